Source: an optimization exercise on an open RTL-to-GDS flow (aim: small area and a short achievable clock period). Production flows keep margins and buffers that such runs may drop.
Function was checked by simulation only, so behaviour that the tests miss may differ from the original.
Order is by start time. A run may have started before the one above it ended, and the first run may already hold edits.
The series may have gaps, and a smaller design here may also do less where the tests do not look.

`flow/config.mk`:
```
export PLATFORM = sky130hd
export DESIGN_NAME = wb_lms
export DESIGN_NICKNAME = wb_lms
export VERILOG_FILES = /design/flow/design.v
export SDC_FILE = /design/flow/constraint.sdc
export NUM_CORES = 4
export LEC_CHECK = 0
export CAP_MARGIN = 20
export CORE_MARGIN = 2
export CORE_UTILIZATION = 40
export SLEW_MARGIN = 20
```
`flow/design.v`:
```
module LMS (
    input Clk,
    input Rst,
    input mode_train,                  
    input signed [15:0] x_in,         
    input signed [15:0] d_in,         
    output signed [15:0] y_out,       
    output signed [15:0] err,         
    output signed [15:0] w0, w1, w2, w3  
);
    parameter signed [15:0] gamma = 16'b0000100000000000;  
    reg signed [15:0] wn[0:3];  
    reg signed [15:0] x[0:3];   
    reg signed [15:0] err_reg;
    always @(posedge Clk or posedge Rst) begin
        if (Rst) begin
            x[0]<=16'sd0; x[1]<=16'sd0; x[2]<=16'sd0; x[3]<=16'sd0;
        end else begin
            x[3]<=x[2];
            x[2]<=x[1];
            x[1]<=x[0];
            x[0]<=x_in;
        end
    end
    wire signed [31:0] y_acc = $signed(wn[0])*x[0] +
                               $signed(wn[1])*x[1] +
                               $signed(wn[2])*x[2] +
                               $signed(wn[3])*x[3];
    assign y_out = y_acc[27:12];
    always @(posedge Clk or posedge Rst) begin
        if (Rst)
            err_reg <= 16'sd0;
        else if (mode_train)
            err_reg <= d_in - y_out;
        else
            err_reg <= 16'sd0;
    end
    assign err = err_reg;
    wire signed [31:0] p0 = $signed(err_reg) * x[0];
    wire signed [31:0] p1 = $signed(err_reg) * x[1];
    wire signed [31:0] p2 = $signed(err_reg) * x[2];
    wire signed [31:0] p3 = $signed(err_reg) * x[3];
    wire signed [15:0] p0_q = p0[27:12];
    wire signed [15:0] p1_q = p1[27:12];
    wire signed [15:0] p2_q = p2[27:12];
    wire signed [15:0] p3_q = p3[27:12];
    wire signed [31:0] m0_long = $signed(gamma) * $signed(p0_q);
    wire signed [31:0] m1_long = $signed(gamma) * $signed(p1_q);
    wire signed [31:0] m2_long = $signed(gamma) * $signed(p2_q);
    wire signed [31:0] m3_long = $signed(gamma) * $signed(p3_q);
    wire signed [15:0] m0 = m0_long[27:12];
    wire signed [15:0] m1 = m1_long[27:12];
    wire signed [15:0] m2 = m2_long[27:12];
    wire signed [15:0] m3 = m3_long[27:12];
    wire signed [15:0] wn_u0 = wn[0] + m0;
    wire signed [15:0] wn_u1 = wn[1] + m1;
    wire signed [15:0] wn_u2 = wn[2] + m2;
    wire signed [15:0] wn_u3 = wn[3] + m3;
    always @(posedge Clk or posedge Rst) begin
        if (Rst)
            {wn[0],wn[1],wn[2],wn[3]} <= 64'sd0;
        else if (mode_train)
            {wn[0],wn[1],wn[2],wn[3]} <= {wn_u0,wn_u1,wn_u2,wn_u3};
    end
    assign w0=wn[0];
    assign w1=wn[1];
    assign w2=wn[2];
    assign w3=wn[3];
endmodule
module wb_lms (
    input  wire        Clk,
    input  wire        Rst,
    input  wire        wb_cyc_i,
    input  wire        wb_stb_i,
    input  wire        wb_we_i,
    input  wire [31:0] wb_adr_i,
    input  wire [15:0] wb_dat_i,
    output reg  [15:0] wb_dat_o,
    output reg         wb_ack_o,
    output reg         irq_o
);
    reg signed [15:0] x_in_reg, d_in_reg;
    reg mode_train_reg;
    wire signed [15:0] y_out, err, w0, w1, w2, w3;
    LMS dut (
        .Clk(Clk),
        .Rst(Rst),
        .mode_train(mode_train_reg),
        .x_in(x_in_reg),
        .d_in(d_in_reg),
        .y_out(y_out),
        .err(err),
        .w0(w0),
        .w1(w1),
        .w2(w2),
        .w3(w3)
    );
    always @(posedge Clk or posedge Rst) begin
        if (Rst) begin
            wb_ack_o       <= 0;
            wb_dat_o       <= 0;
            irq_o          <= 0;
            x_in_reg       <= 0;
            d_in_reg       <= 0;
            mode_train_reg <= 0;
        end else begin
            wb_ack_o <= 0;
            irq_o    <= 0;
            if (wb_cyc_i && wb_stb_i && !wb_ack_o) begin
                wb_ack_o <= 1;
                if (wb_we_i) begin
                    case (wb_adr_i[5:2])
                        4'h0: x_in_reg       <= wb_dat_i;
                        4'h1: d_in_reg       <= wb_dat_i;
                        4'h2: mode_train_reg <= wb_dat_i[0];  
                    endcase
                    irq_o <= 1;  
                end else begin
                    case (wb_adr_i[5:2])
                        4'h3: wb_dat_o <= y_out;
                        4'h4: wb_dat_o <= err;
                        4'h5: wb_dat_o <= w0;
                        4'h6: wb_dat_o <= w1;
                        4'h7: wb_dat_o <= w2;
                        4'h8: wb_dat_o <= w3;
                        default: wb_dat_o <= 16'd0;
                    endcase
                end
            end
        end
    end
endmodule
```
`flow/run.sh`:
```
#!/bin/bash
# synth_recipe.tcl (not shown) runs the flow's synth.tcl, then flattens the netlist and writes it again
# the make line also repeats each setting of config.mk as NAME=value (left out here)
make -C /OpenROAD-flow-scripts/flow DESIGN_CONFIG=/design/flow/config.mk WORK_HOME=/design/flow/orfs CLKGATE_MAP_FILE= SYNTH_SCRIPT=/design/flow/synth_recipe.tcl finish
```
`flow/constraint.sdc`:
```
create_clock -name core_clock -period 10.0 [get_ports {Clk}]
set_input_delay 2.0000 -clock core_clock [delete_from_list [all_inputs] [get_ports {Clk}]]
set_output_delay 2.0000 -clock core_clock [all_outputs]
set_load 0.01 [all_outputs]
```
==> results of run 1 <==
-- layout by cell type (no fill, tap or decap), drive strengths merged, types with 13 or more instances in the layout --
| cell type | instances |
|---|---|
| a21o | 33 |
| a21oi | 93 |
| a22o | 13 |
| a31oi | 17 |
| and2 | 932 |
| and3 | 14 |
| buf | 368 |
| clkbuf | 19 |
| clkdlybuf4s50 | 41 |
| dfrtp | 195 |
| fa | 1983 |
| ha | 605 |
| inv | 2136 |
| mux2 | 89 |
| nand2 | 1012 |
| nand2b | 102 |
| nand3 | 20 |
| nand4 | 16 |
| nor2 | 124 |
| nor3 | 37 |
| o21a | 26 |
| o21ai | 64 |
| o21bai | 18 |
| o31ai | 13 |
| xnor2 | 233 |
| xor2 | 50 |
-- what timing repair did --
action                                  CTS  global route
pin swaps                                 0            17
buffers inserted                          0             9
endpoints found under the setup margin    1             8
resized for setup                         3            59
-- worst max path at each step --
stage / to / slack [ns] / cells past startpoint
global route: dut.err_reg[15] / -0.13 / 37
global placement: dut.err_reg[15] / 0.06 / 34
finish: dut.err_reg[15] / 0.29 / 32
floorplan: dut.err_reg[15] / 0.75 / 39
CTS: dut.err_reg[15] / 0.04 / 38
detailed placement: dut.err_reg[15] / -0.003 / 34
-- cell type report --
type / count / area [sq um]
inverters: 2129 / 8000
multi-input cells: 5620 / 64900
diodes: 5 / 12.5
repair buffers: 409 / 3300
clock inverters: 13 / 138
well taps: 2640 / 3300
fillers: 19200 / 112000
flip-flops and latches: 195 / 4940
clock buffers: 19 / 433
-- metal layers --
metal  vias up  wire length [microns]  global-route usage
li1      24100                      -                   -
met1     28900                  92000               0.306
met2      1625                 107000               0.382
met3       307                  13800              0.0344
met4         0                   8980              0.0829
met5         -                      0                   0
-- critical path, delay by kind of cell, from the launching register on --
family          cells  cell delay (ns)
buf+inv             4             0.55
flops               1             0.69
fa+ha+maj          12             5.58
xor+xnor            2             0.60
simple gates        7             0.83
compound gates      7             1.39
-- per-stage QoR --
stage / TNS (ns) / instance area [sq um] / hold WS (ns) / std cells / worst slack [ns]
6_report: 0 / 85100 / 0.379 / 11000 / 0.288
5_1_grt: -0.129 / 85100 / 0.385 / 11000 / -0.129
4_1_cts: 0 / 84800 / 0.380 / 11000 / 0.0376
3_5_place_dp: -0.00265 / 84200 / 0.361 / 11000 / -0.00265
3_3_place_gp: 0 / 84200 / 0.354 / 11000 / 0.0584
2_1_floorplan: 0 / 79100 / 0.349 / 8329 / 0.753
-- kinds of logic (layout without fill, tap and decap cells) --
family / after synthesis / in the layout
AO/OA/AOI/OAI: 353 / 353
XOR/XNOR: 284 / 284
adder cells (fa/ha/maj): 2588 / 2588
buffers and inverters: 2514 / 2570
flip-flops: 195 / 195
multiplexers: 95 / 95
other: 0 / 5
AND/OR/NAND/NOR: 2300 / 2300
==> impl_results.md, run 1 <==
- Dominant cells by area after synthesis: fa_1 50%, inv_1 10%, ha_1 9.6%, and2_1 7.4%, dfrtp_1 6.2%
- Initial antenna violation count: 7
- Synth Area in Compound Gates: 0.0302
- Hold path startpoint: x_in_reg[9]
- H-tree levels: 4
- Clk buf depth: 2
- CTS tree: built
- HPWL Detailed: 185 mm
- Fin util: 0.432
- Xor and xnor area share after synthesis: 0.0317
- Final Skew: 0.0495 ns
- Synthesized area: 0.0791 sq mm
- Hold WC Path Type: reg -> reg
- Layout overhead on the synthesized area: 7.50%
- Mux cell area share after synthesis: 0.0142
- Top cells by count, synth: 2,126 x inv_1, 1,983 x fa_1, 1,012 x nand2_1, 932 x and2_1, 605 x ha_1
- Total CTS buffers: 17
- Fin. Hold Viols: 0
- YS warnings: 4
- Slowest cell on the critical path: dfrtp_1
- Layout Nets: 11,000
- Reg2reg end: dut.err_reg[15]
- Mapped Cells: 8,329
- Post-synthesis sequential area ratio: 0.0617
- # IOs: 71
- Die width: 449 microns
- Largest family of logic cells by synthesized area: adder cells
- Core region area: 0.197 sq mm
- Rel. slew slack: 0.246
- Ys async rst share: 1.00
- Hold_buf cts: 0
- Yosys reg bits: 195
- Post-synth top area share: 0.502
- Max_cap viols: 0
- Main flop type after synthesis: dfrtp_1
- Crit Path Max Fanout: 9
- DRC: 0
- Reg-to-reg startpoint: dut.wn[1][6]
- TritonCTS Sinks: 195
- TritonRoute pass-1 iters: 8
- Top-count cell post-synth: inv_1
- Crit end category: flip-flop
- Worst skew pair latency: 0.57 ns
- F_max: 0.103 GHz
- Final setup fails: 0
- Slew at the pin closest to its max-slew limit: 1.13 ns
- GR Util All Layers: 0.230
- ANT nets after route: 0
- Largest net degree at the start of global routing: 116
- Crit path from: dut.wn[1][6]
- Largest stage delay on the critical path: 0.69 ns
- RSZ-0062 raised after global routing: yes
- Final Max Tran Viols: 0
- Min cycle time layout: 9.71 ns
- Overflow after GRT: 0
- Status: timing/DRC/antenna clean
- First-iteration detailed-routing DRC count: 3,467
- Num rows: 163
- Syn_nets: 11,000
- R2R setup slack: 0.29 ns
- Worst path most repeated cell: fa_1
- Reg2Reg Depth: 32
- Ratio of cells with drive above 1 in the final layout: 0.0685
- Post-synth EDFFs: 0
- WL per Instance: 20.1 microns
- Detailed-route via count: 54,900
- Largest area contributor in the netlist: fa_1
- Syn avg cell area: 9.50 sq um
- Worst path arrival time: 10.16 ns
- Worst Hold Endpoint: dut.x[0][9]
- Crit Path Category: reg -> reg
- Die area: 0.201 sq mm
- Root buffer cell: clkbuf_16
- Hold-critical path depth: 0
- Clk slew on worst S/H paths: 0.08 ns
- CP required: 10.45 ns
- Routed WL: 222 mm
- Setup crit start kind: flip-flop
- Vias/cell: 4.98
- GP Congestion: 0.930
- Simple logic cell fraction of the synthesized area: 0.146
- First-pass GRT wire length: 358 mm
- Die H: 449 microns
- Yosys cell types: 77
- Final worst-path cycle share: 0.971
- Synth Area in Adders: 0.597
- # port buffers: 42
- Vias in the first global route: 61,600
- Initial core utilization: 0.402
Power of run 1 is left out: the tool's default activity adds up to more than one toggle a clock period on the data nets, which glitch-free logic cannot reach.
## Run 2: large edit since run 1, in outline
flow/design.v: 132 -> 3029 lines; modules unchanged: 1
  LMS: edited, 69 -> 2966 lines, shown in part
==> module LMS, changes in run 2, first 51 of 3029 lines <==
@@ -1,69 +1,2966 @@
 module LMS (
     input Clk,
     input Rst,
-    input mode_train,                  
-    input signed [15:0] x_in,         
-    input signed [15:0] d_in,         
-    output signed [15:0] y_out,       
-    output signed [15:0] err,         
-    output signed [15:0] w0, w1, w2, w3  
+    input mode_train,
+    input [15:0] x_in,
+    input [15:0] d_in,
+    output [15:0] y_out,
+    output [15:0] err,
+    output [15:0] w0, w1, w2, w3
 );
-    parameter signed [15:0] gamma = 16'b0000100000000000;  
-    reg signed [15:0] wn[0:3];  
-    reg signed [15:0] x[0:3];   
-    reg signed [15:0] err_reg;
-    always @(posedge Clk or posedge Rst) begin
-        if (Rst) begin
-            x[0]<=16'sd0; x[1]<=16'sd0; x[2]<=16'sd0; x[3]<=16'sd0;
-        end else begin
-            x[3]<=x[2];
-            x[2]<=x[1];
-            x[1]<=x[0];
-            x[0]<=x_in;
-        end
+  reg [15:0] wn0, wn1, wn2, wn3, err_reg;
+  reg [7:0] x0_neg, x0_one, x0_two;
+  reg [7:0] x1_neg, x1_one, x1_two;
+  reg [7:0] x2_neg, x2_one, x2_two;
+  reg [7:0] x3_neg, x3_one, x3_two;
+  wire [16:0] xe = {x_in, 1'b0};
+  wire [7:0] e_neg, e_one, e_two;
+  genvar g;
+  generate for (g = 0; g < 8; g = g + 1) begin : enc
+    wire b2 = xe[2*g+2], b1 = xe[2*g+1], b0 = xe[2*g];
+    assign e_one[g] = b1 ^ b0;
+    assign e_two[g] = (b2 & ~b1 & ~b0) | (~b2 & b1 & b0);
+    assign e_neg[g] = b2 & ~(b1 & b0);
+  end endgenerate
+  always @(posedge Clk or posedge Rst) begin
+    if (Rst) begin
+      x0_neg <= 8'd0; x0_one <= 8'd0; x0_two <= 8'd0;
+      x1_neg <= 8'd0; x1_one <= 8'd0; x1_two <= 8'd0;
+      x2_neg <= 8'd0; x2_one <= 8'd0; x2_two <= 8'd0;
+      x3_neg <= 8'd0; x3_one <= 8'd0; x3_two <= 8'd0;
+    end else begin
==> run 2 against run 1 <==
  * Global-route usage increased by 6.2 points
  * Flip-flop and latch count increased by 32
  * Maximum frequency increased by 12%
  * Worst setup slack improved by 1.0 ns
  * Clock-buffer cell count increased by 21
  * First-iteration DRC count increased by 70%
  * Via count decreased by 16%
  * Die area decreased by 29%
  * Clock skew decreased by 0.011 ns
  * Critical path depth unchanged
  * Worst hold slack improved by 0.087 ns
  * Core utilization decreased by 0.22 points
  * Critical path type unchanged
  * Largest cell class unchanged
==> impl_results.md, run 2 <==
- Status: timing/DRC/antenna clean
- Placed cell area: 0.0579 sq mm (-31%)
- Root buffer cell: clkbuf_16
- Post-synthesis sequential area ratio: 0.102 (+0.0403)
- Die H: 377 microns (-16%)
- RSZ-0062 raised after global routing: no
- Post-CTS setup buffer count: 0 (unchanged)
- Commonest non-fill, non-tap cell in the layout: a22oi_1
- Yosys reg bits: 227 (+16%)
- Ratio of cells with drive above 1 in the final layout: 0.0745 (+0.00607)
- Initial antenna violation count: 5 (-2)
- Final Max Tran Viols: 0 (unchanged)
- CTS tree: built
- Total CTS buffers: 35 (+18)
- Vias in the first global route: 47,600 (-23%)
- Syn avg cell area: 9.32 sq um (-1.9%)
- GRT Max-Usage Layer: met2
- Detailed-route via count: 46,000 (-16%)
- First-iteration detailed-routing DRC count: 5,910 (+70%)
- Met3 Use GR: 0.0865 (+0.0522)
- Core region area: 0.138 sq mm (-30%)
- Initial core utilization: 0.404 (+0.00272)
- Mapped Cells: 5,983 (-28%)
- Slew at the pin closest to its max-slew limit: 1.20 ns (+0.0729 ns)
- Hold WC Path Type: reg -> reg
- Pre-CTS setup slack: 1.49 ns (+1.50 ns)
- Setup_tns: 0 ns (unchanged)
- Setup crit start kind: flip-flop
- Top-count cell post-synth: a22oi_1
- Max_cap viols: 0 (unchanged)
- HPWL Detailed: 151 mm (-18%)
- Setup ws final: 1.30 ns (+1.01 ns)
- Vias/cell: 6.12 (+23%)
- H-tree levels: 2 (-2)
- GP Congestion: 1.05 (+13%)
- Final setup fails: 0 (unchanged)
- GR Util met1: 0.376 (+0.0696)
- ANT nets after route: 0 (unchanged)
- Overflow after GRT: 0 (unchanged)
- YS warnings: 2 (-2)
- Ys async rst share: 1.00 (unchanged)
- WL per Instance: 27.6 microns (+38%)
- Hold_buf cts: 0 (unchanged)
- DRC: 0 (unchanged)
- TritonCTS Sinks: 227 (+16%)
- Worst path most repeated cell: fa_1
- # port buffers: 42 (unchanged)
- Main flop type after synthesis: dfrtp_1
- First-pass GRT wire length: 310 mm (-13%)
- Slowest cell on the critical path: dfrtp_1
- Layout Nets: 6,917 (-37%)
- Largest stage delay on the critical path: 0.96 ns (+0.27 ns)
- CP required: 10.51 ns (+0.06 ns)
- Final Skew: 0.0383 ns (-0.0111 ns)
- Crit end category: flip-flop
- F_max: 0.115 GHz (+12%)
- Num rows: 136 (-17%)
- # fillers: 13,400 (-30%)
- Layout overhead on the synthesized area: 6.23%
- Fin. Hold Viols: 0 (unchanged)
- Worst skew pair latency: 0.63 ns (+0.06 ns)
- Top cells by count, synth: 943 x a22oi_1, 895 x inv_1, 854 x xnor2_1, 837 x fa_1, 423 x clkbuf_1
- Finished Cell Area: 0.0592 sq mm (-30%)
- Rel. slew slack: 0.197 (-0.0486)
- Clk buf depth: 3 (+1)
- TritonRoute pass-1 iters: 11 (+3)
- Dominant cells by area after synthesis: fa_1 30%, xnor2_1 13%, a22oi_1 13%, dfrtp_1 10%, ha_1 7.6%
- Post_cts resized: 0 (-3)
- # IOs: 71 (unchanged)
- Die area: 0.142 sq mm (-29%)
- Post-synth EDFFs: 0 (unchanged)
- Crit Path Category: reg -> reg
- Crit Path Max Fanout: 18 (+9)
- Die width: 377 microns (-16%)
- Yosys cell types: 76 (-1.3%)
- Met2 GRT Util: 0.437 (+0.0551)
- Min cycle time layout: 8.70 ns (-1.01 ns)
- Post-synth top area share: 0.301 (-0.201)
- Largest area contributor in the netlist: fa_1
- Largest net degree at the start of global routing: 125 (+7.8%)
- GR Util All Layers: 0.292 (+0.0619)
- Clk slew on worst S/H paths: 0.06 ns (-0.02 ns)
- Commonest cells after routing, fill and taps aside: 943 x a22oi_1, 894 x inv_1, 854 x xnor2_1, 837 x fa_1, 349 x xor2_1
- Syn_nets: 7,210 (-34%)
- Final worst-path cycle share: 0.870 (-0.101)
- Synthesized area: 0.0557 sq mm (-30%)
- Worst path arrival time: 9.22 ns (-0.94 ns)
- Routed WL: 208 mm (-6.3%)
run 2: changes by cell type after synthesis, sizes merged, moves of 622 or more:
cell   change
a22oi    +933
and2     -919
fa      -1146
inv     -1218
nand2    -880
xnor2    +622
run 2: metrics by stage:
step,std cells,hold slack (ns),utilization
finish,7515,0.466,0.430
global route,7510,0.476,0.429
CTS,7510,0.467,0.429
detailed placement,7447,0.456,0.420
global placement,7447,0.447,0.420
floorplan,5983,0.349,-
run 2: final timing paths:
| kind | cells after the start | start | slack (ns) | to |
|---|---|---|---|---|
| max | 32 | dut.x0_two[3] | 1.30 | dut.err_reg[15] |
| min reg2reg | 0 | x_in_reg[0] | 0.47 | dut.x0_one[0] |
| min in group asynchronous | 2 | Rst | 1.97 | x_in_reg[14] |
| max in group asynchronous | 3 | Rst | 6.53 | dut.x3_neg[3] |
| min | 0 | x_in_reg[0] | 0.47 | dut.x0_one[0] |
| max reg2reg | 32 | dut.x0_two[3] | 1.30 | dut.err_reg[15] |
run 2: layer usage:
metal	part of all wire	wire, microns	vias to the layer above
met4	0.067	13900	2
met1	0.38	78800	23200
met3	0.12	25100	699
met2	0.43	89800	3043
li1	-	-	19000
met5	0.00011	23	-
run 2: critical path: cells and delay by family, from the launching register on:
family / cells / cell delay (ns)
and+or+nand+nor: 5 / 0.63
buffers and inverters: 4 / 0.65
xor gates and xnor gates: 2 / 0.37
adders and majority gates: 10 / 3.78
AOI/OAI and AO/OA: 11 / 2.20
DFF: 1 / 0.96
run 2: area by class of cell:
| cell class | instances | area, sq um | share of cell area |
|---|---|---|---|
| multi-input combinational | 4258 | 44400 | 0.750 |
| sequential | 227 | 5720 | 0.0967 |
| inverter | 912 | 3430 | 0.0579 |
| tap | 1794 | 2240 | 0.0379 |
| timing repair buffer | 256 | 2060 | 0.0349 |
| clock buffer | 40 | 935 | 0.0158 |
| clock inverter | 23 | 360 | 0.00609 |
| antenna | 5 | 12.5 | 0.000211 |
run 2: cell families (layout without fill, tap and decap cells):
group | Yosys count | count (layout) | share of synthesized area
compound gates | 1396 | 1396 | 0.180
flops | 227 | 227 | 0.102
simple gates | 388 | 388 | 0.0323
other cells | 0 | 5 | 0
xor+xnor | 1204 | 1204 | 0.189
buf+inv | 1498 | 1231 | 0.101
fa+ha+maj | 1174 | 1174 | 0.376
mux | 96 | 96 | 0.0192
Power of run 2 is left out for the same reason.
## Run 3: large edit since run 2, in outline
flow/design.v: 3029 -> 7277 lines; modules unchanged: 1
  LMS: edited, 2966 -> 7214 lines, shown in part
==> module LMS as of run 3, first 47 of 7214 lines <==
module LMS (
    input Clk,
    input Rst,
    input mode_train,
    input [15:0] x_in,
    input [15:0] d_in,
    output [15:0] y_out,
    output [15:0] err,
    output [15:0] w0, w1, w2, w3
);
  reg [15:0] wn0, wn1, wn2, wn3, err_reg;
  reg [7:0] x0_neg, x0_one, x0_two;
  reg [7:0] x1_neg, x1_one, x1_two;
  reg [7:0] x2_neg, x2_one, x2_two;
  reg [7:0] x3_neg, x3_one, x3_two;
  wire [16:0] xe = {x_in, 1'b0};
  wire [7:0] e_neg, e_one, e_two;
  genvar g;
  generate for (g = 0; g < 8; g = g + 1) begin : enc
    wire b2 = xe[2*g+2], b1 = xe[2*g+1], b0 = xe[2*g];
    assign e_one[g] = b1 ^ b0;
    assign e_two[g] = (b2 & ~b1 & ~b0) | (~b2 & b1 & b0);
    assign e_neg[g] = b2 & ~(b1 & b0);
  end endgenerate
  always @(posedge Clk or posedge Rst) begin
    if (Rst) begin
      x0_neg <= 8'd0; x0_one <= 8'd0; x0_two <= 8'd0;
      x1_neg <= 8'd0; x1_one <= 8'd0; x1_two <= 8'd0;
      x2_neg <= 8'd0; x2_one <= 8'd0; x2_two <= 8'd0;
      x3_neg <= 8'd0; x3_one <= 8'd0; x3_two <= 8'd0;
    end else begin
      x3_neg <= x2_neg; x3_one <= x2_one; x3_two <= x2_two;
      x2_neg <= x1_neg; x2_one <= x1_one; x2_two <= x1_two;
      x1_neg <= x0_neg; x1_one <= x0_one; x1_two <= x0_two;
      x0_neg <= e_neg; x0_one <= e_one; x0_two <= e_two;
    end
  end
  wire yss_1;
  wire ysc_2;
  assign yss_1 = x0_neg[0] ^ x1_neg[0] ^ x2_neg[0];
  assign ysc_2 = (x0_neg[0] & x1_neg[0]) | (x0_neg[0] & x2_neg[0]) | (x1_neg[0] & x2_neg[0]);
  wire yss_3;
  wire ysc_4;
  assign yss_3 = x3_neg[0] ^ ((x0_one[0] & wn0[0]) ^ x0_neg[0]) ^ ((x1_one[0] & wn1[0]) ^ x1_neg[0]);
  assign ysc_4 = (x3_neg[0] & ((x0_one[0] & wn0[0]) ^ x0_neg[0])) | (x3_neg[0] & ((x1_one[0] & wn1[0]) ^ x1_neg[0])) | (((x0_one[0] & wn0[0]) ^ x0_neg[0]) & ((x1_one[0] & wn1[0]) ^ x1_neg[0]));
  wire yss_5;
  wire ysc_6;
--- a/flow/config.mk
+++ b/flow/config.mk
@@ -5,7 +5,8 @@
 export SDC_FILE = /design/flow/constraint.sdc
 export NUM_CORES = 4
 export LEC_CHECK = 0
+export ABC_AREA = 1
 export CAP_MARGIN = 20
 export CORE_MARGIN = 2
-export CORE_UTILIZATION = 40
+export CORE_UTILIZATION = 55
 export SLEW_MARGIN = 20
==> run 3 against run 2 <==
  * Highest routed layer unchanged
  * Sequential share of layout area shrank 0.054 points
  * Cell count up 2.2%
  * Flip-flop and latch count did not move
  * Synthesized cell count rose by 7.7%
  * Worst setup slack worse by 0.63 ns
  * Non-clock buffer count is 29 higher
  * Critical path depth is 5 lower
  * Maximum frequency down 6.8%
  * Routed wire length increased by 12%
  * Register-to-register slack lost 0.63 ns
  * Core utilization increased by 16 points
  * Die area is 27% lower
  * Critical endpoint is now dut.err_reg[7]
==> impl_results.md, run 3 <==
- Commonest cells after routing, fill and taps aside: 1,221 x inv_1, 1,054 x xor2_1, 957 x o22ai_1, 917 x fa_1, 550 x nand2_1
- Rel. slew slack: 0.172 (-0.0251)
- Crit Path Category: reg -> reg
- Hold path startpoint: dut.x0_two[1]
- Worst skew pair latency: 0.65 ns (+0.02 ns)
- Die H: 322 microns (-15%)
- Initial antenna violation count: 14 (+9)
- Crit path from: dut.wn0[0]
- Synthesized area: 0.0557 sq mm (about the same)
- Syn_nets: 7,752 (+7.5%)
- Post_cts resized: 0 (unchanged)
- Worst path arrival time: 9.91 ns (+0.69 ns)
- HPWL Detailed: 179 mm (+18%)
- Top-count cell post-synth: inv_1
- Yosys cell types: 46 (-39%)
- Ys async rst share: 1.00 (unchanged)
- CP required: 10.57 ns (+0.06 ns)
- Post-synth EDFFs: 0 (unchanged)
- RSZ-0062 raised after global routing: no
- Max_cap viols: 0 (unchanged)
- Ratio of cells with drive above 1 in the final layout: 0.0591 (-0.0154)
- Top cells by count, synth: 1,230 x inv_1, 1,054 x xor2_1, 957 x o22ai_1, 917 x fa_1, 550 x nand2_1
- Routed WL: 233 mm (+12%)
- Vias/cell: 6.31 (+3.2%)
- GR Util All Layers: 0.455 (+0.163)
- Vias in the first global route: 48,100 (+1.1%)
- H-tree levels: 2 (unchanged)
- Num rows: 116 (-15%)
- Hold WC Path Type: reg -> reg
- Mapped Cells: 6,444 (+7.7%)
- Final Max Tran Viols: 0 (unchanged)
- Reg-to-reg startpoint: dut.wn0[0]
- Final setup fails: 0 (unchanged)
- YS warnings: 2 (unchanged)
- Hold_buf cts: 0 (unchanged)
- Final Skew: 0.0581 ns (+0.0198 ns)
- Yosys reg bits: 227 (unchanged)
- Detailed-route via count: 48,400 (+5.4%)
- Post-CTS setup buffer count: 0 (unchanged)
- # IOs: 71 (unchanged)
- Fin util: 0.589 (+0.160)
- Non-Filler Instances: 7,677 (+2.2%)
- Largest area contributor in the netlist: fa_1
- Post-placement cell count: 7,601 (+2.1%)
- Setup crit start kind: flip-flop
- TritonRoute pass-1 iters: 7 (-4)
- Post-synthesis sequential area ratio: 0.102 (about the same)
- Die area: 0.104 sq mm (-27%)
- Crit end category: flip-flop
- Crit Path Max Fanout: 10 (-8)
- # port buffers: 42 (unchanged)
- Largest net degree at the start of global routing: 128 (+2.4%)
- TritonCTS Sinks: 227 (unchanged)
- Root buffer cell: clkbuf_16
- CTS tree: built
- Commonest non-fill, non-tap cell in the layout: inv_1
- ANT nets after route: 0 (unchanged)
- First-pass GRT wire length: 337 mm (+8.6%)
- Dominant cells by area after synthesis: fa_1 33%, xor2_1 17%, o22ai_1 11%, dfrtp_1 10%, inv_1 8.3%
- Total CTS buffers: 36 (+2.9%)
- Initial core utilization: 0.555 (+0.151)
- Clk slew on worst S/H paths: 0.07 ns (about the same)
- Layout overhead on the synthesized area: 6.13% (about the same)
- Core region area: 0.100 sq mm (-27%)
- Clk buf depth: 3 (unchanged)
- Min cycle time layout: 9.34 ns (+0.634 ns)
- Slew at the pin closest to its max-slew limit: 1.24 ns (+0.0377 ns)
- Layout Nets: 7,591 (+9.7%)
- Syn avg cell area: 8.64 sq um (-7.2%)
- Setup_tns: 0 ns (unchanged)
- Fin. Hold Viols: 0 (unchanged)
- Die width: 322 microns (-15%)
- Status: timing/DRC/antenna clean
- Overflow after GRT: 0 (unchanged)
- GP Congestion: 1.08 (+3.2%)
- DRC: 0 (unchanged)
- F_max: 0.107 GHz (-6.8%)
- Main flop type after synthesis: dfrtp_1
- First-iteration detailed-routing DRC count: 6,485 (+9.7%)
- Final worst-path cycle share: 0.934 (+0.0634)
- Post-synth top area share: 0.330 (+0.0289)
- WL per Instance: 30.4 microns (+10%)
-- run 3: final cells by class --
cell class | instances | area [sq um]
inverters | 1323 | 4990
fillers | 9149 | 41200
flip-flops and latches | 227 | 5680
repair buffers | 285 | 2330
multi-input cells | 4410 | 43100
diodes | 10 | 25.0
clock inverters | 20 | 300
well taps | 1357 | 1700
clock buffers | 45 | 985
-- run 3: worst max-delay path: stages, from the launching register on --
cell      delay [ns]
dfrtp_1         0.72
clkinv_1        0.79
o22ai_1         0.47
xor2_1          0.42
fa_1            0.53
fa_1            0.52
inv_1           0.06
fa_1            0.55
inv_1           0.06
fa_1            0.47
inv_1           0.05
fa_1            0.39
fa_1            0.53
inv_1           0.05
fa_1            0.68
ha_1            0.32
inv_1           0.12
fa_1            0.43
ha_1            0.35
a21oi_1         0.14
inv_1           0.05
a31oi_1         0.27
nor2_1          0.09
o21ai_0         0.26
nand2_1         0.29
inv_1           0.14
fa_1            0.41
nor2_1          0.11
-- run 3: metal layers --
layer / wire length, microns / track usage
met1: 86500 / 0.591
met4: 19900 / 0.305
met2: 95400 / 0.646
met5: 65 / 0
met3: 31400 / 0.152
-- run 3: metrics by stage --
| stage | instance area (sq um) | hold slack [ns] | worst slack, ns |
|---|---|---|---|
| after floorplan | 55700 | 0.352 | 1.78 |
| after global routing | 59100 | 0.438 | 0.509 |
| after CTS | 59100 | 0.422 | 0.985 |
| final | 59100 | 0.425 | 0.663 |
| after global placement | 57800 | 0.398 | 1.05 |
| after detailed placement | 57800 | 0.397 | 0.997 |
-- run 3: path summary, 6_finish.rpt --
| path | slack [ns] | to | depth (start not counted) |
|---|---|---|---|
| worst max-delay path | 0.66 | dut.err_reg[7] | 27 |
| worst min-delay path | 0.42 | dut.x1_two[1] | 0 |
| worst max register to register | 0.66 | dut.err_reg[7] | 27 |
| worst min register to register | 0.42 | dut.x1_two[1] | 0 |
| max in group asynchronous | 6.91 | dut.x3_two[0] | 3 |
| min in group asynchronous | 1.76 | x_in_reg[10] | 2 |
-- run 3: cell families after synthesis --
group | after synthesis | share of synthesized area
flip-flops | 227 | 0.102
AO/OA/AOI/OAI | 1274 | 0.139
adder cells (fa/ha/maj) | 1255 | 0.405
buffers and inverters | 1807 | 0.124
XOR/XNOR | 1092 | 0.172
AND/OR/NAND/NOR | 789 | 0.0579
Power of run 3 is left out for the same reason.
==> run 4, diff against run 3 <==
==> flow/flow/run.sh (new file) <==
#!/bin/bash
# Standard synthesis, then full adders flipped to drop the inverters between them, then the
# standard layout from the floorplan on.
set -euo pipefail
R=$PWD/orfs/results/$FLOW_PLATFORM/wb_lms/base
bash standard.sh "$R/1_2_yosys.v" > synth.log 2>&1
python3 flow/fixinv.py "$R/1_2_yosys.v" "$R/1_2_yosys.fixed.v" > fixinv.log 2>&1
cp "$R/1_2_yosys.v" "$R/1_2_yosys.orig.v"
mv "$R/1_2_yosys.fixed.v" "$R/1_2_yosys.v"
touch "$R/1_2_yosys.v"
bash standard.sh > layout.log 2>&1
==> flow/flow/fixinv.py (new file) <==
#!/usr/bin/env python3
"""Push inverters through full adders in a Yosys netlist.

A full adder is self-dual: FA(~a,~b,~c) = (~sum, ~cout). The adder extraction of the
standard synthesis leaves many inverters between full adders; this script chooses, for
every full adder, whether it works on inverted signals, so that as few inverters as
possible remain, and rewrites the netlist with only those inverters.
usage: fixinv.py in.v out.v
"""
import re, sys, random

src = open(sys.argv[1]).read()
inst_re = re.compile(r'^  (sky130_fd_sc_hd__\w+) (\S+) +\(\n((?:    \.\w+\([^\n]*\),?\n)+)  \);\n', re.M)
pin_re = re.compile(r'    \.(\w+)\((.*)\),?$')
cells = []  # [type, name, [(pin, net)], span]
for m in inst_re.finditer(src):
    pins = [pin_re.match(l).groups() for l in m.group(3).rstrip('\n').split('\n')]
    cells.append([m.group(1), m.group(2), pins, m.span()])

ninst = len(re.findall(r'^  sky130_fd_sc_hd__\w+ ', src, re.M))
if ninst != len(cells) or re.search(r'^\s*assign ', src, re.M):
    print(f"netlist not understood ({ninst} instances, {len(cells)} parsed); left as it is", file=sys.stderr)
    open(sys.argv[2], "w").write(src)
    sys.exit(0)
OUTP = {'X', 'Y', 'Q', 'Q_N', 'SUM', 'COUT', 'HI', 'LO'}
mod_m = re.search(r'^module \w+\((.*?)\);', src, re.M | re.S)
ports = set()
for m in re.finditer(r'^\s*(input|output)\s+(\[\d+:\d+\]\s+)?(\S+);', src, re.M):
    ports.add(m.group(3))
def base_name(n):
    n = n.strip()
    if n.startswith('\\'):
        return n.split(' ')[0][1:]
    return re.sub(r'\[\d+\]$', '', n)
def is_port(n):
    return base_name(n) in ports

def is_inv(t):
    return re.match(r'sky130_fd_sc_hd__(clk)?inv_\d+$', t) is not None
def is_fa(t):
    return re.match(r'sky130_fd_sc_hd__fa_\d+$', t) is not None

driver = {}
inv_of = {}  # out net -> in net for collapsible inverters
for ci, (t, name, pins, span) in enumerate(cells):
    for p, n in pins:
        if p in OUTP:
            driver[n.strip()] = ci
for ci, (t, name, pins, span) in enumerate(cells):
    if is_inv(t):
        d = dict(pins)
        o, a = d['Y'].strip(), d['A'].strip()
        if not is_port(o):
            inv_of[o] = a

def resolve(n):
    c = 0
    while n in inv_of:
        n = inv_of[n]; c ^= 1
    return n, c

flip = [0] * len(cells)
def is_x(t):
    return re.match(r'sky130_fd_sc_hd__x(n)?or2_1$', t) is not None
fa_ids = [ci for ci, c in enumerate(cells) if is_fa(c[0])]
x_ids = [ci for ci, c in enumerate(cells) if is_x(c[0])]
# consumer pins: (ci, pin, base, c)
cons = []
for ci, (t, name, pins, span) in enumerate(cells):
    if ci in () or (is_inv(t) and dict(pins)['Y'].strip() in inv_of):
        continue
    for pi, (p, n) in enumerate(pins):
        if p in OUTP: continue
        n = n.strip()
        if n.startswith("1'b") or n == '': continue
        b, c = resolve(n)
        cons.append((ci, pi, b, c))
by_base = {}
by_cell = {}
for k, (ci, pi, b, c) in enumerate(cons):
    by_base.setdefault(b, []).append(k)
    by_cell.setdefault(ci, []).append(k)
def f_drv(b):
    d = driver.get(b)
    return flip[d] if d is not None else 0
isfa = [is_fa(c[0]) for c in cells]
def need(k):
    ci, pi, b, c = cons[k]
    return c ^ (flip[ci] if isfa[ci] else 0) ^ f_drv(b)
ninv = {}
for b, ks in by_base.items():
    ninv[b] = sum(need(k) for k in ks)
def cost():
    return sum(1 for v in ninv.values() if v > 0)
start = cost()
outs_of = {ci: [n.strip() for p, n in cells[ci][2] if p in OUTP] for ci in fa_ids + x_ids}
def affected(ci):
    ks = set(by_cell.get(ci, [])) if isfa[ci] else set()
    for o in outs_of[ci]:
        ks.update(by_base.get(o, []))
    return ks
def do_flip(ci):
    ks = affected(ci)
    bases = set(cons[k][2] for k in ks)
    before = sum(1 for b in bases if ninv[b] > 0)
    for k in ks: ninv[cons[k][2]] -= need(k)
    flip[ci] ^= 1
    for k in ks: ninv[cons[k][2]] += need(k)
    after = sum(1 for b in bases if ninv[b] > 0)
    return after - before
import math
fl_ids = fa_ids + x_ids
random.seed(1)
cur = cost()
best = cur; bestflip = flip[:]
T = 2.0
nmoves = 400000
for it in range(nmoves):
    ci = random.choice(fl_ids)
    d = do_flip(ci)
    if d <= 0 or random.random() < math.exp(-d / T):
        cur += d
        if cur < best:
            best = cur; bestflip = flip[:]
    else:
        do_flip(ci)
    T = max(0.02, 2.0 * (1 - it / nmoves))
for ci in fl_ids:
    if flip[ci] != bestflip[ci]:
        do_flip(ci)
end = cost()
print(f"inverters: {len(inv_of)} collapsible, nets needing one before {start}, after {end}", file=sys.stderr)

# rewrite
newinv = {}
def esc(n):
    return n + ' ' if n.startswith('\\') else n
def inv_net(b):
    if b not in newinv:
        newinv[b] = f"_fixinv{len(newinv)}_"
    return newinv[b]
pieces = []
last = 0
for ci, (t, name, pins, span) in enumerate(cells):
    pieces.append(src[last:span[0]])
    last = span[1]
    if is_inv(t) and dict(pins)['Y'].strip() in inv_of:
        continue
    ks = {cons[k][1]: k for k in by_cell.get(ci, [])}
    lines = []
    for pi, (p, n) in enumerate(pins):
        if pi in ks:
            k = ks[pi]
            b = cons[k][2]
            n = inv_net(b) if need(k) else esc(b)
        if is_x(t) and flip[ci] and p in ('X', 'Y'):
            p = 'Y' if p == 'X' else 'X'
        lines.append(f"    .{p}({n})")
    if is_x(t) and flip[ci]:
        t = t.replace('xnor2', 'XOR2') if 'xnor2' in t else t.replace('xor2', 'xnor2')
        t = t.replace('XOR2', 'xor2')
    pieces.append(f"  {t} {name} (\n" + ",\n".join(lines) + "\n  );\n")
pieces.append(src[last:])
out = "".join(pieces)
decl = "".join(f"  wire {v};\n" for v in newinv.values())
cellsv = "".join(f"  sky130_fd_sc_hd__inv_1 _fixinvc{i}_ (\n    .A({esc(b)}),\n    .Y({v})\n  );\n" for i, (b, v) in enumerate(newinv.items()))
k = out.rfind("endmodule")
out = out[:k] + cellsv + out[k:]
# declarations after the module header
m = re.search(r'^module \w+\(.*?\);\n', out, re.M | re.S)
out = out[:m.end()] + decl + out[m.end():]
open(sys.argv[2], "w").write(out)
==> flow/standard.sh (new file) <==
#!/bin/bash
# synth_recipe.tcl (not shown) runs the flow's synth.tcl, then flattens the netlist and writes it again
# the make line also repeats each setting of config.mk as NAME=value (left out here)
make -C /OpenROAD-flow-scripts/flow DESIGN_CONFIG=/design/flow/config.mk WORK_HOME=/design/flow/orfs CLKGATE_MAP_FILE= SYNTH_SCRIPT=/design/flow/synth_recipe.tcl "${@:-finish}"
removed: flow/run.sh
==> run 4 against run 3 <==
  * Register-to-register slack improved by 0.50 ns
  * Critical path type unchanged
  * Clock skew decreased by 0.027 ns
  * Critical path depth is 2 higher
  * Critical endpoint is now dut.err_reg[8]
  * Worst setup slack improved by 0.50 ns
  * Highest routed layer unchanged
  * Synthesized cell count decreased by 13%
==> impl_results.md, run 4 <==
- Status: timing/DRC/antenna clean
- Setup_tns: 0 ns (unchanged)
- Final setup fails: 0 (unchanged)
- Commonest non-fill, non-tap cell in the layout: o22ai_1
- Layout overhead on the synthesized area: 5.77%
- Final Skew: 0.0309 ns (-0.0272 ns)
- Vias in the first global route: 46,100 (-4.3%)
- GR Util All Layers: 0.437 (-0.0181)
- CP required: 10.51 ns (-0.06 ns)
- Routed WL: 212 mm (-9.1%)
- GP Congestion: 1.05 (-3.5%)
- # IOs: 71 (unchanged)
- Slowest cell on the critical path: dfrtp_1
- Die area: 0.0981 sq mm (-5.5%)
- Vias/cell: 6.71 (+6.4%)
- Hold_buf cts: 0 (unchanged)
- RSZ-0062 raised after global routing: no
- # port buffers: 42 (unchanged)
- F_max: 0.113 GHz (+5.7%)
- Root buffer cell: clkbuf_16
- # fillers: 8,405 (-8.1%)
- Crit path from: dut.wn1[0]
- Post_cts resized: 0 (unchanged)
- Num rows: 113 (-2.6%)
- Fin. Hold Viols: 0 (unchanged)
- Total CTS buffers: 37 (+2.8%)
- Clk slew on worst S/H paths: 0.07 ns (about the same)
- Die width: 313 microns (-2.8%)
- Final Max Tran Viols: 0 (unchanged)
- Hold path startpoint: dut.x1_two[7]
- Fin util: 0.586 (-0.00322)
- Crit Path Category: reg -> reg
- Setup crit start kind: flip-flop
- Post-CTS setup buffer count: 0 (unchanged)
- Detailed-route via count: 45,100 (-6.8%)
- Max_cap viols: 0 (unchanged)
- Clk buf depth: 3 (unchanged)
- Crit Path Max Fanout: 11 (+1)
- Die H: 313 microns (-2.8%)
- Core region area: 0.0949 sq mm (-5.4%)
- Mapped Cells: 5,618 (-13%)
- Slew at the pin closest to its max-slew limit: 1.24 ns (+0.00293 ns)
- Crit end category: flip-flop
- DRC: 0 (unchanged)
- Final worst-path cycle share: 0.884 (-0.0501)
- Worst skew pair latency: 0.65 ns (about the same)
- TritonRoute pass-1 iters: 9 (+2)
- Largest net degree at the start of global routing: 77 (-40%)
- Synthesized area: 0.0526 sq mm (-5.6%)
- Largest stage delay on the critical path: 0.86 ns (+0.07 ns)
- Initial core utilization: 0.554 (-0.00113)
- First-pass GRT wire length: 312 mm (-7.4%)
- YS warnings: 2 (unchanged)
- Worst path arrival time: 9.35 ns (-0.56 ns)
- Initial antenna violation count: 10 (-4)
- Worst path most repeated cell: fa_1
- Syn avg cell area: 9.36 sq um (+8.3%)
- Rel. slew slack: 0.169 (-0.00286)
- WL per Instance: 31.5 microns (+3.8%)
- Min cycle time layout: 8.84 ns (-0.501 ns)
- H-tree levels: 2 (unchanged)
- First-iteration detailed-routing DRC count: 6,111 (-5.8%)
- Hold WC Path Type: reg -> reg
- HPWL Detailed: 159 mm (-12%)
- Layout Nets: 6,732 (-11%)
- Syn_nets: 6,926 (-11%)
- ANT nets after route: 0 (unchanged)
- Commonest cells after routing, fill and taps aside: 957 x o22ai_1, 917 x fa_1, 614 x xnor2_1, 550 x nand2_1, 480 x inv_1
- TritonCTS Sinks: 227 (unchanged)
- Ratio of cells with drive above 1 in the final layout: 0.0576 (-0.00151)
- CTS tree: built
- Overflow after GRT: 0 (unchanged)
- Reg-to-reg startpoint: dut.wn1[0]
[run 4: final timing paths]
check,end,slack (ns),cells after the start
worst min-delay path,dut.x2_two[7],0.41,0
worst max-delay path,dut.err_reg[8],1.16,29
worst max register to register,dut.err_reg[8],1.16,29
max in group asynchronous,dut.wn2[5],6.77,3
min in group asynchronous,x_in_reg[10],1.84,2
worst min register to register,dut.x2_two[7],0.41,0
[run 4: worst max-delay path: cells and delay by family (launching register included)]
family,cells,cell delay (ns)
fa+ha+maj,11,4.27
simple gates,9,1.39
flops,1,0.86
compound gates,3,0.83
buf+inv,4,0.75
xor+xnor,2,0.61
[run 4: layout make-up]
cell class,instances,area [sq um],area share
Multi-Input combinational cell,4410,43100,0.775
Sequential cell,227,5680,0.102
Timing Repair Buffer,251,2020,0.0364
Inverter,497,1870,0.0337
Tap cell,1265,1580,0.0285
Clock buffer,44,992,0.0178
Clock inverter,22,333,0.00598
Antenna cell,7,17.5,0.000315
[run 4: metrics by stage]
stage	worst slack (ns)	cell area [sq um]	hold slack, ns	cells
after floorplan	1.78	52600	0.352	5618
after global placement	1.61	54300	0.395	6649
after detailed placement	1.56	54300	0.398	6649
after CTS	1.55	55600	0.418	6715
after global routing	0.782	55600	0.428	6717
final	1.16	55600	0.414	6723
[run 4: routing by layer]
metal / GRT usage / part of all wire / vias to the layer above
li1: - / - / 18400
met1: 0.558 / 0.36 / 22200
met2: 0.612 / 0.41 / 3522
met3: 0.176 / 0.15 / 976
met4: 0.287 / 0.084 / 10
met5: 0 / 0.00041 / -
Power of run 4 is left out for the same reason.
## Run 5: large edit since run 4, in outline
flow/design.v: 7277 -> 7405 lines; modules unchanged: 0
  LMS: edited, 7214 -> 7337 lines, shown in part
  wb_lms: edited, 63 -> 68 lines
==> module LMS as of run 5, first 47 of 7337 lines <==
module LMS (
    input Clk,
    input Rst,
    input mode_train,
    input [15:0] x_in,
    input [15:0] d_in,
    output [15:0] y_out,
    output [15:0] err,
    output [15:0] w0, w1, w2, w3
);
  reg [15:0] wn0, wn1, wn2, wn3;
  reg [7:0] x0_neg, x0_one, x0_two;
  reg [7:0] x1_neg, x1_one, x1_two;
  reg [7:0] x2_neg, x2_one, x2_two;
  reg [7:0] x3_neg, x3_one, x3_two;
  wire [16:0] xe = {x_in, 1'b0};
  wire [7:0] e_neg, e_one, e_two;
  genvar g;
  generate for (g = 0; g < 8; g = g + 1) begin : enc
    wire b2 = xe[2*g+2], b1 = xe[2*g+1], b0 = xe[2*g];
    assign e_one[g] = b1 ^ b0;
    assign e_two[g] = (b2 & ~b1 & ~b0) | (~b2 & b1 & b0);
    assign e_neg[g] = b2 & ~(b1 & b0);
  end endgenerate
  always @(posedge Clk or posedge Rst) begin
    if (Rst) begin
      x0_neg <= 8'd0; x0_one <= 8'd0; x0_two <= 8'd0;
      x1_neg <= 8'd0; x1_one <= 8'd0; x1_two <= 8'd0;
      x2_neg <= 8'd0; x2_one <= 8'd0; x2_two <= 8'd0;
      x3_neg <= 8'd0; x3_one <= 8'd0; x3_two <= 8'd0;
    end else begin
      x3_neg <= x2_neg; x3_one <= x2_one; x3_two <= x2_two;
      x2_neg <= x1_neg; x2_one <= x1_one; x2_two <= x1_two;
      x1_neg <= x0_neg; x1_one <= x0_one; x1_two <= x0_two;
      x0_neg <= e_neg; x0_one <= e_one; x0_two <= e_two;
    end
  end
  wire yss_1;
  wire ysc_2;
  assign yss_1 = x0_neg[0] ^ x1_neg[0] ^ x2_neg[0];
  assign ysc_2 = (x0_neg[0] & x1_neg[0]) | (x0_neg[0] & x2_neg[0]) | (x1_neg[0] & x2_neg[0]);
  wire yss_3;
  wire ysc_4;
  assign yss_3 = x3_neg[0] ^ ((x0_one[0] & wn0[0]) ^ x0_neg[0]) ^ ((x1_one[0] & wn1[0]) ^ x1_neg[0]);
  assign ysc_4 = (x3_neg[0] & ((x0_one[0] & wn0[0]) ^ x0_neg[0])) | (x3_neg[0] & ((x1_one[0] & wn1[0]) ^ x1_neg[0])) | (((x0_one[0] & wn0[0]) ^ x0_neg[0]) & ((x1_one[0] & wn1[0]) ^ x1_neg[0]));
  wire yss_5;
  wire ysc_6;
==> module wb_lms as of run 5 <==
module wb_lms (
    input  wire        Clk,
    input  wire        Rst,
    input  wire        wb_cyc_i,
    input  wire        wb_stb_i,
    input  wire        wb_we_i,
    input  wire [31:0] wb_adr_i,
    input  wire [15:0] wb_dat_i,
    output reg  [15:0] wb_dat_o,
    output reg         wb_ack_o,
    output reg         irq_o
);
    reg [15:0] x_in_reg, d_in_reg;
    reg mode_train_reg;
    wire [15:0] y_out, err, w0, w1, w2, w3;
    LMS dut (
        .Clk(Clk),
        .Rst(Rst),
        .mode_train(mode_train_reg),
        .x_in(x_in_reg),
        .d_in(d_in_reg),
        .y_out(y_out),
        .err(err),
        .w0(w0),
        .w1(w1),
        .w2(w2),
        .w3(w3)
    );
    wire       acc = wb_cyc_i & wb_stb_i & ~wb_ack_o;
    wire [3:0] a   = wb_adr_i[5:2];
    wire       rd  = acc & ~wb_we_i;
    reg [15:0] rd_other;
    always @(*) begin
        case (a)
            4'h4:    rd_other = err;
            4'h5:    rd_other = w0;
            4'h6:    rd_other = w1;
            4'h7:    rd_other = w2;
            4'h8:    rd_other = w3;
            default: rd_other = 16'd0;
        endcase
    end
    wire        sel_y   = rd & (a == 4'h3);
    wire [15:0] dat_old = rd ? rd_other : wb_dat_o;
    wire [15:0] dat_nxt = sel_y ? y_out : dat_old;
    always @(posedge Clk or posedge Rst) begin
        if (Rst) begin
            wb_ack_o       <= 0;
            wb_dat_o       <= 0;
            irq_o          <= 0;
            x_in_reg       <= 0;
            d_in_reg       <= 0;
            mode_train_reg <= 0;
        end else begin
            wb_ack_o <= acc;
            irq_o    <= acc & wb_we_i;
            wb_dat_o <= dat_nxt;
            if (acc && wb_we_i) begin
                case (a)
                    4'h0: x_in_reg       <= wb_dat_i;
                    4'h1: d_in_reg       <= wb_dat_i;
                    4'h2: mode_train_reg <= wb_dat_i[0];
                    default: ;
                endcase
            end
        end
    end
endmodule
--- a/flow/config.mk
+++ b/flow/config.mk
@@ -9,4 +9,5 @@
 export CAP_MARGIN = 20
 export CORE_MARGIN = 2
 export CORE_UTILIZATION = 55
+export SETUP_SLACK_MARGIN = 2
 export SLEW_MARGIN = 20
==> run 5 against run 4 <==
  * Worst hold slack got worse by 0.035 ns
  * Largest cell class unchanged
  * Synthesized cell count rose by 0.28%
  * Non-clock buffer count up 12
==> impl_results.md, run 5 <==
- Status: timing/DRC/antenna clean
- Crit path max-delay family: adder cells
- Crit Path Category: reg -> reg
- Fin. Hold Viols: 0 (unchanged)
- Worst skew pair latency: 0.66 ns (about the same)
- Placed cell area: 0.0551 sq mm (+1.6%)
- Min cycle time layout: 7.75 ns (-1.09 ns)
- Die area: 0.0997 sq mm (+1.6%)
- DRC: 0 (unchanged)
- Commonest cells after routing, fill and taps aside: 952 x o22ai_1, 913 x fa_1, 560 x xor2_1, 548 x xnor2_1, 477 x inv_1
- WP buf/inv: 5 (+1)
- Die width: 316 microns (+0.82%)
- First-iteration detailed-routing DRC count: 6,135 (+0.39%)
- Initial core utilization: 0.554 (-0.000662)
- Final setup fails: 0 (unchanged)
- Setup_tns: 0 ns (unchanged)
- Met3 Use GR: 0.141 (-0.0352)
- H-tree levels: 2 (unchanged)
- Worst path most repeated cell: fa_1
- Core region area: 0.0966 sq mm (+1.8%)
- GR Util met1: 0.524 (-0.0347)
- # port buffers: 42 (unchanged)
- Slowest cell on the critical path: inv_1
- Crit Path Max Fanout: 17 (+6)
- Largest stage delay on the critical path: 0.75 ns (-0.11 ns)
- Finished Cell Area: 0.0570 sq mm (+2.5%)
- Rel. slew slack: 0.230 (+0.0609)
- Overflow after GRT: 0 (unchanged)
- Worst path arrival time: 8.28 ns (-1.07 ns)
- TritonRoute pass-1 iters: 9 (unchanged)
- Die H: 316 microns (+0.82%)
- Syn_nets: 6,938 (+0.17%)
- Clk slew on worst S/H paths: 0.06 ns (about the same)
- CP cell instances: inv_1 > o22ai_1 > xor2_1 > fa_1 > fa_1 > fa_1 > fa_1 > fa_1 > inv_1 > fa_1 > fa_1 > ha_1 > inv_1 > ha_1 > inv_1 > nor3_1 > nand3_1 > nand2_1 > fa_1 > nand2_1 > nand2_1 > o22ai_1 > inv_1
- CTS tree: built
- Slew at the pin closest to its max-slew limit: 1.13 ns (-0.119 ns)
- Final Max Tran Viols: 0 (unchanged)
- GR Util All Layers: 0.408 (-0.0290)
- Max_cap viols: 0 (unchanged)
- Setup crit start kind: flip-flop
- HPWL Detailed: 148 mm (-6.8%)
- GRT Max-Usage Layer: met2
- Total CTS buffers: 40 (+8.1%)
- Mapped Cells: 5,634 (+0.28%)
- # IOs: 71 (unchanged)
- Final worst-path cycle share: 0.775 (-0.109)
- Met2 GRT Util: 0.602 (-0.00960)
- Initial antenna violation count: 3 (-7)
- Layout Nets: 6,760 (+0.42%)
- CP required: 10.53 ns (+0.02 ns)
- Detailed-route via count: 44,900 (-0.57%)
- Commonest non-fill, non-tap cell in the layout: o22ai_1
- Final Skew: 0.0414 ns (+0.0105 ns)
- Synthesized area: 0.0535 sq mm (+1.7%)
- Vias in the first global route: 45,300 (-1.7%)
- YS warnings: 2 (unchanged)
- GP Congestion: 1.04 (-0.36%)
- TritonCTS Sinks: 255 (+12%)
- Ratio of cells with drive above 1 in the final layout: 0.0669 (+0.00928)
- Root buffer cell: clkbuf_16
- F_max: 0.129 GHz (+14%)
- Syn avg cell area: 9.49 sq um (+1.4%)
- ANT nets after route: 0 (unchanged)
- Hold WC Path Type: reg -> reg
- # fillers: 8,569 (+2.0%)
- Hold_buf cts: 0 (unchanged)
- WL per Instance: 29.7 microns (-6.0%)
- Layout overhead on the synthesized area: 6.68%
- Largest net degree at the start of global routing: 159 (+110%)
- RSZ-0062 raised after global routing: yes
- Vias/cell: 6.63 (-1.2%)
- Num rows: 114 (+0.88%)
- Routed WL: 201 mm (-5.4%)
- First-pass GRT wire length: 298 mm (-4.5%)
- Clk buf depth: 3 (unchanged)
- Crit end category: flip-flop
run 5: final timing paths:
| check | to | depth (start not counted) | slack (ns) | startpoint |
|---|---|---|---|---|
| worst max-delay path | wb_dat_o[4] | 23 | 2.25 | dut.wn2[3] |
| worst min-delay path | dut.x3_two[7] | 0 | 0.38 | dut.x2_two[7] |
| worst max register to register | wb_dat_o[4] | 23 | 2.25 | dut.wn2[3] |
| worst min register to register | dut.x3_two[7] | 0 | 0.38 | dut.x2_two[7] |
| max in group asynchronous | dut.x1_neg[0] | 4 | 6.76 | Rst |
| min in group asynchronous | dut.wn2[10] | 3 | 1.87 | Rst |
run 5: timing repair:
| item | CTS | global route |
|---|---|---|
| setup endpoints to repair | 0 | 12 |
| resized for setup | 0 | 28 |
| setup buffers | 0 | 47 |
run 5: layout make-up:
cell class	instances	area (sq um)	share of cell area
Multi-Input combinational cell	4385	43400	0.761
Tap cell	1276	1600	0.0280
Clock inverter	19	278	0.00487
Timing Repair Buffer	263	2200	0.0387
Inverter	507	2000	0.0351
Clock buffer	54	1130	0.0199
Antenna cell	1	2.50	0.0000439
Sequential cell	255	6390	0.112
Timing Repair inverter	4	20.0	0.000351
run 5: per-layer routing:
metal,wire length [microns],up-vias
met1,73100,22200
met5,10,-
met2,86700,3348
met4,14300,2
met3,26600,798
li1,-,18500
run 5: through the flow:
step | hold slack, ns | setup slack [ns] | utilization | cells
CTS | 0.384 | 2.14 | 0.586 | 6712
detailed placement | 0.371 | 2.16 | 0.571 | 6639
floorplan | 0.352 | 3.10 | - | 5634
global route | 0.399 | 1.95 | 0.591 | 6763
global placement | 0.358 | 2.12 | 0.571 | 6639
finish | 0.379 | 2.25 | 0.591 | 6764
Power of run 5 is left out for the same reason.
==> run 6, diff against run 5 <==
--- a/flow/design.v
+++ b/flow/design.v
@@ -8,11 +8,16 @@
     output [15:0] err,
     output [15:0] w0, w1, w2, w3
 );
-  reg [15:0] wn0, wn1, wn2, wn3;
-  reg [7:0] x0_neg, x0_one, x0_two;
-  reg [7:0] x1_neg, x1_one, x1_two;
-  reg [7:0] x2_neg, x2_one, x2_two;
-  reg [7:0] x3_neg, x3_one, x3_two;
+  reg [15:0] nwn0, nwn1, nwn2, nwn3;
+  wire [15:0] wn0 = ~nwn0, wn1 = ~nwn1, wn2 = ~nwn2, wn3 = ~nwn3;
+  reg [7:0] x0_neg, x0_none, x0_ntwo;
+  wire [7:0] x0_one = ~x0_none, x0_two = ~x0_ntwo;
+  reg [7:0] x1_neg, x1_none, x1_ntwo;
+  wire [7:0] x1_one = ~x1_none, x1_two = ~x1_ntwo;
+  reg [7:0] x2_neg, x2_none, x2_ntwo;
+  wire [7:0] x2_one = ~x2_none, x2_two = ~x2_ntwo;
+  reg [7:0] x3_neg, x3_none, x3_ntwo;
+  wire [7:0] x3_one = ~x3_none, x3_two = ~x3_ntwo;
   wire [16:0] xe = {x_in, 1'b0};
   wire [7:0] e_neg, e_one, e_two;
   genvar g;
@@ -24,15 +29,15 @@
   end endgenerate
   always @(posedge Clk or posedge Rst) begin
     if (Rst) begin
-      x0_neg <= 8'd0; x0_one <= 8'd0; x0_two <= 8'd0;
-      x1_neg <= 8'd0; x1_one <= 8'd0; x1_two <= 8'd0;
-      x2_neg <= 8'd0; x2_one <= 8'd0; x2_two <= 8'd0;
-      x3_neg <= 8'd0; x3_one <= 8'd0; x3_two <= 8'd0;
+      x0_neg <= 8'd0; x0_none <= 8'd0; x0_ntwo <= 8'd0;
+      x1_neg <= 8'd0; x1_none <= 8'd0; x1_ntwo <= 8'd0;
+      x2_neg <= 8'd0; x2_none <= 8'd0; x2_ntwo <= 8'd0;
+      x3_neg <= 8'd0; x3_none <= 8'd0; x3_ntwo <= 8'd0;
     end else begin
-      x3_neg <= x2_neg; x3_one <= x2_one; x3_two <= x2_two;
-      x2_neg <= x1_neg; x2_one <= x1_one; x2_two <= x1_two;
-      x1_neg <= x0_neg; x1_one <= x0_one; x1_two <= x0_two;
-      x0_neg <= e_neg; x0_one <= e_one; x0_two <= e_two;
+      x3_neg <= x2_neg; x3_none <= x2_none; x3_ntwo <= x2_ntwo;
+      x2_neg <= x1_neg; x2_none <= x1_none; x2_ntwo <= x1_ntwo;
+      x1_neg <= x0_neg; x1_none <= x0_none; x1_ntwo <= x0_ntwo;
+      x0_neg <= e_neg; x0_none <= ~e_one; x0_ntwo <= ~e_two;
     end
   end
   wire yss_1;
@@ -7325,9 +7330,9 @@
   wire [15:0] wn_u3 = {wa3s_3561 ^ r14_3_3419 ^ r15_3_3420, wa3s_3560, wa3s_3559, wa3s_3558, wa3s_3557, wa3s_3556, wa3s_3555, wa3s_3554, wa3s_3553, wa3s_3552, wa3s_3551, wa3s_3550, wa3s_3549, wa3s_3548, wa3s_3547, wa3p_3452};
   always @(posedge Clk or posedge Rst) begin
     if (Rst) begin
-      wn0 <= 16'd0; wn1 <= 16'd0; wn2 <= 16'd0; wn3 <= 16'd0;
+      nwn0 <= 16'hffff; nwn1 <= 16'hffff; nwn2 <= 16'hffff; nwn3 <= 16'hffff;
     end else if (mode_train) begin
-      wn0 <= wn_u0; wn1 <= wn_u1; wn2 <= wn_u2; wn3 <= wn_u3;
+      nwn0 <= ~wn_u0; nwn1 <= ~wn_u1; nwn2 <= ~wn_u2; nwn3 <= ~wn_u3;
     end
   end
   assign w0 = wn0;
--- a/flow/flow/fixinv.py
+++ b/flow/flow/fixinv.py
@@ -163,7 +163,14 @@
 pieces.append(src[last:])
 out = "".join(pieces)
 decl = "".join(f"  wire {v};\n" for v in newinv.values())
-cellsv = "".join(f"  sky130_fd_sc_hd__inv_1 _fixinvc{i}_ (\n    .A({esc(b)}),\n    .Y({v})\n  );\n" for i, (b, v) in enumerate(newinv.items()))
+# inv_2 has the area of inv_1: use it where an inverter drives more than two pins
+nfo = {}
+for k in range(len(cons)):
+    if need(k):
+        nfo[cons[k][2]] = nfo.get(cons[k][2], 0) + 1
+def invcell(b):
+    return "inv_2" if nfo.get(b, 0) > 2 else "inv_1"
+cellsv = "".join(f"  sky130_fd_sc_hd__{invcell(b)} _fixinvc{i}_ (\n    .A({esc(b)}),\n    .Y({v})\n  );\n" for i, (b, v) in enumerate(newinv.items()))
 k = out.rfind("endmodule")
 out = out[:k] + cellsv + out[k:]
 # declarations after the module header
==> run 6 against run 5 <==
  * Sequential share of layout area is 0.35 points higher
  * Flip-flop and latch count stayed put
  * Clock skew is 0.0054 ns lower
  * Non-clock buffer count is 78 lower
  * Routed wire length is 1.1% lower
  * Core utilization is 1.0 points lower
  * First-iteration DRC count is 2.0% lower
  * Still clean
  * Worst setup slack better by 0.052 ns
  * Synthesized cell count is 0.83% higher
==> impl_results.md, run 6 <==
- Status: timing/DRC/antenna clean
- Hold WC Path Type: reg -> reg
- Final Skew: 0.0360 ns (-0.00538 ns)
- Die area: 0.0997 sq mm (about the same)
- First-iteration detailed-routing DRC count: 6,011 (-2.0%)
- CP required: 10.49 ns (-0.04 ns)
- Routed WL: 198 mm (-1.1%)
- Slew at the pin closest to its max-slew limit: 1.11 ns (-0.0173 ns)
- Final Max Tran Viols: 0 (unchanged)
- H-tree levels: 2 (unchanged)
- Clk buf depth: 3 (unchanged)
- First-pass GRT wire length: 297 mm (-0.19%)
- Root buffer cell: clkbuf_16
- CTS tree: built
- HPWL Detailed: 141 mm (-4.8%)
- TritonRoute pass-1 iters: 9 (unchanged)
- DRC: 0 (unchanged)
- Core region area: 0.0966 sq mm (unchanged)
- Hold-critical path depth: 1 (+1)
- Mapped Cells: 5,681 (+0.83%)
- Setup crit start kind: flip-flop
- Worst skew pair latency: 0.64 ns (-0.02 ns)
- Antenna cells: 0 (-1)
- Min cycle time layout: 7.70 ns (-0.0520 ns)
- Die width: 316 microns (about the same)
- Final worst-path cycle share: 0.770 (-0.00520)
- Total CTS buffers: 39 (-2.5%)
- Synthesized area: 0.0535 sq mm (about the same)
- # IOs: 71 (unchanged)
- Syn_nets: 6,985 (+0.68%)
- Reg2Reg Depth: 23 (unchanged)
- GP Congestion: 0.959 (-8.0%)
- Max_cap viols: 0 (unchanged)
- Reg-to-reg startpoint: dut.x2_neg[6]
- Commonest cells after routing, fill and taps aside: 970 x o22ai_1, 914 x fa_1, 613 x xor2_1, 469 x xnor2_1, 395 x inv_1
- Layout Nets: 6,625 (-2.0%)
- Die H: 316 microns (about the same)
- Clk slew on worst S/H paths: 0.06 ns (about the same)
- Num rows: 114 (unchanged)
- Hold path startpoint: x_in_reg[0]
- Crit Path Category: reg -> reg
- Rel. slew slack: 0.261 (+0.0309)
- Initial core utilization: 0.554 (about the same)
- ANT nets after route: 0 (unchanged)
- Crit end category: flip-flop
- RSZ-0062 raised after global routing: yes
- Final setup fails: 0 (unchanged)
- Crit Path Max Fanout: 15 (-2)
- Worst path arrival time: 8.19 ns (-0.09 ns)
- R2R setup slack: 2.30 ns (+0.05 ns)
- YS warnings: 2 (unchanged)
- Setup_tns: 0 ns (unchanged)
- Commonest non-fill, non-tap cell in the layout: o22ai_1
- TritonCTS Sinks: 255 (unchanged)
- Worst Hold Endpoint: dut.x0_none[0]
- Largest net degree at the start of global routing: 119 (-25%)
- Initial antenna violation count: 1 (-2)
- Detailed-route via count: 44,600 (-0.62%)
- F_max: 0.130 GHz (+0.68%)
- Vias in the first global route: 45,500 (+0.50%)
- Reg2reg end: wb_dat_o[12]
- Syn avg cell area: 9.41 sq um (-0.83%)
- Layout overhead on the synthesized area: 4.89%
- WL per Instance: 29.9 microns (+0.88%)
- Ratio of cells with drive above 1 in the final layout: 0.0732 (+0.00636)
- Overflow after GRT: 0 (unchanged)
- Post-CTS setup buffer count: 0 (unchanged)
- GR Util All Layers: 0.405 (-0.00282)
- Vias/cell: 6.73 (+1.4%)
- Fin. Hold Viols: 0 (unchanged)
- # port buffers: 42 (unchanged)
==> run 6: timing repair <==
action | 4_1_cts | 5_1_grt
gates resized for setup | 0 | 14
hold buffers | 0 | 0
endpoints found under the setup margin | 0 | 13
==> run 6: area by class of cell <==
class | count | area [sq um]
multi-input combinational | 4383 | 43200
fill | 8537 | 40500
sequential | 255 | 6480
inverter | 457 | 1730
timing repair buffer | 185 | 1640
tap | 1276 | 1600
clock buffer | 53 | 1100
clock inverter | 19 | 350
==> run 6: metrics by stage <==
step | hold slack, ns | std cells | setup slack (ns) | instance area (sq um) | utilization
2_1_floorplan | 0.349 | 5681 | 3.19 | 53500 | -
3_5_place_dp | 0.453 | 6553 | 2.28 | 54500 | 0.565
6_report | 0.460 | 6628 | 2.30 | 56100 | 0.581
5_1_grt | 0.482 | 6628 | 1.98 | 56100 | 0.581
3_3_place_gp | 0.437 | 6553 | 2.31 | 54500 | 0.565
4_1_cts | 0.453 | 6625 | 2.28 | 56000 | 0.580
==> run 6: how the worst max path moves through the flow <==
| stage | start | end | cells past startpoint |
|---|---|---|---|
| finish | dut.x2_neg[6] | wb_dat_o[12] | 23 |
| global route | dut.x2_neg[6] | wb_dat_o[15] | 25 |
| CTS | dut.x0_none[1] | wb_dat_o[12] | 25 |
| detailed placement | dut.x0_none[1] | wb_dat_o[12] | 25 |
| global placement | dut.x0_none[1] | wb_dat_o[12] | 25 |
| floorplan | dut.x2_neg[3] | wb_dat_o[12] | 26 |
==> run 6: critical path: stages, from the launching register on <==
cell     delay, ns
dfrtp_1       0.86
inv_2         0.51
xnor2_1       0.28
fa_1          0.42
fa_1          0.53
fa_1          0.54
fa_1          0.53
fa_1          0.42
fa_1          0.53
fa_1          0.52
ha_1          0.24
ha_1          0.29
ha_1          0.33
a21oi_1       0.29
o21ai_0       0.13
a21oi_1       0.29
inv_1         0.08
nand2_1       0.06
nand2_1       0.08
inv_1         0.07
nand2_1       0.08
or2_2         0.28
nand3_1       0.12
a21oi_1       0.08
==> run 6: per-layer routing <==
layer / vias up / GRT usage / wire length, microns
met4: 2 / 0.231 / 14200
met5: - / 0.00331 / 17
li1: 18200 / - / -
met2: 3542 / 0.582 / 82700
met1: 22100 / 0.537 / 73800
met3: 774 / 0.137 / 27600
Power of run 6 is left out for the same reason.
==> run 7, diff against run 6 <==
--- a/flow/config.mk
+++ b/flow/config.mk
@@ -9,5 +9,6 @@
 export CAP_MARGIN = 20
 export CORE_MARGIN = 2
 export CORE_UTILIZATION = 55
+export CTS_BUF_LIST = sky130_fd_sc_hd__clkbuf_4 sky130_fd_sc_hd__clkbuf_8
 export SETUP_SLACK_MARGIN = 2
 export SLEW_MARGIN = 20
==> run 7 against run 6 <==
  * Final area down 0.27%
  * Still clean on timing, DRC and antenna
  * Routed wire length down 0.23%
  * Core utilization down 0.16 points
  * Critical path type unchanged
  * Non-clock buffer count unchanged
  * Worst hold slack better by 0.031 ns
==> impl_results.md, run 7 <==
- Layout overhead on the synthesized area: 4.61%
- F_max: 0.129 GHz (-0.56%)
- WL per Instance: 29.7 microns (-0.62%)
- Final setup fails: 0 (unchanged)
- Rel. slew slack: 0.219 (-0.0422)
- # IOs: 71 (unchanged)
- Reg2Reg Depth: 23 (unchanged)
- Reg2reg end: wb_dat_o[14]
- Crit end category: flip-flop
- Status: timing/DRC/antenna clean
- Commonest cells after routing, fill and taps aside: 970 x o22ai_1, 914 x fa_1, 613 x xor2_1, 469 x xnor2_1, 395 x inv_1
- First-pass GRT wire length: 297 mm (-0.22%)
- CP required: 10.67 ns (+0.18 ns)
- Mapped Cells: 5,681 (unchanged)
- Syn_nets: 6,985 (unchanged)
- Clk slew on worst S/H paths: 0.07 ns (about the same)
- Final worst-path cycle share: 0.774 (+0.00434)
- Synthesized area: 0.0535 sq mm (unchanged)
- Crit Path Category: reg -> reg
- Hold path startpoint: x_in_reg[0]
- Post_cts resized: 0 (unchanged)
- Vias in the first global route: 45,600 (+0.11%)
- DRC: 0 (unchanged)
- Fin. Hold Viols: 0 (unchanged)
- Min cycle time layout: 7.74 ns (+0.0434 ns)
- GR Util All Layers: 0.404 (-0.00114)
- Slowest cell on the critical path: dfrtp_1
- CP cell instances: inv_2 > xnor2_1 > fa_1 > fa_1 > fa_1 > fa_1 > fa_1 > fa_1 > fa_1 > fa_1 > fa_1 > inv_1 > ha_1 > inv_2 > nor3_1 > nand2_1 > inv_1 > nand2_1 > nand2_1 > nand3_1 > nand2_1 > nand3_1 > a21oi_1
- Die H: 316 microns (unchanged)
- Overflow after GRT: 0 (unchanged)
- Setup_tns: 0 ns (unchanged)
- Detailed-route via count: 44,700 (+0.13%)
- TritonCTS Sinks: 255 (unchanged)
- Max_cap viols: 0 (unchanged)
- Final Skew: 0.0953 ns (+0.0593 ns)
- Setup crit start kind: flip-flop
- Worst skew pair latency: 0.81 ns (+0.17 ns)
- Layout Nets: 6,639 (+0.21%)
- Largest stage delay on the critical path: 0.84 ns (-0.02 ns)
- YS warnings: 2 (unchanged)
- # port buffers: 42 (unchanged)
- Routed WL: 198 mm (-0.23%)
- Setup crit end: wb_dat_o[14]
- RSZ-0062 raised after global routing: yes
- GP Congestion: 0.959 (unchanged)
- ANT nets after route: 0 (unchanged)
- Worst path most repeated cell: fa_1
- Clk buf depth: 3 (unchanged)
- Initial antenna violation count: 1 (unchanged)
- Slew at the pin closest to its max-slew limit: 1.17 ns (+0.0633 ns)
- Die width: 316 microns (unchanged)
- Vias/cell: 6.71 (-0.26%)
- CTS tree: built
- Core region area: 0.0966 sq mm (unchanged)
- Syn avg cell area: 9.41 sq um (unchanged)
- Reg-to-reg startpoint: dut.x2_neg[6]
- R2R setup slack: 2.26 ns (-0.04 ns)
- Initial core utilization: 0.554 (unchanged)
- Crit path from: dut.x2_neg[6]
- H-tree levels: 2 (unchanged)
- Root buffer cell: clkbuf_8
- Total CTS buffers: 53 (+36%)
- HPWL Detailed: 141 mm (unchanged)
- Num rows: 114 (unchanged)
- Die area: 0.0997 sq mm (unchanged)
- Crit Path Max Fanout: 15 (unchanged)
- Worst path arrival time: 8.41 ns (+0.22 ns)
- Post-CTS setup buffer count: 0 (unchanged)
- Commonest non-fill, non-tap cell in the layout: o22ai_1
- Ratio of cells with drive above 1 in the final layout: 0.0781 (+0.00487)
- First-iteration detailed-routing DRC count: 6,017 (+0.10%)
- Hold WC Path Type: reg -> reg
- Final Max Tran Viols: 0 (unchanged)
- Largest net degree at the start of global routing: 119 (unchanged)
- TritonRoute pass-1 iters: 10 (+1)
- Hold-critical path depth: 1 (unchanged)
- Hold_buf cts: 0 (unchanged)
==> run 7: worst min path at each step <==
| stage | end | slack, ns |
|---|---|---|
| 2_1_floorplan | dut.x3_none[7] | 0.35 |
| 3_3_place_gp | dut.x0_none[0] | 0.44 |
| 3_5_place_dp | dut.x0_none[0] | 0.45 |
| 4_1_cts | dut.x0_none[0] | 0.48 |
| 5_1_grt | dut.x0_none[0] | 0.50 |
| 6_report | dut.x0_none[0] | 0.49 |
==> run 7: per-layer routing <==
| metal | vias to the layer above | global-route usage | part of all wire |
|---|---|---|---|
| met4 | 0 | 0.233 | 0.075 |
| met3 | 809 | 0.138 | 0.14 |
| met5 | - | 0.000947 | 0 |
| li1 | 18300 | - | - |
| met2 | 3602 | 0.580 | 0.42 |
| met1 | 22000 | 0.533 | 0.37 |
==> run 7: through the flow <==
| stage | hold slack [ns] | std cells | worst slack [ns] | cell area (sq um) | utilization |
|---|---|---|---|---|---|
| after floorplan | 0.349 | 5681 | 3.19 | 53500 | - |
| after global placement | 0.437 | 6553 | 2.31 | 54500 | 0.565 |
| after detailed placement | 0.453 | 6553 | 2.28 | 54500 | 0.565 |
| after CTS | 0.477 | 6650 | 2.27 | 55800 | 0.578 |
| after global routing | 0.503 | 6654 | 1.94 | 55900 | 0.579 |
| final | 0.491 | 6654 | 2.26 | 55900 | 0.579 |
==> run 7: cell type report <==
cell class / count / area, sq um
multi-input cells: 4383 / 43200
flip-flops and latches: 255 / 6470
diodes: 1 / 2.50
inverters: 457 / 1730
clock inverters: 16 / 262
well taps: 1276 / 1600
repair buffers: 185 / 1640
fillers: 8564 / 40600
clock buffers: 81 / 1050
==> run 7: worst max-delay path, delay by kind of cell (launching register included) <==
kind	cells	cell delay [ns]
fa+ha+maj	10	4.45
simple gates	7	1.06
compound gates	1	0.17
flops	1	0.84
xor+xnor	1	0.31
buf+inv	4	0.77
Power of run 7 is left out for the same reason.
==> run 8, diff against run 7 <==
==> flow/flow/run.sh (replaced) <==
#!/bin/bash
# Standard synthesis, then full adders flipped to drop the inverters between them, then the
# standard layout from the floorplan on, with a clock tree of small buffers and no dummy loads.
set -euo pipefail
R=$PWD/orfs/results/$FLOW_PLATFORM/wb_lms/base
bash standard.sh "$R/1_2_yosys.v" > synth.log 2>&1
python3 flow/fixinv.py "$R/1_2_yosys.v" "$R/1_2_yosys.fixed.v" > fixinv.log 2>&1
cp "$R/1_2_yosys.v" "$R/1_2_yosys.orig.v"
mv "$R/1_2_yosys.fixed.v" "$R/1_2_yosys.v"
touch "$R/1_2_yosys.v"
export CTS_ARGS="-sink_clustering_enable -repair_clock_nets -dont_use_dummy_load -buf_list {sky130_fd_sc_hd__clkbuf_4 sky130_fd_sc_hd__clkbuf_8}"
bash standard.sh > layout.log 2>&1
--- a/flow/config.mk
+++ b/flow/config.mk
@@ -9,6 +9,5 @@
 export CAP_MARGIN = 20
 export CORE_MARGIN = 2
 export CORE_UTILIZATION = 55
-export CTS_BUF_LIST = sky130_fd_sc_hd__clkbuf_4 sky130_fd_sc_hd__clkbuf_8
 export SETUP_SLACK_MARGIN = 2
 export SLEW_MARGIN = 20
==> run 8 against run 7 <==
  * Critical endpoint is now wb_dat_o[12]
  * Worst hold slack worse by 0.0052 ns
  * Register-to-register slack got worse by 0.06 ns
  * Cell count fell by 0.63%
  * Highest routed layer is now met5
==> impl_results.md, run 8 <==
- Final Skew: 0.105 ns (+0.00934 ns)
- Mapped Cells: 5,681 (unchanged)
- Hold_buf cts: 0 (unchanged)
- Final worst-path cycle share: 0.780 (+0.00569)
- Die H: 316 microns (unchanged)
- Initial antenna violation count: 2 (+1)
- Placed cell area: 0.0545 sq mm (unchanged)
- Layout Nets: 6,639 (unchanged)
- F_max: 0.128 GHz (-0.73%)
- Worst path most repeated cell: fa_1
- Worst path arrival time: 8.40 ns (about the same)
- Detailed-route via count: 44,600 (-0.24%)
- Vias/cell: 6.74 (+0.39%)
- # fillers: 8,622 (+0.68%)
- Overflow after GRT: 0 (unchanged)
- WL per Instance: 29.9 microns (+0.66%)
- ANT nets after route: 0 (unchanged)
- TritonRoute pass-1 iters: 8 (-2)
- Worst skew pair latency: 0.76 ns (-0.05 ns)
- Post-placement cell count: 6,553 (unchanged)
- Syn_nets: 6,985 (unchanged)
- WP buf/inv: 3 (-1)
- Hold-critical path depth: 1 (unchanged)
- CP required: 10.60 ns (-0.07 ns)
- Initial core utilization: 0.554 (unchanged)
- Hold WC Path Type: reg -> reg
- Clk slew on worst S/H paths: 0.06 ns (about the same)
- Fin util: 0.573 (-0.00604)
- Number of cells on the critical path: 23 (unchanged)
- DRC: 0 (unchanged)
- Finished Cell Area: 0.0553 sq mm (-1.0%)
- # IOs: 71 (unchanged)
- HPWL Detailed: 141 mm (unchanged)
- CP cell instances: inv_2 > xnor2_1 > fa_1 > fa_1 > fa_1 > fa_1 > fa_1 > fa_1 > fa_1 > ha_1 > ha_1 > ha_1 > a21oi_1 > o21ai_0 > a21oi_1 > inv_1 > nand2_1 > nand2_1 > inv_1 > nand2_1 > or2_2 > nand3_1 > a21oi_1
- Final Max Tran Viols: 0 (unchanged)
- Die width: 316 microns (unchanged)
- Max_cap viols: 0 (unchanged)
- Total CTS buffers: 53 (unchanged)
- GP Congestion: 0.959 (unchanged)
- TritonCTS Sinks: 255 (unchanged)
- Post_cts resized: 0 (unchanged)
- Layout overhead on the synthesized area: 3.52%
- Min cycle time layout: 7.80 ns (+0.0569 ns)
- RSZ-0062 raised after global routing: yes
- Setup crit start kind: flip-flop
- H-tree levels: 2 (unchanged)
- Core region area: 0.0966 sq mm (unchanged)
- Fin. Hold Viols: 0 (unchanged)
- Setup_tns: 0 ns (unchanged)
- Routed WL: 198 mm (about the same)
- Ratio of cells with drive above 1 in the final layout: 0.0705 (-0.00761)
- Non-Filler Instances: 6,612 (-0.63%)
- # port buffers: 42 (unchanged)
- Reg2Reg Depth: 23 (unchanged)
- First-pass GRT wire length: 297 mm (about the same)
- GR Util All Layers: 0.404 (about the same)
- Crit Path Max Fanout: 15 (unchanged)
- Synthesized area: 0.0535 sq mm (unchanged)
- Largest net degree at the start of global routing: 119 (unchanged)
- Commonest non-fill, non-tap cell in the layout: o22ai_1
- Final setup fails: 0 (unchanged)
- Syn avg cell area: 9.41 sq um (unchanged)
- CTS tree: built
- First-iteration detailed-routing DRC count: 5,940 (-1.3%)
- Die area: 0.0997 sq mm (unchanged)
- Slew at the pin closest to its max-slew limit: 1.18 ns (+0.00818 ns)
- Slowest cell on the critical path: dfrtp_1
- Crit Path Category: reg -> reg
- Crit end category: flip-flop
- Crit path max-delay family: adder cells
- Commonest cells after routing, fill and taps aside: 970 x o22ai_1, 914 x fa_1, 613 x xor2_1, 469 x xnor2_1, 394 x inv_1
- Largest stage delay on the critical path: 0.87 ns (+0.03 ns)
- Root buffer cell: clkbuf_8
- Vias in the first global route: 45,500 (-0.15%)
- Status: timing/DRC/antenna clean
- Post-CTS setup buffer count: 0 (unchanged)
- Clk buf depth: 3 (unchanged)
- Num rows: 114 (unchanged)
- YS warnings: 2 (unchanged)
- Rel. slew slack: 0.214 (-0.00545)
[run 8: worst register-to-register path, stage by stage, from the launching register on]
cell	delay, ns
dfrtp_1	0.87
inv_2	0.52
xnor2_1	0.42
fa_1	0.49
fa_1	0.42
fa_1	0.41
fa_1	0.47
fa_1	0.56
fa_1	0.42
fa_1	0.58
ha_1	0.24
ha_1	0.29
ha_1	0.33
a21oi_1	0.31
o21ai_0	0.15
a21oi_1	0.28
inv_1	0.08
nand2_1	0.06
nand2_1	0.08
inv_1	0.07
nand2_1	0.08
or2_2	0.28
nand3_1	0.12
a21oi_1	0.08
[run 8: final cells by class]
type	count	area, sq um	area share
tap	1276	1600	0.0289
inverter	457	1730	0.0313
sequential	255	6470	0.117
timing repair buffer	185	1630	0.0294
multi-input combinational	4383	43200	0.780
antenna	3	7.51	0.000136
clock buffer	53	729	0.0132
[run 8: metal layers]
| metal | part of all wire | GRT usage | vias to the layer above |
|---|---|---|---|
| met2 | 0.41 | 0.579 | 3581 |
| met4 | 0.076 | 0.233 | 4 |
| met5 | 0.00064 | 0.00900 | - |
| met3 | 0.14 | 0.140 | 797 |
| met1 | 0.37 | 0.532 | 22000 |
| li1 | - | - | 18200 |
[run 8: path summary, 6_finish.rpt]
kind | from | end | slack, ns
worst max register to register | dut.x2_neg[6] | wb_dat_o[12] | 2.20
worst max-delay path | dut.x2_neg[6] | wb_dat_o[12] | 2.20
max in group asynchronous | Rst | dut.nwn3[6] | 6.20
worst min register to register | x_in_reg[0] | dut.x0_none[0] | 0.49
worst min-delay path | x_in_reg[0] | dut.x0_none[0] | 0.49
min in group asynchronous | Rst | x_in_reg[9] | 1.84
[run 8: stage by stage]
stage	setup slack [ns]	hold slack, ns
after floorplan	3.19	0.349
after global placement	2.31	0.437
after detailed placement	2.28	0.453
after CTS	2.26	0.480
after global routing	1.96	0.506
final	2.20	0.486
Power of run 8 is left out for the same reason.
==> run 9, diff against run 8 <==
--- a/flow/flow/fixinv.py
+++ b/flow/flow/fixinv.py
@@ -84,9 +84,15 @@
     d = driver.get(b)
     return flip[d] if d is not None else 0
 isfa = [is_fa(c[0]) for c in cells]
-def need(k):
+isx = [is_x(c[0]) for c in cells]
+def rawneed(k):
     ci, pi, b, c = cons[k]
     return c ^ (flip[ci] if isfa[ci] else 0) ^ f_drv(b)
+def need(k):
+    # an xor/xnor absorbs an inverted input by changing its type (see the rewrite)
+    if isx[cons[k][0]]:
+        return 0
+    return rawneed(k)
 ninv = {}
 for b, ks in by_base.items():
     ninv[b] = sum(need(k) for k in ks)
@@ -147,18 +153,23 @@
     if is_inv(t) and dict(pins)['Y'].strip() in inv_of:
         continue
     ks = {cons[k][1]: k for k in by_cell.get(ci, [])}
+    swap = 0
+    if is_x(t):
+        swap = flip[ci]
+        for k in by_cell.get(ci, []):
+            swap ^= rawneed(k)
+    if swap:
+        t = t.replace('xnor2', 'XOR2') if 'xnor2' in t else t.replace('xor2', 'xnor2')
+        t = t.replace('XOR2', 'xor2')
     lines = []
     for pi, (p, n) in enumerate(pins):
         if pi in ks:
             k = ks[pi]
             b = cons[k][2]
             n = inv_net(b) if need(k) else esc(b)
-        if is_x(t) and flip[ci] and p in ('X', 'Y'):
+        if swap and p in ('X', 'Y'):
             p = 'Y' if p == 'X' else 'X'
         lines.append(f"    .{p}({n})")
-    if is_x(t) and flip[ci]:
-        t = t.replace('xnor2', 'XOR2') if 'xnor2' in t else t.replace('xor2', 'xnor2')
-        t = t.replace('XOR2', 'xor2')
     pieces.append(f"  {t} {name} (\n" + ",\n".join(lines) + "\n  );\n")
 pieces.append(src[last:])
 out = "".join(pieces)
==> run 9 against run 8 <==
  * Still clean on timing, DRC and antenna
  * Core utilization up 0.32 points
  * Synthesized area down 0.17%
  * Register-to-register slack worse by 0.11 ns
  * Cell count up 0.14%
  * Clock-buffer cell count unchanged
  * Sequential share of layout area about the same
==> impl_results.md, run 9 <==
- Setup crit start kind: flip-flop
- Ratio of cells with drive above 1 in the final layout: 0.0734 (+0.00288)
- Min cycle time layout: 7.90 ns (+0.107 ns)
- Clk buf depth: 3 (unchanged)
- Worst path arrival time: 8.56 ns (+0.16 ns)
- DRC: 0 (unchanged)
- ANT nets after route: 0 (unchanged)
- Layout Nets: 6,648 (+0.14%)
- Final Skew: 0.0656 ns (-0.0390 ns)
- First-iteration detailed-routing DRC count: 6,186 (+4.1%)
- Overflow after GRT: 0 (unchanged)
- Commonest cells after routing, fill and taps aside: 970 x o22ai_1, 914 x fa_1, 676 x xor2_1, 406 x xnor2_1, 395 x inv_1
- Commonest non-fill, non-tap cell in the layout: o22ai_1
- Crit Path Max Fanout: 18 (+3)
- Syn_nets: 6,961 (-0.34%)
- Vias in the first global route: 45,800 (+0.75%)
- Die H: 316 microns (about the same)
- Crit path from: dut.x3_none[3]
- Crit Path Category: reg -> reg
- TritonRoute pass-1 iters: 7 (-1)
- H-tree levels: 2 (unchanged)
- CP required: 10.65 ns (+0.05 ns)
- Max_cap viols: 0 (unchanged)
- Worst skew pair latency: 0.75 ns (about the same)
- Total CTS buffers: 53 (unchanged)
- Reg-to-reg startpoint: dut.x3_none[3]
- WL met3: 27.9 mm (+0.60%)
- Die area: 0.0995 sq mm (-0.16%)
- First-pass GRT wire length: 296 mm (about the same)
- Vias/cell: 6.72 (-0.24%)
- Layout overhead on the synthesized area: 4.12%
- Hold path startpoint: x_in_reg[0]
- CTS tree: built
- Crit end category: flip-flop
- Final worst-path cycle share: 0.790 (+0.0107)
- GP Congestion: 0.975 (+1.6%)
- YS warnings: 2 (unchanged)
- Slew at the pin closest to its max-slew limit: 1.19 ns (+0.00579 ns)
- # IOs: 71 (unchanged)
- Syn avg cell area: 9.43 sq um (+0.26%)
- Root buffer cell: clkbuf_8
- Rel. slew slack: 0.189 (-0.0243)
- Setup_tns: 0 ns (unchanged)
- TritonCTS Sinks: 255 (unchanged)
- Core region area: 0.0964 sq mm (-0.15%)
- Final setup fails: 0 (unchanged)
- Mapped Cells: 5,657 (-0.42%)
- Met2 WL: 82.0 mm (+0.54%)
- Fin. Hold Viols: 0 (unchanged)
- Initial antenna violation count: 3 (+1)
- Largest net degree at the start of global routing: 145 (+22%)
- F_max: 0.127 GHz (-1.4%)
- # port buffers: 42 (unchanged)
- HPWL Detailed: 139 mm (-0.95%)
- Synthesized area: 0.0534 sq mm (-0.17%)
- GR Util All Layers: 0.403 (-0.00104)
- Status: timing/DRC/antenna clean
- Die width: 316 microns (about the same)
- Initial core utilization: 0.553 (about the same)
- # fillers: 8,700 (+0.90%)
- WL met1: 71.1 mm (-3.1%)
- Num rows: 114 (unchanged)
- Detailed-route via count: 44,500 (-0.10%)
- RSZ-0062 raised after global routing: no
- Clk slew on worst S/H paths: 0.07 ns (about the same)
- DR top layer: met4
- WL per Instance: 29.8 microns (-0.35%)
- Routed WL: 197 mm (-0.21%)
- Hold WC Path Type: reg -> reg
- Final Max Tran Viols: 0 (unchanged)
==> run 9: routing by layer <==
metal,vias up,track usage
met5,-,0
met4,0,0.263
met3,908,0.139
met2,3520,0.578
met1,21900,0.519
li1,18200,-
==> run 9: area by class of cell <==
| type | count | area, sq um | share of cell area |
|---|---|---|---|
| multi-input combinational | 4383 | 43200 | 0.777 |
| sequential | 255 | 6480 | 0.117 |
| timing repair buffer | 218 | 1920 | 0.0345 |
| inverter | 433 | 1660 | 0.0299 |
| tap | 1276 | 1600 | 0.0287 |
| clock buffer | 53 | 729 | 0.0131 |
| antenna | 3 | 7.51 | 0.000135 |
==> run 9: final timing paths <==
check	to	slack (ns)	cells after the start
worst min register to register	dut.x0_none[0]	0.43	1
worst min-delay path	dut.x0_none[0]	0.43	1
min in group asynchronous	x_in_reg[15]	1.71	2
worst max register to register	wb_dat_o[15]	2.10	26
worst max-delay path	wb_dat_o[15]	2.10	26
max in group asynchronous	dut.x1_ntwo[2]	6.87	3
==> run 9: repair_timing <==
item / CTS / global route
hold buffers: 0 / 0
buffers inserted: 0 / 23
resized for setup: 0 / 11
setup endpoints to repair: 0 / 38
==> run 9: per-stage QoR <==
stage / instances / utilization / instance area, sq um / hold WS [ns] / worst slack [ns]
after global routing: 6619 / 0.576 / 55600 / 0.439 / 2.02
after global placement: 6540 / 0.566 / 54500 / 0.420 / 2.02
final: 6621 / 0.576 / 55600 / 0.428 / 2.10
after detailed placement: 6541 / 0.566 / 54600 / 0.428 / 2.02
after CTS: 6594 / 0.573 / 55300 / 0.431 / 2.00
after floorplan: 5657 / - / 53400 / 0.349 / 3.06
==> run 9: worst max-delay path, cell delays in order, from the launching register on <==
cell and delay (ns):
dfrtp_1 0.98, buf_4 0.40, o22ai_1 0.14, xor2_1 0.20
fa_1 0.51, fa_1 0.59, fa_1 0.45, fa_1 0.50
fa_1 0.41, fa_1 0.53, fa_1 0.47, ha_1 0.23
ha_1 0.31, ha_1 0.33, a21oi_1 0.36, o21ai_0 0.15
a21oi_1 0.34, inv_1 0.08, nand2_1 0.07, nand2_1 0.07
nand2_1 0.06, nand2_1 0.04, a21oi_1 0.21, inv_1 0.08
nand2_1 0.07, nand3_1 0.07, a21oi_1 0.16
Power of run 9 is left out for the same reason.
==> run 10, diff against run 9 <==
--- a/flow/config.mk
+++ b/flow/config.mk
@@ -9,5 +9,5 @@
 export CAP_MARGIN = 20
 export CORE_MARGIN = 2
 export CORE_UTILIZATION = 55
-export SETUP_SLACK_MARGIN = 2
+export SETUP_SLACK_MARGIN = 2.4
 export SLEW_MARGIN = 20
==> run 10 against run 9 <==
  * Clock-buffer cell count stayed put
  * Synthesized area stayed put
  * Core utilization is 0.49 points higher
  * Flip-flop and latch count stayed put
  * Worst setup slack better by 0.43 ns
  * Cell count is 0.41% higher
  * Clock skew is 0.0028 ns higher
  * Via count is 0.75% higher
==> impl_results.md, run 10 <==
- Status: timing/DRC/antenna clean
- Largest stage delay on the critical path: 0.78 ns (-0.20 ns)
- Crit Path Category: reg -> reg
- Routed WL: 199 mm (+0.97%)
- TritonRoute pass-1 iters: 10 (+3)
- Ratio of cells with drive above 1 in the final layout: 0.0842 (+0.0108)
- Rel. slew slack: 0.168 (-0.0217)
- RSZ-0062 raised after global routing: no
- Initial antenna violation count: 5 (+2)
- CP cell instances: buf_4 > o22ai_1 > xor2_1 > fa_1 > fa_1 > fa_1 > fa_1 > fa_1 > fa_1 > fa_1 > fa_1 > inv_1 > ha_1 > inv_2 > nor3_1 > nand2_1 > inv_1 > nand2_1 > nand2_1 > nand2_1 > nand3_1 > nand3_1 > a21oi_1
- Overflow after GRT: 0 (unchanged)
- Syn_nets: 6,961 (unchanged)
- DRC: 0 (unchanged)
- Final setup fails: 0 (unchanged)
- Post-placement cell count: 6,541 (unchanged)
- Hold-critical path depth: 1 (unchanged)
- Mapped Cells: 5,657 (unchanged)
- Crit end category: flip-flop
- Crit Path Max Fanout: 27 (+9)
- Worst path arrival time: 8.14 ns (-0.42 ns)
- Final worst-path cycle share: 0.747 (-0.0433)
- H-tree levels: 2 (unchanged)
- Worst Hold Endpoint: dut.x0_none[0]
- Commonest cells after routing, fill and taps aside: 970 x o22ai_1, 914 x fa_1, 676 x xor2_1, 406 x xnor2_1, 389 x nand2_1
- Crit path max-delay family: adder cells
- Root buffer cell: clkbuf_8
- Synthesized area: 0.0534 sq mm (unchanged)
- Hold WC Path Type: reg -> reg
- First-pass GRT wire length: 298 mm (+0.60%)
- Reg2reg end: wb_dat_o[13]
- TritonCTS Sinks: 255 (unchanged)
- First-iteration detailed-routing DRC count: 6,440 (+4.1%)
- Die area: 0.0995 sq mm (unchanged)
- CP required: 10.67 ns (+0.02 ns)
- Layout Nets: 6,673 (+0.38%)
- Fin. Hold Viols: 0 (unchanged)
- Reg2Reg Depth: 23 (-12%)
- Die width: 316 microns (unchanged)
- ANT nets after route: 0 (unchanged)
- Setup crit start kind: flip-flop
- GP Congestion: 0.975 (unchanged)
- Worst skew pair latency: 0.76 ns (about the same)
- Num rows: 114 (unchanged)
- WL per Instance: 30.0 microns (+0.56%)
- Clk slew on worst S/H paths: 0.07 ns (about the same)
- Final Max Tran Viols: 0 (unchanged)
- Vias in the first global route: 45,800 (-0.015%)
- Reg-to-reg startpoint: dut.x2_none[6]
- CTS tree: built
- GR Util All Layers: 0.406 (+0.00284)
- F_max: 0.134 GHz (+5.8%)
- Final Skew: 0.0684 ns (+0.00279 ns)
- # port buffers: 42 (unchanged)
- Initial core utilization: 0.553 (unchanged)
- Layout overhead on the synthesized area: 5.00%
- R2R setup slack: 2.53 ns (+0.43 ns)
- Largest net degree at the start of global routing: 145 (unchanged)
- Non-Filler Instances: 6,648 (+0.41%)
- Core region area: 0.0964 sq mm (unchanged)
- Setup_tns: 0 ns (unchanged)
- Die H: 316 microns (unchanged)
- Clk buf depth: 3 (unchanged)
- Worst path most repeated cell: fa_1
- Max_cap viols: 0 (unchanged)
- Vias/cell: 6.74 (+0.34%)
- Syn avg cell area: 9.43 sq um (unchanged)
- Total CTS buffers: 53 (unchanged)
- Slew at the pin closest to its max-slew limit: 1.22 ns (+0.0317 ns)
- Slowest cell on the critical path: dfrtp_1
- # IOs: 71 (unchanged)
- HPWL Detailed: 139 mm (unchanged)
- Commonest non-fill, non-tap cell in the layout: o22ai_1
- Hold path startpoint: x_in_reg[0]
- YS warnings: 2 (unchanged)
- WHS: 0.427 ns (-0.00143 ns)
- Min cycle time layout: 7.47 ns (-0.433 ns)
- WP buf/inv: 4 (+1)
- Detailed-route via count: 44,800 (+0.75%)
[run 10: repair_timing]
action / 4_1_cts / 5_1_grt
resized for setup: 11 / 92
gates cloned: 1 / 0
pin swaps: 1 / 3
endpoints found under the hold margin: 0 / 0
setup buffers: 16 / 32
setup endpoints to repair: 34 / 47
hold buffers: 0 / 0
[run 10: metal layers]
layer | GRT usage | up-vias | wire [microns]
li1 | - | 18300 | -
met1 | 0.519 | 22000 | 71500
met2 | 0.582 | 3550 | 82700
met3 | 0.145 | 985 | 28000
met4 | 0.266 | 6 | 17000
met5 | 0 | - | 38
[run 10: worst reg2reg max path: cells and delay by family, from the launching register on]
kind                       cells  cell delay (ns)
xor gates and xnor gates       1             0.20
and+or+nand+nor                7             1.15
DFF                            1             0.78
AOI/OAI and AO/OA              2             0.30
adders and majority gates      9             4.21
buffers and inverters          4             0.74
[run 10: per-stage QoR]
step	util	cell area [sq um]	setup WS, ns
global route	0.581	56000	2.40
detailed placement	0.566	54600	2.02
CTS	0.576	55500	2.40
finish	0.581	56000	2.53
global placement	0.566	54500	2.02
floorplan	-	53400	3.06
[run 10: final cells by class]
class                      instances  area, sq um
inverter                         433         1700
timing repair buffer             242         2130
multi-input combinational       4384        43200
antenna                            5         12.5
tap                             1276         1600
sequential                       255         6640
fill                            8656        40400
clock buffer                      53          729
[run 10: how the worst max path moves through the flow]
stage          cells after the start            from            to  slack [ns]
5_1_grt                           25   dut.x2_neg[1]   wb_dat_o[5]        2.40
2_1_floorplan                     25   dut.x2_neg[1]  wb_dat_o[12]        3.06
3_3_place_gp                      29         dut.eg3   dut.nwn0[9]        2.02
4_1_cts                           26  dut.x3_none[3]  wb_dat_o[15]        2.40
6_report                          23  dut.x2_none[6]  wb_dat_o[13]        2.53
3_5_place_dp                      29         dut.eg3   dut.nwn0[9]        2.02
Power of run 10 is left out for the same reason.
==> run 11, diff against run 10 <==
--- a/flow/config.mk
+++ b/flow/config.mk
@@ -9,5 +9,5 @@
 export CAP_MARGIN = 20
 export CORE_MARGIN = 2
 export CORE_UTILIZATION = 55
-export SETUP_SLACK_MARGIN = 2.4
+export SETUP_SLACK_MARGIN = 1.6
 export SLEW_MARGIN = 20
==> run 11 against run 10 <==
  * Global-route usage down 0.28 points
  * Clock skew shrank 0.0055 ns
  * Routed wire length down 0.89%
  * Worst setup slack got worse by 0.69 ns
  * Cell count fell by 0.74%
  * Critical path depth grew 2
  * Worst hold slack improved by 0.0014 ns
  * Die area is the same
  * Sequential share of layout area decreased by 0.14 points
  * Flip-flop and latch count is the same
  * Final area down 1.2%
  * Highest routed layer unchanged
==> impl_results.md, run 11 <==
- Setup_tns: 0 ns (unchanged)
- Commonest non-fill, non-tap cell in the layout: o22ai_1
- CTS tree: built
- Layout Nets: 6,627 (-0.69%)
- GR Util All Layers: 0.403 (-0.00284)
- Worst path arrival time: 8.81 ns (+0.67 ns)
- Total CTS buffers: 53 (unchanged)
- Final Skew: 0.0629 ns (-0.00552 ns)
- Rel. slew slack: 0.175 (+0.00776)
- Non-Filler Instances: 6,599 (-0.74%)
- Mapped Cells: 5,657 (unchanged)
- Final Max Tran Viols: 0 (unchanged)
- HPWL Detailed: 139 mm (unchanged)
- Syn avg cell area: 9.43 sq um (unchanged)
- YS warnings: 2 (unchanged)
- Layout overhead on the synthesized area: 3.72%
- Die width: 316 microns (unchanged)
- Clk buf depth: 3 (unchanged)
- Crit Path Max Fanout: 10 (-63%)
- Routed WL: 198 mm (-0.89%)
- Detailed-route via count: 44,500 (-0.67%)
- Synthesized area: 0.0534 sq mm (unchanged)
- Crit end category: flip-flop
- Min cycle time layout: 8.15 ns (+0.685 ns)
- WL per Instance: 29.9 microns (-0.15%)
- TritonCTS Sinks: 255 (unchanged)
- Commonest cells after routing, fill and taps aside: 970 x o22ai_1, 914 x fa_1, 676 x xor2_1, 406 x xnor2_1, 402 x inv_1
- RSZ-0062 raised after global routing: no
- Vias/cell: 6.75 (about the same)
- Initial core utilization: 0.553 (unchanged)
- Die H: 316 microns (unchanged)
- Post_cts resized: 0 (-11)
- First-pass GRT wire length: 296 mm (-0.60%)
- Root buffer cell: clkbuf_8
- CP required: 10.65 ns (-0.02 ns)
- Overflow after GRT: 0 (unchanged)
- Die area: 0.0995 sq mm (unchanged)
- DRC: 0 (unchanged)
- Clk slew on worst S/H paths: 0.07 ns (about the same)
- Fin. Hold Viols: 0 (unchanged)
- Post-placement cell count: 6,541 (unchanged)
- Final setup fails: 0 (unchanged)
- Max_cap viols: 0 (unchanged)
- TritonRoute pass-1 iters: 7 (-3)
- Slew at the pin closest to its max-slew limit: 1.21 ns (-0.0114 ns)
- # IOs: 71 (unchanged)
- # port buffers: 42 (unchanged)
- F_max: 0.123 GHz (-8.4%)
- Final worst-path cycle share: 0.815 (+0.0685)
- Largest net degree at the start of global routing: 145 (unchanged)
- Initial antenna violation count: 3 (-2)
- Syn_nets: 6,961 (unchanged)
- Num rows: 114 (unchanged)
- H-tree levels: 2 (unchanged)
- Status: timing/DRC/antenna clean
- Hold WC Path Type: reg -> reg
- Core region area: 0.0964 sq mm (unchanged)
- ANT nets after route: 0 (unchanged)
- Worst skew pair latency: 0.75 ns (about the same)
- Vias in the first global route: 45,800 (+0.015%)
- Setup crit start kind: flip-flop
- First-iteration detailed-routing DRC count: 6,359 (-1.3%)
- Crit Path Category: reg -> reg
- Ratio of cells with drive above 1 in the final layout: 0.0678 (-0.0164)
- GP Congestion: 0.975 (unchanged)
==> run 11: through the flow <==
step	util	hold slack, ns	worst slack [ns]	area, sq um
detailed placement	0.566	0.428	2.02	54600
floorplan	-	0.349	3.06	53400
CTS	0.573	0.431	2.00	55300
global route	0.574	0.439	1.70	55400
global placement	0.566	0.420	2.02	54500
finish	0.574	0.428	1.85	55400
==> run 11: what timing repair did <==
item                       4_1_cts  5_1_grt
hold buffers                     0        0
setup endpoints to repair        0        1
setup buffers                    0        2
==> run 11: area by class of cell <==
class / count / area, sq um
tap: 1276 / 1600
inverter: 433 / 1630
clock buffer: 53 / 729
sequential: 255 / 6480
timing repair buffer: 197 / 1750
multi-input combinational: 4383 / 43200
antenna: 2 / 5.00
fill: 8708 / 41100
==> run 11: path summary, 6_finish.rpt <==
| kind | cells past startpoint | endpoint | startpoint | slack, ns |
|---|---|---|---|---|
| max | 25 | wb_dat_o[15] | dut.x2_neg[6] | 1.85 |
| min | 1 | dut.x0_none[0] | x_in_reg[0] | 0.43 |
| max reg2reg | 25 | wb_dat_o[15] | dut.x2_neg[6] | 1.85 |
| min reg2reg | 1 | dut.x0_none[0] | x_in_reg[0] | 0.43 |
| max in group asynchronous | 3 | dut.x1_ntwo[2] | Rst | 6.88 |
| min in group asynchronous | 2 | x_in_reg[15] | Rst | 1.71 |
==> run 11: worst max-delay path, stage by stage (launching register included) <==
cell and delay, ns:
dfrtp_1 0.99, inv_1 0.72, xnor2_1 0.33, fa_1 0.42, fa_1 0.54, fa_1 0.53
fa_1 0.52, fa_1 0.41, fa_1 0.53, fa_1 0.46, ha_1 0.22, ha_1 0.30
ha_1 0.33, a21oi_1 0.35, o21ai_0 0.15, a21oi_1 0.33, inv_1 0.08, nand2_1 0.07
nand2_1 0.07, nand2_1 0.06, nand2_1 0.04, a21oi_1 0.22, inv_1 0.07, nand2_1 0.07
nand3_1 0.06, a21oi_1 0.16
==> run 11: routing by layer <==
metal | part of all wire | GRT usage
met2 | 0.41 | 0.578
met1 | 0.36 | 0.519
met5 | 0.00068 | 0
met3 | 0.14 | 0.139
met4 | 0.086 | 0.263
Power of run 11 is left out for the same reason.
==> run 12, diff against run 11 <==
==> flow/flow/run.sh (replaced) <==
#!/bin/bash
# Standard synthesis, then full adders flipped to drop the inverters between them, then the
# standard layout from the floorplan on, with a clock tree of small buffers and no dummy loads, and
# small port buffers.
set -euo pipefail
R=$PWD/orfs/results/$FLOW_PLATFORM/wb_lms/base
bash standard.sh "$R/1_2_yosys.v" > synth.log 2>&1
python3 flow/fixinv.py "$R/1_2_yosys.v" "$R/1_2_yosys.fixed.v" > fixinv.log 2>&1
cp "$R/1_2_yosys.v" "$R/1_2_yosys.orig.v"
mv "$R/1_2_yosys.fixed.v" "$R/1_2_yosys.v"
touch "$R/1_2_yosys.v"
export CTS_ARGS="-sink_clustering_enable -repair_clock_nets -dont_use_dummy_load -buf_list {sky130_fd_sc_hd__clkbuf_4 sky130_fd_sc_hd__clkbuf_8}"
export BUFFER_PORTS_ARGS="-buffer_cell sky130_fd_sc_hd__buf_2"
bash standard.sh > layout.log 2>&1
--- a/flow/flow/fixinv.py
+++ b/flow/flow/fixinv.py
@@ -84,15 +84,9 @@
     d = driver.get(b)
     return flip[d] if d is not None else 0
 isfa = [is_fa(c[0]) for c in cells]
-isx = [is_x(c[0]) for c in cells]
-def rawneed(k):
+def need(k):
     ci, pi, b, c = cons[k]
     return c ^ (flip[ci] if isfa[ci] else 0) ^ f_drv(b)
-def need(k):
-    # an xor/xnor absorbs an inverted input by changing its type (see the rewrite)
-    if isx[cons[k][0]]:
-        return 0
-    return rawneed(k)
 ninv = {}
 for b, ks in by_base.items():
     ninv[b] = sum(need(k) for k in ks)
@@ -153,23 +147,18 @@
     if is_inv(t) and dict(pins)['Y'].strip() in inv_of:
         continue
     ks = {cons[k][1]: k for k in by_cell.get(ci, [])}
-    swap = 0
-    if is_x(t):
-        swap = flip[ci]
-        for k in by_cell.get(ci, []):
-            swap ^= rawneed(k)
-    if swap:
-        t = t.replace('xnor2', 'XOR2') if 'xnor2' in t else t.replace('xor2', 'xnor2')
-        t = t.replace('XOR2', 'xor2')
     lines = []
     for pi, (p, n) in enumerate(pins):
         if pi in ks:
             k = ks[pi]
             b = cons[k][2]
             n = inv_net(b) if need(k) else esc(b)
-        if swap and p in ('X', 'Y'):
+        if is_x(t) and flip[ci] and p in ('X', 'Y'):
             p = 'Y' if p == 'X' else 'X'
         lines.append(f"    .{p}({n})")
+    if is_x(t) and flip[ci]:
+        t = t.replace('xnor2', 'XOR2') if 'xnor2' in t else t.replace('xor2', 'xnor2')
+        t = t.replace('XOR2', 'xor2')
     pieces.append(f"  {t} {name} (\n" + ",\n".join(lines) + "\n  );\n")
 pieces.append(src[last:])
 out = "".join(pieces)
--- a/flow/config.mk
+++ b/flow/config.mk
@@ -9,5 +9,5 @@
 export CAP_MARGIN = 20
 export CORE_MARGIN = 2
 export CORE_UTILIZATION = 55
-export SETUP_SLACK_MARGIN = 1.6
+export SETUP_SLACK_MARGIN = 2
 export SLEW_MARGIN = 20
==> run 12 against run 11 <==
  * Clock skew decreased by 0.0038 ns
  * Sequential share of layout area about the same
  * Die area increased by 0.16%
  * Critical path depth increased by 2
==> impl_results.md, run 12 <==
- Status: timing/DRC/antenna clean
- YS warnings: 2 (unchanged)
- TritonRoute pass-1 iters: 7 (unchanged)
- Setup_tns: 0 ns (unchanged)
- Overflow after GRT: 0 (unchanged)
- Die width: 316 microns (about the same)
- RSZ-0062 raised after global routing: no
- Initial core utilization: 0.554 (about the same)
- Rel. slew slack: 0.269 (+0.0933)
- Max_cap viols: 0 (unchanged)
- Final Max Tran Viols: 0 (unchanged)
- Final Skew: 0.0590 ns (-0.00382 ns)
- WL per Instance: 29.9 microns (-0.17%)
- Hold-critical path depth: 2 (+1)
- GP Congestion: 0.959 (-1.7%)
- Largest net degree at the start of global routing: 93 (-36%)
- Ratio of cells with drive above 1 in the final layout: 0.0808 (+0.0129)
- Reg2Reg Depth: 27 (+8.0%)
- HPWL Detailed: 141 mm (+1.1%)
- Root buffer cell: clkbuf_8
- Vias in the first global route: 45,600 (-0.48%)
- Num rows: 114 (unchanged)
- Min cycle time layout: 7.82 ns (-0.339 ns)
- Setup crit start kind: flip-flop
- Commonest cells after routing, fill and taps aside: 970 x o22ai_1, 914 x fa_1, 613 x xor2_1, 469 x xnor2_1, 394 x inv_1
- Synthesized area: 0.0535 sq mm (+0.17%)
- Post-placement cell count: 6,562 (+0.32%)
- First-iteration detailed-routing DRC count: 6,225 (-2.1%)
- GR Util met1: 0.530 (+0.0101)
- Routed WL: 198 mm (+0.27%)
- Crit end category: flip-flop
- Commonest non-fill, non-tap cell in the layout: o22ai_1
- Multi-input logic area: 0.0432 sq mm (about the same)
- Layout overhead on the synthesized area: 3.27%
- Crit Path Category: reg -> reg
- Clk buf depth: 3 (unchanged)
- Total CTS buffers: 56 (+5.7%)
- GR Util All Layers: 0.403 (about the same)
- # IOs: 71 (unchanged)
- R2R setup slack: 2.18 ns (+0.34 ns)
- Met2 GRT Util: 0.577 (-0.000648)
- Worst path arrival time: 8.48 ns (-0.33 ns)
- Core region area: 0.0966 sq mm (+0.15%)
- Syn avg cell area: 9.41 sq um (-0.25%)
- CTS tree: built
- Hold path startpoint: x_in_reg[0]
- Reg-to-reg startpoint: dut.x0_neg[6]
- TritonCTS Sinks: 255 (unchanged)
- Die H: 316 microns (about the same)
- Mapped Cells: 5,681 (+0.42%)
- Vias/cell: 6.72 (-0.49%)
- Reg2reg end: wb_dat_o[15]
- # port buffers: 42 (unchanged)
- Slew at the pin closest to its max-slew limit: 1.10 ns (-0.109 ns)
- Fin. Hold Viols: 0 (unchanged)
- Met3 Use GR: 0.144 (+0.00446)
- FF+latch area: 0.00647 sq mm (about the same)
- Detailed-route via count: 44,500 (-0.052%)
- Final worst-path cycle share: 0.782 (-0.0339)
- GRT Max-Usage Layer: met2
- Hold WC Path Type: reg -> reg
- # fillers: 8,502 (-2.4%)
- Clk slew on worst S/H paths: 0.06 ns (about the same)
- Worst Hold Endpoint: x_in_reg[0]
- Layout Nets: 6,655 (+0.42%)
- Non-Filler Instances: 6,628 (+0.44%)
- Final setup fails: 0 (unchanged)
- CP required: 10.66 ns (about the same)
- First-pass GRT wire length: 296 mm (-0.27%)
- Fin util: 0.572 (-0.00240)
- Pre-CTS setup slack: 2.23 ns (+0.204 ns)
- Die area: 0.0997 sq mm (+0.16%)
- Syn_nets: 6,985 (+0.34%)
- ANT nets after route: 0 (unchanged)
- Initial antenna violation count: 6 (+3)
- H-tree levels: 2 (unchanged)
- Setup ws final: 2.18 ns (+0.339 ns)
- DRC: 0 (unchanged)
- Crit Path Max Fanout: 21 (+11)
- F_max: 0.128 GHz (+4.3%)
- Worst skew pair latency: 0.75 ns (about the same)
## run 12: cell count changes in the layout (fill, tap and decap cells not counted), sizes merged
cell | before | now
xnor2 | 408 | 471
xor2 | 684 | 622
buf | 155 | 197
clkdlybuf4s50 | 42 | 0
inv | 432 | 455
clkbuf | 53 | 56
clkinv | 1 | 2
diode | 2 | 3
## run 12: through the flow
step	hold slack (ns)	instance area [sq um]
after floorplan	0.349	53500
after global placement	0.468	54300
after detailed placement	0.465	54300
after CTS	0.490	55100
after global routing	0.508	55200
final	0.494	55200
## run 12: area by class of cell
cell class,instances,share of cell area
multi-input combinational,4384,0.782
antenna,3,0.000136
tap,1276,0.0289
sequential,255,0.117
inverter,457,0.0313
clock buffer,56,0.0140
timing repair buffer,197,0.0262
## run 12: metal layers
| metal | wire [microns] | up-vias |
|---|---|---|
| met2 | 82400 | 3547 |
| met3 | 28300 | 827 |
| met5 | 28 | - |
| li1 | - | 18200 |
| met1 | 72700 | 21900 |
| met4 | 14800 | 4 |
## run 12: worst max path at each step
stage / start / end / slack, ns
finish: dut.x0_neg[6] / wb_dat_o[15] / 2.18
global route: dut.eg3 / dut.nwn2[15] / 2.03
CTS: dut.eg3 / dut.nwn0[9] / 2.21
detailed placement: dut.eg3 / dut.nwn1[15] / 2.23
global placement: dut.eg3 / dut.nwn1[8] / 2.29
floorplan: dut.x2_neg[3] / wb_dat_o[12] / 3.19
## run 12: repair_timing
action / 4_1_cts / 5_1_grt
hold buffers: 0 / 0
hold endpoints to repair: 0 / 0
resized for setup: 0 / 5
buffers inserted: 0 / 6
endpoints found under the setup margin: 0 / 22
## run 12: worst max-delay path, cell delays in order (launching register included)
cell and delay [ns]:
dfrtp_1 0.33, buf_4 0.50, inv_2 0.47, xnor2_1 0.28, fa_1 0.44, fa_1 0.53, fa_1 0.46, fa_1 0.45
fa_1 0.45, fa_1 0.39, fa_1 0.46, fa_1 0.39, fa_1 0.67, inv_1 0.13, ha_1 0.32, inv_2 0.07
o21ai_0 0.09, a21oi_1 0.24, inv_1 0.07, nand2_1 0.06, nand2_1 0.10, nand2_1 0.07, nand2_1 0.05, a21oi_1 0.28
inv_1 0.08, nand2_1 0.08, nand3_1 0.06, a21oi_1 0.15
Power of run 12 is left out for the same reason.
==> run 13, diff against run 12 <==
--- a/flow/config.mk
+++ b/flow/config.mk
@@ -9,5 +9,5 @@
 export CAP_MARGIN = 20
 export CORE_MARGIN = 2
 export CORE_UTILIZATION = 55
-export SETUP_SLACK_MARGIN = 2
+export SETUP_SLACK_MARGIN = 2.4
 export SLEW_MARGIN = 20
==> run 13 against run 12 <==
  * Still clean on timing, DRC and antenna
  * Non-clock buffer count grew 15
  * Maximum frequency grew 3.5%
  * First-iteration DRC count up 1.1%
  * Worst setup slack improved by 0.27 ns
  * Register-to-register slack improved by 0.27 ns
  * Die area stayed put
  * Synthesized area did not move
  * Global-route usage up 0.26 points
  * Critical path type unchanged
==> impl_results.md, run 13 <==
- Status: timing/DRC/antenna clean
- Commonest cells after routing, fill and taps aside: 970 x o22ai_1, 913 x fa_1, 613 x xor2_1, 469 x xnor2_1, 393 x inv_1
- Min cycle time layout: 7.55 ns (-0.266 ns)
- # port buffers: 42 (unchanged)
- Syn_nets: 6,985 (unchanged)
- ANT nets after route: 0 (unchanged)
- Final setup fails: 0 (unchanged)
- GP Congestion: 0.959 (unchanged)
- Syn avg cell area: 9.41 sq um (unchanged)
- Final Max Tran Viols: 0 (unchanged)
- Layout overhead on the synthesized area: 4.11%
- Routed WL: 199 mm (+0.60%)
- Slew at the pin closest to its max-slew limit: 1.06 ns (-0.0401 ns)
- Fin. Hold Viols: 0 (unchanged)
- Worst path most repeated cell: fa_1
- Hold WC Path Type: reg -> reg
- R2R setup slack: 2.45 ns (+0.27 ns)
- Mapped Cells: 5,681 (unchanged)
- Commonest non-fill, non-tap cell in the layout: o22ai_1
- Vias/cell: 6.73 (+0.23%)
- Crit path max-delay family: adder cells
- Hold_buf cts: 0 (unchanged)
- Crit Path Category: reg -> reg
- CTS tree: built
- WL per Instance: 30.0 microns (+0.34%)
- TritonRoute pass-1 iters: 9 (+2)
- Final worst-path cycle share: 0.755 (-0.0266)
- H-tree levels: 2 (unchanged)
- Vias in the first global route: 45,700 (+0.096%)
- Crit Path Max Fanout: 17 (-19%)
- Synthesized area: 0.0535 sq mm (unchanged)
- Max_cap viols: 0 (unchanged)
- CP cell instances: o22ai_1 > xor2_1 > fa_1 > fa_1 > fa_1 > fa_1 > fa_1 > fa_1 > fa_1 > ha_1 > ha_1 > ha_1 > a21oi_1 > o21ai_0 > a21oi_1 > inv_1 > nand2_1 > nand2_1 > nand2_1 > nand2_1 > a21oi_1 > nand3_1 > nand3_1 > a21oi_1
- Initial core utilization: 0.554 (unchanged)
- First-pass GRT wire length: 297 mm (+0.45%)
- Die area: 0.0997 sq mm (unchanged)
- Detailed-route via count: 44,700 (+0.49%)
- Setup_tns: 0 ns (unchanged)
- First-iteration detailed-routing DRC count: 6,293 (+1.1%)
- CP required: 10.59 ns (-0.07 ns)
- WP buf/inv: 1 (-5)
- Largest stage delay on the critical path: 0.88 ns (+0.21 ns)
- Final Skew: 0.0634 ns (+0.00438 ns)
- Clk slew on worst S/H paths: 0.05 ns (about the same)
- Num rows: 114 (unchanged)
- Slowest cell on the critical path: dfrtp_1
- Core region area: 0.0966 sq mm (unchanged)
- Overflow after GRT: 0 (unchanged)
- Die H: 316 microns (unchanged)
- DRC: 0 (unchanged)
- Layout Nets: 6,672 (+0.26%)
- Die width: 316 microns (unchanged)
- RSZ-0062 raised after global routing: no
- Largest net degree at the start of global routing: 93 (unchanged)
- # fillers: 8,479 (-0.27%)
- Crit end category: flip-flop
- HPWL Detailed: 141 mm (unchanged)
- F_max: 0.132 GHz (+3.5%)
- # IOs: 71 (unchanged)
- Setup crit start kind: flip-flop
- GR Util All Layers: 0.406 (+0.00262)
- Worst skew pair latency: 0.76 ns (about the same)
- Initial antenna violation count: 7 (+1)
- Rel. slew slack: 0.295 (+0.0261)
- Ratio of cells with drive above 1 in the final layout: 0.0898 (+0.00906)
- Clk buf depth: 3 (unchanged)
- Fin util: 0.576 (+0.00464)
- Total CTS buffers: 56 (unchanged)
- Root buffer cell: clkbuf_8
- YS warnings: 2 (unchanged)
- TritonCTS Sinks: 255 (unchanged)
- Worst path arrival time: 8.14 ns (-0.34 ns)
run 13: worst reg2reg max path, cell delays in order (launching register included):
cell     delay [ns]
dfrtp_1        0.88
o22ai_1        0.26
xor2_1         0.20
fa_1           0.53
fa_1           0.64
fa_1           0.47
fa_1           0.49
fa_1           0.43
fa_1           0.53
fa_1           0.54
ha_1           0.25
ha_1           0.30
ha_1           0.33
a21oi_1        0.26
o21ai_0        0.13
a21oi_1        0.25
inv_1          0.07
nand2_1        0.06
nand2_1        0.11
nand2_1        0.08
nand2_1        0.05
a21oi_1        0.29
nand3_1        0.14
nand3_1        0.10
a21oi_1        0.06
run 13: cell type report:
| class | instances | area (sq um) | area share |
|---|---|---|---|
| diodes | 3 | 7.51 | 0.000135 |
| well taps | 1276 | 1600 | 0.0287 |
| repair buffers | 212 | 1650 | 0.0297 |
| flip-flops and latches | 255 | 6620 | 0.119 |
| clock buffers | 56 | 771 | 0.0138 |
| inverters | 457 | 1750 | 0.0315 |
| multi-input cells | 4386 | 43300 | 0.777 |
run 13: path summary, 6_finish.rpt:
kind | from | endpoint | depth (start not counted)
max | dut.x2_none[5] | wb_dat_o[15] | 24
min | x_in_reg[0] | x_in_reg[0] | 2
max reg2reg | dut.x2_none[5] | wb_dat_o[15] | 24
min reg2reg | x_in_reg[0] | x_in_reg[0] | 2
max in group asynchronous | Rst | dut.x2_none[2] | 3
min in group asynchronous | Rst | x_in_reg[14] | 2
run 13: what timing repair did:
item	CTS	global route
endpoints found under the setup margin	17	43
buffers inserted	5	16
pin swaps	2	8
resized for setup	5	104
gates cloned	1	2
run 13: per-layer routing:
| metal | vias up | GRT usage | part of all wire |
|---|---|---|---|
| met2 | 3583 | 0.576 | 0.41 |
| met3 | 846 | 0.148 | 0.14 |
| met5 | - | 0.00237 | 0.00022 |
| met1 | 22000 | 0.530 | 0.37 |
| li1 | 18300 | - | - |
| met4 | 4 | 0.242 | 0.078 |
run 13: stage by stage:
step	instance area [sq um]	std cells	hold slack (ns)	setup slack (ns)
2_1_floorplan	53500	5681	0.349	3.19
3_3_place_gp	54300	6562	0.468	2.29
3_5_place_dp	54300	6562	0.465	2.23
4_1_cts	55200	6624	0.490	2.42
5_1_grt	55600	6643	0.508	2.40
6_report	55700	6645	0.493	2.45
Power of run 13 is left out for the same reason.
==> run 14, diff against run 13 <==
==> flow/flow/run.sh (replaced) <==
#!/bin/bash
# Standard synthesis, then full adders flipped to drop the inverters between them, then the
# standard layout from the floorplan on, with a clock tree of small buffers and no dummy loads.
set -euo pipefail
R=$PWD/orfs/results/$FLOW_PLATFORM/wb_lms/base
bash standard.sh "$R/1_2_yosys.v" > synth.log 2>&1
python3 flow/fixinv.py "$R/1_2_yosys.v" "$R/1_2_yosys.fixed.v" > fixinv.log 2>&1
cp "$R/1_2_yosys.v" "$R/1_2_yosys.orig.v"
mv "$R/1_2_yosys.fixed.v" "$R/1_2_yosys.v"
touch "$R/1_2_yosys.v"
export CTS_ARGS="-sink_clustering_enable -repair_clock_nets -dont_use_dummy_load -buf_list {sky130_fd_sc_hd__clkbuf_4 sky130_fd_sc_hd__clkbuf_8}"
bash standard.sh > layout.log 2>&1
--- a/flow/flow/fixinv.py
+++ b/flow/flow/fixinv.py
@@ -84,9 +84,15 @@
     d = driver.get(b)
     return flip[d] if d is not None else 0
 isfa = [is_fa(c[0]) for c in cells]
-def need(k):
+isx = [is_x(c[0]) for c in cells]
+def rawneed(k):
     ci, pi, b, c = cons[k]
     return c ^ (flip[ci] if isfa[ci] else 0) ^ f_drv(b)
+def need(k):
+    # an xor/xnor absorbs an inverted input by changing its type (see the rewrite)
+    if isx[cons[k][0]]:
+        return 0
+    return rawneed(k)
 ninv = {}
 for b, ks in by_base.items():
     ninv[b] = sum(need(k) for k in ks)
@@ -147,18 +153,23 @@
     if is_inv(t) and dict(pins)['Y'].strip() in inv_of:
         continue
     ks = {cons[k][1]: k for k in by_cell.get(ci, [])}
+    swap = 0
+    if is_x(t):
+        swap = flip[ci]
+        for k in by_cell.get(ci, []):
+            swap ^= rawneed(k)
+    if swap:
+        t = t.replace('xnor2', 'XOR2') if 'xnor2' in t else t.replace('xor2', 'xnor2')
+        t = t.replace('XOR2', 'xor2')
     lines = []
     for pi, (p, n) in enumerate(pins):
         if pi in ks:
             k = ks[pi]
             b = cons[k][2]
             n = inv_net(b) if need(k) else esc(b)
-        if is_x(t) and flip[ci] and p in ('X', 'Y'):
+        if swap and p in ('X', 'Y'):
             p = 'Y' if p == 'X' else 'X'
         lines.append(f"    .{p}({n})")
-    if is_x(t) and flip[ci]:
-        t = t.replace('xnor2', 'XOR2') if 'xnor2' in t else t.replace('xor2', 'xnor2')
-        t = t.replace('XOR2', 'xor2')
     pieces.append(f"  {t} {name} (\n" + ",\n".join(lines) + "\n  );\n")
 pieces.append(src[last:])
 out = "".join(pieces)
--- a/flow/config.mk
+++ b/flow/config.mk
@@ -9,5 +9,5 @@
 export CAP_MARGIN = 20
 export CORE_MARGIN = 2
 export CORE_UTILIZATION = 55
-export SETUP_SLACK_MARGIN = 2.4
+export SETUP_SLACK_MARGIN = 2.8
 export SLEW_MARGIN = 20
==> run 14 against run 13 <==
  * Critical path depth shrank 6
  * Non-clock buffer count grew 228
  * Maximum frequency grew 7.4%
  * Register-to-register slack gained 0.52 ns
  * Clock-buffer cell count shrank 3
  * Global-route usage grew 0.15 points
  * Final area grew 5.2%
  * Worst setup slack gained 0.52 ns
  * Clock skew grew 0.0041 ns
  * Synthesized cell count shrank 0.42%
  * Worst hold slack lost 0.070 ns
  * Critical endpoint is now dut.eg11
  * Largest cell class unchanged
  * Highest routed layer unchanged
==> impl_results.md, run 14 <==
- TritonCTS Sinks: 255 (unchanged)
- GR Util All Layers: 0.407 (+0.00147)
- First-iteration detailed-routing DRC count: 6,926 (+10%)
- HPWL Detailed: 139 mm (-1.1%)
- ANT nets after route: 0 (unchanged)
- Vias in the first global route: 46,100 (+0.84%)
- Min cycle time layout: 7.03 ns (-0.521 ns)
- Clk slew on worst S/H paths: 0.07 ns (+0.02 ns)
- F_max: 0.142 GHz (+7.4%)
- Hold_buf cts: 0 (unchanged)
- Status: timing/DRC/antenna clean
- DRC: 0 (unchanged)
- Final worst-path cycle share: 0.703 (-0.0521)
- Overflow after GRT: 0 (unchanged)
- Placed cell area: 0.0546 sq mm (+0.41%)
- Commonest cells after routing, fill and taps aside: 967 x o22ai_1, 901 x fa_1, 676 x xor2_1, 405 x xnor2_1, 384 x nand2_1
- Final setup fails: 0 (unchanged)
- RSZ-0062 raised after global routing: no
- First-pass GRT wire length: 299 mm (+0.68%)
- GR Util met1: 0.521 (-0.00961)
- Layout overhead on the synthesized area: 9.69%
- Met3 Use GR: 0.143 (-0.00420)
- Commonest non-fill, non-tap cell in the layout: o22ai_1
- Met2 GRT Util: 0.585 (+0.00852)
- Core region area: 0.0964 sq mm (-0.15%)
- Finished Cell Area: 0.0585 sq mm (+5.2%)
- Worst skew pair latency: 0.76 ns (about the same)
- H-tree levels: 2 (unchanged)
- Setup crit start kind: flip-flop
- Worst path arrival time: 7.67 ns (-0.47 ns)
- Initial core utilization: 0.553 (about the same)
- Routed WL: 209 mm (+4.7%)
- Fin. Hold Viols: 0 (unchanged)
- Final Max Tran Viols: 0 (unchanged)
- Synthesized area: 0.0534 sq mm (-0.17%)
- Crit end category: flip-flop
- Vias/cell: 6.74 (+0.17%)
- Total CTS buffers: 53 (-5.4%)
- Root buffer cell: clkbuf_8
- Final Skew: 0.0676 ns (+0.00415 ns)
- Num rows: 114 (unchanged)
- Initial antenna violation count: 3 (-4)
- Pre-CTS setup slack: 2.02 ns (-0.204 ns)
- Setup_tns: 0 ns (unchanged)
- GRT Max-Usage Layer: met2
- Clk buf depth: 3 (unchanged)
- FF+latch area: 0.00682 sq mm (+3.0%)
- Max_cap viols: 0 (unchanged)
- CP required: 10.64 ns (+0.05 ns)
- WL per Instance: 30.5 microns (+1.6%)
- Ratio of cells with drive above 1 in the final layout: 0.128 (+0.0381)
- Slew at the pin closest to its max-slew limit: 1.22 ns (+0.164 ns)
- Setup ws final: 2.97 ns (+0.521 ns)
- Multi-input logic area: 0.0434 sq mm (+0.28%)
- GP Congestion: 0.975 (+1.7%)
- # port buffers: 42 (unchanged)
- Mapped Cells: 5,657 (-0.42%)
- YS warnings: 2 (unchanged)
- # fillers: 8,445 (-0.40%)
- Die H: 316 microns (about the same)
- Crit Path Category: reg -> reg
- Die width: 316 microns (about the same)
- Largest net degree at the start of global routing: 145 (+56%)
- Crit Path Max Fanout: 8 (-9)
- Fin util: 0.607 (+0.0308)
- CTS tree: built
- # IOs: 71 (unchanged)
- Detailed-route via count: 46,200 (+3.2%)
- Syn avg cell area: 9.43 sq um (+0.26%)
- Hold WC Path Type: reg -> reg
- Layout Nets: 6,871 (+3.0%)
- Rel. slew slack: 0.165 (-0.130)
- Die area: 0.0995 sq mm (-0.16%)
- Syn_nets: 6,961 (-0.34%)
- TritonRoute pass-1 iters: 9 (unchanged)
[run 14: final timing paths]
check,start,to,slack [ns],depth (start not counted)
worst max-delay path,dut.nwn1[11],dut.eg11,2.97,18
worst min-delay path,x_in_reg[0],dut.x0_none[0],0.42,1
worst max register to register,dut.nwn1[11],dut.eg11,2.97,18
worst min register to register,x_in_reg[0],dut.x0_none[0],0.42,1
max in group asynchronous,Rst,dut.x3_ntwo[1],6.82,3
min in group asynchronous,Rst,x_in_reg[15],1.71,2
[run 14: critical path: stages (launching register included)]
cell     delay (ns)
dfstp_4        0.72
buf_4          0.18
o22ai_1        0.10
xor2_1         0.29
fa_2           0.52
fa_1           0.43
fa_1           0.42
fa_1           0.44
fa_1           0.41
fa_1           0.40
fa_1           0.49
fa_1           0.41
fa_2           0.61
inv_1          0.13
fa_1           0.46
ha_1           0.33
a21oi_1        0.22
o21ai_0        0.15
a22o_1         0.22
[run 14: layout make-up]
class                      count  area share
multi-input combinational   4384       0.741
tap                         1276      0.0273
sequential                   255       0.116
clock buffer                  53      0.0125
timing repair buffer         440      0.0732
antenna                        3    0.000128
inverter                     433      0.0295
[run 14: what timing repair did]
action,4_1_cts,5_1_grt
pin swaps,2,16
setup buffers,28,209
setup endpoints to repair,57,48
gates cloned,1,9
resized for setup,88,199
[run 14: per-stage QoR]
stage	cells	hold slack, ns
after floorplan	5657	0.349
after global placement	6540	0.420
after detailed placement	6541	0.428
after CTS	6623	0.431
after global routing	6842	0.435
final	6844	0.424
[run 14: layer usage]
| layer | wire length (microns) | up-vias | share of wire |
|---|---|---|---|
| met2 | 85700 | 3816 | 0.41 |
| met3 | 31100 | 1041 | 0.15 |
| li1 | - | 18700 | - |
| met4 | 18500 | 4 | 0.089 |
| met1 | 73300 | 22600 | 0.35 |
| met5 | 26 | - | 0.00012 |
Power of run 14 is left out for the same reason.
==> run 15, diff against run 14 <==
==> flow/flow/run.sh (replaced) <==
#!/bin/bash
# Standard synthesis, then full adders flipped to drop the inverters between them, then the
# standard layout from the floorplan on, with a clock tree of small buffers and no dummy loads, and
# small port buffers.
set -euo pipefail
R=$PWD/orfs/results/$FLOW_PLATFORM/wb_lms/base
bash standard.sh "$R/1_2_yosys.v" > synth.log 2>&1
python3 flow/fixinv.py "$R/1_2_yosys.v" "$R/1_2_yosys.fixed.v" > fixinv.log 2>&1
cp "$R/1_2_yosys.v" "$R/1_2_yosys.orig.v"
mv "$R/1_2_yosys.fixed.v" "$R/1_2_yosys.v"
touch "$R/1_2_yosys.v"
export CTS_ARGS="-sink_clustering_enable -repair_clock_nets -dont_use_dummy_load -buf_list {sky130_fd_sc_hd__clkbuf_4 sky130_fd_sc_hd__clkbuf_8}"
export BUFFER_PORTS_ARGS="-buffer_cell sky130_fd_sc_hd__buf_2"
bash standard.sh > layout.log 2>&1
--- a/flow/flow/fixinv.py
+++ b/flow/flow/fixinv.py
@@ -84,15 +84,9 @@
     d = driver.get(b)
     return flip[d] if d is not None else 0
 isfa = [is_fa(c[0]) for c in cells]
-isx = [is_x(c[0]) for c in cells]
-def rawneed(k):
+def need(k):
     ci, pi, b, c = cons[k]
     return c ^ (flip[ci] if isfa[ci] else 0) ^ f_drv(b)
-def need(k):
-    # an xor/xnor absorbs an inverted input by changing its type (see the rewrite)
-    if isx[cons[k][0]]:
-        return 0
-    return rawneed(k)
 ninv = {}
 for b, ks in by_base.items():
     ninv[b] = sum(need(k) for k in ks)
@@ -153,23 +147,18 @@
     if is_inv(t) and dict(pins)['Y'].strip() in inv_of:
         continue
     ks = {cons[k][1]: k for k in by_cell.get(ci, [])}
-    swap = 0
-    if is_x(t):
-        swap = flip[ci]
-        for k in by_cell.get(ci, []):
-            swap ^= rawneed(k)
-    if swap:
-        t = t.replace('xnor2', 'XOR2') if 'xnor2' in t else t.replace('xor2', 'xnor2')
-        t = t.replace('XOR2', 'xor2')
     lines = []
     for pi, (p, n) in enumerate(pins):
         if pi in ks:
             k = ks[pi]
             b = cons[k][2]
             n = inv_net(b) if need(k) else esc(b)
-        if swap and p in ('X', 'Y'):
+        if is_x(t) and flip[ci] and p in ('X', 'Y'):
             p = 'Y' if p == 'X' else 'X'
         lines.append(f"    .{p}({n})")
+    if is_x(t) and flip[ci]:
+        t = t.replace('xnor2', 'XOR2') if 'xnor2' in t else t.replace('xor2', 'xnor2')
+        t = t.replace('XOR2', 'xor2')
     pieces.append(f"  {t} {name} (\n" + ",\n".join(lines) + "\n  );\n")
 pieces.append(src[last:])
 out = "".join(pieces)
==> run 15 against run 14 <==
  * Critical path depth grew 7
  * Via count shrank 0.40%
  * Register-to-register slack lost 0.11 ns
  * Worst setup slack lost 0.11 ns
  * Core utilization shrank 0.83 points
  * Non-clock buffer count shrank 47
  * Clock-buffer cell count grew 3
  * Synthesized area grew 0.17%
  * Final area shrank 1.2%
  * Maximum frequency shrank 1.5%
  * Cell count shrank 0.23%
  * Largest cell class unchanged
==> impl_results.md, run 15 <==
- Status: timing/DRC/antenna clean
- Total CTS buffers: 56 (+5.7%)
- Root buffer cell: clkbuf_8
- Routed WL: 207 mm (-0.56%)
- # fillers: 8,329 (-1.4%)
- Crit path from: dut.x2_neg[4]
- Rel. slew slack: 0.311 (+0.147)
- Crit Path Max Fanout: 24 (+16)
- Commonest non-fill, non-tap cell in the layout: o22ai_1
- Worst path arrival time: 7.75 ns (+0.08 ns)
- Detailed-route via count: 46,000 (-0.40%)
- GP Congestion: 0.959 (-1.7%)
- GR Util All Layers: 0.410 (+0.00287)
- Initial antenna violation count: 9 (+6)
- # IOs: 71 (unchanged)
- Slowest cell on the critical path: fa_2
- Max_cap viols: 0 (unchanged)
- YS warnings: 2 (unchanged)
- Clk slew on worst S/H paths: 0.06 ns (about the same)
- H-tree levels: 2 (unchanged)
- Core region area: 0.0966 sq mm (+0.15%)
- Hold WC Path Type: reg -> reg
- CTS tree: built
- Initial core utilization: 0.554 (about the same)
- Final worst-path cycle share: 0.713 (+0.0106)
- Final setup fails: 0 (unchanged)
- Worst path most repeated cell: fa_1
- Crit Path Category: reg -> reg
- Ratio of cells with drive above 1 in the final layout: 0.129 (+0.000799)
- Die H: 316 microns (about the same)
- Overflow after GRT: 0 (unchanged)
- CP required: 10.61 ns (-0.03 ns)
- Final Skew: 0.0614 ns (-0.00616 ns)
- HPWL Detailed: 141 mm (+1.1%)
- TritonCTS Sinks: 255 (unchanged)
- Die area: 0.0997 sq mm (+0.16%)
- # port buffers: 42 (unchanged)
- F_max: 0.140 GHz (-1.5%)
- Syn avg cell area: 9.41 sq um (-0.25%)
- Reg-to-reg startpoint: dut.x2_neg[4]
- First-pass GRT wire length: 300 mm (+0.31%)
- Setup crit start kind: flip-flop
- WL per Instance: 30.4 microns (-0.33%)
- Hold_buf cts: 0 (unchanged)
- Worst skew pair latency: 0.76 ns (about the same)
- Largest stage delay on the critical path: 0.64 ns (-0.08 ns)
- Setup_tns: 0 ns (unchanged)
- TritonRoute pass-1 iters: 10 (+1)
- Vias/cell: 6.73 (-0.17%)
- Reg2Reg Depth: 25 (+7)
- Largest net degree at the start of global routing: 93 (-36%)
- Synthesized area: 0.0535 sq mm (+0.17%)
- Slew at the pin closest to its max-slew limit: 1.03 ns (-0.190 ns)
- Crit end category: flip-flop
- Layout overhead on the synthesized area: 8.17%
- Fin. Hold Viols: 0 (unchanged)
- ANT nets after route: 0 (unchanged)
- Num rows: 114 (unchanged)
- First-iteration detailed-routing DRC count: 6,909 (-0.25%)
- RSZ-0062 raised after global routing: yes
- Syn_nets: 6,985 (+0.34%)
- Vias in the first global route: 46,000 (-0.13%)
- Commonest cells after routing, fill and taps aside: 969 x o22ai_1, 897 x fa_1, 613 x xor2_1, 469 x xnor2_1, 393 x inv_1
- Hold path startpoint: x_in_reg[0]
- Min cycle time layout: 7.13 ns (+0.106 ns)
- Final Max Tran Viols: 0 (unchanged)
- Hold-critical path depth: 2 (+1)
- DRC: 0 (unchanged)
- Clk buf depth: 3 (unchanged)
- Mapped Cells: 5,681 (+0.42%)
- Layout Nets: 6,852 (-0.28%)
- Die width: 316 microns (about the same)
==> run 15: repair_timing <==
action,CTS,global route
hold endpoints to repair,0,0
pin swaps,7,20
setup buffers,38,161
endpoints found under the setup margin,44,45
resized for setup,115,208
cloned,2,3
==> run 15: worst max-delay path, delay by kind of cell (launching register included) <==
family          cells  cell delay, ns
fa+ha+maj          10            4.45
xor+xnor            1            0.16
compound gates      3            0.41
buf+inv             6            0.90
flops               1            0.36
simple gates        5            0.67
==> run 15: cell type report <==
type / instances / area [sq um] / share of cell area
Antenna cell: 6 / 15.0 / 0.000260
Clock buffer: 56 / 771 / 0.0133
Inverter: 457 / 1820 / 0.0315
Multi-Input combinational cell: 4385 / 43400 / 0.750
Sequential cell: 255 / 6810 / 0.118
Tap cell: 1276 / 1600 / 0.0276
Timing Repair Buffer: 393 / 3430 / 0.0594
==> run 15: per-stage QoR <==
stage	area [sq um]	util	setup WS, ns	hold slack (ns)	cells
2_1_floorplan	53500	-	3.19	0.349	5681
3_3_place_gp	54300	0.563	2.29	0.468	6562
3_5_place_dp	54300	0.563	2.23	0.465	6562
4_1_cts	55800	0.578	2.80	0.490	6658
5_1_grt	57800	0.599	2.77	0.508	6823
6_report	57800	0.599	2.87	0.492	6828
==> run 15: per-layer routing <==
metal	vias up	GRT usage	part of all wire
li1	18700	-	-
met1	22500	0.534	0.36
met2	3867	0.582	0.41
met3	948	0.154	0.15
met4	0	0.244	0.082
met5	-	0.00237	0
==> run 15: worst paths after layout <==
| path | end | slack, ns |
|---|---|---|
| setup / recovery | wb_dat_o[12] | 2.87 |
| hold / removal | x_in_reg[0] | 0.49 |
| hold reg to reg | x_in_reg[0] | 0.49 |
| setup reg to reg | wb_dat_o[12] | 2.87 |
| max in group asynchronous | dut.x3_ntwo[3] | 7.10 |
| min in group asynchronous | x_in_reg[15] | 1.35 |
Power of run 15 is left out for the same reason.
==> run 16, diff against run 15 <==
--- a/flow/config.mk
+++ b/flow/config.mk
@@ -9,5 +9,5 @@
 export CAP_MARGIN = 20
 export CORE_MARGIN = 2
 export CORE_UTILIZATION = 55
-export SETUP_SLACK_MARGIN = 2.8
+export SETUP_SLACK_MARGIN = 3.0
 export SLEW_MARGIN = 20
==> run 16 against run 15 <==
  * Routed wire length grew 3.5%
  * Clock-buffer cell count is the same
  * Synthesized cell count is the same
  * Critical path type unchanged
  * Largest cell class unchanged
  * Highest routed layer is now met5
  * Register-to-register slack gained 0.19 ns
  * Flip-flop and latch count is the same
  * Global-route usage grew 1.9 points
  * Still clean
==> impl_results.md, run 16 <==
- WL per Instance: 31.3 microns (+3.0%)
- WL met1: 76.0 mm (+2.4%)
- Worst path most repeated cell: fa_1
- Hold WC Path Type: reg -> reg
- CTS tree: built
- Final Skew: 0.0578 ns (-0.00359 ns)
- Met2 WL: 86.7 mm (+2.3%)
- Syn avg cell area: 9.41 sq um (unchanged)
- Initial core utilization: 0.554 (unchanged)
- Commonest cells after routing, fill and taps aside: 967 x o22ai_1, 850 x fa_1, 613 x xor2_1, 466 x xnor2_1, 391 x inv_1
- Crit end category: flip-flop
- F_max: 0.144 GHz (+2.7%)
- Largest net degree at the start of global routing: 93 (unchanged)
- TritonRoute pass-1 iters: 12 (+2)
- # port buffers: 42 (unchanged)
- Slowest cell on the critical path: dfstp_4
- Setup crit start kind: flip-flop
- Commonest non-fill, non-tap cell in the layout: o22ai_1
- Setup_tns: 0 ns (unchanged)
- # fillers: 8,197 (-1.6%)
- H-tree levels: 2 (unchanged)
- Crit path from: dut.nwn2[1]
- Routed WL: 215 mm (+3.5%)
- Layout Nets: 6,885 (+0.48%)
- Die width: 316 microns (unchanged)
- CP cell instances: o22ai_1 > xnor2_2 > fa_1 > fa_1 > fa_1 > fa_1 > fa_1 > fa_1 > fa_1 > ha_4 > inv_1 > ha_1 > inv_2 > nor2_1 > inv_1 > nor2_1 > nor3_2 > nand2_2 > fa_2 > xnor2_2 > o21ai_0 > o22ai_1 > inv_1
- Die area: 0.0997 sq mm (unchanged)
- # IOs: 71 (unchanged)
- Root buffer cell: clkbuf_8
- Num rows: 114 (unchanged)
- TritonCTS Sinks: 255 (unchanged)
- HPWL Detailed: 141 mm (unchanged)
- Worst skew pair latency: 0.76 ns (about the same)
- Reg-to-reg startpoint: dut.nwn2[1]
- Crit path max-delay family: adder cells
- Hold path startpoint: x_in_reg[0]
- Hold_buf cts: 0 (unchanged)
- Rel. slew slack: 0.282 (-0.0294)
- Clk slew on worst S/H paths: 0.06 ns (about the same)
- Crit Path Category: reg -> reg
- First-iteration detailed-routing DRC count: 7,592 (+9.9%)
- YS warnings: 2 (unchanged)
- Status: timing/DRC/antenna clean
- GR Util All Layers: 0.428 (+0.0185)
- Synthesized area: 0.0535 sq mm (unchanged)
- Final setup fails: 0 (unchanged)
- Slew at the pin closest to its max-slew limit: 1.07 ns (+0.0410 ns)
- Layout overhead on the synthesized area: 9.84%
- DRC: 0 (unchanged)
- GP Congestion: 0.959 (unchanged)
- WP buf/inv: 4 (-2)
- Min cycle time layout: 6.95 ns (-0.189 ns)
- Clk buf depth: 3 (unchanged)
- Ratio of cells with drive above 1 in the final layout: 0.149 (+0.0207)
- Fin. Hold Viols: 0 (unchanged)
- Vias/cell: 6.78 (+0.72%)
- RSZ-0062 raised after global routing: yes
- Max_cap viols: 0 (unchanged)
- Core region area: 0.0966 sq mm (unchanged)
- Crit Path Max Fanout: 18 (-25%)
- Detailed-route via count: 46,500 (+1.2%)
- Mapped Cells: 5,681 (unchanged)
- CP required: 10.64 ns (+0.03 ns)
- First-pass GRT wire length: 311 mm (+3.7%)
- Syn_nets: 6,985 (unchanged)
- ANT nets after route: 0 (unchanged)
- Total CTS buffers: 56 (unchanged)
- Largest stage delay on the critical path: 0.79 ns (+0.15 ns)
- Worst path arrival time: 7.59 ns (-0.16 ns)
- Final Max Tran Viols: 0 (unchanged)
- DR top layer: met5
- Overflow after GRT: 0 (unchanged)
- WL met3: 33.1 mm (+5.2%)
- Initial antenna violation count: 9 (unchanged)
- Die H: 316 microns (unchanged)
- Final worst-path cycle share: 0.695 (-0.0189)
- Vias in the first global route: 46,600 (+1.4%)
-- run 16: worst register-to-register path, cell delays in order, from the launching register on --
cell	delay, ns
dfstp_4	0.79
o22ai_1	0.18
xnor2_2	0.23
fa_1	0.49
fa_1	0.51
fa_1	0.45
fa_1	0.50
fa_1	0.41
fa_1	0.50
fa_1	0.45
ha_4	0.31
inv_1	0.11
ha_1	0.34
inv_2	0.09
nor2_1	0.05
inv_1	0.07
nor2_1	0.06
nor3_2	0.17
nand2_2	0.21
fa_2	0.46
xnor2_2	0.18
o21ai_0	0.09
o22ai_1	0.14
inv_1	0.05
-- run 16: worst paths after layout --
path | end | slack, ns | depth (start not counted)
setup / recovery | wb_dat_o[5] | 3.05 | 23
hold / removal | x_in_reg[0] | 0.49 | 2
setup reg to reg | wb_dat_o[5] | 3.05 | 23
hold reg to reg | x_in_reg[0] | 0.49 | 2
max in group asynchronous | dut.x3_none[3] | 7.07 | 3
min in group asynchronous | dut.x0_none[6] | 1.38 | 2
-- run 16: per-stage QoR --
step           hold WS [ns]  std cells  setup slack [ns]  cell area, sq um  utilization
6_report              0.491       6861              3.05             58700        0.608
5_1_grt               0.508       6857              2.92             58700        0.608
4_1_cts               0.490       6795              3.00             57300        0.593
3_5_place_dp          0.465       6562              2.23             54300        0.563
3_3_place_gp          0.468       6562              2.29             54300        0.563
2_1_floorplan         0.349       5681              3.19             53500            -
-- run 16: area by class of cell --
type | instances | area, sq um | area share
diodes | 6 | 15.0 | 0.000256
clock buffers | 56 | 771 | 0.0131
inverters | 457 | 1820 | 0.0310
multi-input cells | 4385 | 43800 | 0.745
flip-flops and latches | 255 | 6820 | 0.116
well taps | 1276 | 1600 | 0.0272
repair buffers | 426 | 3940 | 0.0671
-- run 16: repair_timing --
item / in CTS / in global routing
cloned: 4 / 7
buffers inserted: 173 / 53
pin swaps: 17 / 59
resized for setup: 220 / 213
setup endpoints to repair: 54 / 48
-- run 16: routing by layer --
layer  up-vias  global-route usage
li1      18700                   -
met1     22700               0.546
met2      3982               0.605
met3      1060               0.181
met4         2               0.257
met5         -             0.00947
Power of run 16 is left out for the same reason.

[afterwards: timing with drivers on the ports]
The results above use ideal ports. As a check the final layouts listed here were re-extracted and re-timed, cells and wires unchanged.
Step 1 assumes that a clkbuf_16 drives the clock port and a buf_2 every other input.
Step 2, shift: input delay + t, output delay - t, t = (earliest + latest rising clock arrival at the registers) / 2. This alone moves slack from input paths to output paths.
a / b / c = ideal / step 1 / step 2; a / b = the first two.
run	t (ns)	setup slack, ns	hold WS [ns]	worst register clock-pin slew, ns
run 1	0.636	0.288 / 0.288 / 0.288	0.379 / 0.379 / 0.379	0.12 / 0.12
run 2	0.694	1.296 / 1.296 / 1.296	0.466 / 0.466 / 0.466	0.07 / 0.07
run 3	0.697	0.663 / 0.663 / 0.663	0.425 / 0.425 / 0.425	0.07 / 0.07
run 4	0.703	1.164 / 1.164 / 1.164	0.414 / 0.414 / 0.414	0.07 / 0.07
run 5	0.709	2.252 / 2.252 / 2.252	0.379 / 0.379 / 0.379	0.07 / 0.07
run 6	0.691	2.304 / 2.304 / 2.304	0.460 / 0.460 / 0.460	0.06 / 0.06
run 7	0.835	2.261 / 2.261 / 2.261	0.491 / 0.491 / 0.491	0.08 / 0.08
run 8	0.783	2.204 / 2.204 / 2.204	0.486 / 0.486 / 0.486	0.06 / 0.06
run 9	0.783	2.097 / 2.097 / 2.097	0.428 / 0.428 / 0.428	0.07 / 0.07
run 10	0.792	2.530 / 2.530 / 2.530	0.427 / 0.427 / 0.427	0.07 / 0.07
run 11	0.782	1.845 / 1.845 / 1.845	0.428 / 0.428 / 0.428	0.07 / 0.07
run 12	0.784	2.184 / 2.184 / 2.184	0.494 / 0.494 / 0.494	0.07 / 0.07
run 13	0.794	2.451 / 2.451 / 2.451	0.493 / 0.493 / 0.493	0.07 / 0.07
run 14	0.790	2.971 / 2.971 / 2.971	0.424 / 0.424 / 0.424	0.08 / 0.08
run 15	0.792	2.866 / 2.866 / 2.866	0.492 / 0.492 / 0.492	0.07 / 0.07
run 16	0.800	3.055 / 3.055 / 3.055	0.491 / 0.491 / 0.491	0.07 / 0.07
After both steps every run listed still meets setup and hold.
